Background: an optimization exercise with open tools, aiming at small area and a short achievable clock period. Do not read the settings as production practice. Where RTL was checked, it was by simulation tests only, not by an equivalence proof against the original. Runs are listed by start time; runs that overlapped did not see each other's results, and the first one shown may already differ from the original design. Not every run is shown, and edits may drop behaviour that the tests do not exercise. The RTL of runs 3 to 8, 13, 16 to 22 and 28 was laid out without a check of its function. Power is estimated from default activity; no workload was simulated.

<file path="flow/constraint.sdc">
create_clock -name core_clock -period 5.5 [get_ports {clk}]
set_input_delay 1.1000 -clock core_clock [delete_from_list [all_inputs] [get_ports {clk}]]
set_output_delay 1.1000 -clock core_clock [all_outputs]
set_load 0.01 [all_outputs]
</file>
<file path="flow/run.sh">
#!/bin/bash
# synth_recipe.tcl (not shown) runs the flow's synth.tcl, then flattens the netlist and writes it again
# the make line also repeats each setting of config.mk as NAME=value (left out here)
make -C /OpenROAD-flow-scripts/flow DESIGN_CONFIG=/design/flow/config.mk WORK_HOME=/design/flow/orfs CLKGATE_MAP_FILE= SYNTH_SCRIPT=/design/flow/synth_recipe.tcl finish
</file>
<file path="flow/config.mk">
export PLATFORM = sky130hd
export DESIGN_NAME = byte_fifo
export DESIGN_NICKNAME = byte_fifo
export VERILOG_FILES = /design/flow/design.v
export SDC_FILE = /design/flow/constraint.sdc
export NUM_CORES = 4
export LEC_CHECK = 0
export CAP_MARGIN = 20
export CORE_MARGIN = 2
export CORE_UTILIZATION = 30
export SLEW_MARGIN = 20
</file>
<file path="flow/design.v">
module byte_fifo
  #(parameter DATA_OUT_BYTE_W = 16,
    parameter DATA_IN_BYTES_W = 16,
    parameter FIFO_BYTE_W = 32,    
    parameter NUM_BYTES_IN_W = 
    (DATA_IN_BYTES_W>511) ? 10 :
    (DATA_IN_BYTES_W>255) ? 9 :
    (DATA_IN_BYTES_W>127) ? 8 :
    (DATA_IN_BYTES_W>63)  ? 7 :
    (DATA_IN_BYTES_W>31)  ? 6 :
    (DATA_IN_BYTES_W>15)  ? 5 :
    (DATA_IN_BYTES_W>7)   ? 4 :
    (DATA_IN_BYTES_W>3)   ? 3 :
    (DATA_IN_BYTES_W>1)   ? 2 : 1,
    parameter NUM_BYTES_TAKEN_W =
    (DATA_OUT_BYTE_W>511) ? 10 :
    (DATA_OUT_BYTE_W>255) ? 9 :
    (DATA_OUT_BYTE_W>127) ? 8 :
    (DATA_OUT_BYTE_W>63)  ? 7 :
    (DATA_OUT_BYTE_W>31)  ? 6 :
    (DATA_OUT_BYTE_W>15)  ? 5 :
    (DATA_OUT_BYTE_W>7)   ? 4 :
    (DATA_OUT_BYTE_W>3)   ? 3 :
    (DATA_OUT_BYTE_W>1)   ? 2 : 1,
    parameter ADD_W = 
    (FIFO_BYTE_W>511) ? 10 :
    (FIFO_BYTE_W>255) ? 9 :
    (FIFO_BYTE_W>127) ? 8 :
    (FIFO_BYTE_W>63)  ? 7 :
    (FIFO_BYTE_W>31)  ? 6 :
    (FIFO_BYTE_W>15)  ? 5 :
    (FIFO_BYTE_W>7)   ? 4 :
    (FIFO_BYTE_W>3)   ? 3 :
    (FIFO_BYTE_W>1)   ? 2 : 1
    ) 
   (
    input                     clk,
    input                     rst_n,
    input                     sync_rst,
    input                            input_data_valid,
    input [NUM_BYTES_TAKEN_W-1:0]    num_bytes_taken_from_fifo,
    input [(DATA_IN_BYTES_W*8)-1:0]  input_data,
    input [NUM_BYTES_IN_W-1:0]       num_bytes_in,
    output                           data_valid,
    output reg [ADD_W-1:0]           num_bytes,
    output [(DATA_OUT_BYTE_W*8)-1:0] data
    );
   reg [(FIFO_BYTE_W*8)-1:0]      data_fifo;   
   wire [ADD_W-1:0]               din_shl;
   reg [ADD_W-1:0]                num_bytes_i;
   wire [(FIFO_BYTE_W*8)-1:0]     data_shl;
   wire [(DATA_IN_BYTES_W*8)-1:0] input_data_mask;
   reg [(FIFO_BYTE_W*8)-1:0]      data_fifo_in;
   wire [(FIFO_BYTE_W*8)-1:0]     data_fifo_shr;
   always @(*)
     if (sync_rst) 
       num_bytes_i = {ADD_W{1'b0}};
     else 
       num_bytes_i = (num_bytes_in & {NUM_BYTES_IN_W{input_data_valid}}) - (num_bytes_taken_from_fifo & {NUM_BYTES_TAKEN_W{data_valid}}) + num_bytes; 
   always @(posedge clk or negedge rst_n)
     if (~rst_n)
       num_bytes <= 'b0;
     else if (input_data_valid | data_valid | sync_rst)            
       num_bytes <= num_bytes_i ;
   assign din_shl         = (num_bytes - ({1'b0,num_bytes_taken_from_fifo} & {NUM_BYTES_TAKEN_W{data_valid}}));
   assign input_data_mask = input_data_valid ? {(DATA_IN_BYTES_W*8){1'b1}} >> ((DATA_IN_BYTES_W-num_bytes_in)*8) : {FIFO_BYTE_W*8{1'b0}};
   assign data_shl        = (input_data & input_data_mask) << (din_shl*8);
   always @(*)
    if (sync_rst) 
      data_fifo_in = {(FIFO_BYTE_W*8){1'b0}};
    else 
      data_fifo_in = (data_fifo_shr | data_shl);  
   always @(posedge clk or negedge rst_n)
     if (~rst_n)
       data_fifo <= 'b0;
     else if (input_data_valid | data_valid | sync_rst)            
       data_fifo <= data_fifo_in ;
   assign data = data_fifo[(DATA_OUT_BYTE_W*8)-1:0];
   assign data_valid = (num_bytes_taken_from_fifo=={NUM_BYTES_TAKEN_W{1'b0}}) ? 1'b0: (num_bytes>=num_bytes_taken_from_fifo & num_bytes!={ADD_W{1'b0}});
   assign data_fifo_shr =   ~data_valid ? data_fifo : data_fifo >> (num_bytes_taken_from_fifo*8);
endmodule
</file>
==> flow_summary.yaml, run 1 <==
die:
  core_area_um2: 114000
  die_width_um: 342
  rows: 124
  start_util_pct: 30.1
  chipHeight_um: 342
  die-area_um2: 117000
  ios: 277
routing:
  drt_first_pass_iters: 7
  ant_nets: 0
  drt_wl_total_mm: 238
  drtIter0Drc: 8169
  vias: 43309
  drc: 0
  viasPerCell: 6.93
  avgRoutedWirePerCell_um: 38.1
synth:
  seq_area_frac_synth_pct: 19.1
  ys_seq_elements: 262
  yosysUniqueCellTypes: 91
  syn_avg_cell_area_um2: 7.99
  synthFlopType: "dfrtp_1"
  synth_async_sr_flop_share_pct: 100
  synth_edf_count: 0
  postSynthCellCount: 4300
  synth_nets: 4467
  syn_area_um2: 34400
  yosys_warnings: 1
grt:
  grt_max_degree: 158
  track_usage_pct: 39.3
  grt_pass1_wl_mm: 329
  grt-ovfl-total: 0
  antenna_found_initial: 6
  grt_pass1_vias: 39759
timing:
  fin_crit_sh_pct: 96.0
  skew_ns: 0.0309
  slew_headroom_pct: 24.4
  rsz0062_at_grt: "false"
  fin_tns_setup_ns: 0
  tightest_slew_ns: 1.13
  finalHoldViolCount: 0
  final.min_clock_period_ns: 5.28
  slew_violations: 0
  setup_viol: 0
  holdWs_ns: 0.544
  max_freq_ghz: 0.189
power:
  p_leak_nw: 16.7
  power_density_nw_per_um2: 794
  peakVddDrop_mv: 0.654
  p_comb_share_pct: 82.0
  pwr-share-seq_pct: 10.4
  pwr-share-clk_pct: 7.7
  p_switching_mw: 20.4
  switching_share_pct: 59.1
  intPower_mw: 14.1
clock_tree:
  cts_tree: "yes"
  cts-root-buf: "clkbuf_16"
  cts_buffers: 36
  cts_sinks: 262
  cts-htree-levels: 2
  holdBufCountCts: 0
  post_cts_resized: 0
  cts_setup_buffers: 0
  clock_latency_ns: 0.60
  path_clk_slew_ns: 0.06
  clockBufferDepth: 3
setup_path:
  crit_arrival_ns: 5.71
  required_ns: 5.93
  path_class: "input pin to flop"
  cp-start-kind: "input pin"
  critPathLaunch: "num_bytes_taken_from_fifo[4]"
  cp_max_fo: 23
  r2r_start: "num_bytes[1]"
  cp-end-kind: "flop"
layout:
  syn_to_final_growth_pct: 26.3
  multiInputGateArea_um2: 25300
  regArea_um2: 6560
  final_area_um2: 43400
  layout.nets: 4866
  fillers: 11830
  drive_gt1_share_pct: 23.1
  utilization_pct: 38.1
place:
  place_area_um2: 42100
  hpwl_mm: 184
  portBuffers: 276
  routabilityCongestion: 1.09
status:
  status: "no timing/DRC/antenna violations"
min_path:
  hold_path_class: "input pin to asynchronous set/reset pin"
job:
  maxCapViolCount: 0
[metal layers]
layer	vias up	GRT usage, %	routed length [um]
met1	21289	54.4	95200
met3	620	16.7	38800
met2	4027	53.2	92300
met5	-	0	72
met4	10	15.5	12000
li1	17363	-	-
[logic make-up (layout without fill, tap and decap cells)]
logic type / Yosys count / count (layout) / share of synthesized area (%)
AO/OA/AOI/OAI: 1562 / 1562 / 31.6
AND/OR/NAND/NOR: 1301 / 1301 / 16.0
buffers and inverters: 609 / 1035 / 8.30
multiplexers: 528 / 528 / 23.7
flip-flops: 262 / 262 / 19.1
adder cells (fa/ha/maj): 25 / 25 / 1.04
XOR/XNOR: 13 / 13 / 0.331
other: 0 / 12 / 0
[sequential cells by signal, indices dropped and copies added (netlist names)]
name       cells
num_bytes      6
data_fifo    256
[synthesized netlist by cell type, types with 25 or more instances]
master,count,area [um^2]
a211oi_1,88,661
a21oi_1,306,1530
a221o_1,32,320
a221oi_1,58,508
a22o_1,89,780
a22oi_1,98,736
a31oi_1,38,238
and3_1,25,156
buf_1,79,297
buf_2,39,195
buf_4,130,976
clkbuf_1,313,1170
dfrtp_1,262,6560
inv_1,41,154
mux2_2,65,732
mux2i_1,241,2410
mux4_2,222,5000
nand2_1,634,2380
nand3_1,46,230
nor2_1,379,1420
nor3_1,102,510
o211ai_1,65,488
o21a_1,32,240
o21ai_0,280,1400
o221ai_1,62,543
o22ai_1,116,726
o2bb2ai_1,25,219
o32ai_1,42,368
[power groups by stage]
stage,Combinational (mW),Clock (mW),Sequential (mW)
finish,28.3,2.64,3.57
global route,28.5,2.69,3.58
CTS,26.5,2.63,3.48
detailed placement,26.5,0,3.52
global placement,26.5,0,3.51
floorplan,12.7,0,2.93
[through the flow]
stage	power [mW]	worst slack, ns	instances
detailed placement	30.0	-0.177	6171
global placement	30.0	-0.195	6171
CTS	32.7	0.432	6236
finish	34.5	0.219	6250
global route	34.7	0.0000240	6239
floorplan	15.6	0.00742	4300
[path summary, 6_finish.rpt]
path	endpoint	slack [ns]	cells past startpoint
min in group core_clock	data_fifo[3]	0.56	1
setup reg to reg	data_fifo[222]	0.27	17
hold / removal	data_fifo[109]	0.54	1
setup / recovery	data_fifo[222]	0.22	18
hold reg to reg	data_fifo[3]	0.56	1
max in group asynchronous	data_fifo[71]	3.65	2
[layout by cell type (no fill, tap or decap), types with 12 or more instances in the layout]
cell	instances
o221ai_1	62
a32oi_1	18
a21oi_1	303
nor3_1	98
mux2_2	65
a221o_1	32
a211oi_1	85
nand2b_1	15
a31oi_1	38
clkbuf_16	38
mux4_2	222
nand2_1	627
a211o_1	13
a2bb2oi_1	18
o2bb2ai_1	25
o32ai_1	42
o21ai_0	278
nand4_1	22
a22o_1	89
and3_1	25
a21o_1	22
dfrtp_1	262
nand3_1	46
buf_4	606
ha_1	17
o21a_1	32
a311oi_1	20
and2_1	17
o22ai_1	116
a221oi_1	58
a32o_1	22
nor2_1	373
a22oi_1	98
diode_2	12
o211ai_1	65
clkdlybuf4s50_1	269
o31ai_1	15
buf_12	43
mux2i_1	236
inv_1	37
[layout make-up]
cell class / count / area share (%)
Timing Repair Buffer: 925 / 18.9
Tap cell: 1512 / 4.36
Antenna cell: 12 / 0.0692
Multi-Input combinational cell: 3429 / 58.2
Clock buffer: 52 / 2.50
Sequential cell: 262 / 15.1
Clock inverter: 13 / 0.427
Inverter: 45 / 0.429
[critical path: stages]
cell	delay [ns]
buf_4	0.15
inv_2	0.07
ha_1	0.28
nor3_1	0.05
nor2_1	0.42
nand2_8	0.12
nor2_4	0.13
ha_2	0.19
inv_1	0.05
fa_4	0.49
xnor2_2	0.44
buf_4	0.41
buf_4	0.26
mux2i_1	0.27
buf_4	0.15
nor2_1	0.03
a2111oi_0	0.85
o22ai_1	0.22
==> run 2, diff against run 1 <==
==> flow/design.v (replaced) <==
module byte_fifo
  (
   input              clk,
   input              rst_n,
   input              sync_rst,
   input              input_data_valid,
   input  [4:0]       num_bytes_taken_from_fifo,
   input  [127:0]     input_data,
   input  [4:0]       num_bytes_in,
   output             data_valid,
   output reg [5:0]   num_bytes,
   output [127:0]     data
   );
   reg [4:0]   rp;    
   reg [4:0]   wp;    
   reg [127:0] mem_lo;   
   reg [127:0] mem_hi;   
   wire [4:0] t   = num_bytes_taken_from_fifo;
   wire [4:0] nin = input_data_valid ? num_bytes_in : 5'd0;
   assign data_valid = (t != 5'd0) && ({1'b0, t} <= num_bytes);
   wire [4:0] t_eff = data_valid ? t : 5'd0;
   always @(posedge clk or negedge rst_n)
     if (~rst_n) begin
        num_bytes <= 6'd0;
        rp        <= 5'd0;
        wp        <= 5'd0;
     end else if (sync_rst) begin
        num_bytes <= 6'd0;
        rp        <= 5'd0;
        wp        <= 5'd0;
     end else begin
        num_bytes <= num_bytes - {1'b0, t_eff} + {1'b0, nin};
        rp        <= rp + t_eff;
        wp        <= wp + nin;
     end
   wire [127:0] rot_d [0:4];
   wire [15:0]  rot_m [0:4];
   wire [15:0]  therm;
   genvar g, l;
   generate
      for (l = 0; l < 16; l = l + 1) begin : g_therm
         assign therm[l] = (nin > l);
      end
   endgenerate
   assign rot_d[0] = input_data;
   assign rot_m[0] = therm;
   generate
      for (g = 0; g < 4; g = g + 1) begin : g_wrot
         localparam integer S = 1 << g;
         assign rot_d[g+1] = wp[g] ? {rot_d[g][127-8*S:0], rot_d[g][127:128-8*S]} : rot_d[g];
         assign rot_m[g+1] = wp[g] ? {rot_m[g][15-S:0], rot_m[g][15:16-S]} : rot_m[g];
      end
   endgenerate
   generate
      for (l = 0; l < 16; l = l + 1) begin : g_lane
         wire hi = wp[4] ^ (l < wp[3:0]);
         always @(posedge clk) begin
            if (rot_m[4][l] & ~hi) mem_lo[8*l +: 8] <= rot_d[4][8*l +: 8];
            if (rot_m[4][l] &  hi) mem_hi[8*l +: 8] <= rot_d[4][8*l +: 8];
         end
      end
   endgenerate
   wire [127:0] sel;
   generate
      for (l = 0; l < 16; l = l + 1) begin : g_half
         wire hi = rp[4] ^ (l < rp[3:0]);
         assign sel[8*l +: 8] = hi ? mem_hi[8*l +: 8] : mem_lo[8*l +: 8];
      end
   endgenerate
   wire [127:0] rot_q [0:4];
   assign rot_q[0] = sel;
   generate
      for (g = 0; g < 4; g = g + 1) begin : g_rrot
         localparam integer S = 1 << g;
         assign rot_q[g+1] = rp[g] ? {rot_q[g][8*S-1:0], rot_q[g][127:8*S]} : rot_q[g];
      end
   endgenerate
   assign data = rot_q[4];
endmodule
==> flow_summary.yaml, run 2 <==
timing:
  skew_ns: 0.0168
  tightest_slew_ns: 1.10
  layout_setup_ws_ns: 0.0607
  fin_tns_setup_ns: 0
  final.min_clock_period_ns: 5.44
  max_freq_ghz: 0.184
  slew_violations: 0
  slew_headroom_pct: 26.4
  fin_crit_sh_pct: 98.9
  rsz0062_at_grt: "false"
  setup_viol: 0
  finalHoldViolCount: 0
power:
  peakVddDrop_mv: 0.484
  pwr-share-clk_pct: 9.2
  intPower_mw: 12.2
  finalPower_mw: 23.9
  pwr-share-seq_pct: 14.2
  p_comb_share_pct: 76.6
  switching_share_pct: 49.1
  p_leak_nw: 10.8
  p_switching_mw: 11.7
  power_density_nw_per_um2: 750
layout:
  reg_top3: "mem_hi (128), mem_lo (128), num_bytes (6)"
  layout_common_cells: "mux4_2 (307), clkdlybuf4s50_1 (276), edfxtp_1 (256)"
  drive_gt1_share_pct: 29.3
  layout.nets: 2629
  fillers: 8398
  syn_to_final_growth_pct: 21.9
  diodes: 0
  mostFrequentLayoutCell: "mux4_2"
synth:
  yosys_warnings: 1
  synth_edf_count: 256
  syn_avg_cell_area_um2: 11.7
  ys_seq_elements: 272
  seq_area_frac_synth_pct: 31.0
  yosys.area.top_type: "edfxtp_1"
  synthTopCellsByCount: "mux4_2 (307), edfxtp_1 (256), nand3_1 (193)"
  synthFlopType: "edfxtp_1"
  syn_area_um2: 26100
  synth_nets: 2408
  yosysUniqueCellTypes: 82
  netlist.area_leader.share_pct: 29.4
  yosys.cell_count.top_type: "mux4_2"
  netlist_top_cells_area: "edfxtp_1 (29%), mux4_2 (26%), mux2_2 (7.1%)"
  postSynthCellCount: 2240
  synth_async_sr_flop_share_pct: 5.88
die:
  core_area_um2: 86500
  die_width_um: 299
  chipHeight_um: 299
  ios: 277
  die-area_um2: 89400
  rows: 108
  start_util_pct: 30.2
routing:
  drc: 0
  drt_wl_total_mm: 121
  avgRoutedWirePerCell_um: 33.2
  vias: 23383
  ant_nets: 0
  drtIter0Drc: 3211
  drt_first_pass_iters: 8
  viasPerCell: 6.43
clock_tree:
  holdBufCountCts: 0
  path_clk_slew_ns: 0.06
  clockBufferDepth: 3
  cts_buffers: 29
  cts_tree: "yes"
  cts-root-buf: "clkbuf_16"
  clock_latency_ns: 0.59
  cts-htree-levels: 1
  cts_sinks: 272
setup_path:
  path_class: "flop to primary output"
  cp_max_fo: 30
  cp-start-kind: "flop"
  cp-end-kind: "primary output"
  required_ns: 4.40
  crit_arrival_ns: 4.34
job:
  maxCapViolCount: 0
grt:
  antenna_found_initial: 3
  grt_pass1_vias: 22249
  grt_max_degree: 86
  track_usage_pct: 26.4
  grt-ovfl-total: 0
  grt_pass1_wl_mm: 170
place:
  hpwl_mm: 96.0
  dp_slack_ns: 0.508
  portBuffers: 276
  routabilityCongestion: 1.02
status:
  status: "no timing/DRC/antenna violations"
min_path:
  hold_path_class: "flop to flop"
-- run 2: logic make-up (layout without fill, tap and decap cells) --
| family | count (synthesis) | in the layout | synth area share (%) |
|---|---|---|---|
| muxes | 623 | 623 | 39.7 |
| xor gates and xnor gates | 28 | 28 | 1.05 |
| AOI/OAI and AO/OA | 497 | 497 | 13.1 |
| adders and majority gates | 28 | 28 | 1.52 |
| DFF | 272 | 272 | 31.0 |
| buffers and inverters | 261 | 505 | 4.14 |
| and+or+nand+nor | 531 | 531 | 9.51 |
-- run 2: final timing paths --
check | from | to | slack, ns | cells after the start
max | rp[3] | data[118] | 0.06 | 7
min | num_bytes[0] | num_bytes[0] | 0.70 | 2
max reg2reg | num_bytes[1] | num_bytes[5] | 1.64 | 17
min reg2reg | num_bytes[0] | num_bytes[0] | 0.70 | 2
max in group asynchronous | rst_n | rp[3] | 3.92 | 1
min in group asynchronous | rst_n | wp[1] | 0.98 | 1
-- run 2: critical path, stage by stage (launching register included) --
cell	delay (ns)
dfrtp_4	0.67
or4_1	0.69
nand2_8	0.26
mux4_1	0.70
mux2_2	0.39
mux2_2	0.28
mux2_2	0.26
clkdlybuf4s50_1	0.48
-- run 2: routing by layer --
layer | global-route usage, % | up-vias | wire length (um)
li1 | - | 9657 | -
met1 | 36.0 | 11955 | 48100
met2 | 41.3 | 1577 | 54700
met3 | 5.07 | 194 | 12500
met4 | 10.3 | 0 | 5570
met5 | 0 | - | 0
-- run 2: stage by stage --
step | cells | cell area, um^2 | hold WS, ns | utilization [%]
finish | 3639 | 31800 | 0.702 | 36.8
global route | 3639 | 31800 | 0.755 | 36.8
CTS | 3632 | 31700 | 0.709 | 36.7
detailed placement | 3578 | 30600 | 0.699 | 35.4
global placement | 3578 | 30600 | 0.678 | 35.4
floorplan | 2240 | 26100 | 0.580 | -
-- run 2: power by group through the flow --
stage / clock [mW] / combinational, mW / sequential (mW)
finish: 2.21 / 18.3 / 3.39
global route: 2.30 / 18.9 / 3.42
CTS: 2.22 / 17.9 / 3.36
detailed placement: 0 / 17.8 / 3.40
global placement: 0 / 17.7 / 3.39
floorplan: 0 / 9.56 / 3.06
-- run 2: what timing repair did --
| item | CTS | global route |
|---|---|---|
| pin swaps | 0 | 1 |
| setup buffers | 0 | 5 |
| resized for setup | 1 | 7 |
| endpoints found under the setup margin | 1 | 19 |
-- run 2: layout make-up --
| type | count | area (um^2) | share of cell area [%] |
|---|---|---|---|
| Clock buffer | 31 | 733 | 2.30 |
| Clock inverter | 23 | 325 | 1.02 |
| Inverter | 31 | 120 | 0.377 |
| Multi-Input combinational cell | 1707 | 17100 | 53.6 |
| Sequential cell | 272 | 8120 | 25.5 |
| Tap cell | 1155 | 1450 | 4.54 |
| Timing Repair Buffer | 420 | 4030 | 12.7 |
==> run 3, diff against run 2 <==
--- a/flow/design.v
+++ b/flow/design.v
@@ -17,2 +17,3 @@
    reg [127:0] mem_hi;   
+   reg [15:0]  rd_hi;    
    wire [4:0] t   = num_bytes_taken_from_fifo;
@@ -20,3 +21,4 @@
    assign data_valid = (t != 5'd0) && ({1'b0, t} <= num_bytes);
-   wire [4:0] t_eff = data_valid ? t : 5'd0;
+   wire [4:0] t_eff  = data_valid ? t : 5'd0;
+   wire [4:0] rp_nxt = rp + t_eff;
    always @(posedge clk or negedge rst_n)
@@ -32,5 +34,17 @@
         num_bytes <= num_bytes - {1'b0, t_eff} + {1'b0, nin};
-        rp        <= rp + t_eff;
+        rp        <= rp_nxt;
         wp        <= wp + nin;
      end
+   genvar g, l;
+   generate
+      for (l = 0; l < 16; l = l + 1) begin : g_rdhi
+         always @(posedge clk or negedge rst_n)
+           if (~rst_n)
+             rd_hi[l] <= 1'b0;
+           else if (sync_rst)
+             rd_hi[l] <= 1'b0;
+           else
+             rd_hi[l] <= rp_nxt[4] ^ (l < rp_nxt[3:0]);
+      end
+   endgenerate
    wire [127:0] rot_d [0:4];
@@ -38,3 +52,2 @@
    wire [15:0]  therm;
-   genvar g, l;
    generate
@@ -65,4 +78,3 @@
       for (l = 0; l < 16; l = l + 1) begin : g_half
-         wire hi = rp[4] ^ (l < rp[3:0]);
-         assign sel[8*l +: 8] = hi ? mem_hi[8*l +: 8] : mem_lo[8*l +: 8];
+         assign sel[8*l +: 8] = rd_hi[l] ? mem_hi[8*l +: 8] : mem_lo[8*l +: 8];
       end
--- a/flow/config.mk
+++ b/flow/config.mk
@@ -7,2 +7,3 @@
 export LEC_CHECK = 0
+export ABC_CLOCK_PERIOD_IN_PS = 3000
 export CAP_MARGIN = 20
@@ -10,2 +11,3 @@
 export CORE_UTILIZATION = 30
+export SETUP_SLACK_MARGIN = 2.0
 export SLEW_MARGIN = 20
==> flow_summary.yaml, run 3 <==
synth:
  synth_nets: 1875
  synthTopCellsByCount: "mux4_2 (385), mux2_2 (273), edfxtp_1 (256)"
  syn_avg_cell_area_um2: 14.6
  synth_async_sr_flop_share_pct: 10.8
  synth_edf_count: 256
  yosys.cell_count.top_type: "mux4_2"
  synthFlopType: "edfxtp_1"
  netlist.area_leader.share_pct: 34.9
  yosys_warnings: 1
  yosys.area.top_type: "mux4_2"
  syn_area_um2: 24900
  postSynthCellCount: 1707
  yosysUniqueCellTypes: 58
  seq_area_frac_synth_pct: 34.0
  netlist_top_cells_area: "mux4_2 (35%), edfxtp_1 (31%), mux2_2 (12%)"
  ys_seq_elements: 287
setup_path:
  cp-start-kind: "flop"
  crit_chain: "buf_8 > buf_6 > buf_12 > buf_16 > mux2i_4 > mux2_4 > mux4_2 > inv_2 > buf_6"
  cp_common_cell: "buf_6"
  critPathTopFamily: "multiplexers"
  crit_buf_inv: 6
  cp-end-kind: "primary output"
  path_class: "flop to primary output"
  cp_max_fo: 6
  required_ns: 4.40
  crit_slowest_cell: "mux4_2"
  cpPeakStageDelay_ns: 0.52
  crit_arrival_ns: 2.79
grt:
  track_usage_pct: 18.3
  grt_pass1_wl_mm: 116
  antenna_found_initial: 2
  grt-ovfl-total: 0
  grt_max_degree: 148
  grt_pass1_vias: 16723
power:
  intPower_mw: 11.8
  finalPower_mw: 19.8
  p_leak_nw: 11.0
  pwr-share-clk_pct: 8.4
  p_comb_share_pct: 74.6
  pwr-share-seq_pct: 17.0
  power_density_nw_per_um2: 626
  peakVddDrop_mv: 0.333
  switching_share_pct: 40.5
  p_switching_mw: 8.02
job:
  maxCapViolCount: 0
layout:
  reg_top3: "mem_hi (128), mem_lo (128), rd_hi (16)"
  layout_common_cells: "mux4_2 (385), edfxtp_1 (256), mux2_4 (138), clkdlybuf4s50_1 (138), mux2_2 (135)"
  mostFrequentLayoutCell: "mux4_2"
  drive_gt1_share_pct: 60.4
  final_area_um2: 31600
  utilization_pct: 38.5
  syn_to_final_growth_pct: 27.3
  layout.nets: 2123
  fillers: 7559
timing:
  final.min_clock_period_ns: 3.89
  slew_violations: 0
  finalHoldViolCount: 0
  layout_setup_ws_ns: 1.61
  fin_tns_setup_ns: 0
  rsz0062_at_grt: "true"
  slew_headroom_pct: 29.2
  tightest_slew_ns: 1.06
  max_freq_ghz: 0.257
  setup_viol: 0
  skew_ns: 0.00756
  fin_crit_sh_pct: 70.7
die:
  die-area_um2: 85200
  die_width_um: 292
  start_util_pct: 30.3
  chipHeight_um: 292
  core_area_um2: 82100
  ios: 277
  rows: 105
clock_tree:
  cts-htree-levels: 1
  cts_tree: "yes"
  cts_buffers: 24
  cts-root-buf: "clkbuf_16"
  path_clk_slew_ns: 0.06
  clockBufferDepth: 3
  holdBufCountCts: 0
  clock_latency_ns: 0.55
  cts_sinks: 287
routing:
  drc: 0
  vias: 17608
  avgRoutedWirePerCell_um: 26.3
  ant_nets: 0
  drt_first_pass_iters: 8
  drtIter0Drc: 1884
  viasPerCell: 5.79
  drt_wl_total_mm: 80.1
place:
  routabilityCongestion: 0.932
  hpwl_mm: 63.4
  portBuffers: 276
  dp_slack_ns: 0.535
  place_area_um2: 28800
status:
  status: "no timing/DRC/antenna violations"
min_path:
  hold_path_class: "flop to flop"
run 3: cell count changes in the layout (fill, tap and decap cells not counted), sizes merged, moves of 34 or more:
cell / before / now
nand3: 193 / 7
clkdlybuf4s50: 276 / 138
inv: 34 / 157
nand2: 154 / 42
mux2: 165 / 273
o21ai: 119 / 13
buf: 144 / 236
mux4: 313 / 385
a21oi: 95 / 37
o221ai: 38 / 1
nor2: 91 / 57
run 3: final timing paths:
check                              from      endpoint  slack (ns)  depth (start not counted)
max in group asynchronous         rst_n         rp[1]        4.17                          2
hold / removal             num_bytes[0]  num_bytes[0]        0.72                          2
hold reg to reg            num_bytes[0]  num_bytes[0]        0.72                          2
setup reg to reg           num_bytes[3]     rd_hi[12]        2.14                         16
setup / recovery                  rp[1]      data[97]        1.61                          9
min in group asynchronous         rst_n  num_bytes[1]        0.98                          2
run 3: worst min-delay path: cells and delay by family (launching register included):
kind	cells	cell delay (ns)
DFF	1	0.42
and+or+nand+nor	1	0.11
adders and majority gates	1	0.15
run 3: power groups by stage:
| stage | clock network [mW] | registers (mW) | logic [mW] |
|---|---|---|---|
| 2_1_floorplan | 0 | 3.14 | 7.65 |
| 3_3_place_gp | 0 | 3.57 | 11.8 |
| 3_5_place_dp | 0 | 3.59 | 12.1 |
| 4_1_cts | 1.67 | 3.39 | 14.1 |
| 5_1_grt | 1.76 | 3.43 | 15.6 |
| 6_report | 1.66 | 3.38 | 14.8 |
run 3: layout make-up:
class | instances | area (um^2) | share of cell area [%]
Sequential cell | 287 | 8520 | 26.9
Clock buffer | 30 | 654 | 2.07
Clock inverter | 10 | 105 | 0.332
Inverter | 158 | 597 | 1.89
Timing Repair Buffer | 384 | 4300 | 13.6
Multi-Input combinational cell | 1100 | 16100 | 51.0
Antenna cell | 1 | 2.50 | 0.00791
Tap cell | 1070 | 1340 | 4.23
run 3: logic make-up after synthesis:
logic type	after synthesis	share of synthesized area, %
muxes	793	52.7
buffers and inverters	320	5.34
DFF	287	34.0
and+or+nand+nor	145	2.57
AOI/OAI and AO/OA	115	3.08
adders and majority gates	26	1.52
xor gates and xnor gates	21	0.770
run 3: metal layers:
metal / part of all wire, % / up-vias / track usage [%]
met3: 8.8 / 50 / 2.66
met1: 48 / 9228 / 29.8
met4: 0.98 / 4 / 2.09
met2: 42 / 925 / 26.0
met5: 0.034 / - / 0
li1: - / 7401 / -
run 3: repair_timing:
item                       in CTS  in global routing
setup endpoints to repair     223                258
pin swaps                      17                 16
buffers inserted               44                  3
gates cloned                   10                  2
gates resized for setup       953                150
run 3: through the flow:
stage	std cells	hold WS [ns]
after floorplan	1707	0.586
after global placement	2940	0.680
after detailed placement	2940	0.686
after CTS	3034	0.744
after global routing	3039	0.794
final	3040	0.725
==> run 4, diff against run 3 <==
--- a/flow/config.mk
+++ b/flow/config.mk
@@ -7,3 +7,2 @@
 export LEC_CHECK = 0
-export ABC_CLOCK_PERIOD_IN_PS = 3000
 export CAP_MARGIN = 20
==> flow_summary.yaml, run 4 <==
status:
  status: "no timing/DRC/antenna violations"
die:
  chipHeight_um: 292
  die-area_um2: 85200
  ios: 277
  rows: 105
  die_width_um: 292
  core_area_um2: 82100
  start_util_pct: 30.3
timing:
  slew_headroom_pct: 29.2
  fin_crit_sh_pct: 70.7
  fin_tns_setup_ns: 0
  setup_viol: 0
  tightest_slew_ns: 1.06
  rsz0062_at_grt: "true"
  finalHoldViolCount: 0
  skew_ns: 0.00756
  max_freq_ghz: 0.257
  final.min_clock_period_ns: 3.89
  slew_violations: 0
power:
  p_leak_nw: 11.0
  peakVddDrop_mv: 0.333
  power_density_nw_per_um2: 626
min_path:
  hold_end: "num_bytes[0]"
  hold_path_class: "flop to flop"
  min_from: "num_bytes[0]"
  whs_path_depth: 2
synth:
  synth_async_sr_flop_share_pct: 10.8
  yosys_warnings: 1
  netlist_top_cells_area: "mux4_2 (35%), edfxtp_1 (31%), mux2_2 (12%)"
  netlist.area_leader.share_pct: 34.9
  syn_avg_cell_area_um2: 14.6
  syn_area_um2: 24900
  yosys.area.top_type: "mux4_2"
  synth_nets: 1875
  synth_edf_count: 256
  yosys.cell_count.top_type: "mux4_2"
  yosysUniqueCellTypes: 58
  synthFlopType: "edfxtp_1"
  synthTopCellsByCount: "mux4_2 (385), mux2_2 (273), edfxtp_1 (256)"
  postSynthCellCount: 1707
  ys_seq_elements: 287
  seq_area_frac_synth_pct: 34.0
place:
  routabilityCongestion: 0.932
  portBuffers: 276
  place_area_um2: 28800
  hpwl_mm: 63.4
layout:
  final_area_um2: 31600
  mostFrequentLayoutCell: "mux4_2"
  fillers: 7559
  layout.nets: 2123
  reg_top3: "mem_hi (128), mem_lo (128), rd_hi (16)"
  drive_gt1_share_pct: 60.4
  syn_to_final_growth_pct: 27.3
  layout_common_cells: "mux4_2 (385), edfxtp_1 (256), mux2_4 (138), clkdlybuf4s50_1 (138), mux2_2 (135)"
setup_path:
  r2r_end: "rd_hi[12]"
  r2r_start: "num_bytes[3]"
  cp_num_cells: 9
  cp_common_cell: "buf_6"
  cp-start-kind: "flop"
  critPathTopFamily: "multiplexers"
  required_ns: 4.40
  reg2reg_depth: 16
  cpPeakStageDelay_ns: 0.52
  crit_arrival_ns: 2.79
  cp-end-kind: "primary output"
  crit_slowest_cell: "mux4_2"
  crit_buf_inv: 6
  ff2ff_setup_slack_ns: 2.14
  cp_max_fo: 6
  path_class: "flop to primary output"
  crit_chain: "buf_8 > buf_6 > buf_12 > buf_16 > mux2i_4 > mux2_4 > mux4_2 > inv_2 > buf_6"
routing:
  avgRoutedWirePerCell_um: 26.3
  drtIter0Drc: 1884
  drt_first_pass_iters: 8
  drt_wl_total_mm: 80.1
  ant_nets: 0
  viasPerCell: 5.79
  drc: 0
  vias: 17608
grt:
  track_usage_pct: 18.3
  antenna_found_initial: 2
  grt_pass1_wl_mm: 116
  grt_pass1_vias: 16723
  grt-ovfl-total: 0
  grt_max_degree: 148
clock_tree:
  cts_sinks: 287
  holdBufCountCts: 0
  clockBufferDepth: 3
  cts-htree-levels: 1
  cts_tree: "yes"
  cts_buffers: 24
  clock_latency_ns: 0.55
  cts-root-buf: "clkbuf_16"
  path_clk_slew_ns: 0.06
job:
  maxCapViolCount: 0
run 4: how the worst max path moves through the flow:
| stage | startpoint | end | slack (ns) |
|---|---|---|---|
| 2_1_floorplan | num_bytes_taken_from_fifo[3] | rd_hi[10] | 1.74 |
| 3_3_place_gp | num_bytes_taken_from_fifo[3] | rd_hi[2] | 0.65 |
| 3_5_place_dp | num_bytes_taken_from_fifo[3] | rd_hi[1] | 0.54 |
| 4_1_cts | rp[1] | data[29] | 1.51 |
| 5_1_grt | rp[1] | data[105] | 1.56 |
| 6_report | rp[1] | data[97] | 1.61 |
run 4: layer usage:
metal	vias to the layer above	share of wire (%)	track usage, %
met2	925	42	26.0
met4	4	0.98	2.09
met3	50	8.8	2.66
met5	-	0.034	0
met1	9228	48	29.8
li1	7401	-	-
run 4: what timing repair did:
item	in CTS	in global routing
buffers inserted	44	3
endpoints found under the setup margin	223	258
gates resized for setup	953	150
cloned	10	2
pin swaps	17	16
run 4: worst register-to-register path: stages, from the launching register on:
cell and delay, ns:
dfrtp_1 0.39, inv_1 0.15, ha_4 0.23, and3_4 0.19, a31oi_4 0.14, o21ai_2 0.08, buf_6 0.13, and2_4 0.14
ha_4 0.16, fa_2 0.33, a21o_1 0.19, a21oi_2 0.18, xnor2_2 0.14, xnor2_4 0.25, buf_12 0.14, buf_16 0.12
mux2_4 0.29
run 4: cells by family (layout without fill, tap and decap cells):
kind of cell	Yosys count	after routing	share of synthesized area, %
adder cells (fa/ha/maj)	26	26	1.52
multiplexers	793	793	52.7
XOR/XNOR	21	21	0.770
flip-flops	287	287	34.0
AND/OR/NAND/NOR	145	145	2.57
other	0	1	0
AO/OA/AOI/OAI	115	115	3.08
buffers and inverters	320	582	5.34
run 4: where the power goes:
part | switching, mW | total, mW | internal, mW | leakage [nW]
Clock | 0.761 | 1.66 | 0.896 | 0.362
Combinational | 6.92 | 14.8 | 7.86 | 7.91
Sequential | 0.342 | 3.38 | 3.03 | 2.75
run 4: per-stage QoR:
stage	cells	setup WS, ns	hold WS (ns)	total power [mW]	util, %
after floorplan	1707	1.74	0.586	10.8	-
after global placement	2940	0.653	0.680	15.4	35.1
after detailed placement	2940	0.535	0.686	15.7	35.1
after CTS	3034	1.51	0.744	19.1	38.0
after global routing	3039	1.56	0.794	20.8	38.5
final	3040	1.61	0.725	19.8	38.5
run 4: cell type report:
cell class	count	area [um^2]	area share, %
sequential	287	8520	26.9
tap	1070	1340	4.23
timing repair buffer	384	4300	13.6
inverter	158	597	1.89
multi-input combinational	1100	16100	51.0
antenna	1	2.50	0.00791
clock inverter	10	105	0.332
clock buffer	30	654	2.07
==> run 5, diff against run 4 <==
==> flow/design.v (replaced) <==
module byte_fifo
  (
   input              clk,
   input              rst_n,
   input              sync_rst,
   input              input_data_valid,
   input  [4:0]       num_bytes_taken_from_fifo,
   input  [127:0]     input_data,
   input  [4:0]       num_bytes_in,
   output             data_valid,
   output reg [5:0]   num_bytes,
   output [127:0]     data
   );
   reg [3:0]   rp;       
   reg [3:0]   wp;       
   reg [127:0] mem_a;    
   reg [127:0] mem_b;    
   wire [4:0] t   = num_bytes_taken_from_fifo;
   wire [4:0] nin = input_data_valid ? num_bytes_in : 5'd0;
   assign data_valid = (t != 5'd0) && ({1'b0, t} <= num_bytes);
   wire [4:0] t_eff = data_valid ? t : 5'd0;
   always @(posedge clk or negedge rst_n)
     if (~rst_n) begin
        num_bytes <= 6'd0;
        rp        <= 4'd0;
        wp        <= 4'd0;
     end else if (sync_rst) begin
        num_bytes <= 6'd0;
        rp        <= 4'd0;
        wp        <= 4'd0;
     end else begin
        num_bytes <= num_bytes - {1'b0, t_eff} + {1'b0, nin};
        rp        <= rp + t_eff[3:0];
        wp        <= wp + nin[3:0];
     end
   wire [127:0] rot_d [0:4];
   assign rot_d[0] = input_data;
   genvar g, l;
   generate
      for (g = 0; g < 4; g = g + 1) begin : g_wrot
         localparam integer S = 1 << g;
         assign rot_d[g+1] = wp[g] ? {rot_d[g][127-8*S:0], rot_d[g][127:128-8*S]} : rot_d[g];
      end
   endgenerate
   generate
      for (l = 0; l < 16; l = l + 1) begin : g_lane
         localparam [3:0] L = l;
         wire [3:0] p     = L - rp;
         wire       empty = (num_bytes <= {2'b00, p});
         wire       full  = (num_bytes > {2'b01, p});
         wire       rd    = data_valid & ({1'b0, p} < t);
         wire [7:0] din   = rot_d[4][8*l +: 8];
         always @(posedge clk) begin
            if (rd | empty) mem_a[8*l +: 8] <= full ? mem_b[8*l +: 8] : din;
            if (rd | ~full) mem_b[8*l +: 8] <= din;
         end
      end
   endgenerate
   wire [127:0] rot_q [0:4];
   assign rot_q[0] = mem_a;
   generate
      for (g = 0; g < 4; g = g + 1) begin : g_rrot
         localparam integer S = 1 << g;
         assign rot_q[g+1] = rp[g] ? {rot_q[g][8*S-1:0], rot_q[g][127:8*S]} : rot_q[g];
      end
   endgenerate
   assign data = rot_q[4];
endmodule
--- a/flow/config.mk
+++ b/flow/config.mk
@@ -10,3 +10,3 @@
 export CORE_UTILIZATION = 30
-export SETUP_SLACK_MARGIN = 2.0
+export SETUP_SLACK_MARGIN = 2
 export SLEW_MARGIN = 20
==> flow_summary.yaml, run 5 <==
setup_path:
  r2r_end: "num_bytes[5]"
  cp-end-kind: "primary output"
  cp_max_fo: 5
  required_ns: 4.40
  cp-start-kind: "flop"
  reg2reg_depth: 17
  ff2ff_setup_slack_ns: 1.79
  crit_arrival_ns: 2.89
  path_class: "flop to primary output"
  r2r_start: "num_bytes[4]"
place:
  portBuffers: 276
  dp_slack_ns: 0.464
  routabilityCongestion: 0.946
  place_inst: 3006
  hpwl_mm: 78.6
synth:
  netlist_top_cells_area: "edfxtp_1 (32%), mux4_2 (24%), mux2_2 (13%)"
  yosys_warnings: 1
  netlist.area_leader.share_pct: 31.5
  synth_nets: 2013
  synthFlopType: "edfxtp_1"
  synthTopCellsByCount: "mux2_2 (292), edfxtp_1 (256), mux4_2 (256)"
  syn_area_um2: 24400
  yosys.cell_count.top_type: "mux2_2"
  synth_async_sr_flop_share_pct: 5.19
  yosys.area.top_type: "edfxtp_1"
  postSynthCellCount: 1782
  syn_avg_cell_area_um2: 13.7
  seq_area_frac_synth_pct: 33.0
  yosysUniqueCellTypes: 56
  ys_seq_elements: 270
  synth_edf_count: 256
grt:
  antenna_found_initial: 8
  grt_pass1_vias: 19064
  track_usage_pct: 23.5
  grt_max_degree: 76
  grt-ovfl-total: 0
  grt_pass1_wl_mm: 143
clock_tree:
  holdBufCountCts: 0
  cts_sinks: 270
  cts_tree: "yes"
  clock_latency_ns: 0.56
  cts_buffers: 26
  cts-root-buf: "clkbuf_16"
  clockBufferDepth: 3
  path_clk_slew_ns: 0.07
  cts-htree-levels: 1
timing:
  rsz0062_at_grt: "true"
  fin_tns_setup_ns: 0
  layout_setup_ws_ns: 1.51
  slew_headroom_pct: 25.0
  final.min_clock_period_ns: 3.99
  max_freq_ghz: 0.250
  skew_ns: 0.0247
  slew_violations: 0
  finalHoldViolCount: 0
  holdWs_ns: 0.536
  setup_viol: 0
  fin_crit_sh_pct: 72.6
  tightest_slew_ns: 1.13
routing:
  ant_nets: 0
  avgRoutedWirePerCell_um: 32.4
  drtIter0Drc: 2665
  drt_wl_total_mm: 102
  drt_first_pass_iters: 6
  vias: 19980
  viasPerCell: 6.33
  drc: 0
die:
  chipHeight_um: 289
  core_area_um2: 80400
  rows: 104
  start_util_pct: 30.3
  die_width_um: 289
  ios: 277
  die-area_um2: 83500
layout:
  layout.nets: 2307
  layout_common_cells: "mux2_2 (292), mux4_2 (256), edfxtp_1 (256)"
  reg_top3: "mem_a (128), mem_b (128), num_bytes (6)"
  mostFrequentLayoutCell: "mux2_2"
  drive_gt1_share_pct: 47.6
  final_cells: 3156
  syn_to_final_growth_pct: 25.7
power:
  power_density_nw_per_um2: 772
  p_leak_nw: 10.5
  peakVddDrop_mv: 0.326
min_path:
  hold_end: "mem_a[21]"
  min_from: "mem_b[21]"
  whs_path_depth: 1
  hold_path_class: "flop to flop"
job:
  maxCapViolCount: 0
status:
  status: "no timing/DRC/antenna violations"
[run 5: cell count changes after synthesis, sizes merged, moves of 41 or more]
cell | before | now
o22ai | 9 | 99
ha | 19 | 82
mux2 | 273 | 314
mux4 | 385 | 256
o2bb2ai | 3 | 44
inv | 157 | 72
mux2i | 135 | 77
a221oi | 1 | 100
[run 5: final cells by class]
cell class | instances | area, um^2
Clock buffer | 33 | 677
Clock inverter | 14 | 96.3
Multi-Input combinational cell | 1275 | 15800
Timing Repair Buffer | 429 | 4370
Sequential cell | 270 | 8060
Antenna cell | 1 | 2.50
Inverter | 74 | 305
Fill cell | 7572 | 49800
Tap cell | 1060 | 1330
[run 5: worst max path at each step]
stage,endpoint,slack [ns],depth (start not counted),start
after global routing,data[51],1.49,7,rp[0]
final,data[51],1.51,7,rp[0]
after CTS,data[117],1.33,6,rp[0]
after detailed placement,num_bytes[5],0.46,15,num_bytes_taken_from_fifo[1]
after floorplan,num_bytes[5],1.45,14,num_bytes_taken_from_fifo[1]
after global placement,num_bytes[5],0.55,15,num_bytes_taken_from_fifo[1]
[run 5: cells by family after synthesis]
group,after synthesis,share of synthesized area [%]
xor+xnor,27,0.970
mux,647,41.9
simple gates,133,2.91
buf+inv,237,4.29
fa+ha+maj,89,4.78
compound gates,379,12.2
flops,270,33.0
[run 5: power by group]
part / switching (mW) / total [mW] / internal (mW)
registers: 1.23 / 5.26 / 4.03
clock network: 0.783 / 1.66 / 0.880
logic: 8.70 / 16.7 / 8.04
[run 5: repair_timing]
| item | 4_1_cts | 5_1_grt |
|---|---|---|
| resized for setup | 183 | 372 |
| cloned | 13 | 10 |
| setup endpoints to repair | 281 | 323 |
| buffers inserted | 38 | 40 |
| pin swaps | 9 | 16 |
[run 5: worst max-delay path, stage by stage (launching register included)]
cell	delay [ns]
dfrtp_4	0.52
clkbuf_16	0.20
buf_8	0.14
buf_16	0.13
mux4_2	0.52
buf_6	0.16
mux4_2	0.51
buf_6	0.15
[run 5: through the flow]
step	total power, mW	cell area [um^2]	util, %
after floorplan	13.9	24500	-
after global placement	20.5	28300	35.2
final	23.7	30600	38.1
after detailed placement	20.8	28300	35.2
after global routing	24.6	30600	38.1
after CTS	22.9	30000	37.3
[run 5: routing by layer]
layer  vias to the layer above  routed length (um)  GRT usage [%]
li1                       8119                   -              -
met1                     10205               38100           29.9
met2                      1407               48100           38.5
met3                       245                9780           4.20
met4                         4                6100           11.4
met5                         -                  27              0
==> run 6, diff against run 5 <==
--- a/flow/config.mk
+++ b/flow/config.mk
@@ -10,3 +10,3 @@
 export CORE_UTILIZATION = 30
-export SETUP_SLACK_MARGIN = 2
+export SETUP_SLACK_MARGIN = 3
 export SLEW_MARGIN = 20
==> flow_summary.yaml, run 6 <==
setup_path:
  crit_chain: "buf_12 > buf_8 > mux4_2 > mux4_2 > clkdlybuf4s15_2"
  required_ns: 4.40
  cp-start-kind: "flop"
  crit_slowest_cell: "mux4_2"
  cpPeakStageDelay_ns: 0.59
  crit_buf_inv: 3
  crit_arrival_ns: 2.82
  critPathTopFamily: "multiplexers"
  cp_common_cell: "mux4_2"
  cp_max_fo: 9
  cp-end-kind: "primary output"
  path_class: "flop to primary output"
synth:
  ys_seq_elements: 270
  synth_async_sr_flop_share_pct: 5.19
  synthTopCellsByCount: "mux2_2 (292), edfxtp_1 (256), mux4_2 (256)"
  netlist_top_cells_area: "edfxtp_1 (32%), mux4_2 (24%), mux2_2 (13%)"
  yosys.cell_count.top_type: "mux2_2"
  synth_nets: 2013
  syn_avg_cell_area_um2: 13.7
  yosys_warnings: 1
  yosys.area.top_type: "edfxtp_1"
  synth_edf_count: 256
  netlist.area_leader.share_pct: 31.5
  yosysUniqueCellTypes: 56
  syn_area_um2: 24400
  synthFlopType: "edfxtp_1"
  postSynthCellCount: 1782
  seq_area_frac_synth_pct: 33.0
power:
  peakVddDrop_mv: 0.416
  power_density_nw_per_um2: 821
  finalPower_mw: 28.6
  p_leak_nw: 12.4
clock_tree:
  cts-root-buf: "clkbuf_16"
  clock_latency_ns: 0.56
  cts_sinks: 270
  path_clk_slew_ns: 0.07
  clockBufferDepth: 3
  cts_tree: "yes"
  cts_buffers: 26
  cts-htree-levels: 1
layout:
  final_cells: 3273
  reg_top3: "mem_a (128), mem_b (128), num_bytes (6)"
  diodes: 0
  utilization_pct: 43.4
  layout_common_cells: "mux4_2 (256), edfxtp_1 (256), buf_6 (180)"
  syn_to_final_growth_pct: 43.0
  layout.nets: 2427
  drive_gt1_share_pct: 57.4
routing:
  avgRoutedWirePerCell_um: 32.0
  ant_nets: 0
  drtIter0Drc: 3138
  vias: 20484
  drc: 0
  drt_wl_total_mm: 105
  drt_first_pass_iters: 6
  viasPerCell: 6.26
job:
  maxCapViolCount: 0
grt:
  use_met2_pct: 39.2
  grt_pass1_wl_mm: 145
  track_usage_pct: 23.9
  grt_busiest_layer: "met2"
  use_met3_pct: 4.13
  grt_pass1_vias: 19691
  grtUsageMet1_pct: 32.0
  grt_max_degree: 88
  grt-ovfl-total: 0
  antenna_found_initial: 4
place:
  hpwl_mm: 76.5
  portBuffers: 276
  routabilityCongestion: 0.949
  place_inst: 2985
timing:
  rsz0062_at_grt: "true"
  setup_viol: 0
  tightest_slew_ns: 1.07
  fin_tns_setup_ns: 0
  skew_ns: 0.00938
  slew_headroom_pct: 28.5
  finalHoldViolCount: 0
  fin_crit_sh_pct: 71.2
  max_freq_ghz: 0.255
  final.min_clock_period_ns: 3.92
  slew_violations: 0
die:
  ios: 277
  core_area_um2: 80400
  rows: 104
  die_width_um: 289
  die-area_um2: 83500
  chipHeight_um: 289
  start_util_pct: 30.3
status:
  status: "no timing/DRC/antenna violations"
min_path:
  hold_path_class: "flop to flop"
==> run 6: cell counts after synthesis <==
No cell type changed its count.
==> run 6: area by class of cell <==
class | count | area, um^2
fill | 7054 | 45600
multi-input combinational | 1285 | 17700
sequential | 270 | 8080
timing repair buffer | 539 | 6610
tap | 1060 | 1330
clock buffer | 29 | 662
inverter | 74 | 329
clock inverter | 16 | 159
==> run 6: power by group <==
group	leakage (nW)	total (mW)	switching, mW	internal (mW)
Sequential	2.72	5.19	1.16	4.03
Combinational	9.26	21.7	10.2	11.5
Clock	0.391	1.76	0.795	0.966
==> run 6: repair_timing <==
action | 4_1_cts | 5_1_grt
cloned | 27 | 9
setup buffers | 160 | 47
gates resized for setup | 897 | 154
pin swaps | 81 | 70
setup endpoints to repair | 657 | 558
hold buffers | 0 | 0
==> run 6: metal layers <==
metal	vias to the layer above	wire, um	share of wire, %
li1	8376	-	-
met1	10361	40300	39
met2	1498	49100	47
met3	249	10600	10
met4	0	4630	4.4
met5	-	0	0
==> run 6: through the flow <==
| step | hold WS [ns] | setup WS [ns] | instance area [um^2] |
|---|---|---|---|
| after global routing | 0.552 | 1.56 | 34900 |
| final | 0.539 | 1.58 | 34900 |
| after detailed placement | 0.535 | 0.464 | 29300 |
| after global placement | 0.530 | 0.509 | 29300 |
| after CTS | 0.542 | 1.58 | 33800 |
| after floorplan | 0.523 | 1.45 | 25900 |
==> run 6: cells by family (layout without fill, tap and decap cells) <==
kind of cell / count (synthesis) / count (layout) / synth area share (%)
mux: 647 / 647 / 41.9
compound gates: 379 / 383 / 12.2
flops: 270 / 270 / 33.0
buf+inv: 237 / 658 / 4.29
simple gates: 133 / 139 / 2.91
fa+ha+maj: 89 / 89 / 4.78
xor+xnor: 27 / 27 / 0.970
==> run 6: worst paths after layout <==
| path | slack (ns) | end | startpoint | cells after the start |
|---|---|---|---|---|
| worst max-delay path | 1.58 | data[77] | rp[0] | 5 |
| worst min-delay path | 0.54 | mem_a[38] | mem_b[38] | 1 |
| worst max register to register | 1.84 | num_bytes[5] | num_bytes[4] | 16 |
| worst min register to register | 0.54 | mem_a[38] | mem_b[38] | 1 |
| max in group asynchronous | 4.01 | num_bytes[5] | rst_n | 1 |
| min in group asynchronous | 0.96 | wp[0] | rst_n | 1 |
==> run 7, diff against run 6 <==
--- a/flow/design.v
+++ b/flow/design.v
@@ -19,4 +19,7 @@
    wire [4:0] nin = input_data_valid ? num_bytes_in : 5'd0;
-   assign data_valid = (t != 5'd0) && ({1'b0, t} <= num_bytes);
-   wire [4:0] t_eff = data_valid ? t : 5'd0;
+   wire [6:0] left = {1'b0, num_bytes} - {2'b00, t};
+   assign data_valid = (t != 5'd0) && !left[6];
+   wire [5:0] cnt_keep = num_bytes + {1'b0, nin};
+   wire [5:0] cnt_take = num_bytes + {1'b0, nin} - {1'b0, t};
+   wire [4:0] rp_take  = {1'b0, rp} + t;    
    always @(posedge clk or negedge rst_n)
@@ -31,9 +34,21 @@
      end else begin
-        num_bytes <= num_bytes - {1'b0, t_eff} + {1'b0, nin};
-        rp        <= rp + t_eff[3:0];
-        wp        <= wp + nin[3:0];
+        num_bytes <= data_valid ? cnt_take : cnt_keep;
+        if (data_valid)
+          rp <= rp_take[3:0];
+        wp <= wp + nin[3:0];
      end
+   wire [15:0] ge_rp, lt_wp, lt_re;
+   genvar g, l;
+   generate
+      for (l = 0; l < 16; l = l + 1) begin : g_therm
+         assign ge_rp[l] = (rp <= l);
+         assign lt_wp[l] = (wp > l);
+         assign lt_re[l] = (rp_take[3:0] > l);
+      end
+   endgenerate
+   wire        wrap_w = (wp < rp);
+   wire [15:0] extra  = wrap_w ? (ge_rp | lt_wp) : (ge_rp & lt_wp);
+   wire [15:0] rd_int = rp_take[4] ? (ge_rp | lt_re) : (ge_rp & lt_re);
    wire [127:0] rot_d [0:4];
    assign rot_d[0] = input_data;
-   genvar g, l;
    generate
@@ -44,9 +59,8 @@
    endgenerate
+   wire ge16 = num_bytes[5] | num_bytes[4];
    generate
       for (l = 0; l < 16; l = l + 1) begin : g_lane
-         localparam [3:0] L = l;
-         wire [3:0] p     = L - rp;
-         wire       empty = (num_bytes <= {2'b00, p});
-         wire       full  = (num_bytes > {2'b01, p});
-         wire       rd    = data_valid & ({1'b0, p} < t);
+         wire       empty = ~ge16 & ~extra[l];
+         wire       full  = num_bytes[5] | (num_bytes[4] & extra[l]);
+         wire       rd    = data_valid & rd_int[l];
          wire [7:0] din   = rot_d[4][8*l +: 8];
--- a/flow/config.mk
+++ b/flow/config.mk
@@ -10,3 +10,3 @@
 export CORE_UTILIZATION = 30
-export SETUP_SLACK_MARGIN = 3
+export SETUP_SLACK_MARGIN = 2
 export SLEW_MARGIN = 20
==> flow_summary.yaml, run 7 <==
status:
  status: "no timing/DRC/antenna violations"
setup_path:
  cp-start-kind: "flop"
  cp_max_fo: 7
  cp-end-kind: "primary output"
  path_class: "flop to primary output"
  crit_buf_inv: 5
  critPathTopFamily: "multiplexers"
  crit_chain: "buf_12 > buf_12 > buf_16 > mux4_2 > buf_6 > mux4_2 > buf_6"
  critPathLaunch: "rp[0]"
  cpPeakStageDelay_ns: 0.57
  crit_arrival_ns: 2.82
  r2r_start: "rp[0]"
  crit_slowest_cell: "mux4_2"
  required_ns: 4.40
power:
  power_density_nw_per_um2: 727
  peakVddDrop_mv: 0.321
  p_leak_nw: 9.98
timing:
  final.min_clock_period_ns: 3.92
  slew_violations: 0
  skew_ns: 0.0127
  fin_tns_setup_ns: 0
  slew_headroom_pct: 37.7
  setup_viol: 0
  holdWs_ns: 0.541
  finalHoldViolCount: 0
  tightest_slew_ns: 0.935
  rsz0062_at_grt: "true"
  fin_crit_sh_pct: 71.3
  max_freq_ghz: 0.255
synth:
  synthMuxAreaShare_pct: 55.0
  synthFlopType: "edfxtp_1"
  synth_fa_ha_area_share_pct: 1.84
  yosys_warnings: 1
  yosysUniqueCellTypes: 53
  synth_compound_area_share_pct: 3.88
  synth_top_family_by_area: "multiplexers"
  seq_area_frac_synth_pct: 33.5
  syn_area_um2: 24000
  synth_edf_count: 256
  yosys.area.top_type: "mux4_2"
  synth_xor_area_share_pct: 0.512
  yosys.area_share.simple_pct: 2.13
  netlist.area_leader.share_pct: 46.3
  syn_avg_cell_area_um2: 17.6
  postSynthCellCount: 1358
  synth_nets: 1524
  yosys.cell_count.top_type: "mux4_2"
  synth_async_sr_flop_share_pct: 5.19
  synthTopCellsByCount: "mux4_2 (493), edfxtp_1 (256), mux2_2 (95)"
  ys_seq_elements: 270
  netlist_top_cells_area: "mux4_2 (46%), edfxtp_1 (32%), mux2_2 (4.5%)"
routing:
  viasPerCell: 6.27
  vias: 16927
  drt_first_pass_iters: 7
  wl_met1_mm: 36.8
  drt_wl_total_mm: 79.8
  ant_nets: 0
  drc: 0
  wl_met3_mm: 8.30
  drtIter0Drc: 2000
  highest_layer: "met4"
  avgRoutedWirePerCell_um: 29.5
  wl_met2_mm: 33.6
layout:
  reg_top3: "mem_a (128), mem_b (128), num_bytes (6)"
  drive_gt1_share_pct: 60.6
  diodes: 0
  syn_to_final_growth_pct: 24.9
  layout_common_cells: "mux4_2 (493), edfxtp_1 (256), clkdlybuf4s50_1 (138)"
  mostFrequentLayoutCell: "mux4_2"
  layout.nets: 1797
clock_tree:
  cts_sinks: 270
  cts-root-buf: "clkbuf_16"
  path_clk_slew_ns: 0.07
  cts_buffers: 26
  cts-htree-levels: 1
  cts_tree: "yes"
  clock_latency_ns: 0.56
  clockBufferDepth: 3
min_path:
  hold_path_class: "flop to flop"
  min_from: "mem_b[99]"
die:
  chipHeight_um: 287
  die-area_um2: 82100
  start_util_pct: 30.3
  core_area_um2: 79000
  die_width_um: 287
  rows: 103
  ios: 277
grt:
  grt_pass1_vias: 15429
  antenna_found_initial: 4
  grt_max_degree: 139
  track_usage_pct: 18.5
  grt_pass1_wl_mm: 112
  grt-ovfl-total: 0
job:
  maxCapViolCount: 0
place:
  hpwl_mm: 60.7
  portBuffers: 276
  routabilityCongestion: 0.881
## run 7: cell types whose count changed after synthesis, moves of 25 or more
cell	previous run	this run
mux4_2	256	493
a211oi_1	28	3
o22ai_1	99	3
o2bb2ai_1	44	1
a221oi_1	91	2
nor2_1	50	20
inv_1	71	9
ha_1	82	22
nand2_1	9	35
mux2i_1	68	2
mux2_2	292	95
## run 7: path summary, 6_finish.rpt
path,cells after the start,slack (ns),end
max,7,1.58,data[58]
min,1,0.54,mem_a[99]
max reg2reg,14,2.00,mem_a[110]
min reg2reg,1,0.54,mem_a[99]
max in group asynchronous,1,3.91,rp[3]
min in group asynchronous,1,1.01,num_bytes[3]
## run 7: area by class of cell
cell class	count	area [um^2]
repair buffers	391	3890
repair inverters	1	8.76
clock buffers	26	651
flip-flops and latches	270	8070
well taps	1050	1310
clock inverters	21	144
multi-input cells	928	15800
inverters	13	78.8
fillers	7190	49100
## run 7: report_power, final
part	switching, mW	total [mW]	internal (mW)
registers	1.11	5.22	4.11
logic	7.27	14.8	7.54
clock network	0.802	1.72	0.914
## run 7: cells by family after synthesis
group / Yosys count
muxes: 642
DFF: 270
buffers and inverters: 160
AOI/OAI and AO/OA: 131
and+or+nand+nor: 105
adders and majority gates: 36
xor gates and xnor gates: 14
## run 7: metrics by stage
step / total power [mW] / area (um^2) / setup slack, ns / utilization (%) / cells
5_1_grt: 22.8 / 29900 / 1.53 / 37.9 / 2700
3_5_place_dp: 19.3 / 27700 / 1.00 / 35.1 / 2567
6_report: 21.7 / 29900 / 1.58 / 37.9 / 2700
4_1_cts: 21.5 / 29200 / 1.38 / 37.0 / 2640
3_3_place_gp: 19.0 / 27700 / 1.05 / 35.1 / 2567
2_1_floorplan: 13.5 / 24000 / 1.86 / - / 1358
## run 7: per-layer routing
metal / track usage (%) / vias up
met2: 25.4 / 1100
met4: 2.45 / 0
met5: 0 / -
met3: 2.85 / 60
met1: 30.9 / 9087
li1: - / 6680
## run 7: what timing repair did
action / CTS / global route
gates resized for setup: 120 / 384
endpoints found under the setup margin: 507 / 355
setup buffers: 22 / 50
pin swaps: 9 / 23
gates cloned: 4 / 10
hold buffers: 0 / 0
==> run 8, diff against run 7 <==
--- a/flow/config.mk
+++ b/flow/config.mk
@@ -10,3 +10,3 @@
 export CORE_UTILIZATION = 30
-export SETUP_SLACK_MARGIN = 2
+export SETUP_SLACK_MARGIN = 1.5
 export SLEW_MARGIN = 20
==> flow_summary.yaml, run 8 <==
routing:
  drtIter0Drc: 2039
  drt_first_pass_iters: 6
  drt_wl_total_mm: 77.9
  ant_nets: 0
  drc: 0
  vias: 16500
  wl_met2_mm: 32.1
  highest_layer: "met4"
  wl_met3_mm: 8.84
  avgRoutedWirePerCell_um: 29.6
  viasPerCell: 6.26
  wl_met1_mm: 36.4
timing:
  setup_viol: 0
  slew_violations: 0
  tightest_slew_ns: 1.12
  fin_tns_setup_ns: 0
  fin_crit_sh_pct: 74.2
  final.min_clock_period_ns: 4.08
  max_freq_ghz: 0.245
  rsz0062_at_grt: "true"
  slew_headroom_pct: 25.5
  skew_ns: 0.0113
  finalHoldViolCount: 0
setup_path:
  cp_common_cell: "mux4_2"
  crit_slowest_cell: "mux4_2"
  cp_max_fo: 11
  critPathLaunch: "rp[0]"
  cp-end-kind: "primary output"
  path_class: "flop to primary output"
  cpPeakStageDelay_ns: 0.57
  r2r_start: "rp[1]"
  required_ns: 4.40
  crit_arrival_ns: 2.98
  cp-start-kind: "flop"
  crit_chain: "buf_12 > buf_8 > mux4_2 > mux4_2 > clkdlybuf4s50_1"
  crit_buf_inv: 3
  critPathTopFamily: "multiplexers"
place:
  portBuffers: 276
  routabilityCongestion: 0.882
  hpwl_mm: 60.7
grt:
  track_usage_pct: 18.3
  grt_max_degree: 129
  antenna_found_initial: 6
  grt-ovfl-total: 0
  grt_pass1_wl_mm: 111
  grt_pass1_vias: 15459
clock_tree:
  path_clk_slew_ns: 0.07
  cts-root-buf: "clkbuf_16"
  clockBufferDepth: 3
  cts_buffers: 24
  clock_latency_ns: 0.55
  cts_tree: "yes"
  cts_sinks: 270
  cts-htree-levels: 1
synth:
  synth_edf_count: 256
  yosys.cell_count.top_type: "mux4_2"
  syn_area_um2: 24000
  synthTopCellsByCount: "mux4_2 (493), edfxtp_1 (256), mux2_2 (95)"
  yosys_warnings: 1
  syn_avg_cell_area_um2: 17.6
  postSynthCellCount: 1358
  netlist.area_leader.share_pct: 46.3
  yosys.area.top_type: "mux4_2"
  synthFlopType: "edfxtp_1"
  synth_async_sr_flop_share_pct: 5.19
  netlist_top_cells_area: "mux4_2 (46%), edfxtp_1 (32%), mux2_2 (4.5%)"
  seq_area_frac_synth_pct: 33.5
  yosysUniqueCellTypes: 53
  synth_nets: 1524
  ys_seq_elements: 270
power:
  peakVddDrop_mv: 0.384
  pwr-share-clk_pct: 8.1
  p_switching_mw: 8.76
  switching_share_pct: 41.0
  intPower_mw: 12.6
  power_density_nw_per_um2: 734
  p_leak_nw: 9.57
  pwr-share-seq_pct: 24.3
  p_comb_share_pct: 67.6
job:
  maxCapViolCount: 0
die:
  start_util_pct: 30.3
  chipHeight_um: 287
  ios: 277
  die_width_um: 287
  die-area_um2: 82100
  rows: 103
  core_area_um2: 79000
layout:
  layout_common_cells: "mux4_2 (493), edfxtp_1 (256), clkdlybuf4s50_1 (224)"
  mostFrequentLayoutCell: "mux4_2"
  utilization_pct: 36.8
  reg_top3: "mem_a (128), mem_b (128), num_bytes (6)"
  syn_to_final_growth_pct: 21.4
  drive_gt1_share_pct: 48.1
  diodes: 0
  layout.nets: 1733
min_path:
  hold_path_class: "flop to flop"
  min_from: "mem_b[38]"
status:
  status: "no timing/DRC/antenna violations"
## run 8: cell counts after synthesis
Identical to the previous run, type by type.
## run 8: what timing repair did
action                                 in CTS  in global routing
endpoints found under the hold margin       0                  0
hold buffers                                0                  0
resized for setup                          26                 65
pin swaps                                   0                  0
setup buffers                              11                  5
cloned                                      2                  4
setup endpoints to repair                 151                219
## run 8: kinds of logic (layout without fill, tap and decap cells)
| kind of cell | Yosys count | count (layout) | share of synthesized area (%) |
|---|---|---|---|
| adder cells (fa/ha/maj) | 36 | 36 | 1.84 |
| flip-flops | 270 | 270 | 33.5 |
| AND/OR/NAND/NOR | 105 | 105 | 2.13 |
| AO/OA/AOI/OAI | 131 | 131 | 3.88 |
| buffers and inverters | 160 | 387 | 3.07 |
| XOR/XNOR | 14 | 14 | 0.512 |
| multiplexers | 642 | 642 | 55.0 |
## run 8: power by group through the flow
stage	registers (mW)	logic [mW]	clock network [mW]
6_report	5.18	14.4	1.74
5_1_grt	5.27	15.2	1.85
4_1_cts	5.14	14.3	1.77
3_5_place_dp	5.30	14.0	0
3_3_place_gp	5.22	13.8	0
2_1_floorplan	4.51	8.90	0
## run 8: path summary, 6_finish.rpt
| path | endpoint | slack [ns] | cells after the start |
|---|---|---|---|
| max | data[56] | 1.42 | 5 |
| min | mem_a[38] | 0.55 | 1 |
| max reg2reg | mem_b[25] | 1.73 | 9 |
| min reg2reg | mem_a[38] | 0.55 | 1 |
| max in group asynchronous | wp[1] | 3.94 | 1 |
| min in group asynchronous | num_bytes[5] | 1.00 | 1 |
## run 8: per-stage QoR
step                      instances  hold slack (ns)  setup slack [ns]  total power, mW  area (um^2)
final                          2635            0.547              1.42             21.4        29100
after global routing           2635            0.559              1.35             22.4        29100
after CTS                      2626            0.539              1.37             21.3        28700
after detailed placement       2569            0.532             0.871             19.3        27700
after global placement         2569            0.530             0.907             19.0        27700
after floorplan                1358            0.523              1.65             13.4        24000
## run 8: layer usage
layer  up-vias  GRT usage (%)
li1       6547              -
met2      1110           24.7
met4         0           2.25
met3        37           3.74
met5         -              0
met1      8806           30.5
## run 8: layout make-up
type / instances / area [um^2]
timing repair buffer: 330 / 3590
tap: 1050 / 1310
clock inverter: 17 / 188
clock buffer: 27 / 612
fill: 7220 / 49900
sequential: 270 / 8070
inverter: 13 / 65.1
multi-input combinational: 928 / 15200
==> run 9, diff against run 8 <==
--- a/flow/design.v
+++ b/flow/design.v
@@ -15,2 +15,6 @@
    reg [3:0]   wp;       
+   reg [3:0]   rp_lo;    
+   reg [3:0]   rp_hi;    
+   reg [3:0]   wp_lo;    
+   reg [3:0]   wp_hi;    
    reg [127:0] mem_a;    
@@ -24,2 +28,8 @@
    wire [4:0] rp_take  = {1'b0, rp} + t;    
+   wire [3:0] rp_nxt = sync_rst ? 4'd0 : data_valid ? rp_take[3:0] : rp;
+   wire [3:0] wp_nxt = sync_rst ? 4'd0 : wp + nin[3:0];
+   function [3:0] onehot2;
+      input [1:0] v;
+      onehot2 = 4'b0001 << v;
+   endfunction
    always @(posedge clk or negedge rst_n)
@@ -29,14 +39,17 @@
         wp        <= 4'd0;
-     end else if (sync_rst) begin
-        num_bytes <= 6'd0;
-        rp        <= 4'd0;
-        wp        <= 4'd0;
+        rp_lo     <= 4'b0001;
+        rp_hi     <= 4'b0001;
+        wp_lo     <= 4'b0001;
+        wp_hi     <= 4'b0001;
      end else begin
-        num_bytes <= data_valid ? cnt_take : cnt_keep;
-        if (data_valid)
-          rp <= rp_take[3:0];
-        wp <= wp + nin[3:0];
+        num_bytes <= sync_rst ? 6'd0 : data_valid ? cnt_take : cnt_keep;
+        rp        <= rp_nxt;
+        wp        <= wp_nxt;
+        rp_lo     <= onehot2(rp_nxt[1:0]);
+        rp_hi     <= onehot2(rp_nxt[3:2]);
+        wp_lo     <= onehot2(wp_nxt[1:0]);
+        wp_hi     <= onehot2(wp_nxt[3:2]);
      end
    wire [15:0] ge_rp, lt_wp, lt_re;
-   genvar g, l;
+   genvar g, l, i;
    generate
@@ -51,8 +64,13 @@
    wire [15:0] rd_int = rp_take[4] ? (ge_rp | lt_re) : (ge_rp & lt_re);
-   wire [127:0] rot_d [0:4];
-   assign rot_d[0] = input_data;
+   wire [127:0] wr1, wr2;
    generate
-      for (g = 0; g < 4; g = g + 1) begin : g_wrot
-         localparam integer S = 1 << g;
-         assign rot_d[g+1] = wp[g] ? {rot_d[g][127-8*S:0], rot_d[g][127:128-8*S]} : rot_d[g];
+      for (l = 0; l < 16; l = l + 1) begin : g_wrot
+         wire [7:0] s1 [0:3];
+         wire [7:0] s2 [0:3];
+         for (i = 0; i < 4; i = i + 1) begin : g_way
+            assign s1[i] = input_data[8*((l - i + 16) % 16) +: 8] & {8{wp_lo[i]}};
+            assign s2[i] = wr1[8*((l - 4*i + 16) % 16) +: 8] & {8{wp_hi[i]}};
+         end
+         assign wr1[8*l +: 8] = s1[0] | s1[1] | s1[2] | s1[3];
+         assign wr2[8*l +: 8] = s2[0] | s2[1] | s2[2] | s2[3];
       end
@@ -64,7 +82,9 @@
          wire       full  = num_bytes[5] | (num_bytes[4] & extra[l]);
-         wire       rd    = data_valid & rd_int[l];
-         wire [7:0] din   = rot_d[4][8*l +: 8];
+         wire       load  = data_valid & rd_int[l] | empty;
+         wire [7:0] din   = wr2[8*l +: 8];
          always @(posedge clk) begin
-            if (rd | empty) mem_a[8*l +: 8] <= full ? mem_b[8*l +: 8] : din;
-            if (rd | ~full) mem_b[8*l +: 8] <= din;
+            mem_a[8*l +: 8] <= (din & {8{load & ~full}})
+                             | (mem_b[8*l +: 8] & {8{load & full}})
+                             | (mem_a[8*l +: 8] & {8{~load}});
+            if (load | ~full) mem_b[8*l +: 8] <= din;
          end
@@ -72,11 +92,16 @@
    endgenerate
-   wire [127:0] rot_q [0:4];
-   assign rot_q[0] = mem_a;
+   wire [127:0] rd1, rd2;
    generate
-      for (g = 0; g < 4; g = g + 1) begin : g_rrot
-         localparam integer S = 1 << g;
-         assign rot_q[g+1] = rp[g] ? {rot_q[g][8*S-1:0], rot_q[g][127:8*S]} : rot_q[g];
+      for (l = 0; l < 16; l = l + 1) begin : g_rrot
+         wire [7:0] s1 [0:3];
+         wire [7:0] s2 [0:3];
+         for (i = 0; i < 4; i = i + 1) begin : g_way
+            assign s1[i] = mem_a[8*((l + i) % 16) +: 8] & {8{rp_lo[i]}};
+            assign s2[i] = rd1[8*((l + 4*i) % 16) +: 8] & {8{rp_hi[i]}};
+         end
+         assign rd1[8*l +: 8] = s1[0] | s1[1] | s1[2] | s1[3];
+         assign rd2[8*l +: 8] = s2[0] | s2[1] | s2[2] | s2[3];
       end
    endgenerate
-   assign data = rot_q[4];
+   assign data = rd2;
 endmodule
--- a/flow/config.mk
+++ b/flow/config.mk
@@ -10,3 +10,3 @@
 export CORE_UTILIZATION = 30
-export SETUP_SLACK_MARGIN = 1.5
+export SETUP_SLACK_MARGIN = 2
 export SLEW_MARGIN = 20
==> flow_summary.yaml, run 9 <==
synth:
  synth_nets: 3193
  yosys.area.top_type: "a22oi_1"
  seq_area_frac_synth_pct: 29.7
  synthFlopType: "edfxtp_1"
  synth_edf_count: 128
  syn_avg_cell_area_um2: 7.99
  synthTopCellsByCount: "a22oi_1 (950), nand2_1 (600), clkbuf_1 (212)"
  netlist.area_leader.share_pct: 29.5
  netlist_top_cells_area: "a22oi_1 (30%), edfxtp_1 (16%), dfxtp_1 (11%)"
  syn_area_um2: 24100
  yosysUniqueCellTypes: 84
  yosys_warnings: 1
  synth_async_sr_flop_share_pct: 10.5
  yosys.cell_count.top_type: "a22oi_1"
  ys_seq_elements: 286
  postSynthCellCount: 3023
timing:
  layout_setup_ws_ns: 1.92
  tightest_slew_ns: 1.17
  setup_viol: 0
  max_freq_ghz: 0.279
  holdWs_ns: 0.488
  slew_headroom_pct: 22.0
  slew_violations: 0
  fin_tns_setup_ns: 0
  final.min_clock_period_ns: 3.58
  fin_crit_sh_pct: 65.1
  finalHoldViolCount: 0
  skew_ns: 0.0183
  rsz0062_at_grt: "true"
routing:
  drtIter0Drc: 4175
  avgRoutedWirePerCell_um: 27.6
  drc: 0
  drt_first_pass_iters: 7
  ant_nets: 0
  vias: 28245
  viasPerCell: 6.55
  drt_wl_total_mm: 119
layout:
  final_cells: 4315
  fillers: 8146
  layout_common_cells: "a22oi_1 (768), nand2_1 (485), a22oi_2 (182)"
  syn_to_final_growth_pct: 29.9
  drive_gt1_share_pct: 22.9
  reg_top3: "mem_a (128), mem_b (128), num_bytes (6)"
  diodes: 0
  mostFrequentLayoutCell: "a22oi_1"
  final_area_um2: 31400
  layout.nets: 3403
place:
  routabilityCongestion: 0.989
  dp_slack_ns: 0.821
  hpwl_mm: 84.2
  place_inst: 4113
  portBuffers: 276
  place_area_um2: 27600
die:
  die_width_um: 288
  start_util_pct: 30.1
  rows: 104
  die-area_um2: 82800
  ios: 277
  chipHeight_um: 288
  core_area_um2: 80200
clock_tree:
  path_clk_slew_ns: 0.07
  cts-root-buf: "clkbuf_16"
  clock_latency_ns: 0.58
  cts_buffers: 28
  cts-htree-levels: 1
  cts_sinks: 286
  cts_tree: "yes"
  clockBufferDepth: 3
  holdBufCountCts: 0
job:
  maxCapViolCount: 0
setup_path:
  required_ns: 4.40
  reg2reg_depth: 7
  r2r_end: "mem_a[113]"
  ff2ff_setup_slack_ns: 2.15
  path_class: "flop to primary output"
  crit_chain: "buf_8 > buf_16 > a22oi_2 > nand2_2 > buf_6 > buf_4 > a22oi_2 > nand2_1 > buf_6"
  r2r_start: "wp_lo[2]"
  crit_slowest_cell: "dfrtp_4"
  cp-end-kind: "primary output"
  crit_arrival_ns: 2.48
  cp-start-kind: "flop"
  cp_max_fo: 20
  cpPeakStageDelay_ns: 0.54
status:
  status: "no timing/DRC/antenna violations"
min_path:
  min_from: "mem_b[57]"
  hold_path_class: "flop to flop"
  hold_end: "mem_a[57]"
  whs_path_depth: 2
grt:
  track_usage_pct: 26.9
  antenna_found_initial: 2
  grt_pass1_wl_mm: 169
  grt_max_degree: 82
  grt-ovfl-total: 0
  grt_pass1_vias: 24157
power:
  peakVddDrop_mv: 0.403
  p_leak_nw: 12.4
  power_density_nw_per_um2: 743
## run 9: stage by stage
stage	util, %	power, mW
after floorplan	-	13.0
after CTS	37.2	21.5
after global placement	34.5	18.7
final	39.1	23.3
after global routing	39.1	24.4
after detailed placement	34.5	18.8
## run 9: routing by layer
layer	GRT usage (%)	vias to the layer above	wire [um]
li1	-	12403	-
met1	39.2	13662	50500
met2	38.4	1923	49500
met3	5.30	253	13200
met4	10.5	4	5850
met5	0	-	27
## run 9: worst max-delay path, delay by kind of cell, from the launching register on
family / cells / cell delay, ns
buffers and inverters: 5 / 0.75
flip-flops: 1 / 0.54
AO/OA/AOI/OAI: 2 / 0.36
AND/OR/NAND/NOR: 2 / 0.23
## run 9: layout make-up
type	count	area (um^2)	share of cell area, %
inverter	127	492	1.57
multi-input combinational	2309	16800	53.7
tap	1060	1330	4.23
timing repair buffer	481	4560	14.5
clock buffer	33	751	2.39
clock inverter	19	156	0.499
sequential	286	7230	23.0
## run 9: what timing repair did
item | in CTS | in global routing
setup endpoints to repair | 387 | 358
hold endpoints to repair | 0 | 0
gates cloned | 4 | 11
gates resized for setup | 303 | 488
pin swaps | 82 | 129
setup buffers | 101 | 33
## run 9: cell families (layout without fill, tap and decap cells)
logic type,Yosys count,count (layout),synth area share [%]
mux,31,31,1.29
buf+inv,428,660,6.93
fa+ha+maj,46,46,2.35
simple gates,774,774,13.5
compound gates,1445,1445,45.8
flops,286,286,29.7
xor+xnor,13,13,0.503
## run 9: power by group
part / leakage, nW / total [mW] / switching (mW) / internal, mW
Sequential: 2.80 / 5.42 / 1.83 / 3.59
Clock: 0.456 / 1.96 / 0.882 / 1.07
Combinational: 9.15 / 15.9 / 9.77 / 6.14
## run 9: worst max path at each step
stage,start,endpoint
finish,rp_lo[2],data[19]
global route,rp_lo[2],data[108]
CTS,num_bytes_taken_from_fifo[2],data_valid
detailed placement,num_bytes_taken_from_fifo[1],data_valid
global placement,num_bytes_taken_from_fifo[1],data_valid
floorplan,num_bytes_taken_from_fifo[0],mem_b[56]
==> run 10, diff against run 9 <==
--- a/flow/config.mk
+++ b/flow/config.mk
@@ -10,3 +10,3 @@
 export CORE_UTILIZATION = 30
-export SETUP_SLACK_MARGIN = 2
+export SETUP_SLACK_MARGIN = 1.5
 export SLEW_MARGIN = 20
==> flow_summary.yaml, run 10 <==
synth:
  synth_edf_count: 128
  syn_avg_cell_area_um2: 7.99
  synth_async_sr_flop_share_pct: 10.5
  yosysUniqueCellTypes: 84
  synth_xor_area_share_pct: 0.503
  syn_area_um2: 24100
  synth_fa_ha_area_share_pct: 2.35
  seq_area_frac_synth_pct: 29.7
  synthTopCellsByCount: "a22oi_1 (950), nand2_1 (600), clkbuf_1 (212)"
  yosys_warnings: 1
  synth_nets: 3193
  yosys.cell_count.top_type: "a22oi_1"
  postSynthCellCount: 3023
  ys_seq_elements: 286
  synthFlopType: "edfxtp_1"
  synth_top_family_by_area: "compound AO/OA/AOI/OAI gates"
  netlist_top_cells_area: "a22oi_1 (30%), edfxtp_1 (16%), dfxtp_1 (11%)"
  synth_compound_area_share_pct: 45.8
  synthMuxAreaShare_pct: 1.29
  yosys.area_share.simple_pct: 13.5
  netlist.area_leader.share_pct: 29.5
  yosys.area.top_type: "a22oi_1"
setup_path:
  reg2reg_depth: 7
  path_class: "flop to primary output"
  cp-end-kind: "primary output"
  r2r_start: "rp[2]"
  crit_arrival_ns: 2.83
  cp-start-kind: "flop"
  cp_max_fo: 28
  crit_path_end: "data[35]"
  critPathLaunch: "rp_lo[1]"
  required_ns: 4.40
  r2r_end: "mem_b[46]"
  ff2ff_setup_slack_ns: 1.74
timing:
  layout_setup_ws_ns: 1.57
  skew_ns: 0.0363
  holdWs_ns: 0.493
  slew_violations: 0
  rsz0062_at_grt: "false"
  setup_viol: 0
  finalHoldViolCount: 0
  max_freq_ghz: 0.255
  tightest_slew_ns: 1.18
  fin_crit_sh_pct: 71.4
  fin_tns_setup_ns: 0
  final.min_clock_period_ns: 3.93
  slew_headroom_pct: 21.6
grt:
  antenna_found_initial: 1
  grt-ovfl-total: 0
  grt_max_degree: 120
  track_usage_pct: 25.5
  grt_pass1_wl_mm: 161
  grt_pass1_vias: 23034
layout:
  multiInputGateArea_um2: 15400
  reg_top3: "mem_a (128), mem_b (128), num_bytes (6)"
  fillers: 8335
  drive_gt1_share_pct: 6.21
  mostFrequentLayoutCell: "a22oi_1"
  diodes: 0
  layout.nets: 3274
  syn_to_final_growth_pct: 20.0
  layout_common_cells: "a22oi_1 (950), nand2_1 (593), clkdlybuf4s50_1 (270)"
  regArea_um2: 7220
  final_area_um2: 29000
clock_tree:
  cts-root-buf: "clkbuf_16"
  cts_buffers: 28
  clock_latency_ns: 0.59
  holdBufCountCts: 0
  cts-htree-levels: 1
  cts_tree: "yes"
  clockBufferDepth: 3
  cts_sinks: 286
  path_clk_slew_ns: 0.06
place:
  portBuffers: 276
  routabilityCongestion: 0.985
  place_area_um2: 27600
  dp_slack_ns: 0.498
  hpwl_mm: 83.8
routing:
  drtIter0Drc: 4242
  drt_wl_total_mm: 112
  avgRoutedWirePerCell_um: 26.7
  vias: 27087
  drc: 0
  ant_nets: 0
  viasPerCell: 6.47
  drt_first_pass_iters: 7
min_path:
  min_from: "mem_b[63]"
  hold_path_class: "flop to flop"
die:
  chipHeight_um: 288
  core_area_um2: 80200
  rows: 104
  ios: 277
  die-area_um2: 82800
  die_width_um: 288
  start_util_pct: 30.1
power:
  p_leak_nw: 11.4
  peakVddDrop_mv: 0.374
  finalPower_mw: 21.5
  power_density_nw_per_um2: 744
job:
  maxCapViolCount: 0
status:
  status: "no timing/DRC/antenna violations"
-- run 10: per-stage QoR --
step / util [%] / std cells
after floorplan: - / 3023
after global placement: 34.4 / 4118
after detailed placement: 34.4 / 4118
after CTS: 35.9 / 4180
after global routing: 36.1 / 4186
final: 36.1 / 4186
-- run 10: worst min path at each step --
| stage | slack, ns | depth (start not counted) | endpoint |
|---|---|---|---|
| finish | 0.49 | 2 | mem_a[63] |
| global route | 0.51 | 2 | mem_a[63] |
| CTS | 0.49 | 2 | mem_a[17] |
| detailed placement | 0.47 | 2 | mem_a[63] |
| global placement | 0.47 | 2 | mem_a[63] |
| floorplan | 0.45 | 2 | mem_a[70] |
-- run 10: timing repair --
action	CTS	global route
resized for setup	14	31
setup buffers	10	5
endpoints found under the setup margin	304	255
pin swaps	1	1
-- run 10: critical path, cell delays in order (launching register included) --
cell	delay [ns]
dfrtp_4	0.61
buf_4	0.28
a22oi_1	0.29
nand2_1	0.21
a22oi_1	0.23
nand2_1	0.12
clkdlybuf4s50_1	0.50
-- run 10: cell type report --
class	count	area share, %
multi-input combinational	2309	53.3
sequential	286	24.9
timing repair buffer	352	12.2
tap	1060	4.58
clock buffer	40	2.79
inverter	127	1.65
clock inverter	12	0.557
-- run 10: power breakdown --
group,total (mW),internal (mW),switching [mW]
clock,2.04,1.17,0.868
combinational,14.1,5.42,8.69
sequential,5.40,3.59,1.81
total,21.5,10.2,11.4
-- run 10: layer usage --
metal	part of all wire (%)	up-vias	track usage [%]
li1	-	12126	-
met1	44	13009	38.4
met2	41	1758	36.0
met3	11	192	4.29
met4	4.1	2	8.99
met5	0.029	-	0
-- run 10: logic make-up after synthesis --
family | count (synthesis)
fa+ha+maj | 46
mux | 31
flops | 286
buf+inv | 428
xor+xnor | 13
simple gates | 774
compound gates | 1445
==> run 11, diff against run 10 <==
--- a/flow/config.mk
+++ b/flow/config.mk
@@ -10,3 +10,3 @@
 export CORE_UTILIZATION = 30
-export SETUP_SLACK_MARGIN = 1.5
+export SETUP_SLACK_MARGIN = 2.5
 export SLEW_MARGIN = 20
==> flow_summary.yaml, run 11 <==
setup_path:
  crit_slowest_cell: "dfstp_4"
  critPathTopFamily: "buffers and inverters"
  crit_chain: "buf_12 > buf_12 > buf_16 > a22oi_2 > nand2_2 > buf_4 > buf_6 > a22oi_2 > nand2_1 > buf_2"
  cp-start-kind: "flop"
  required_ns: 4.40
  crit_buf_inv: 6
  cp_max_fo: 8
  cpPeakStageDelay_ns: 0.74
  cp-end-kind: "primary output"
  crit_arrival_ns: 2.61
  path_class: "flop to primary output"
routing:
  avgRoutedWirePerCell_um: 28.8
  wl_met2_mm: 53.3
  wl_met1_mm: 51.6
  drt_wl_total_mm: 129
  wl_met3_mm: 15.8
  vias: 30073
  viasPerCell: 6.73
  drtIter0Drc: 4566
  ant_nets: 0
  drt_first_pass_iters: 7
  highest_layer: "met5"
  drc: 0
die:
  die_width_um: 288
  ios: 277
  start_util_pct: 30.1
  die-area_um2: 82800
  core_area_um2: 80200
  rows: 104
  chipHeight_um: 288
timing:
  fin_crit_sh_pct: 67.5
  skew_ns: 0.0248
  tightest_slew_ns: 1.14
  slew_violations: 0
  slew_headroom_pct: 24.2
  rsz0062_at_grt: "true"
  max_freq_ghz: 0.269
  final.min_clock_period_ns: 3.71
  setup_viol: 0
  finalHoldViolCount: 0
  layout_setup_ws_ns: 1.79
  fin_tns_setup_ns: 0
layout:
  reg_top3: "mem_a (128), mem_b (128), num_bytes (6)"
  layout.nets: 3554
  mostFrequentLayoutCell: "a22oi_1"
  final_cells: 4467
  diodes: 0
  drive_gt1_share_pct: 34.9
  syn_to_final_growth_pct: 45.7
  layout_common_cells: "a22oi_1 (624), nand2_1 (454), a22oi_2 (326)"
synth:
  yosys.cell_count.top_type: "a22oi_1"
  synth_edf_count: 128
  synth_xor_area_share_pct: 0.503
  synth_compound_area_share_pct: 45.8
  syn_area_um2: 24100
  yosys.area_share.simple_pct: 13.5
  synth_top_family_by_area: "compound AO/OA/AOI/OAI gates"
  synth_nets: 3193
  yosysUniqueCellTypes: 84
  yosys_warnings: 1
  netlist_top_cells_area: "a22oi_1 (30%), edfxtp_1 (16%), dfxtp_1 (11%)"
  synth_fa_ha_area_share_pct: 2.35
  seq_area_frac_synth_pct: 29.7
  synthFlopType: "edfxtp_1"
  postSynthCellCount: 3023
  synth_async_sr_flop_share_pct: 10.5
  yosys.area.top_type: "a22oi_1"
  syn_avg_cell_area_um2: 7.99
  ys_seq_elements: 286
  synthTopCellsByCount: "a22oi_1 (950), nand2_1 (600), clkbuf_1 (212)"
  synthMuxAreaShare_pct: 1.29
  netlist.area_leader.share_pct: 29.5
clock_tree:
  cts_sinks: 286
  path_clk_slew_ns: 0.06
  clockBufferDepth: 3
  cts-root-buf: "clkbuf_16"
  cts-htree-levels: 1
  holdBufCountCts: 0
  clock_latency_ns: 0.59
  cts_tree: "yes"
  cts_buffers: 29
power:
  pwr-share-clk_pct: 7.3
  p_switching_mw: 14.3
  peakVddDrop_mv: 0.445
  intPower_mw: 13.0
  pwr-share-seq_pct: 20.3
  power_density_nw_per_um2: 775
  switching_share_pct: 52.4
  finalPower_mw: 27.3
  p_comb_share_pct: 72.4
  p_leak_nw: 13.7
grt:
  grt_max_degree: 120
  grt_pass1_vias: 25446
  track_usage_pct: 27.8
  grt-ovfl-total: 0
  antenna_found_initial: 5
  grt_pass1_wl_mm: 175
place:
  place_inst: 4113
  portBuffers: 276
  dp_slack_ns: 0.817
  routabilityCongestion: 0.952
  hpwl_mm: 84.4
job:
  maxCapViolCount: 0
status:
  status: "no timing/DRC/antenna violations"
min_path:
  hold_path_class: "flop to flop"
-- run 11: worst reg2reg max path, cell delays in order (launching register included) --
cell and delay [ns]:
dfrtp_1 0.33, buf_4 0.25, inv_1 0.15, ha_1 0.31, o21a_1 0.24, nor2_4 0.20, buf_8 0.24, o21ai_0 0.21
o221ai_1 0.25, buf_4 0.27, nor4b_1 0.38, a211o_1 0.17
-- run 11: area by class of cell --
class,count,area [um^2]
flip-flops and latches,286,7230
fillers,7694,45000
clock inverters,9,113
multi-input cells,2314,18500
clock buffers,45,816
repair buffers,626,6680
inverters,127,497
well taps,1060,1330
-- run 11: metal layers --
metal	vias to the layer above	track usage, %
li1	12717	-
met5	-	0.349
met2	2326	40.1
met1	14563	39.9
met4	10	11.6
met3	457	5.52
-- run 11: worst paths after layout --
check | startpoint | end | slack [ns] | depth (start not counted)
setup / recovery | rp_lo[0] | data[94] | 1.79 | 10
hold / removal | mem_b[70] | mem_a[70] | 0.49 | 2
setup reg to reg | rp[2] | mem_a[54] | 2.45 | 11
hold reg to reg | mem_b[70] | mem_a[70] | 0.49 | 2
max in group asynchronous | rst_n | rp_hi[2] | 4.18 | 2
min in group asynchronous | rst_n | wp_hi[1] | 0.95 | 2
-- run 11: per-stage QoR --
step / util (%) / instance area [um^2] / hold slack (ns)
after floorplan: - / 25000 / 0.455
after global placement: 35.2 / 28200 / 0.465
after detailed placement: 35.2 / 28200 / 0.472
after CTS: 40.0 / 32100 / 0.489
after global routing: 43.9 / 35200 / 0.524
final: 43.9 / 35200 / 0.486
-- run 11: cell families after synthesis --
kind of cell / Yosys count
AO/OA/AOI/OAI: 1445
AND/OR/NAND/NOR: 774
buffers and inverters: 428
flip-flops: 286
adder cells (fa/ha/maj): 46
multiplexers: 31
XOR/XNOR: 13
-- run 11: power by group through the flow --
stage	Combinational, mW	Sequential, mW	Clock [mW]
6_report	19.7	5.53	2.00
5_1_grt	20.7	5.53	2.08
4_1_cts	16.3	5.25	2.00
3_5_place_dp	14.0	5.49	0
3_3_place_gp	13.9	5.49	0
2_1_floorplan	9.60	4.15	0
-- run 11: timing repair --
action / in CTS / in global routing
endpoints found under the setup margin: 405 / 390
resized for setup: 781 / 544
setup buffers: 162 / 100
cloned: 20 / 18
pin swaps: 229 / 298
==> run 12, diff against run 11 <==
--- a/flow/config.mk
+++ b/flow/config.mk
@@ -10,3 +10,4 @@
 export CORE_UTILIZATION = 30
-export SETUP_SLACK_MARGIN = 2.5
+export CTS_BUF_LIST = sky130_fd_sc_hd__clkbuf_8
+export SETUP_SLACK_MARGIN = 2
 export SLEW_MARGIN = 20
==> flow_summary.yaml, run 12 <==
synth:
  netlist_top_cells_area: "a22oi_1 (30%), edfxtp_1 (16%), dfxtp_1 (11%)"
  yosys.area.top_type: "a22oi_1"
  yosys.cell_count.top_type: "a22oi_1"
  netlist.area_leader.share_pct: 29.5
  synth_edf_count: 128
  postSynthCellCount: 3023
  yosysUniqueCellTypes: 84
  syn_area_um2: 24100
  syn_avg_cell_area_um2: 7.99
  synth_nets: 3193
  synthTopCellsByCount: "a22oi_1 (950), nand2_1 (600), clkbuf_1 (212)"
  yosys_warnings: 1
  synth_async_sr_flop_share_pct: 10.5
  synthFlopType: "edfxtp_1"
  seq_area_frac_synth_pct: 29.7
  ys_seq_elements: 286
setup_path:
  cpPeakStageDelay_ns: 0.60
  cp_max_fo: 25
  crit_chain: "buf_16 > a22oi_1 > nand2_1 > buf_4 > a22oi_1 > nand2_1 > dlygate4sd2_1"
  crit_buf_inv: 3
  path_class: "flop to primary output"
  crit_slowest_cell: "dfrtp_4"
  ff2ff_setup_slack_ns: 2.09
  required_ns: 4.40
  cp-end-kind: "primary output"
  crit_arrival_ns: 2.52
  critPathTopFamily: "buffers and inverters"
  cp-start-kind: "flop"
clock_tree:
  path_clk_slew_ns: 0.07
  clock_latency_ns: 0.62
  cts_buffers: 45
  cts_sinks: 286
  cts_tree: "yes"
  cts-root-buf: "clkbuf_8"
  clockBufferDepth: 3
  cts-htree-levels: 2
timing:
  final.min_clock_period_ns: 3.62
  fin_crit_sh_pct: 65.9
  tightest_slew_ns: 1.14
  slew_headroom_pct: 24.0
  finalHoldViolCount: 0
  slew_violations: 0
  rsz0062_at_grt: "true"
  fin_tns_setup_ns: 0
  setup_viol: 0
  skew_ns: 0.0430
  max_freq_ghz: 0.276
  holdWs_ns: 0.479
power:
  p_leak_nw: 12.6
  power_density_nw_per_um2: 740
  switching_share_pct: 53.6
  p_comb_share_pct: 68.7
  intPower_mw: 10.7
  pwr-share-clk_pct: 7.8
  finalPower_mw: 23.0
  pwr-share-seq_pct: 23.5
  peakVddDrop_mv: 0.397
  p_switching_mw: 12.3
job:
  maxCapViolCount: 0
die:
  chipHeight_um: 288
  die_width_um: 288
  core_area_um2: 80200
  rows: 104
  ios: 277
  start_util_pct: 30.1
  die-area_um2: 82800
min_path:
  hold_path_class: "flop to flop"
layout:
  layout.nets: 3434
  drive_gt1_share_pct: 21.1
  final_cells: 4362
  reg_top3: "mem_a (128), mem_b (128), num_bytes (6)"
  layout_common_cells: "a22oi_1 (811), nand2_1 (504), buf_4 (155)"
  syn_to_final_growth_pct: 28.9
  utilization_pct: 38.8
  mostFrequentLayoutCell: "a22oi_1"
routing:
  avgRoutedWirePerCell_um: 27.2
  viasPerCell: 6.45
  drt_first_pass_iters: 9
  drc: 0
  vias: 28144
  ant_nets: 0
  drtIter0Drc: 4178
  drt_wl_total_mm: 119
place:
  place_inst: 4113
  hpwl_mm: 84.2
  portBuffers: 276
  routabilityCongestion: 0.989
grt:
  track_usage_pct: 27.1
  grt_max_degree: 82
  antenna_found_initial: 4
  grt_pass1_vias: 24455
  grt_pass1_wl_mm: 170
  grt-ovfl-total: 0
status:
  status: "no timing/DRC/antenna violations"
-- run 12: cell counts after synthesis --
No cell type changed its count.
-- run 12: cell families after synthesis --
| family | share of synthesized area, % |
|---|---|
| compound gates | 45.8 |
| xor+xnor | 0.503 |
| fa+ha+maj | 2.35 |
| buf+inv | 6.93 |
| flops | 29.7 |
| mux | 1.29 |
| simple gates | 13.5 |
-- run 12: path summary, 6_finish.rpt --
kind,from,end,depth (start not counted)
setup / recovery,rp_lo[1],data[13],7
hold / removal,mem_b[60],mem_a[60],2
setup reg to reg,wp_lo[0],mem_a[115],7
hold reg to reg,mem_b[60],mem_a[60],2
max in group asynchronous,rst_n,rp_lo[3],2
min in group asynchronous,rst_n,num_bytes[1],2
-- run 12: area by class of cell --
class                   instances  area (um^2)
multi-input cells            2309        16500
clock inverters                30          144
fillers                      8182        49000
repair buffers                495         4670
well taps                    1060         1330
clock buffers                  54          743
inverters                     127          492
flip-flops and latches        286         7230
diodes                          1         2.50
-- run 12: per-layer routing --
layer | vias up | share of wire [%] | global-route usage [%]
met3 | 261 | 11 | 5.98
li1 | 12477 | - | -
met5 | - | 0.023 | 0
met1 | 13548 | 42 | 39.0
met2 | 1854 | 42 | 39.1
met4 | 4 | 4.7 | 10.0
-- run 12: worst register-to-register path: stages (launching register included) --
cell,delay (ns)
dfstp_4,0.67
buf_4,0.47
a22oi_1,0.27
nand2_1,0.18
a22o_1,0.27
a221oi_1,0.88
a2111oi_0,0.29
a211o_1,0.28
-- run 12: repair_timing --
action                     CTS  global route
setup endpoints to repair  384           346
gates cloned                 5             7
buffers inserted           117            33
hold buffers                 0             0
pin swaps                  100           110
resized for setup          368           337
-- run 12: stage by stage --
stage          setup slack [ns]  cell area [um^2]
5_1_grt                    1.80             31100
3_5_place_dp              0.821             27600
6_report                   1.88             31100
2_1_floorplan              1.93             24200
3_3_place_gp              0.809             27600
4_1_cts                    1.74             29900
-- run 12: power groups by stage --
stage               Clock (mW)  Combinational (mW)  Sequential, mW
floorplan                    0                8.81            4.15
global placement             0                13.1            5.54
detailed placement           0                13.2            5.55
CTS                       1.80                14.4            5.20
global route              1.88                16.9            5.45
finish                    1.79                15.8            5.41
==> run 13, diff against run 12 <==
--- a/flow/design.v
+++ b/flow/design.v
@@ -30,5 +30,5 @@
    wire [3:0] wp_nxt = sync_rst ? 4'd0 : wp + nin[3:0];
-   function [3:0] onehot2;
+   function [3:0] onecold2;
       input [1:0] v;
-      onehot2 = 4'b0001 << v;
+      onecold2 = ~(4'b0001 << v);
    endfunction
@@ -39,6 +39,6 @@
         wp        <= 4'd0;
-        rp_lo     <= 4'b0001;
-        rp_hi     <= 4'b0001;
-        wp_lo     <= 4'b0001;
-        wp_hi     <= 4'b0001;
+        rp_lo     <= 4'b1110;
+        rp_hi     <= 4'b1110;
+        wp_lo     <= 4'b1110;
+        wp_hi     <= 4'b1110;
      end else begin
@@ -47,6 +47,6 @@
         wp        <= wp_nxt;
-        rp_lo     <= onehot2(rp_nxt[1:0]);
-        rp_hi     <= onehot2(rp_nxt[3:2]);
-        wp_lo     <= onehot2(wp_nxt[1:0]);
-        wp_hi     <= onehot2(wp_nxt[3:2]);
+        rp_lo     <= onecold2(rp_nxt[1:0]);
+        rp_hi     <= onecold2(rp_nxt[3:2]);
+        wp_lo     <= onecold2(wp_nxt[1:0]);
+        wp_hi     <= onecold2(wp_nxt[3:2]);
      end
@@ -70,7 +70,7 @@
          for (i = 0; i < 4; i = i + 1) begin : g_way
-            assign s1[i] = input_data[8*((l - i + 16) % 16) +: 8] & {8{wp_lo[i]}};
-            assign s2[i] = wr1[8*((l - 4*i + 16) % 16) +: 8] & {8{wp_hi[i]}};
+            assign s1[i] = input_data[8*((l - i + 16) % 16) +: 8] | {8{wp_lo[i]}};
+            assign s2[i] = wr1[8*((l - 4*i + 16) % 16) +: 8] | {8{wp_hi[i]}};
          end
-         assign wr1[8*l +: 8] = s1[0] | s1[1] | s1[2] | s1[3];
-         assign wr2[8*l +: 8] = s2[0] | s2[1] | s2[2] | s2[3];
+         assign wr1[8*l +: 8] = s1[0] & s1[1] & s1[2] & s1[3];
+         assign wr2[8*l +: 8] = s2[0] & s2[1] & s2[2] & s2[3];
       end
@@ -98,7 +98,7 @@
          for (i = 0; i < 4; i = i + 1) begin : g_way
-            assign s1[i] = mem_a[8*((l + i) % 16) +: 8] & {8{rp_lo[i]}};
-            assign s2[i] = rd1[8*((l + 4*i) % 16) +: 8] & {8{rp_hi[i]}};
+            assign s1[i] = mem_a[8*((l + i) % 16) +: 8] | {8{rp_lo[i]}};
+            assign s2[i] = rd1[8*((l + 4*i) % 16) +: 8] | {8{rp_hi[i]}};
          end
-         assign rd1[8*l +: 8] = s1[0] | s1[1] | s1[2] | s1[3];
-         assign rd2[8*l +: 8] = s2[0] | s2[1] | s2[2] | s2[3];
+         assign rd1[8*l +: 8] = s1[0] & s1[1] & s1[2] & s1[3];
+         assign rd2[8*l +: 8] = s2[0] & s2[1] & s2[2] & s2[3];
       end
--- a/flow/config.mk
+++ b/flow/config.mk
@@ -10,3 +10,2 @@
 export CORE_UTILIZATION = 30
-export CTS_BUF_LIST = sky130_fd_sc_hd__clkbuf_8
 export SETUP_SLACK_MARGIN = 2
==> flow_summary.yaml, run 13 <==
synth:
  postSynthCellCount: 2793
  netlist.area_leader.share_pct: 27.5
  netlist_top_cells_area: "o22ai_1 (28%), edfxtp_1 (18%), dfxtp_1 (12%)"
  synth_nets: 2963
  yosys.cell_count.top_type: "o22ai_1"
  synthFlopType: "edfxtp_1"
  ys_seq_elements: 286
  yosys_warnings: 1
  yosysUniqueCellTypes: 81
  synth_edf_count: 128
  syn_avg_cell_area_um2: 7.70
  syn_area_um2: 21500
  synthTopCellsByCount: "o22ai_1 (946), nor2_1 (526), clkbuf_1 (211)"
  yosys.area.top_type: "o22ai_1"
  synth_async_sr_flop_share_pct: 10.5
  seq_area_frac_synth_pct: 33.4
die:
  start_util_pct: 30.2
  chipHeight_um: 272
  die_width_um: 272
  die-area_um2: 73800
  core_area_um2: 71200
  rows: 98
  ios: 277
routing:
  drt_wl_total_mm: 121
  avgRoutedWirePerCell_um: 28.5
  drc: 0
  viasPerCell: 6.91
  ant_nets: 0
  vias: 29308
  drt_first_pass_iters: 12
  drtIter0Drc: 5761
layout:
  reg_top3: "mem_a (128), mem_b (128), num_bytes (6)"
  drive_gt1_share_pct: 32.3
  final_area_um2: 32600
  mostFrequentLayoutCell: "o22ai_1"
  layout.nets: 3439
  syn_to_final_growth_pct: 51.8
  layout_common_cells: "o22ai_1 (763), nor2_1 (358), buf_4 (212)"
clock_tree:
  cts_sinks: 286
  clock_latency_ns: 0.56
  cts_tree: "yes"
  cts-root-buf: "clkbuf_16"
  cts-htree-levels: 1
  clockBufferDepth: 3
  cts_buffers: 27
  path_clk_slew_ns: 0.07
timing:
  max_freq_ghz: 0.250
  setup_viol: 0
  fin_crit_sh_pct: 72.6
  tightest_slew_ns: 0.984
  slew_violations: 0
  slew_headroom_pct: 34.2
  finalHoldViolCount: 0
  rsz0062_at_grt: "true"
  final.min_clock_period_ns: 3.99
  skew_ns: 0.00921
  fin_tns_setup_ns: 0
setup_path:
  cpPeakStageDelay_ns: 0.65
  critPathTopFamily: "buffers and inverters"
  cp-start-kind: "flop"
  ff2ff_setup_slack_ns: 2.05
  crit_chain: "buf_12 > buf_12 > buf_4 > clkbuf_16 > o22ai_1 > nor2_2 > buf_4 > o22ai_1 > nor2_1 > buf_2"
  crit_arrival_ns: 2.89
  required_ns: 4.40
  cp-end-kind: "primary output"
  crit_slowest_cell: "dfstp_4"
  path_class: "flop to primary output"
  crit_buf_inv: 6
  cp_max_fo: 5
job:
  maxCapViolCount: 0
grt:
  grt_max_degree: 106
  track_usage_pct: 25.7
  grt_pass1_wl_mm: 148
  grt_pass1_vias: 22764
  antenna_found_initial: 2
  grt-ovfl-total: 0
place:
  routabilityCongestion: 0.922
  hpwl_mm: 70.9
  place_area_um2: 24800
  portBuffers: 276
status:
  status: "no timing/DRC/antenna violations"
min_path:
  hold_path_class: "flop to flop"
power:
  power_density_nw_per_um2: 842
  p_leak_nw: 12.1
  peakVddDrop_mv: 0.469
==> run 13: cell types whose count changed in the layout (fill, tap and decap cells not counted), sizes merged, moves of 38 or more <==
cell,before,now
nor2,46,529
o22ai,3,946
buf,256,530
a221o,10,56
o211ai,93,15
dlygate4sd2,39,1
clkbuf,98,60
o22a,1,42
nand2,601,109
a22oi,950,24
==> run 13: final cells by class <==
type                    count  area [um^2]
fillers                  6419        38600
multi-input cells        2140        15700
flip-flops and latches    286         7240
repair buffers            707         7240
well taps                 950         1190
clock buffers              32          724
inverters                 107          405
clock inverters            17          126
diodes                      3         7.51
==> run 13: routing by layer <==
layer  vias to the layer above  track usage [%]  part of all wire [%]
met5                         -                0                 0.011
li1                      12037                -                     -
met2                      2813             36.8                    39
met4                         2             5.51                   6.6
met1                     13632             39.4                    39
met3                       824             5.02                    15
==> run 13: what timing repair did <==
| item | 4_1_cts | 5_1_grt |
|---|---|---|
| gates resized for setup | 456 | 806 |
| endpoints found under the hold margin | 0 | 0 |
| hold buffers | 0 | 0 |
| cloned | 15 | 19 |
| pin swaps | 127 | 255 |
| setup buffers | 183 | 184 |
| endpoints found under the setup margin | 386 | 368 |
==> run 13: worst paths after layout <==
kind,from,to,cells after the start
min in group asynchronous,rst_n,num_bytes[0],2
setup reg to reg,rp[0],mem_a[124],12
setup / recovery,rp_lo[1],data[62],10
max in group asynchronous,rst_n,rp_lo[0],2
hold reg to reg,mem_b[23],mem_a[23],2
hold / removal,mem_b[23],mem_a[23],2
==> run 13: kinds of logic after synthesis <==
group                    Yosys count  synth area share, %
AO/OA/AOI/OAI                   1329                 42.1
XOR/XNOR                          14                0.704
flip-flops                       286                 33.4
buffers and inverters            367                 6.61
AND/OR/NAND/NOR                  747                 14.4
adder cells (fa/ha/maj)           49                 2.78
multiplexers                       1               0.0466
==> run 13: per-stage QoR <==
stage                     worst slack [ns]  hold WS, ns  std cells  utilization (%)  power, mW
final                                 1.51        0.448       4242             45.8       27.5
after floorplan                       2.00        0.425       2793                -       12.8
after global placement               0.971        0.431       3789             34.8       18.2
after CTS                             1.65        0.450       4036             39.5       21.9
after detailed placement             0.937        0.434       3789             34.8       18.4
after global routing                  1.54        0.455       4239             45.8       28.2
==> run 13: power by group <==
group	switching [mW]	internal [mW]	total, mW
combinational	11.0	8.80	19.8
sequential	2.25	3.61	5.86
clock	0.837	0.991	1.83
total	14.1	13.4	27.5
==> run 13: worst reg2reg max path: stages, from the launching register on <==
cell      delay (ns)
dfrtp_1         0.56
ha_2            0.27
inv_1           0.06
fa_2            0.49
nand2b_4        0.19
a21oi_4         0.25
buf_12          0.15
xnor2_4         0.12
buf_12          0.15
nand2_1         0.11
nor2_1          0.71
a22oi_1         0.17
o21ai_0         0.14
==> run 14, diff against run 13 <==
--- a/flow/design.v
+++ b/flow/design.v
@@ -30,5 +30,5 @@
    wire [3:0] wp_nxt = sync_rst ? 4'd0 : wp + nin[3:0];
-   function [3:0] onecold2;
+   function [3:0] onehot2;
       input [1:0] v;
-      onecold2 = ~(4'b0001 << v);
+      onehot2 = 4'b0001 << v;
    endfunction
@@ -39,6 +39,6 @@
         wp        <= 4'd0;
-        rp_lo     <= 4'b1110;
-        rp_hi     <= 4'b1110;
-        wp_lo     <= 4'b1110;
-        wp_hi     <= 4'b1110;
+        rp_lo     <= 4'b0001;
+        rp_hi     <= 4'b0001;
+        wp_lo     <= 4'b0001;
+        wp_hi     <= 4'b0001;
      end else begin
@@ -47,6 +47,6 @@
         wp        <= wp_nxt;
-        rp_lo     <= onecold2(rp_nxt[1:0]);
-        rp_hi     <= onecold2(rp_nxt[3:2]);
-        wp_lo     <= onecold2(wp_nxt[1:0]);
-        wp_hi     <= onecold2(wp_nxt[3:2]);
+        rp_lo     <= onehot2(rp_nxt[1:0]);
+        rp_hi     <= onehot2(rp_nxt[3:2]);
+        wp_lo     <= onehot2(wp_nxt[1:0]);
+        wp_hi     <= onehot2(wp_nxt[3:2]);
      end
@@ -70,7 +70,7 @@
          for (i = 0; i < 4; i = i + 1) begin : g_way
-            assign s1[i] = input_data[8*((l - i + 16) % 16) +: 8] | {8{wp_lo[i]}};
-            assign s2[i] = wr1[8*((l - 4*i + 16) % 16) +: 8] | {8{wp_hi[i]}};
+            assign s1[i] = input_data[8*((l - i + 16) % 16) +: 8] & {8{wp_lo[i]}};
+            assign s2[i] = wr1[8*((l - 4*i + 16) % 16) +: 8] & {8{wp_hi[i]}};
          end
-         assign wr1[8*l +: 8] = s1[0] & s1[1] & s1[2] & s1[3];
-         assign wr2[8*l +: 8] = s2[0] & s2[1] & s2[2] & s2[3];
+         assign wr1[8*l +: 8] = s1[0] | s1[1] | s1[2] | s1[3];
+         assign wr2[8*l +: 8] = s2[0] | s2[1] | s2[2] | s2[3];
       end
@@ -98,7 +98,7 @@
          for (i = 0; i < 4; i = i + 1) begin : g_way
-            assign s1[i] = mem_a[8*((l + i) % 16) +: 8] | {8{rp_lo[i]}};
-            assign s2[i] = rd1[8*((l + 4*i) % 16) +: 8] | {8{rp_hi[i]}};
+            assign s1[i] = mem_a[8*((l + i) % 16) +: 8] & {8{rp_lo[i]}};
+            assign s2[i] = rd1[8*((l + 4*i) % 16) +: 8] & {8{rp_hi[i]}};
          end
-         assign rd1[8*l +: 8] = s1[0] & s1[1] & s1[2] & s1[3];
-         assign rd2[8*l +: 8] = s2[0] & s2[1] & s2[2] & s2[3];
+         assign rd1[8*l +: 8] = s1[0] | s1[1] | s1[2] | s1[3];
+         assign rd2[8*l +: 8] = s2[0] | s2[1] | s2[2] | s2[3];
       end
==> flow/flow/run.sh (new file) <==
#!/bin/bash
# Standard layout, with plain buf_1 cells as the port buffers.
set -euo pipefail
bash standard.sh "BUFFER_PORTS_ARGS=-buffer_cell sky130_fd_sc_hd__buf_1" finish > standard.log 2>&1
==> flow/standard.sh (new file) <==
#!/bin/bash
# synth_recipe.tcl (not shown) runs the flow's synth.tcl, then flattens the netlist and writes it again
# the make line also repeats each setting of config.mk as NAME=value (left out here)
make -C /OpenROAD-flow-scripts/flow DESIGN_CONFIG=/design/flow/config.mk WORK_HOME=/design/flow/orfs CLKGATE_MAP_FILE= SYNTH_SCRIPT=/design/flow/synth_recipe.tcl "${@:-finish}"
removed: flow/run.sh
==> flow_summary.yaml, run 14 <==
die:
  die-area_um2: 82800
  rows: 104
  start_util_pct: 30.1
  chipHeight_um: 288
  ios: 277
  die_width_um: 288
  core_area_um2: 80200
timing:
  finalHoldViolCount: 0
  skew_ns: 0.0365
  final.min_clock_period_ns: 3.49
  slew_headroom_pct: 8.78
  max_freq_ghz: 0.286
  tightest_slew_ns: 1.37
  fin_crit_sh_pct: 63.5
  slew_violations: 0
  fin_tns_setup_ns: 0
  setup_viol: 0
  rsz0062_at_grt: "true"
synth:
  yosys.area_share.simple_pct: 13.5
  syn_area_um2: 24100
  synth_top_family_by_area: "compound AO/OA/AOI/OAI gates"
  yosys.area.top_type: "a22oi_1"
  synth_edf_count: 128
  synthTopCellsByCount: "a22oi_1 (950), nand2_1 (600), clkbuf_1 (212)"
  postSynthCellCount: 3023
  yosys.cell_count.top_type: "a22oi_1"
  yosys_warnings: 1
  synthMuxAreaShare_pct: 1.29
  synth_async_sr_flop_share_pct: 10.5
  syn_avg_cell_area_um2: 7.99
  netlist.area_leader.share_pct: 29.5
  ys_seq_elements: 286
  synth_xor_area_share_pct: 0.503
  synth_nets: 3193
  synthFlopType: "edfxtp_1"
  synth_compound_area_share_pct: 45.8
  netlist_top_cells_area: "a22oi_1 (30%), edfxtp_1 (16%), dfxtp_1 (11%)"
  yosysUniqueCellTypes: 84
  synth_fa_ha_area_share_pct: 2.35
  seq_area_frac_synth_pct: 29.7
layout:
  reg_top3: "mem_a (128), mem_b (128), num_bytes (6)"
  drive_gt1_share_pct: 7.84
  layout.nets: 3283
  final_cells: 4198
  syn_to_final_growth_pct: 14.2
  layout_common_cells: "a22oi_1 (947), nand2_1 (581), buf_1 (269)"
  mostFrequentLayoutCell: "a22oi_1"
setup_path:
  cp-start-kind: "flop"
  cp_max_fo: 4
  crit_arrival_ns: 2.39
  cp-end-kind: "primary output"
  required_ns: 4.40
  path_class: "flop to primary output"
clock_tree:
  cts-htree-levels: 1
  cts_tree: "yes"
  cts_buffers: 29
  clockBufferDepth: 3
  cts_sinks: 286
  path_clk_slew_ns: 0.07
  clock_latency_ns: 0.60
  cts-root-buf: "clkbuf_16"
power:
  p_leak_nw: 10.7
  power_density_nw_per_um2: 751
  peakVddDrop_mv: 0.492
routing:
  vias: 27503
  drc: 0
  ant_nets: 0
  drt_first_pass_iters: 12
  drtIter0Drc: 4657
  avgRoutedWirePerCell_um: 27.3
  viasPerCell: 6.55
  drt_wl_total_mm: 115
place:
  place_inst: 4111
  hpwl_mm: 83.0
  portBuffers: 276
  routabilityCongestion: 1.05
status:
  status: "no timing/DRC/antenna violations"
job:
  maxCapViolCount: 0
min_path:
  hold_path_class: "flop to flop"
grt:
  grt_max_degree: 120
  antenna_found_initial: 3
  grt_pass1_vias: 23432
  grt_pass1_wl_mm: 164
  track_usage_pct: 26.1
  grt-ovfl-total: 0
## run 14: cell count changes after synthesis, sizes merged, moves of 41 or more
cell / before / now
o22ai: 946 / 3
a22oi: 24 / 950
nand2: 109 / 601
nor2: 529 / 46
o211ai: 15 / 93
a221o: 56 / 10
o22a: 42 / 1
## run 14: metrics by stage
stage | setup slack, ns | area (um^2) | util [%] | hold slack, ns | power [mW]
6_report | 2.01 | 27600 | 34.4 | 0.481 | 20.7
5_1_grt | 1.97 | 27600 | 34.4 | 0.497 | 21.8
2_1_floorplan | 1.93 | 24200 | - | 0.455 | 13.0
3_5_place_dp | 1.26 | 25900 | 32.3 | 0.471 | 17.5
4_1_cts | 2.00 | 27200 | 34.0 | 0.479 | 19.9
3_3_place_gp | 1.34 | 25900 | 32.3 | 0.466 | 17.4
## run 14: cells by family after synthesis
| group | after synthesis |
|---|---|
| multiplexers | 31 |
| AO/OA/AOI/OAI | 1445 |
| buffers and inverters | 428 |
| flip-flops | 286 |
| XOR/XNOR | 13 |
| AND/OR/NAND/NOR | 774 |
| adder cells (fa/ha/maj) | 46 |
## run 14: final cells by class
type / count / area, um^2
clock buffers: 41 / 822
multi-input cells: 2309 / 15600
well taps: 1060 / 1330
clock inverters: 13 / 144
flip-flops and latches: 286 / 7230
repair buffers: 360 / 1980
diodes: 2 / 5.00
fillers: 8471 / 52600
inverters: 127 / 482
## run 14: report_power, final
group          switching, mW  total, mW  leakage (nW)  internal (mW)
registers               1.75       5.34          2.80           3.59
logic                   8.95       13.3          7.44           4.36
clock network          0.901       2.05         0.475           1.15
total                   11.6       20.7          10.7           9.10
## run 14: repair_timing
item	in CTS	in global routing
buffers inserted	19	10
hold buffers	0	0
pin swaps	1	0
cloned	0	1
resized for setup	21	50
endpoints found under the setup margin	265	279
## run 14: final timing paths
| path | startpoint | to | slack [ns] | cells past startpoint |
|---|---|---|---|---|
| setup / recovery | rp_lo[0] | data[12] | 2.01 | 7 |
| min in group asynchronous | rst_n | wp_lo[2] | 0.61 | 1 |
| hold reg to reg | mem_b[123] | mem_a[123] | 0.48 | 2 |
| setup reg to reg | wp_lo[2] | mem_a[114] | 2.16 | 7 |
| max in group asynchronous | rst_n | rp_hi[1] | 4.26 | 1 |
| hold / removal | mem_b[123] | mem_a[123] | 0.48 | 2 |
## run 14: layer usage
layer / wire length, um / up-vias / global-route usage, %
met5: 27 / - / 0
met4: 5030 / 4 / 9.37
met3: 14700 / 206 / 5.88
met2: 46600 / 1991 / 36.5
met1: 48500 / 13162 / 38.7
li1: - / 12140 / -
## run 14: critical path: stages, from the launching register on
cell and delay (ns):
dfstp_4 0.65, buf_4 0.20, buf_4 0.18, a22oi_1 0.09, nand2_1 0.21, a22oi_1 0.12, nand2_1 0.16, buf_1 0.20
==> run 15, diff against run 14 <==
--- a/flow/config.mk
+++ b/flow/config.mk
@@ -10,3 +10,3 @@
 export CORE_UTILIZATION = 30
-export SETUP_SLACK_MARGIN = 2
+export SETUP_SLACK_MARGIN = 2.25
 export SLEW_MARGIN = 20
==> flow_summary.yaml, run 15 <==
timing:
  skew_ns: 0.0171
  tightest_slew_ns: 1.22
  fin_crit_sh_pct: 63.7
  finalHoldViolCount: 0
  final.min_clock_period_ns: 3.50
  rsz0062_at_grt: "true"
  fin_tns_setup_ns: 0
  max_freq_ghz: 0.285
  slew_headroom_pct: 18.4
  setup_viol: 0
  slew_violations: 0
layout:
  layout.nets: 3355
  multiInputGateArea_um2: 18200
  mostFrequentLayoutCell: "a22oi_1"
  drive_gt1_share_pct: 30.6
  syn_to_final_growth_pct: 32.3
  regArea_um2: 7230
  final_area_um2: 32000
  layout_common_cells: "a22oi_1 (561), nand2_1 (457), a22oi_2 (389)"
  reg_top3: "mem_a (128), mem_b (128), num_bytes (6)"
  fillers: 7986
grt:
  track_usage_pct: 27.6
  antenna_found_initial: 3
  grt_pass1_vias: 24980
  grt-ovfl-total: 0
  grt_pass1_wl_mm: 173
  grt_max_degree: 83
min_path:
  min_from: "mem_b[57]"
  hold_path_class: "flop to flop"
synth:
  synthMuxAreaShare_pct: 1.29
  seq_area_frac_synth_pct: 29.7
  synth_top_family_by_area: "compound AO/OA/AOI/OAI gates"
  synth_xor_area_share_pct: 0.503
  netlist_top_cells_area: "a22oi_1 (30%), edfxtp_1 (16%), dfxtp_1 (11%)"
  ys_seq_elements: 286
  yosys.area.top_type: "a22oi_1"
  synth_compound_area_share_pct: 45.8
  yosys_warnings: 1
  netlist.area_leader.share_pct: 29.5
  synth_edf_count: 128
  synth_nets: 3193
  syn_avg_cell_area_um2: 7.99
  yosys.area_share.simple_pct: 13.5
  yosys.cell_count.top_type: "a22oi_1"
  synth_async_sr_flop_share_pct: 10.5
  synthFlopType: "edfxtp_1"
  syn_area_um2: 24100
  synth_fa_ha_area_share_pct: 2.35
  yosysUniqueCellTypes: 84
  postSynthCellCount: 3023
  synthTopCellsByCount: "a22oi_1 (950), nand2_1 (600), clkbuf_1 (212)"
power:
  p_comb_share_pct: 68.1
  pwr-share-clk_pct: 8.9
  p_leak_nw: 12.0
  intPower_mw: 11.2
  pwr-share-seq_pct: 23.0
  peakVddDrop_mv: 0.360
  power_density_nw_per_um2: 769
  p_switching_mw: 13.3
  switching_share_pct: 54.4
  finalPower_mw: 24.6
die:
  core_area_um2: 80200
  rows: 104
  start_util_pct: 30.1
  ios: 277
  die-area_um2: 82800
  chipHeight_um: 288
  die_width_um: 288
clock_tree:
  cts_buffers: 29
  holdBufCountCts: 0
  cts-root-buf: "clkbuf_16"
  cts_tree: "yes"
  clockBufferDepth: 3
  cts-htree-levels: 1
  clock_latency_ns: 0.58
  cts_sinks: 286
  path_clk_slew_ns: 0.07
routing:
  drtIter0Drc: 4708
  vias: 28516
  viasPerCell: 6.68
  avgRoutedWirePerCell_um: 28.7
  drc: 0
  drt_wl_total_mm: 122
  drt_first_pass_iters: 9
  ant_nets: 0
setup_path:
  required_ns: 4.40
  crit_arrival_ns: 2.40
  cp_max_fo: 6
  critPathLaunch: "rp_lo[2]"
  path_class: "flop to primary output"
  cp-start-kind: "flop"
  cp-end-kind: "primary output"
  r2r_start: "wp_lo[2]"
status:
  status: "no timing/DRC/antenna violations"
place:
  place_area_um2: 26100
  routabilityCongestion: 0.982
  hpwl_mm: 83.6
  portBuffers: 276
job:
  maxCapViolCount: 0
-- run 15: stage by stage --
step,setup WS [ns],cells,utilization [%],hold slack [ns]
after floorplan,2.05,3023,-,0.455
after global placement,1.34,4108,32.6,0.468
after global routing,1.93,4268,39.9,0.515
after CTS,2.06,4241,38.0,0.487
after detailed placement,1.31,4109,32.6,0.470
final,2.00,4269,39.9,0.487
-- run 15: final timing paths --
check | endpoint | slack [ns] | cells past startpoint
min in group asynchronous | wp_lo[3] | 0.62 | 1
worst min-delay path | mem_a[57] | 0.49 | 2
worst max register to register | mem_b[123] | 2.32 | 6
max in group asynchronous | rp_hi[3] | 4.26 | 1
worst min register to register | mem_a[57] | 0.49 | 2
worst max-delay path | data[10] | 2.00 | 7
-- run 15: area by class of cell --
class | count | area share, %
clock buffers | 35 | 2.44
inverters | 127 | 1.55
well taps | 1060 | 4.15
clock inverters | 19 | 0.862
diodes | 1 | 0.00783
multi-input cells | 2312 | 57.0
flip-flops and latches | 286 | 22.6
repair buffers | 429 | 11.4
-- run 15: per-layer routing --
layer / track usage, % / part of all wire, % / vias to the layer above
met5: 0 / 0.018 / -
met4: 12.2 / 6.2 / 2
met3: 6.11 / 13 / 397
met2: 39.5 / 41 / 2170
met1: 39.4 / 40 / 13642
li1: - / - / 12305
-- run 15: power by group through the flow --
stage	combinational [mW]	sequential, mW	clock [mW]
4_1_cts	15.0	5.40	2.20
3_3_place_gp	12.0	5.61	0
6_report	16.7	5.64	2.19
3_5_place_dp	12.1	5.63	0
5_1_grt	17.6	5.66	2.28
2_1_floorplan	9.19	4.15	0
-- run 15: timing repair --
action	4_1_cts	5_1_grt
cloned	26	5
setup buffers	52	21
pin swaps	337	183
resized for setup	555	266
setup endpoints to repair	357	275
-- run 15: cells by family (layout without fill, tap and decap cells) --
kind of cell,count (synthesis),count (layout)
AOI/OAI and AO/OA,1445,1445
and+or+nand+nor,774,776
buffers and inverters,428,610
xor gates and xnor gates,13,13
DFF,286,286
muxes,31,31
adders and majority gates,46,47
other,0,1
-- run 15: worst max-delay path: stages (launching register included) --
cell and delay [ns]:
dfrtp_4 0.52, buf_12 0.17, buf_6 0.15, a22oi_1 0.29, nand2_2 0.16, a22oi_1 0.20
nand2_1 0.16, buf_2 0.18
==> run 16, diff against run 15 <==
--- a/flow/design.v
+++ b/flow/design.v
@@ -52,3 +52,3 @@
      end
-   wire [15:0] ge_rp, lt_wp, lt_re;
+   wire [15:0] ge_rp, lt_wp, lt_t;
    genvar g, l, i;
@@ -58,3 +58,3 @@
          assign lt_wp[l] = (wp > l);
-         assign lt_re[l] = (rp_take[3:0] > l);
+         assign lt_t[l]  = (t > l);
       end
@@ -63,3 +63,14 @@
    wire [15:0] extra  = wrap_w ? (ge_rp | lt_wp) : (ge_rp & lt_wp);
-   wire [15:0] rd_int = rp_take[4] ? (ge_rp | lt_re) : (ge_rp & lt_re);
+   wire [15:0] rd_q, rd_int;
+   generate
+      for (l = 0; l < 16; l = l + 1) begin : g_rdrot
+         wire [3:0] s1, s2;
+         for (i = 0; i < 4; i = i + 1) begin : g_way
+            assign s1[i] = lt_t[(l - i + 16) % 16] & rp_lo[i];
+            assign s2[i] = rd_q[(l - 4*i + 16) % 16] & rp_hi[i];
+         end
+         assign rd_q[l]   = |s1;
+         assign rd_int[l] = |s2;
+      end
+   endgenerate
    wire [127:0] wr1, wr2;
--- a/flow/config.mk
+++ b/flow/config.mk
@@ -10,3 +10,3 @@
 export CORE_UTILIZATION = 30
-export SETUP_SLACK_MARGIN = 2.25
+export SETUP_SLACK_MARGIN = 2
 export SLEW_MARGIN = 20
==> flow_summary.yaml, run 16 <==
min_path:
  hold_path_class: "flop to flop"
  min_from: "mem_b[127]"
  whs_path_depth: 1
grt:
  grt_pass1_wl_mm: 158
  grt-ovfl-total: 0
  grt_pass1_vias: 22719
  grt_max_degree: 96
  track_usage_pct: 25.0
  antenna_found_initial: 9
setup_path:
  crit_arrival_ns: 2.38
  cp-end-kind: "primary output"
  reg2reg_depth: 9
  cp-start-kind: "input pin"
  r2r_start: "rp[2]"
  required_ns: 4.40
  critPathLaunch: "num_bytes_taken_from_fifo[0]"
  path_class: "input pin to primary output"
  cp_max_fo: 19
timing:
  layout_setup_ws_ns: 2.02
  fin_crit_sh_pct: 63.3
  skew_ns: 0.0132
  slew_violations: 0
  finalHoldViolCount: 0
  final.min_clock_period_ns: 3.48
  rsz0062_at_grt: "true"
  max_freq_ghz: 0.287
  setup_viol: 0
  fin_tns_setup_ns: 0
  tightest_slew_ns: 1.02
  slew_headroom_pct: 31.7
clock_tree:
  clock_latency_ns: 0.58
  clockBufferDepth: 3
  cts_buffers: 27
  cts_tree: "yes"
  cts_sinks: 286
  path_clk_slew_ns: 0.07
  cts-root-buf: "clkbuf_16"
  holdBufCountCts: 0
  cts-htree-levels: 1
power:
  finalPower_mw: 18.8
  peakVddDrop_mv: 0.322
  p_leak_nw: 10.4
  power_density_nw_per_um2: 682
die:
  die_width_um: 289
  die-area_um2: 83300
  core_area_um2: 80400
  rows: 104
  ios: 277
  chipHeight_um: 289
  start_util_pct: 30.2
routing:
  drt_first_pass_iters: 8
  drt_wl_total_mm: 112
  viasPerCell: 6.62
  ant_nets: 0
  vias: 27620
  drtIter0Drc: 5023
  drc: 0
  avgRoutedWirePerCell_um: 26.8
synth:
  yosys_warnings: 1
  seq_area_frac_synth_pct: 29.5
  netlist_top_cells_area: "a22oi_1 (32%), edfxtp_1 (16%), dfxtp_1 (11%)"
  synthFlopType: "edfxtp_1"
  syn_avg_cell_area_um2: 8.05
  yosysUniqueCellTypes: 100
  yosys.area.top_type: "a22oi_1"
  synth_edf_count: 128
  ys_seq_elements: 286
  postSynthCellCount: 3018
  synthTopCellsByCount: "a22oi_1 (1037), nand2_1 (614), clkbuf_1 (214)"
  yosys.cell_count.top_type: "a22oi_1"
  synth_nets: 3187
  netlist.area_leader.share_pct: 32.0
  syn_area_um2: 24300
  synth_async_sr_flop_share_pct: 10.5
status:
  status: "no timing/DRC/antenna violations"
place:
  hpwl_mm: 81.7
  routabilityCongestion: 0.958
  dp_slack_ns: 1.34
  portBuffers: 276
layout:
  reg_top3: "mem_a (128), mem_b (128), num_bytes (6)"
  utilization_pct: 34.2
  mostFrequentLayoutCell: "a22oi_1"
  layout.nets: 3261
  syn_to_final_growth_pct: 13.2
  layout_common_cells: "a22oi_1 (1036), nand2_1 (594), buf_1 (270)"
  drive_gt1_share_pct: 8.54
job:
  maxCapViolCount: 0
[run 16: per-stage QoR]
stage          instance area, um^2  cells  hold slack, ns
3_3_place_gp                 25600   4082           0.447
5_1_grt                      27500   4174           0.481
2_1_floorplan                24400   3018           0.441
6_report                     27500   4174           0.464
3_5_place_dp                 25600   4082           0.454
4_1_cts                      27100   4157           0.467
[run 16: logic make-up after synthesis]
family / synth area share, %
adder cells (fa/ha/maj): 1.68
buffers and inverters: 6.46
XOR/XNOR: 0.504
flip-flops: 29.5
AND/OR/NAND/NOR: 15.5
multiplexers: 1.37
AO/OA/AOI/OAI: 45.0
[run 16: timing repair]
| item | CTS | global route |
|---|---|---|
| pin swaps | 3 | 8 |
| gates resized for setup | 41 | 47 |
| buffers inserted | 22 | 15 |
| endpoints found under the hold margin | 0 | 0 |
| endpoints found under the setup margin | 176 | 255 |
| cloned | 3 | 1 |
[run 16: cell type report]
| class | count | area (um^2) |
|---|---|---|
| timing repair inverter | 1 | 8.76 |
| clock buffer | 37 | 764 |
| tap | 1060 | 1330 |
| sequential | 286 | 7220 |
| clock inverter | 13 | 214 |
| antenna | 1 | 2.50 |
| timing repair buffer | 354 | 2020 |
| inverter | 39 | 170 |
| multi-input combinational | 2383 | 15800 |
| fill | 8430 | 52900 |
[run 16: metal layers]
layer  part of all wire (%)  vias up  global-route usage [%]
met2                     40     2163                    34.3
met5                  0.063        -                       0
met3                     14      144                    4.74
met4                    2.3       10                    5.10
met1                     43    13191                    39.5
li1                       -    12112                       -
[run 16: worst max-delay path, cell delays in order]
cell	delay (ns)
buf_1	0.06
buf_4	0.29
nand2b_1	0.11
a211oi_1	0.28
o21a_2	0.19
or2_4	0.19
inv_16	0.04
buf_6	0.11
[run 16: where the power goes]
part / switching, mW / leakage (nW) / internal (mW)
combinational: 7.66 / 7.16 / 3.90
sequential: 1.65 / 2.80 / 3.50
clock: 0.850 / 0.476 / 1.22
[run 16: path summary, 6_finish.rpt]
| kind | to | slack, ns |
|---|---|---|
| setup / recovery | data_valid | 2.02 |
| hold / removal | mem_a[127] | 0.46 |
| max in group asynchronous | wp_lo[2] | 4.31 |
| hold reg to reg | mem_a[127] | 0.46 |
| min in group asynchronous | num_bytes[5] | 0.59 |
| setup reg to reg | mem_a[88] | 2.03 |
==> run 17, diff against run 16 <==
--- a/flow/design.v
+++ b/flow/design.v
@@ -39,4 +39,4 @@
         wp        <= 4'd0;
-        rp_lo     <= 4'b0001;
-        rp_hi     <= 4'b0001;
+        rp_lo     <= 4'b0000;    
+        rp_hi     <= 4'b0000;
         wp_lo     <= 4'b0001;
==> flow_summary.yaml, run 17 <==
synth:
  ys_seq_elements: 286
  syn_avg_cell_area_um2: 8.05
  yosys.cell_count.top_type: "a22oi_1"
  synth_edf_count: 128
  synth_async_sr_flop_share_pct: 10.5
  synthTopCellsByCount: "a22oi_1 (1037), nand2_1 (614), clkbuf_1 (214)"
  synthFlopType: "edfxtp_1"
  yosysUniqueCellTypes: 100
  seq_area_frac_synth_pct: 29.5
  yosys_warnings: 1
  yosys.area.top_type: "a22oi_1"
  syn_area_um2: 24300
  synth_nets: 3187
  netlist_top_cells_area: "a22oi_1 (32%), edfxtp_1 (16%), dfxtp_1 (11%)"
  postSynthCellCount: 3018
  netlist.area_leader.share_pct: 32.0
die:
  chipHeight_um: 289
  die-area_um2: 83300
  die_width_um: 289
  core_area_um2: 80400
  ios: 277
  start_util_pct: 30.2
  rows: 104
timing:
  tightest_slew_ns: 1.07
  fin_crit_sh_pct: 65.3
  setup_viol: 0
  max_freq_ghz: 0.278
  skew_ns: 0.0264
  rsz0062_at_grt: "true"
  fin_tns_setup_ns: 0
  slew_headroom_pct: 28.4
  finalHoldViolCount: 0
  slew_violations: 0
  final.min_clock_period_ns: 3.59
layout:
  layout.nets: 3276
  layout_common_cells: "a22oi_1 (1030), nand2_1 (588), buf_1 (271)"
  diodes: 0
  syn_to_final_growth_pct: 13.3
  fillers: 8472
  regArea_um2: 7220
  drive_gt1_share_pct: 9.17
  multiInputGateArea_um2: 15800
  mostFrequentLayoutCell: "a22oi_1"
  reg_top3: "mem_a (128), mem_b (128), num_bytes (6)"
clock_tree:
  cts_sinks: 286
  path_clk_slew_ns: 0.06
  cts_tree: "yes"
  cts-root-buf: "clkbuf_16"
  clock_latency_ns: 0.59
  cts_buffers: 28
  clockBufferDepth: 3
  cts-htree-levels: 1
power:
  peakVddDrop_mv: 0.309
  pwr-share-seq_pct: 27.5
  p_comb_share_pct: 62.1
  p_leak_nw: 10.4
  pwr-share-clk_pct: 10.4
  power_density_nw_per_um2: 677
  finalPower_mw: 18.6
  switching_share_pct: 54.4
  p_switching_mw: 10.1
  intPower_mw: 8.50
routing:
  drc: 0
  vias: 27144
  ant_nets: 0
  avgRoutedWirePerCell_um: 26.0
  drt_wl_total_mm: 109
  drt_first_pass_iters: 9
  viasPerCell: 6.48
  drtIter0Drc: 4369
grt:
  grt-ovfl-total: 0
  grt_pass1_vias: 22428
  grt_pass1_wl_mm: 154
  antenna_found_initial: 7
  track_usage_pct: 24.3
  grt_max_degree: 105
job:
  maxCapViolCount: 0
setup_path:
  cp-end-kind: "primary output"
  cp_max_fo: 4
  path_class: "input pin to primary output"
  crit_arrival_ns: 2.49
  cp-start-kind: "input pin"
  required_ns: 4.40
place:
  routabilityCongestion: 0.952
  hpwl_mm: 79.5
  portBuffers: 276
min_path:
  hold_path_class: "flop to flop"
status:
  status: "no timing/DRC/antenna violations"
==> run 17: per-stage QoR <==
stage          worst slack [ns]  hold WS [ns]  instances  util, %  cell area, um^2
4_1_cts                    1.71         0.456       4148     33.4            26900
3_3_place_gp               1.18         0.449       4079     31.8            25600
2_1_floorplan              1.69         0.441       3018        -            24400
6_report                   1.91         0.463       4189     34.2            27500
5_1_grt                    1.82         0.477       4189     34.2            27500
3_5_place_dp               1.10         0.454       4079     31.8            25600
==> run 17: cell type report <==
type / instances / area share (%)
multi-input cells: 2383 / 57.4
flip-flops and latches: 286 / 26.2
repair buffers: 368 / 7.60
well taps: 1060 / 4.82
clock buffers: 39 / 2.77
inverters: 39 / 0.655
clock inverters: 13 / 0.518
repair inverters: 1 / 0.0409
==> run 17: cells by family after synthesis <==
kind of cell    Yosys count  share of synthesized area (%)
compound gates         1434                           45.0
flops                   286                           29.5
mux                      31                           1.37
buf+inv                 349                           6.47
fa+ha+maj                31                           1.68
xor+xnor                 14                          0.504
simple gates            873                           15.5
==> run 17: worst max-delay path: stages <==
cell and delay, ns:
buf_1 0.10, buf_8 0.11, inv_1 0.08, ha_1 0.29
o211ai_1 0.08, o21a_2 0.25, or2_4 0.30, clkinv_16 0.06
clkbuf_2 0.12
==> run 17: final timing paths <==
check | start | to | slack [ns] | cells past startpoint
setup / recovery | num_bytes_taken_from_fifo[3] | data_valid | 1.91 | 9
hold / removal | mem_b[20] | mem_a[20] | 0.46 | 1
setup reg to reg | rp[1] | mem_a[87] | 2.14 | 8
hold reg to reg | mem_b[20] | mem_a[20] | 0.46 | 1
max in group asynchronous | rst_n | wp_hi[2] | 4.31 | 1
min in group asynchronous | rst_n | num_bytes[1] | 0.59 | 1
==> run 17: metal layers <==
layer,vias up,global-route usage (%),part of all wire [%]
met5,-,0,0.011
met3,90,5.29,14
met2,1878,32.9,40
met1,13045,38.8,44
li1,12129,-,-
met4,2,3.78,1.7
==> run 17: what timing repair did <==
| action | CTS | global route |
|---|---|---|
| hold buffers | 0 | 0 |
| cloned | 0 | 3 |
| buffers inserted | 17 | 38 |
| resized for setup | 31 | 57 |
| endpoints found under the setup margin | 215 | 218 |
| pin swaps | 1 | 6 |
==> run 17: power groups by stage <==
stage               Clock [mW]  Sequential (mW)  Combinational, mW
floorplan                    0             4.05               7.82
global placement             0             5.28               10.1
detailed placement           0             5.29               10.3
CTS                       1.94             5.04               10.8
global route              2.01             5.16               12.5
finish                    1.93             5.12               11.6
==> run 18, diff against run 17 <==
--- a/flow/design.v
+++ b/flow/design.v
@@ -27,3 +27,3 @@
    wire [5:0] cnt_take = num_bytes + {1'b0, nin} - {1'b0, t};
-   wire [4:0] rp_take  = {1'b0, rp} + t;    
+   wire [4:0] rp_take  = {1'b0, rp} + t;
    wire [3:0] rp_nxt = sync_rst ? 4'd0 : data_valid ? rp_take[3:0] : rp;
@@ -52,3 +52,3 @@
      end
-   wire [15:0] ge_rp, lt_wp, lt_t;
+   wire [15:0] lt_t, lt_nin;
    genvar g, l, i;
@@ -56,9 +56,6 @@
       for (l = 0; l < 16; l = l + 1) begin : g_therm
-         assign ge_rp[l] = (rp <= l);
-         assign lt_wp[l] = (wp > l);
-         assign lt_t[l]  = (t > l);
+         assign lt_t[l]   = (t > l);
+         assign lt_nin[l] = (nin > l);
       end
    endgenerate
-   wire        wrap_w = (wp < rp);
-   wire [15:0] extra  = wrap_w ? (ge_rp | lt_wp) : (ge_rp & lt_wp);
    wire [15:0] rd_q, rd_int;
@@ -75,2 +72,27 @@
    endgenerate
+   wire [15:0] wr_q, wr_int;
+   generate
+      for (l = 0; l < 16; l = l + 1) begin : g_wrlane
+         wire [3:0] s1, s2;
+         for (i = 0; i < 4; i = i + 1) begin : g_way
+            assign s1[i] = lt_nin[(l - i + 16) % 16] & wp_lo[i];
+            assign s2[i] = wr_q[(l - 4*i + 16) % 16] & wp_hi[i];
+         end
+         assign wr_q[l]   = |s1;
+         assign wr_int[l] = |s2;
+      end
+   endgenerate
+   reg [15:0] lane_ne, lane_fu;
+   wire [15:0] rd = {16{data_valid}} & rd_int;
+   always @(posedge clk or negedge rst_n)
+     if (~rst_n) begin
+        lane_ne <= 16'd0;
+        lane_fu <= 16'd0;
+     end else if (sync_rst) begin
+        lane_ne <= 16'd0;
+        lane_fu <= 16'd0;
+     end else begin
+        lane_ne <= lane_fu | (lane_ne & ~rd) | wr_int;
+        lane_fu <= (lane_fu & (~rd | wr_int)) | (lane_ne & ~lane_fu & ~rd & wr_int);
+     end
    wire [127:0] wr1, wr2;
@@ -88,8 +110,6 @@
    endgenerate
-   wire ge16 = num_bytes[5] | num_bytes[4];
    generate
       for (l = 0; l < 16; l = l + 1) begin : g_lane
-         wire       empty = ~ge16 & ~extra[l];
-         wire       full  = num_bytes[5] | (num_bytes[4] & extra[l]);
-         wire       load  = data_valid & rd_int[l] | empty;
+         wire       full  = lane_fu[l];
+         wire       load  = rd[l] | ~lane_ne[l];
          wire [7:0] din   = wr2[8*l +: 8];
==> flow_summary.yaml, run 18 <==
clock_tree:
  path_clk_slew_ns: 0.06
  clock_latency_ns: 0.61
  clockBufferDepth: 3
  holdBufCountCts: 0
  cts-root-buf: "clkbuf_16"
  cts_buffers: 30
  cts-htree-levels: 1
  cts_tree: "yes"
  cts_sinks: 318
synth:
  synthTopCellsByCount: "a22oi_1 (1034), nand2_1 (593), clkbuf_1 (242)"
  syn_avg_cell_area_um2: 8.46
  synth_edf_count: 128
  netlist.area_leader.share_pct: 30.5
  yosys.cell_count.top_type: "a22oi_1"
  postSynthCellCount: 3010
  seq_area_frac_synth_pct: 31.3
  yosys_warnings: 1
  yosysUniqueCellTypes: 77
  ys_seq_elements: 318
  synth_nets: 3171
  syn_area_um2: 25500
  synth_async_sr_flop_share_pct: 19.5
  yosys.area.top_type: "a22oi_1"
  netlist_top_cells_area: "a22oi_1 (30%), edfxtp_1 (15%), mux2_2 (11%)"
  synthFlopType: "edfxtp_1"
setup_path:
  crit_buf_inv: 2
  crit_chain: "buf_16 > a22oi_1 > nand2_2 > a22oi_1 > nand2_1 > buf_1"
  path_class: "flop to primary output"
  cp-start-kind: "flop"
  crit_arrival_ns: 2.37
  cpPeakStageDelay_ns: 0.58
  critPathLaunch: "rp_lo[2]"
  ff2ff_setup_slack_ns: 2.27
  r2r_end: "mem_a[49]"
  cp_num_cells: 6
  crit_slowest_cell: "dfrtp_4"
  cp_common_cell: "a22oi_1"
  critPathTopFamily: "flip-flops"
  cp-end-kind: "primary output"
  r2r_start: "rp_lo[0]"
  cp_max_fo: 38
  crit_path_end: "data[122]"
  required_ns: 4.40
  reg2reg_depth: 8
place:
  place_area_um2: 27200
  routabilityCongestion: 0.935
  dp_slack_ns: 1.03
  hpwl_mm: 81.3
  place_inst: 4150
  portBuffers: 276
grt:
  grt_max_degree: 150
  grt_pass1_vias: 23284
  grt_pass1_wl_mm: 160
  antenna_found_initial: 6
  track_usage_pct: 24.1
  grt-ovfl-total: 0
die:
  die-area_um2: 87200
  chipHeight_um: 295
  ios: 277
  die_width_um: 295
  start_util_pct: 30.4
  core_area_um2: 83800
  rows: 106
timing:
  fin_crit_sh_pct: 63.1
  rsz0062_at_grt: "true"
  final.min_clock_period_ns: 3.47
  fin_tns_setup_ns: 0
  max_freq_ghz: 0.288
  setup_viol: 0
  tightest_slew_ns: 0.971
  layout_setup_ws_ns: 2.03
  slew_headroom_pct: 35.3
  finalHoldViolCount: 0
  slew_violations: 0
  skew_ns: 0.0275
routing:
  viasPerCell: 6.42
  drt_first_pass_iters: 12
  avgRoutedWirePerCell_um: 26.6
  ant_nets: 0
  vias: 27198
  drc: 0
  drtIter0Drc: 4862
  drt_wl_total_mm: 113
layout:
  drive_gt1_share_pct: 17.1
  final_area_um2: 29200
  layout.nets: 3240
  syn_to_final_growth_pct: 14.6
  final_cells: 4239
  reg_top3: "mem_a (128), mem_b (128)"
  mostFrequentLayoutCell: "a22oi_1"
  layout_common_cells: "a22oi_1 (994), nand2_1 (537), buf_1 (265)"
power:
  power_density_nw_per_um2: 626
  peakVddDrop_mv: 0.354
  p_leak_nw: 11.1
job:
  maxCapViolCount: 0
min_path:
  hold_path_class: "flop to flop"
status:
  status: "no timing/DRC/antenna violations"
[run 18: changes by cell type after synthesis, sizes merged, moves of 15 or more]
cell    previous run  this run
mux2              15       257
a221o             81         7
buf               96        62
nor2              72        39
dfrtp             28        60
clkbuf           214       242
nand3             57        34
a21oi             71        52
o21ai             73        55
nor3b             16         0
nand2            615       600
[run 18: worst reg2reg max path: stages, from the launching register on]
cell       delay [ns]
dfrtp_4          0.59
clkbuf_16        0.28
o32ai_1          0.33
o221ai_1         0.26
o21ai_0          0.24
o2111ai_1        0.16
o21ai_0          0.49
nand2_1          0.39
mux2_2           0.37
[run 18: worst min path at each step]
stage	startpoint	to	slack, ns	depth (start not counted)
after CTS	lane_ne[12]	lane_fu[12]	0.52	2
final	lane_ne[12]	lane_fu[12]	0.53	2
after global routing	lane_ne[12]	lane_fu[12]	0.57	2
after global placement	lane_ne[8]	lane_fu[8]	0.50	2
after detailed placement	lane_ne[8]	lane_fu[8]	0.50	2
after floorplan	lane_ne[12]	lane_fu[12]	0.48	2
[run 18: power by group]
group,internal [mW],switching (mW)
registers,3.54,1.63
logic,3.89,7.00
clock network,1.24,0.950
total,8.67,9.58
[run 18: cells by family (layout without fill, tap and decap cells)]
family                   Yosys count  in the layout  share of synthesized area [%]
adder cells (fa/ha/maj)           23             23                           1.15
buffers and inverters            336            429                           5.10
XOR/XNOR                          17             17                          0.585
flip-flops                       318            318                           31.3
AO/OA/AOI/OAI                   1313           1313                           38.2
multiplexers                     259            259                           11.7
AND/OR/NAND/NOR                  744            744                           12.0
other                              0              2                              0
[run 18: stage by stage]
| step | power [mW] | util [%] | hold WS [ns] |
|---|---|---|---|
| floorplan | 11.0 | - | 0.477 |
| global placement | 15.0 | 32.4 | 0.498 |
| detailed placement | 15.1 | 32.4 | 0.497 |
| CTS | 17.5 | 34.0 | 0.516 |
| global route | 19.1 | 34.8 | 0.574 |
| finish | 18.3 | 34.8 | 0.527 |
[run 18: final cells by class]
| cell class | count | area (um^2) |
|---|---|---|
| Multi-Input combinational cell | 2356 | 16600 |
| Clock inverter | 19 | 215 |
| Timing Repair Buffer | 341 | 1960 |
| Antenna cell | 2 | 5.00 |
| Tap cell | 1134 | 1420 |
| Sequential cell | 318 | 8020 |
| Fill cell | 8792 | 54600 |
| Inverter | 32 | 124 |
| Clock buffer | 37 | 817 |
[run 18: timing repair]
action | 4_1_cts | 5_1_grt
cloned | 2 | 7
gates resized for setup | 32 | 127
pin swaps | 2 | 7
buffers inserted | 12 | 10
hold endpoints to repair | 0 | 0
setup endpoints to repair | 244 | 167
[run 18: layer usage]
layer / share of wire, % / track usage (%)
met5: 0.024 / 0
met4: 2.4 / 4.64
met3: 11 / 2.53
met2: 43 / 35.3
met1: 44 / 37.8
==> run 19, diff against run 18 <==
--- a/flow/design.v
+++ b/flow/design.v
@@ -27,3 +27,3 @@
    wire [5:0] cnt_take = num_bytes + {1'b0, nin} - {1'b0, t};
-   wire [4:0] rp_take  = {1'b0, rp} + t;
+   wire [4:0] rp_take  = {1'b0, rp} + t;    
    wire [3:0] rp_nxt = sync_rst ? 4'd0 : data_valid ? rp_take[3:0] : rp;
@@ -52,3 +52,3 @@
      end
-   wire [15:0] lt_t, lt_nin;
+   wire [15:0] ge_rp, lt_wp, lt_t;
    genvar g, l, i;
@@ -56,6 +56,9 @@
       for (l = 0; l < 16; l = l + 1) begin : g_therm
-         assign lt_t[l]   = (t > l);
-         assign lt_nin[l] = (nin > l);
+         assign ge_rp[l] = (rp <= l);
+         assign lt_wp[l] = (wp > l);
+         assign lt_t[l]  = (t > l);
       end
    endgenerate
+   wire        wrap_w = (wp < rp);
+   wire [15:0] extra  = wrap_w ? (ge_rp | lt_wp) : (ge_rp & lt_wp);
    wire [15:0] rd_q, rd_int;
@@ -72,27 +75,2 @@
    endgenerate
-   wire [15:0] wr_q, wr_int;
-   generate
-      for (l = 0; l < 16; l = l + 1) begin : g_wrlane
-         wire [3:0] s1, s2;
-         for (i = 0; i < 4; i = i + 1) begin : g_way
-            assign s1[i] = lt_nin[(l - i + 16) % 16] & wp_lo[i];
-            assign s2[i] = wr_q[(l - 4*i + 16) % 16] & wp_hi[i];
-         end
-         assign wr_q[l]   = |s1;
-         assign wr_int[l] = |s2;
-      end
-   endgenerate
-   reg [15:0] lane_ne, lane_fu;
-   wire [15:0] rd = {16{data_valid}} & rd_int;
-   always @(posedge clk or negedge rst_n)
-     if (~rst_n) begin
-        lane_ne <= 16'd0;
-        lane_fu <= 16'd0;
-     end else if (sync_rst) begin
-        lane_ne <= 16'd0;
-        lane_fu <= 16'd0;
-     end else begin
-        lane_ne <= lane_fu | (lane_ne & ~rd) | wr_int;
-        lane_fu <= (lane_fu & (~rd | wr_int)) | (lane_ne & ~lane_fu & ~rd & wr_int);
-     end
    wire [127:0] wr1, wr2;
@@ -110,6 +88,8 @@
    endgenerate
+   wire ge16 = num_bytes[5] | num_bytes[4];
    generate
       for (l = 0; l < 16; l = l + 1) begin : g_lane
-         wire       full  = lane_fu[l];
-         wire       load  = rd[l] | ~lane_ne[l];
+         wire       empty = ~ge16 & ~extra[l];
+         wire       full  = num_bytes[5] | (num_bytes[4] & extra[l]);
+         wire       load  = data_valid & rd_int[l] | empty;
          wire [7:0] din   = wr2[8*l +: 8];
--- a/flow/config.mk
+++ b/flow/config.mk
@@ -9,3 +9,3 @@
 export CORE_MARGIN = 2
-export CORE_UTILIZATION = 30
+export CORE_UTILIZATION = 50
 export SETUP_SLACK_MARGIN = 2
==> flow_summary.yaml, run 19 <==
status:
  status: "no timing/DRC/antenna violations"
die:
  die_width_um: 224
  start_util_pct: 50.8
  chipHeight_um: 224
  die-area_um2: 50400
  ios: 277
  rows: 80
  core_area_um2: 47800
setup_path:
  cpPeakStageDelay_ns: 0.30
  required_ns: 4.40
  cp-end-kind: "primary output"
  cp-start-kind: "input pin"
  crit_buf_inv: 5
  critPathTopFamily: "buffers and inverters"
  crit_arrival_ns: 2.55
  crit_chain: "buf_2 > buf_12 > clkinvlp_4 > ha_4 > a211oi_1 > o21a_2 > or2_4 > inv_16 > buf_2"
  crit_slowest_cell: "or2_4"
  path_class: "input pin to primary output"
  cp_common_cell: "buf_2"
  cp_max_fo: 11
synth:
  synth_top_family_by_area: "compound AO/OA/AOI/OAI gates"
  synth_compound_area_share_pct: 45.0
  netlist.area_leader.share_pct: 32.0
  yosys.cell_count.top_type: "a22oi_1"
  yosysUniqueCellTypes: 100
  syn_area_um2: 24300
  yosys.area.top_type: "a22oi_1"
  postSynthCellCount: 3018
  synth_fa_ha_area_share_pct: 1.68
  yosys_warnings: 1
  seq_area_frac_synth_pct: 29.5
  netlist_top_cells_area: "a22oi_1 (32%), edfxtp_1 (16%), dfxtp_1 (11%)"
  yosys.area_share.simple_pct: 15.5
  synthFlopType: "edfxtp_1"
  synth_xor_area_share_pct: 0.504
  syn_avg_cell_area_um2: 8.05
  synth_edf_count: 128
  synth_nets: 3187
  synth_async_sr_flop_share_pct: 10.5
  synthMuxAreaShare_pct: 1.37
  synthTopCellsByCount: "a22oi_1 (1037), nand2_1 (614), clkbuf_1 (214)"
  ys_seq_elements: 286
clock_tree:
  path_clk_slew_ns: 0.06
  cts-htree-levels: 1
  clock_latency_ns: 0.58
  cts-root-buf: "clkbuf_16"
  cts_buffers: 31
  clockBufferDepth: 3
  holdBufCountCts: 0
  cts_sinks: 286
  cts_tree: "yes"
routing:
  drc: 0
  drt_wl_total_mm: 109
  viasPerCell: 7.39
  ant_nets: 0
  drt_first_pass_iters: 8
  drtIter0Drc: 5082
  avgRoutedWirePerCell_um: 29.3
  vias: 27622
layout:
  layout_common_cells: "a22oi_1 (1033), nand2_1 (597), buf_1 (270)"
  drive_gt1_share_pct: 8.56
  fillers: 4403
  mostFrequentLayoutCell: "a22oi_1"
  syn_to_final_growth_pct: 10.9
  reg_top3: "mem_a (128), mem_b (128), num_bytes (6)"
  layout.nets: 3264
  utilization_pct: 56.4
timing:
  slew_headroom_pct: 33.3
  holdWs_ns: 0.461
  setup_viol: 0
  rsz0062_at_grt: "true"
  fin_tns_setup_ns: 0
  skew_ns: 0.0143
  slew_violations: 0
  finalHoldViolCount: 0
  max_freq_ghz: 0.274
  final.min_clock_period_ns: 3.65
  layout_setup_ws_ns: 1.85
  tightest_slew_ns: 1.00
  fin_crit_sh_pct: 66.3
place:
  dp_slack_ns: 1.01
  portBuffers: 276
  routabilityCongestion: 0.990
  hpwl_mm: 80.5
grt:
  grt-ovfl-total: 0
  grt_max_degree: 129
  track_usage_pct: 41.4
  grt_pass1_wl_mm: 159
  grt_pass1_vias: 23898
  antenna_found_initial: 2
power:
  peakVddDrop_mv: 0.346
  power_density_nw_per_um2: 701
  p_leak_nw: 10.5
job:
  maxCapViolCount: 0
min_path:
  hold_path_class: "flop to flop"
[run 19: changes by cell type in the layout (fill, tap and decap cells not counted), sizes merged, moves of 14 or more]
cell	delta
buf	+18
nand2	+15
a21oi	+19
nor2	+33
mux2i	+14
nand3	+23
mux2	-242
o21ai	+18
nor3b	+16
clkinv	-14
dfrtp	-32
a221o	+74
[run 19: logic make-up (layout without fill, tap and decap cells)]
kind of cell	after synthesis	in the layout
compound gates	1434	1434
simple gates	873	873
buf+inv	349	451
flops	286	286
fa+ha+maj	31	31
mux	31	31
xor+xnor	14	14
other cells	0	2
[run 19: cell type report]
type                       instances  area, um^2  area share, %
multi-input combinational       2383       15700           58.4
sequential                       286        7220           26.8
timing repair buffer             353        2030           7.52
clock buffer                      48         880           3.26
tap                              615         769           2.85
inverter                          39         174          0.645
clock inverter                    10         134          0.496
timing repair inverter             1        8.76         0.0325
antenna                            2        5.00         0.0186
[run 19: metrics by stage]
step	total power, mW	cell area [um^2]	cells
global placement	15.3	25000	3632
finish	18.9	27000	3737
floorplan	11.9	24400	3018
CTS	18.1	26500	3710
detailed placement	15.6	25000	3632
global route	19.8	27000	3736
[run 19: per-layer routing]
metal	track usage (%)	up-vias	wire, um
met5	0	-	0
met4	24.1	0	7630
met3	7.72	264	12500
met2	59.6	1960	45700
met1	57.9	13273	43700
li1	-	12125	-
[run 19: worst paths after layout]
kind                                         startpoint          to  slack (ns)  cells past startpoint
setup / recovery           num_bytes_taken_from_fifo[1]  data_valid        1.85                      9
hold / removal                                 mem_b[9]    mem_a[9]        0.46                      1
setup reg to reg                                  rp[2]   mem_a[63]        2.07                      9
hold reg to reg                                mem_b[9]    mem_a[9]        0.46                      1
max in group asynchronous                         rst_n    rp_hi[0]        4.31                      1
min in group asynchronous                         rst_n    wp_lo[2]        0.60                      1
[run 19: power by group]
part | internal (mW) | total (mW) | leakage, nW | switching (mW)
Clock | 1.24 | 2.09 | 0.491 | 0.855
Combinational | 3.95 | 11.7 | 7.16 | 7.79
Sequential | 3.50 | 5.08 | 2.80 | 1.57
[run 19: worst reg2reg max path, stage by stage (launching register included)]
cell     delay (ns)
dfrtp_1        0.71
inv_1          0.19
ha_1           0.38
nor3_1         0.10
a21oi_4        0.28
nand2_4        0.20
maj3_1         0.43
or2_1          0.37
nor2b_2        0.28
a221o_1        0.36
[run 19: what timing repair did]
item                       in CTS  in global routing
setup endpoints to repair     238                263
pin swaps                       3                  5
setup buffers                  18                 24
gates resized for setup        36                 45
gates cloned                    2                  0
==> run 20, diff against run 19 <==
--- a/flow/config.mk
+++ b/flow/config.mk
@@ -9,4 +9,4 @@
 export CORE_MARGIN = 2
-export CORE_UTILIZATION = 50
-export SETUP_SLACK_MARGIN = 2
+export CORE_UTILIZATION = 30
+export SETUP_SLACK_MARGIN = 1.5
 export SLEW_MARGIN = 20
==> flow_summary.yaml, run 20 <==
place:
  hpwl_mm: 79.8
  routabilityCongestion: 0.929
  dp_slack_ns: 0.960
  portBuffers: 276
die:
  start_util_pct: 30.2
  ios: 277
  chipHeight_um: 289
  rows: 104
  core_area_um2: 80400
  die_width_um: 289
  die-area_um2: 83300
layout:
  drive_gt1_share_pct: 6.33
  syn_to_final_growth_pct: 10.2
  reg_top3: "mem_a (128), mem_b (128), num_bytes (6)"
  fillers: 8536
  layout_common_cells: "a22oi_1 (1037), nand2_1 (614), buf_1 (272)"
  layout.nets: 3227
  regArea_um2: 7220
  mostFrequentLayoutCell: "a22oi_1"
  multiInputGateArea_um2: 15600
timing:
  final.min_clock_period_ns: 3.98
  fin_crit_sh_pct: 72.4
  skew_ns: 0.0185
  slew_headroom_pct: 22.8
  finalHoldViolCount: 0
  rsz0062_at_grt: "true"
  layout_setup_ws_ns: 1.52
  max_freq_ghz: 0.251
  setup_viol: 0
  slew_violations: 0
  tightest_slew_ns: 1.15
  fin_tns_setup_ns: 0
synth:
  syn_avg_cell_area_um2: 8.05
  synthFlopType: "edfxtp_1"
  yosys.area.top_type: "a22oi_1"
  synthTopCellsByCount: "a22oi_1 (1037), nand2_1 (614), clkbuf_1 (214)"
  postSynthCellCount: 3018
  synth_nets: 3187
  seq_area_frac_synth_pct: 29.5
  netlist_top_cells_area: "a22oi_1 (32%), edfxtp_1 (16%), dfxtp_1 (11%)"
  netlist.area_leader.share_pct: 32.0
  yosys.cell_count.top_type: "a22oi_1"
  ys_seq_elements: 286
  syn_area_um2: 24300
  yosys_warnings: 1
  synth_async_sr_flop_share_pct: 10.5
  yosysUniqueCellTypes: 100
  synth_edf_count: 128
setup_path:
  cp_max_fo: 22
  required_ns: 4.40
  critPathTopFamily: "buffers and inverters"
  r2r_start: "rp[2]"
  r2r_end: "mem_a[11]"
  reg2reg_depth: 9
  path_class: "input pin to primary output"
  crit_buf_inv: 6
  ff2ff_setup_slack_ns: 1.77
  cp-start-kind: "input pin"
  crit_chain: "buf_1 > buf_12 > inv_1 > ha_1 > o211ai_1 > o21a_2 > or2_1 > buf_8 > inv_12 > buf_1"
  crit_slowest_cell: "ha_1"
  cpPeakStageDelay_ns: 0.30
  cp-end-kind: "primary output"
  crit_arrival_ns: 2.88
  cp_common_cell: "buf_1"
clock_tree:
  path_clk_slew_ns: 0.07
  clockBufferDepth: 3
  cts-root-buf: "clkbuf_16"
  holdBufCountCts: 0
  clock_latency_ns: 0.59
  cts_buffers: 28
  cts_tree: "yes"
  cts_sinks: 286
  cts-htree-levels: 1
grt:
  grt_pass1_vias: 22212
  grt-ovfl-total: 0
  antenna_found_initial: 2
  track_usage_pct: 23.6
  grt_pass1_wl_mm: 151
  grt_max_degree: 135
routing:
  drt_first_pass_iters: 10
  ant_nets: 0
  drc: 0
  vias: 26982
  drt_wl_total_mm: 105
  avgRoutedWirePerCell_um: 25.4
  viasPerCell: 6.51
  drtIter0Drc: 5168
min_path:
  hold_path_class: "flop to flop"
  min_from: "mem_b[24]"
  whs_path_depth: 1
  hold_end: "mem_a[24]"
power:
  p_leak_nw: 10.1
  power_density_nw_per_um2: 674
  peakVddDrop_mv: 0.362
status:
  status: "no timing/DRC/antenna violations"
job:
  maxCapViolCount: 0
==> run 20: cell counts after synthesis <==
No cell type changed its count.
==> run 20: cells by family (layout without fill, tap and decap cells) <==
family / Yosys count / after routing / synth area share [%]
other cells: 0 / 2 / 0
xor+xnor: 14 / 14 / 0.504
compound gates: 1434 / 1434 / 45.0
simple gates: 873 / 873 / 15.5
fa+ha+maj: 31 / 31 / 1.68
buf+inv: 349 / 411 / 6.47
flops: 286 / 286 / 29.5
mux: 31 / 31 / 1.37
==> run 20: worst max path at each step <==
stage / start / end / slack (ns) / cells past startpoint
after floorplan: num_bytes_taken_from_fifo[1] / data_valid / 1.53 / 11
after global placement: num_bytes_taken_from_fifo[1] / mem_a[18] / 0.92 / 13
after detailed placement: num_bytes_taken_from_fifo[1] / mem_a[22] / 0.96 / 13
after CTS: num_bytes_taken_from_fifo[1] / data_valid / 1.35 / 10
after global routing: num_bytes_taken_from_fifo[3] / data_valid / 1.44 / 10
final: num_bytes_taken_from_fifo[3] / data_valid / 1.52 / 10
==> run 20: metrics by stage <==
| stage | power [mW] | instances | util [%] | hold WS (ns) | instance area [um^2] |
|---|---|---|---|---|---|
| 6_report | 18.0 | 4142 | 33.3 | 0.458 | 26800 |
| 5_1_grt | 19.1 | 4141 | 33.3 | 0.481 | 26800 |
| 4_1_cts | 17.6 | 4131 | 33.1 | 0.454 | 26600 |
| 3_5_place_dp | 15.6 | 4077 | 31.8 | 0.454 | 25600 |
| 3_3_place_gp | 15.4 | 4075 | 31.8 | 0.447 | 25600 |
| 2_1_floorplan | 11.8 | 3018 | - | 0.441 | 24300 |
==> run 20: metal layers <==
layer	vias to the layer above	share of wire, %	global-route usage (%)
li1	12038	-	-
met1	12888	45	38.9
met2	1951	40	31.6
met3	105	14	3.86
met4	0	1.5	3.41
met5	-	0	0
==> run 20: report_power, final <==
part           switching (mW)  internal [mW]  leakage (nW)
combinational            7.23           3.62          6.89
clock                   0.870           1.09         0.451
sequential               1.72           3.50          2.80
==> run 20: timing repair <==
item	4_1_cts	5_1_grt
cloned	0	1
hold endpoints to repair	0	0
pin swaps	0	1
setup endpoints to repair	97	59
resized for setup	8	16
setup buffers	2	8
==> run 20: area by class of cell <==
cell class              count  area share (%)
inverters                  39           0.607
clock inverters            17           0.640
repair buffers            320            5.68
diodes                      2          0.0187
well taps                1060            4.95
flip-flops and latches    286            27.0
multi-input cells        2383            58.3
clock buffers              35            2.87
==> run 21, diff against run 20 <==
--- a/flow/config.mk
+++ b/flow/config.mk
@@ -10,3 +10,3 @@
 export CORE_UTILIZATION = 30
-export SETUP_SLACK_MARGIN = 1.5
+export SETUP_SLACK_MARGIN = 1.75
 export SLEW_MARGIN = 20
==> flow_summary.yaml, run 21 <==
status:
  status: "no timing/DRC/antenna violations"
timing:
  rsz0062_at_grt: "true"
  final.min_clock_period_ns: 3.87
  setup_viol: 0
  max_freq_ghz: 0.258
  slew_headroom_pct: 28.3
  slew_violations: 0
  fin_crit_sh_pct: 70.4
  holdWs_ns: 0.470
  tightest_slew_ns: 1.08
  skew_ns: 0.0115
  fin_tns_setup_ns: 0
  finalHoldViolCount: 0
min_path:
  hold_end: "mem_a[125]"
  min_from: "mem_b[125]"
  hold_path_class: "flop to flop"
  whs_path_depth: 1
setup_path:
  cpPeakStageDelay_ns: 0.40
  critPathTopFamily: "simple AND/OR/NAND/NOR gates"
  ff2ff_setup_slack_ns: 1.93
  crit_arrival_ns: 2.77
  r2r_start: "rp[3]"
  crit_chain: "clkbuf_2 > buf_4 > nor3_4 > and2_4 > or2_4 > bufinv_16 > buf_2"
  cp-end-kind: "primary output"
  cp_max_fo: 28
  crit_slowest_cell: "nor3_4"
  r2r_end: "mem_a[58]"
  crit_buf_inv: 4
  reg2reg_depth: 9
  cp-start-kind: "input pin"
  required_ns: 4.40
  path_class: "input pin to primary output"
place:
  hpwl_mm: 80.7
  routabilityCongestion: 0.944
  place_area_um2: 25600
  portBuffers: 276
  place_inst: 4082
layout:
  fillers: 8513
  diodes: 0
  final_cells: 4152
  utilization_pct: 33.6
  layout_common_cells: "a22oi_1 (1037), nand2_1 (614), buf_1 (271)"
  layout.nets: 3239
  reg_top3: "mem_a (128), mem_b (128), num_bytes (6)"
  drive_gt1_share_pct: 6.76
  mostFrequentLayoutCell: "a22oi_1"
  final_area_um2: 27000
  syn_to_final_growth_pct: 11.1
die:
  core_area_um2: 80400
  start_util_pct: 30.2
  chipHeight_um: 289
  rows: 104
  die-area_um2: 83300
  die_width_um: 289
  ios: 277
synth:
  yosysUniqueCellTypes: 100
  postSynthCellCount: 3018
  yosys.area.top_type: "a22oi_1"
  synth_edf_count: 128
  netlist_top_cells_area: "a22oi_1 (32%), edfxtp_1 (16%), dfxtp_1 (11%)"
  synth_xor_area_share_pct: 0.504
  synth_top_family_by_area: "compound AO/OA/AOI/OAI gates"
  synth_fa_ha_area_share_pct: 1.68
  synthMuxAreaShare_pct: 1.37
  yosys.area_share.simple_pct: 15.5
  ys_seq_elements: 286
  netlist.area_leader.share_pct: 32.0
  synthTopCellsByCount: "a22oi_1 (1037), nand2_1 (614), clkbuf_1 (214)"
  synth_compound_area_share_pct: 45.0
  seq_area_frac_synth_pct: 29.5
  synthFlopType: "edfxtp_1"
  syn_avg_cell_area_um2: 8.05
  syn_area_um2: 24300
  yosys_warnings: 1
  synth_async_sr_flop_share_pct: 10.5
  synth_nets: 3187
  yosys.cell_count.top_type: "a22oi_1"
clock_tree:
  path_clk_slew_ns: 0.06
  clock_latency_ns: 0.58
  cts_tree: "yes"
  cts_sinks: 286
  cts-htree-levels: 1
  cts_buffers: 28
  clockBufferDepth: 3
  cts-root-buf: "clkbuf_16"
routing:
  drt_wl_total_mm: 108
  viasPerCell: 6.55
  vias: 27214
  drc: 0
  drt_first_pass_iters: 7
  avgRoutedWirePerCell_um: 26.0
  ant_nets: 0
  drtIter0Drc: 5210
power:
  power_density_nw_per_um2: 675
  p_leak_nw: 10.3
  peakVddDrop_mv: 0.328
grt:
  grt_pass1_wl_mm: 156
  grt_max_degree: 108
  track_usage_pct: 24.5
  grt_pass1_vias: 22497
  grt-ovfl-total: 0
  antenna_found_initial: 5
job:
  maxCapViolCount: 0
## run 21: cell count changes in the layout (fill, tap and decap cells not counted), moves of 2 or more
cell / before / now
buf_12: 8 / 10
clkbuf_2: 4 / 2
clkinv_1: 2 / 5
buf_4: 29 / 36
clkbuf_8: 3 / 5
buf_16: 1 / 4
diode_2: 2 / 0
## run 21: layout make-up
| class | count | area [um^2] | area share, % |
|---|---|---|---|
| repair buffers | 331 | 1730 | 6.40 |
| inverters | 39 | 180 | 0.667 |
| well taps | 1060 | 1330 | 4.91 |
| repair inverters | 1 | 8.76 | 0.0324 |
| multi-input cells | 2383 | 15600 | 57.9 |
| clock buffers | 36 | 781 | 2.89 |
| clock inverters | 16 | 135 | 0.500 |
| flip-flops and latches | 286 | 7220 | 26.7 |
## run 21: per-layer routing
| layer | up-vias | wire (um) | global-route usage, % |
|---|---|---|---|
| met5 | - | 27 | 0 |
| met4 | 4 | 2060 | 4.63 |
| met3 | 122 | 14500 | 3.99 |
| met2 | 2006 | 43400 | 33.4 |
| met1 | 13030 | 48000 | 39.5 |
| li1 | 12052 | - | - |
## run 21: logic make-up (layout without fill, tap and decap cells)
logic type | Yosys count | after routing
AO/OA/AOI/OAI | 1434 | 1434
AND/OR/NAND/NOR | 873 | 873
buffers and inverters | 349 | 423
flip-flops | 286 | 286
adder cells (fa/ha/maj) | 31 | 31
multiplexers | 31 | 31
XOR/XNOR | 14 | 14
## run 21: how the worst max path moves through the flow
stage / start / endpoint / slack [ns] / depth (start not counted)
after floorplan: num_bytes_taken_from_fifo[1] / data_valid / 1.69 / 11
after global placement: num_bytes_taken_from_fifo[2] / data_valid / 1.10 / 8
after global routing: num_bytes_taken_from_fifo[4] / data_valid / 1.58 / 7
final: num_bytes_taken_from_fifo[4] / data_valid / 1.63 / 7
after detailed placement: num_bytes_taken_from_fifo[2] / data_valid / 1.12 / 8
after CTS: num_bytes_taken_from_fifo[1] / data_valid / 1.62 / 9
## run 21: report_power, final
part,internal (mW),total (mW),switching (mW)
Sequential,3.50,5.20,1.70
Combinational,3.74,11.1,7.37
Clock,1.06,1.90,0.849
## run 21: per-stage QoR
step / power [mW] / setup slack, ns
floorplan: 11.9 / 1.69
global placement: 15.5 / 1.10
detailed placement: 15.6 / 1.12
CTS: 17.7 / 1.62
global route: 19.2 / 1.58
finish: 18.2 / 1.63
## run 21: repair_timing
item,4_1_cts,5_1_grt
cloned,2,0
resized for setup,24,13
pin swaps,0,1
buffers inserted,11,5
hold buffers,0,0
endpoints found under the setup margin,97,123
==> run 22, diff against run 21 <==
--- a/flow/config.mk
+++ b/flow/config.mk
@@ -7,2 +7,3 @@
 export LEC_CHECK = 0
+export ABC_AREA = 1
 export CAP_MARGIN = 20
@@ -10,3 +11,3 @@
 export CORE_UTILIZATION = 30
-export SETUP_SLACK_MARGIN = 1.75
+export SETUP_SLACK_MARGIN = 2
 export SLEW_MARGIN = 20
==> flow_summary.yaml, run 22 <==
synth:
  synth_edf_count: 128
  ys_seq_elements: 286
  yosys_warnings: 1
  synth_async_sr_flop_share_pct: 10.5
  yosys.area_share.simple_pct: 30.6
  synth_nets: 4105
  synth_xor_area_share_pct: 0.309
  synthTopCellsByCount: "nand2_1 (786), inv_1 (487), nand3_1 (371)"
  yosys.cell_count.top_type: "nand2_1"
  synth_fa_ha_area_share_pct: 1.44
  synthMuxAreaShare_pct: 0
  netlist.area_leader.share_pct: 15.1
  syn_avg_cell_area_um2: 6.47
  yosys.area.top_type: "edfxtp_1"
  synth_compound_area_share_pct: 27.9
  netlist_top_cells_area: "edfxtp_1 (15%), nand2_1 (12%), dfxtp_1 (10%)"
  synthFlopType: "edfxtp_1"
  syn_area_um2: 25500
  yosysUniqueCellTypes: 52
  seq_area_frac_synth_pct: 28.1
  synth_top_family_by_area: "simple AND/OR/NAND/NOR gates"
  postSynthCellCount: 3936
timing:
  rsz0062_at_grt: "true"
  final.min_clock_period_ns: 3.61
  layout_setup_ws_ns: 1.89
  fin_crit_sh_pct: 65.5
  slew_headroom_pct: 19.4
  fin_tns_setup_ns: 0
  slew_violations: 0
  finalHoldViolCount: 0
  max_freq_ghz: 0.277
  tightest_slew_ns: 1.20
  setup_viol: 0
  skew_ns: 0.0197
routing:
  drt_wl_total_mm: 117
  vias: 30951
  drt_first_pass_iters: 8
  viasPerCell: 5.90
  ant_nets: 0
  avgRoutedWirePerCell_um: 22.4
  drtIter0Drc: 4933
  drc: 0
setup_path:
  ff2ff_setup_slack_ns: 2.07
  reg2reg_depth: 8
  crit_arrival_ns: 2.51
  cp_max_fo: 10
  path_class: "flop to primary output"
  cp-end-kind: "primary output"
  r2r_start: "wp_lo[3]"
  r2r_end: "mem_a[51]"
  cp-start-kind: "flop"
  required_ns: 4.40
die:
  start_util_pct: 30.4
  core_area_um2: 83800
  rows: 106
  die_width_um: 295
  ios: 277
  die-area_um2: 87300
  chipHeight_um: 295
clock_tree:
  holdBufCountCts: 0
  clock_latency_ns: 0.58
  path_clk_slew_ns: 0.07
  cts_buffers: 27
  cts_sinks: 286
  clockBufferDepth: 3
  cts-htree-levels: 1
  cts_tree: "yes"
  cts-root-buf: "clkbuf_16"
layout:
  regArea_um2: 7180
  layout.nets: 4257
  fillers: 9118
  diodes: 0
  multiInputGateArea_um2: 16000
  reg_top3: "mem_a (128), mem_b (128), num_bytes (6)"
  mostFrequentLayoutCell: "nand2_1"
  layout_common_cells: "nand2_1 (785), inv_1 (462), nand3_1 (370)"
  syn_to_final_growth_pct: 17.0
  drive_gt1_share_pct: 13.3
grt:
  antenna_found_initial: 2
  track_usage_pct: 25.5
  grt-ovfl-total: 0
  grt_pass1_wl_mm: 171
  grt_pass1_vias: 25961
  grt_max_degree: 98
status:
  status: "no timing/DRC/antenna violations"
min_path:
  min_from: "mem_b[125]"
  hold_end: "mem_a[125]"
  whs_path_depth: 2
  hold_path_class: "flop to flop"
place:
  hpwl_mm: 89.4
  routabilityCongestion: 0.970
  dp_slack_ns: 1.34
  portBuffers: 276
power:
  power_density_nw_per_um2: 691
  peakVddDrop_mv: 0.371
  p_leak_nw: 12.8
job:
  maxCapViolCount: 0
## run 22: cell count changes in the layout (fill, tap and decap cells not counted), moves of 61 or more
cell	change
a21oi_1	+154
nand3_1	+313
inv_1	+428
a22oi_1	-964
nor2_1	+198
buf_2	+65
nor2_2	+61
nand4_1	+147
buf_1	-95
o21ai_0	+141
o22ai_1	+312
nand2_1	+171
a221o_1	-81
## run 22: worst max-delay path by stage
stage / from / end / slack [ns] / depth (start not counted)
after floorplan: num_bytes_taken_from_fifo[1] / data_valid / 2.10 / 10
after detailed placement: num_bytes_taken_from_fifo[4] / mem_b[45] / 1.34 / 12
after CTS: rp_lo[0] / data[102] / 1.90 / 9
after global placement: num_bytes_taken_from_fifo[4] / mem_b[73] / 1.41 / 12
after global routing: rp_lo[0] / data[76] / 1.84 / 11
final: rp_lo[0] / data[72] / 1.89 / 8
## run 22: cell families (layout without fill, tap and decap cells)
logic type	Yosys count	after routing
AOI/OAI and AO/OA	1138	1138
buffers and inverters	762	934
and+or+nand+nor	1714	1714
adders and majority gates	27	27
xor gates and xnor gates	9	9
DFF	286	286
## run 22: worst max-delay path, stage by stage, from the launching register on
cell,delay [ns]
dfrtp_4,0.63
clkinv_16,0.14
buf_8,0.16
o22ai_1,0.21
nor2_2,0.08
o22ai_1,0.15
a21oi_1,0.05
o21ai_0,0.28
buf_1,0.23
## run 22: per-stage QoR
stage          cells  area [um^2]  power [mW]  util, %  hold WS [ns]
2_1_floorplan   3936        25500        12.5        -         0.442
3_3_place_gp    5134        27300        16.8     32.6         0.484
3_5_place_dp    5134        27300        16.9     32.6         0.493
4_1_cts         5220        29100        19.6     34.7         0.499
5_1_grt         5242        29800        21.9     35.6         0.523
6_report        5242        29800        20.6     35.6         0.488
## run 22: timing repair
item / 4_1_cts / 5_1_grt
gates cloned: 13 / 3
endpoints found under the hold margin: 0 / 0
gates resized for setup: 179 / 259
endpoints found under the setup margin: 211 / 164
buffers inserted: 24 / 19
pin swaps: 15 / 23
## run 22: report_power, final
group / switching, mW / leakage [nW] / internal (mW) / total, mW
clock: 0.852 / 0.439 / 1.05 / 1.90
sequential: 1.11 / 2.78 / 3.50 / 4.61
combinational: 9.72 / 9.55 / 4.37 / 14.1
## run 22: area by class of cell
class	instances	share of cell area [%]
clock buffers	39	2.65
clock inverters	10	0.319
inverters	506	6.77
multi-input cells	2888	53.6
flip-flops and latches	286	24.1
well taps	1134	4.76
repair buffers	368	7.29
repair inverters	11	0.499
## run 22: per-layer routing
metal / up-vias / share of wire (%) / GRT usage (%)
li1: 14180 / - / -
met1: 14498 / 44 / 38.6
met2: 2103 / 41 / 37.6
met3: 166 / 12 / 3.71
met4: 4 / 3.0 / 6.35
met5: - / 0.022 / 0
==> run 23, diff against run 22 <==
--- a/flow/design.v
+++ b/flow/design.v
@@ -23,4 +23,5 @@
    wire [4:0] nin = input_data_valid ? num_bytes_in : 5'd0;
-   wire [6:0] left = {1'b0, num_bytes} - {2'b00, t};
-   assign data_valid = (t != 5'd0) && !left[6];
+   wire [6:0] left   = {1'b0, num_bytes} - {2'b00, t};
+   wire       t_le_n = !left[6];
+   assign data_valid = (t != 5'd0) && t_le_n;
    wire [5:0] cnt_keep = num_bytes + {1'b0, nin};
@@ -28,3 +29,3 @@
    wire [4:0] rp_take  = {1'b0, rp} + t;    
-   wire [3:0] rp_nxt = sync_rst ? 4'd0 : data_valid ? rp_take[3:0] : rp;
+   wire [3:0] rp_nxt = sync_rst ? 4'd0 : t_le_n ? rp_take[3:0] : rp;
    wire [3:0] wp_nxt = sync_rst ? 4'd0 : wp + nin[3:0];
@@ -44,3 +45,3 @@
      end else begin
-        num_bytes <= sync_rst ? 6'd0 : data_valid ? cnt_take : cnt_keep;
+        num_bytes <= sync_rst ? 6'd0 : t_le_n ? cnt_take : cnt_keep;
         rp        <= rp_nxt;
@@ -93,3 +94,3 @@
          wire       full  = num_bytes[5] | (num_bytes[4] & extra[l]);
-         wire       load  = data_valid & rd_int[l] | empty;
+         wire       load  = t_le_n & rd_int[l] | empty;
          wire [7:0] din   = wr2[8*l +: 8];
--- a/flow/config.mk
+++ b/flow/config.mk
@@ -7,3 +7,2 @@
 export LEC_CHECK = 0
-export ABC_AREA = 1
 export CAP_MARGIN = 20
==> flow_summary.yaml, run 23 <==
status:
  status: "no timing/DRC/antenna violations"
timing:
  finalHoldViolCount: 0
  fin_tns_setup_ns: 0
  skew_ns: 0.0181
  tightest_slew_ns: 1.07
  setup_viol: 0
  final.min_clock_period_ns: 3.51
  slew_headroom_pct: 28.0
  rsz0062_at_grt: "true"
  max_freq_ghz: 0.285
  slew_violations: 0
  layout_setup_ws_ns: 1.99
  fin_crit_sh_pct: 63.9
synth:
  synth_edf_count: 128
  synth_async_sr_flop_share_pct: 10.5
  synth_nets: 3143
  synthTopCellsByCount: "a22oi_1 (1038), nand2_1 (567), clkbuf_1 (202)"
  netlist.area_leader.share_pct: 32.9
  ys_seq_elements: 286
  yosys.cell_count.top_type: "a22oi_1"
  seq_area_frac_synth_pct: 30.2
  syn_avg_cell_area_um2: 7.96
  yosys.area.top_type: "a22oi_1"
  syn_area_um2: 23700
  synthFlopType: "edfxtp_1"
  netlist_top_cells_area: "a22oi_1 (33%), edfxtp_1 (16%), dfxtp_1 (11%)"
  postSynthCellCount: 2974
  yosys_warnings: 1
  yosysUniqueCellTypes: 75
clock_tree:
  cts_sinks: 286
  cts_buffers: 28
  cts_tree: "yes"
  cts-htree-levels: 1
  clock_latency_ns: 0.58
  cts-root-buf: "clkbuf_16"
  clockBufferDepth: 3
  path_clk_slew_ns: 0.06
grt:
  antenna_found_initial: 4
  grt_pass1_wl_mm: 158
  grt_max_degree: 101
  grt_pass1_vias: 22800
  grt-ovfl-total: 0
  track_usage_pct: 25.4
setup_path:
  required_ns: 4.40
  reg2reg_depth: 8
  crit_arrival_ns: 2.41
  cp-start-kind: "flop"
  cp-end-kind: "primary output"
  path_class: "flop to primary output"
  cp_max_fo: 11
place:
  hpwl_mm: 79.8
  portBuffers: 276
  place_area_um2: 25300
  dp_slack_ns: 1.04
  routabilityCongestion: 0.978
layout:
  layout_common_cells: "a22oi_1 (1024), nand2_1 (543), buf_1 (271)"
  mostFrequentLayoutCell: "a22oi_1"
  layout.nets: 3222
  final_area_um2: 27100
  reg_top3: "mem_a (128), mem_b (128), num_bytes (6)"
  utilization_pct: 34.5
  drive_gt1_share_pct: 7.84
  syn_to_final_growth_pct: 14.4
  fillers: 8280
die:
  start_util_pct: 30.1
  core_area_um2: 78600
  ios: 277
  rows: 103
  die-area_um2: 81200
  chipHeight_um: 285
  die_width_um: 285
power:
  p_switching_mw: 10.6
  power_density_nw_per_um2: 712
  p_leak_nw: 10.7
  peakVddDrop_mv: 0.308
  pwr-share-seq_pct: 26.9
  p_comb_share_pct: 63.3
  intPower_mw: 8.63
  switching_share_pct: 55.2
  pwr-share-clk_pct: 9.7
routing:
  drt_first_pass_iters: 8
  avgRoutedWirePerCell_um: 26.8
  drc: 0
  viasPerCell: 6.53
  drt_wl_total_mm: 111
  vias: 26937
  ant_nets: 0
  drtIter0Drc: 4694
min_path:
  whs_path_depth: 1
  hold_path_class: "flop to flop"
job:
  maxCapViolCount: 0
## run 23: changes by cell type in the layout (fill, tap and decap cells not counted), sizes merged, moves of 38 or more
| cell | change |
|---|---|
| nand4 | -156 |
| o221ai | -63 |
| a22oi | +962 |
| inv | -470 |
| nand3 | -328 |
| a221o | +59 |
| nand2 | -267 |
| nor2 | -245 |
| o2111ai | -38 |
| a21o | +38 |
| a21oi | -191 |
| o21ai | -205 |
| o22ai | -354 |
## run 23: final cells by class
type | count | area, um^2 | area share (%)
multi-input cells | 2355 | 15600 | 57.5
flip-flops and latches | 286 | 7220 | 26.7
repair buffers | 348 | 1950 | 7.22
well taps | 1050 | 1310 | 4.85
clock buffers | 39 | 762 | 2.81
inverters | 34 | 134 | 0.494
clock inverters | 12 | 118 | 0.434
diodes | 1 | 2.50 | 0.00924
## run 23: cells by family after synthesis
| logic type | synth area share (%) |
|---|---|
| flops | 30.2 |
| simple gates | 15.0 |
| xor+xnor | 0.518 |
| buf+inv | 5.31 |
| mux | 1.26 |
| fa+ha+maj | 1.93 |
| compound gates | 45.8 |
## run 23: final timing paths
path                       startpoint         end  slack [ns]
max                          rp_lo[3]    data[96]        1.99
min                        mem_b[111]  mem_a[111]        0.47
max reg2reg                     rp[3]   mem_a[15]        2.07
min reg2reg                mem_b[111]  mem_a[111]        0.47
max in group asynchronous       rst_n    rp_lo[1]        4.34
min in group asynchronous       rst_n    wp_lo[3]        0.58
## run 23: timing repair
item / in CTS / in global routing
hold buffers: 0 / 0
cloned: 1 / 2
gates resized for setup: 40 / 68
buffers inserted: 18 / 19
pin swaps: 5 / 9
endpoints found under the setup margin: 335 / 185
endpoints found under the hold margin: 0 / 0
## run 23: worst max-delay path: stages (launching register included)
cell,delay [ns]
dfrtp_4,0.59
buf_4,0.18
buf_8,0.15
a22oi_1,0.22
nand2_2,0.13
a22oi_1,0.20
nand2_1,0.18
buf_1,0.17
## run 23: power by group through the flow
stage	clock network (mW)	logic, mW	registers, mW
final	1.87	12.2	5.19
after floorplan	0	8.05	4.08
after CTS	1.89	11.5	5.14
after detailed placement	0	10.9	5.36
after global routing	1.98	13.1	5.24
after global placement	0	10.8	5.36
## run 23: per-layer routing
metal	GRT usage (%)	vias up	part of all wire [%]
met5	0	-	0.028
met4	10.3	4	4.7
met3	6.76	238	13
met2	35.8	1830	41
met1	36.5	12917	41
li1	-	11948	-
## run 23: through the flow
step           power, mW  hold WS [ns]  std cells
2_1_floorplan       12.1         0.432       2974
3_3_place_gp        16.1         0.443       4033
3_5_place_dp        16.2         0.455       4033
4_1_cts             18.5         0.460       4103
5_1_grt             20.4         0.479       4124
6_report            19.3         0.467       4125
==> run 24, diff against run 23 <==
--- a/flow/config.mk
+++ b/flow/config.mk
@@ -10,2 +10,3 @@
 export CORE_UTILIZATION = 30
+export CTS_BUF_LIST = sky130_fd_sc_hd__clkbuf_4 sky130_fd_sc_hd__clkbuf_8
 export SETUP_SLACK_MARGIN = 2
==> flow_summary.yaml, run 24 <==
setup_path:
  crit_arrival_ns: 2.37
  required_ns: 4.40
  cp_common_cell: "nor2_4"
  cpPeakStageDelay_ns: 0.62
  cp_max_fo: 9
  path_class: "input pin to primary output"
  cp-start-kind: "input pin"
  crit_buf_inv: 3
  crit_slowest_cell: "or4_4"
  critPathTopFamily: "simple AND/OR/NAND/NOR gates"
  crit_chain: "buf_4 > buf_12 > or4_4 > nor2_4 > nor2_4 > buf_2"
  cp-end-kind: "primary output"
timing:
  setup_viol: 0
  rsz0062_at_grt: "true"
  max_freq_ghz: 0.288
  skew_ns: 0.0361
  slew_headroom_pct: 33.8
  layout_setup_ws_ns: 2.03
  final.min_clock_period_ns: 3.47
  fin_tns_setup_ns: 0
  finalHoldViolCount: 0
  tightest_slew_ns: 0.993
  slew_violations: 0
  holdWs_ns: 0.468
  fin_crit_sh_pct: 63.0
synth:
  synthTopCellsByCount: "a22oi_1 (1038), nand2_1 (567), clkbuf_1 (202)"
  netlist_top_cells_area: "a22oi_1 (33%), edfxtp_1 (16%), dfxtp_1 (11%)"
  yosys.area.top_type: "a22oi_1"
  postSynthCellCount: 2974
  ys_seq_elements: 286
  synth_fa_ha_area_share_pct: 1.93
  yosysUniqueCellTypes: 75
  seq_area_frac_synth_pct: 30.2
  synth_top_family_by_area: "compound AO/OA/AOI/OAI gates"
  synthMuxAreaShare_pct: 1.26
  yosys_warnings: 1
  syn_avg_cell_area_um2: 7.96
  synth_compound_area_share_pct: 45.8
  synth_async_sr_flop_share_pct: 10.5
  syn_area_um2: 23700
  netlist.area_leader.share_pct: 32.9
  yosys.cell_count.top_type: "a22oi_1"
  yosys.area_share.simple_pct: 15.0
  synthFlopType: "edfxtp_1"
  synth_edf_count: 128
  synth_nets: 3143
  synth_xor_area_share_pct: 0.518
place:
  hpwl_mm: 79.8
  portBuffers: 276
  dp_slack_ns: 1.04
  routabilityCongestion: 0.978
  place_area_um2: 25300
layout:
  syn_to_final_growth_pct: 15.9
  layout_common_cells: "a22oi_1 (1021), nand2_1 (532), buf_1 (271)"
  utilization_pct: 34.9
  reg_top3: "mem_a (128), mem_b (128), num_bytes (6)"
  mostFrequentLayoutCell: "a22oi_1"
  final_area_um2: 27500
  fillers: 8265
  drive_gt1_share_pct: 9.82
  layout.nets: 3248
clock_tree:
  cts_buffers: 45
  path_clk_slew_ns: 0.07
  cts-htree-levels: 2
  cts_sinks: 286
  clockBufferDepth: 3
  clock_latency_ns: 0.62
  cts-root-buf: "clkbuf_8"
  cts_tree: "yes"
power:
  peakVddDrop_mv: 0.280
  p_leak_nw: 10.8
  power_density_nw_per_um2: 716
die:
  die_width_um: 285
  rows: 103
  start_util_pct: 30.1
  die-area_um2: 81200
  core_area_um2: 78600
  chipHeight_um: 285
  ios: 277
routing:
  vias: 27323
  ant_nets: 0
  drc: 0
  viasPerCell: 6.56
  drtIter0Drc: 4874
  drt_wl_total_mm: 111
  avgRoutedWirePerCell_um: 26.7
  drt_first_pass_iters: 8
grt:
  grt_max_degree: 101
  grt_pass1_vias: 22943
  antenna_found_initial: 4
  grt_pass1_wl_mm: 159
  grt-ovfl-total: 0
  track_usage_pct: 25.5
status:
  status: "no timing/DRC/antenna violations"
job:
  maxCapViolCount: 0
min_path:
  hold_path_class: "flop to flop"
-- run 24: what timing repair did --
item / 4_1_cts / 5_1_grt
pin swaps: 6 / 14
hold endpoints to repair: 0 / 0
endpoints found under the setup margin: 316 / 208
cloned: 1 / 4
setup buffers: 21 / 23
gates resized for setup: 46 / 87
hold buffers: 0 / 0
-- run 24: worst paths after layout --
check / start / to / slack [ns] / cells past startpoint
setup / recovery: num_bytes_taken_from_fifo[4] / data_valid / 2.03 / 6
hold / removal: mem_b[48] / mem_a[48] / 0.47 / 1
setup reg to reg: rp_lo[2] / mem_b[48] / 2.09 / 8
hold reg to reg: mem_b[48] / mem_a[48] / 0.47 / 1
max in group asynchronous: rst_n / rp_hi[1] / 4.34 / 1
min in group asynchronous: rst_n / num_bytes[1] / 0.58 / 1
-- run 24: final cells by class --
class	instances	area, um^2	area share [%]
multi-input cells	2356	15700	57.1
flip-flops and latches	286	7220	26.3
repair buffers	356	2060	7.51
well taps	1050	1310	4.79
clock buffers	61	777	2.83
clock inverters	23	267	0.971
inverters	34	134	0.488
diodes	2	5.00	0.0182
-- run 24: metal layers --
layer / part of all wire, % / track usage, % / up-vias
met5: 0.0090 / 0 / -
met4: 4.6 / 10.0 / 2
met3: 13 / 5.78 / 251
met2: 41 / 36.3 / 1947
met1: 41 / 37.1 / 13099
li1: - / - / 12024
-- run 24: cell families (layout without fill, tap and decap cells) --
kind of cell / Yosys count / in the layout
and+or+nand+nor: 838 / 838
other: 0 / 2
AOI/OAI and AO/OA: 1438 / 1439
DFF: 286 / 286
buffers and inverters: 333 / 474
xor gates and xnor gates: 14 / 14
muxes: 29 / 29
adders and majority gates: 36 / 36
-- run 24: power by group --
group | total (mW) | internal [mW] | switching (mW)
Clock | 2.09 | 1.17 | 0.917
Sequential | 5.21 | 3.53 | 1.68
Combinational | 12.4 | 4.16 | 8.20
Total | 19.7 | 8.86 | 10.8
-- run 24: through the flow --
step	total power, mW	instances
after global routing	20.7	4167
after detailed placement	16.2	4033
final	19.7	4168
after floorplan	12.1	2974
after CTS	18.8	4139
after global placement	16.1	4033
==> run 25, diff against run 24 <==
--- a/flow/config.mk
+++ b/flow/config.mk
@@ -10,4 +10,3 @@
 export CORE_UTILIZATION = 30
-export CTS_BUF_LIST = sky130_fd_sc_hd__clkbuf_4 sky130_fd_sc_hd__clkbuf_8
-export SETUP_SLACK_MARGIN = 2
+export SETUP_SLACK_MARGIN = 2.1
 export SLEW_MARGIN = 20
==> flow_summary.yaml, run 25 <==
setup_path:
  crit_arrival_ns: 2.35
  required_ns: 4.40
  crit_chain: "buf_6 > buf_6 > a22oi_1 > nand2_1 > a22oi_1 > nand2_1 > buf_1"
  reg2reg_depth: 9
  crit_buf_inv: 3
  critPathTopFamily: "flip-flops"
  crit_slowest_cell: "dfrtp_4"
  cp-end-kind: "primary output"
  r2r_start: "rp[3]"
  r2r_end: "mem_a[48]"
  path_class: "flop to primary output"
  cp-start-kind: "flop"
  cp_max_fo: 14
  ff2ff_setup_slack_ns: 2.19
  cpPeakStageDelay_ns: 0.50
routing:
  drt_first_pass_iters: 9
  viasPerCell: 6.59
  avgRoutedWirePerCell_um: 27.6
  drtIter0Drc: 5176
  vias: 27422
  drt_wl_total_mm: 115
  ant_nets: 0
  drc: 0
place:
  dp_slack_ns: 0.967
  hpwl_mm: 80.1
  portBuffers: 276
  routabilityCongestion: 0.980
layout:
  reg_top3: "mem_a (128), mem_b (128), num_bytes (6)"
  drive_gt1_share_pct: 16.0
  layout.nets: 3255
  layout_common_cells: "a22oi_1 (902), nand2_1 (452), buf_1 (266)"
  syn_to_final_growth_pct: 20.6
  mostFrequentLayoutCell: "a22oi_1"
clock_tree:
  cts_tree: "yes"
  clockBufferDepth: 3
  holdBufCountCts: 0
  clock_latency_ns: 0.58
  cts-htree-levels: 1
  path_clk_slew_ns: 0.06
  cts-root-buf: "clkbuf_16"
  cts_sinks: 286
  cts_buffers: 28
timing:
  fin_crit_sh_pct: 62.7
  rsz0062_at_grt: "true"
  fin_tns_setup_ns: 0
  final.min_clock_period_ns: 3.45
  slew_headroom_pct: 33.3
  max_freq_ghz: 0.290
  skew_ns: 0.0178
  finalHoldViolCount: 0
  setup_viol: 0
  tightest_slew_ns: 1.00
  slew_violations: 0
  layout_setup_ws_ns: 2.05
die:
  die-area_um2: 81200
  ios: 277
  core_area_um2: 78600
  rows: 103
  start_util_pct: 30.1
  chipHeight_um: 285
  die_width_um: 285
grt:
  track_usage_pct: 25.5
  grt-ovfl-total: 0
  antenna_found_initial: 4
  grt_pass1_wl_mm: 159
  grt_max_degree: 101
  grt_pass1_vias: 22809
min_path:
  whs_path_depth: 2
  hold_end: "mem_a[62]"
  hold_path_class: "flop to flop"
  min_from: "mem_b[62]"
synth:
  yosys.cell_count.top_type: "a22oi_1"
  netlist.area_leader.share_pct: 32.9
  ys_seq_elements: 286
  synth_edf_count: 128
  yosys.area_share.simple_pct: 15.0
  synth_fa_ha_area_share_pct: 1.93
  synth_compound_area_share_pct: 45.8
  postSynthCellCount: 2974
  synth_nets: 3143
  yosysUniqueCellTypes: 75
  yosys_warnings: 1
  synth_top_family_by_area: "compound AO/OA/AOI/OAI gates"
  yosys.area.top_type: "a22oi_1"
  netlist_top_cells_area: "a22oi_1 (33%), edfxtp_1 (16%), dfxtp_1 (11%)"
  seq_area_frac_synth_pct: 30.2
  synthTopCellsByCount: "a22oi_1 (1038), nand2_1 (567), clkbuf_1 (202)"
  synthFlopType: "edfxtp_1"
  synth_async_sr_flop_share_pct: 10.5
  synthMuxAreaShare_pct: 1.26
  syn_area_um2: 23700
  syn_avg_cell_area_um2: 7.96
  synth_xor_area_share_pct: 0.518
power:
  peakVddDrop_mv: 0.366
  p_leak_nw: 11.0
  power_density_nw_per_um2: 723
job:
  maxCapViolCount: 0
status:
  status: "no timing/DRC/antenna violations"
==> run 25: worst register-to-register path, delay by kind of cell, from the launching register on <==
family	cells	cell delay, ns
buf+inv	1	0.18
compound gates	3	0.75
fa+ha+maj	2	0.66
simple gates	3	1.13
flops	1	0.53
==> run 25: layout make-up <==
class / count / area (um^2)
inverters: 34 / 138
well taps: 1050 / 1310
multi-input cells: 2357 / 16500
fillers: 8089 / 50100
clock buffers: 36 / 731
diodes: 1 / 2.50
repair buffers: 379 / 2480
flip-flops and latches: 286 / 7220
clock inverters: 16 / 189
==> run 25: layer usage <==
| metal | share of wire (%) | vias up | track usage (%) |
|---|---|---|---|
| met3 | 13 | 264 | 4.90 |
| met5 | 0 | - | 0 |
| met4 | 5.0 | 0 | 9.31 |
| li1 | - | 12023 | - |
| met2 | 41 | 2022 | 36.6 |
| met1 | 40 | 13113 | 37.5 |
==> run 25: cell families after synthesis <==
logic type               after synthesis
AO/OA/AOI/OAI                       1438
XOR/XNOR                              14
adder cells (fa/ha/maj)               36
buffers and inverters                333
flip-flops                           286
multiplexers                          29
AND/OR/NAND/NOR                      838
==> run 25: where the power goes <==
| group | internal [mW] | leakage (nW) | switching (mW) |
|---|---|---|---|
| clock network | 1.09 | 0.439 | 0.861 |
| logic | 4.70 | 7.74 | 8.75 |
| registers | 3.53 | 2.80 | 1.73 |
==> run 25: worst max path at each step <==
stage,from,endpoint,cells past startpoint
floorplan,num_bytes_taken_from_fifo[4],data_valid,11
global placement,num_bytes_taken_from_fifo[2],mem_a[115],10
detailed placement,num_bytes_taken_from_fifo[3],mem_a[117],9
CTS,rp_lo[2],data[106],6
global route,rp_lo[2],data[82],7
finish,rp_lo[2],data[33],7
==> run 25: per-stage QoR <==
step                      total power, mW  hold slack [ns]  area (um^2)  std cells  util [%]
after global routing                 21.6            0.482        28600       4159      36.3
after global placement               16.2            0.442        25300       4035      32.2
after detailed placement             16.3            0.449        25300       4035      32.2
after floorplan                      12.1            0.432        23800       2974         -
after CTS                            18.7            0.466        26800       4119      34.1
final                                20.7            0.464        28600       4159      36.3
==> run 25: what timing repair did <==
action,CTS,global route
setup endpoints to repair,341,319
cloned,4,18
buffers inserted,28,20
gates resized for setup,59,290
pin swaps,4,55
==> run 26, diff against run 25 <==
--- a/flow/config.mk
+++ b/flow/config.mk
@@ -10,3 +10,3 @@
 export CORE_UTILIZATION = 30
-export SETUP_SLACK_MARGIN = 2.1
+export SETUP_SLACK_MARGIN = 2.2
 export SLEW_MARGIN = 20
==> flow_summary.yaml, run 26 <==
clock_tree:
  path_clk_slew_ns: 0.07
  cts-htree-levels: 1
  cts_tree: "yes"
  cts-root-buf: "clkbuf_16"
  holdBufCountCts: 0
  clockBufferDepth: 3
  cts_sinks: 286
  clock_latency_ns: 0.60
  cts_buffers: 28
routing:
  viasPerCell: 6.62
  drtIter0Drc: 4564
  drt_wl_total_mm: 116
  drt_first_pass_iters: 7
  drc: 0
  ant_nets: 0
  avgRoutedWirePerCell_um: 27.8
  vias: 27658
place:
  hpwl_mm: 79.8
  place_inst: 4034
  portBuffers: 276
  routabilityCongestion: 0.960
layout:
  final_cells: 4177
  reg_top3: "mem_a (128), mem_b (128), num_bytes (6)"
  drive_gt1_share_pct: 23.1
  utilization_pct: 38.4
  mostFrequentLayoutCell: "a22oi_1"
  fillers: 7977
  syn_to_final_growth_pct: 27.4
  layout.nets: 3268
  layout_common_cells: "a22oi_1 (761), nand2_1 (428), a22oi_2 (277)"
grt:
  antenna_found_initial: 6
  track_usage_pct: 26.2
  grt_pass1_wl_mm: 163
  grt-ovfl-total: 0
  grt_pass1_vias: 23378
  grt_max_degree: 117
setup_path:
  path_class: "flop to primary output"
  required_ns: 4.40
  cpPeakStageDelay_ns: 0.51
  crit_arrival_ns: 2.32
  cp_common_cell: "a22oi_1"
  crit_chain: "buf_12 > buf_16 > a22oi_1 > nand2_2 > a22oi_1 > nand2_1 > buf_1"
  cp_max_fo: 13
  cp-end-kind: "primary output"
  crit_slowest_cell: "dfrtp_4"
  cp-start-kind: "flop"
synth:
  syn_avg_cell_area_um2: 7.96
  synthTopCellsByCount: "a22oi_1 (1038), nand2_1 (567), clkbuf_1 (202)"
  netlist_top_cells_area: "a22oi_1 (33%), edfxtp_1 (16%), dfxtp_1 (11%)"
  yosys.area.top_type: "a22oi_1"
  synth_edf_count: 128
  yosys.cell_count.top_type: "a22oi_1"
  postSynthCellCount: 2974
  netlist.area_leader.share_pct: 32.9
  synth_async_sr_flop_share_pct: 10.5
  yosys_warnings: 1
  synthFlopType: "edfxtp_1"
  seq_area_frac_synth_pct: 30.2
  ys_seq_elements: 286
  yosysUniqueCellTypes: 75
  synth_nets: 3143
  syn_area_um2: 23700
timing:
  max_freq_ghz: 0.292
  fin_tns_setup_ns: 0
  holdWs_ns: 0.463
  rsz0062_at_grt: "true"
  setup_viol: 0
  finalHoldViolCount: 0
  final.min_clock_period_ns: 3.42
  skew_ns: 0.0275
  slew_violations: 0
  tightest_slew_ns: 1.09
  fin_crit_sh_pct: 62.2
  slew_headroom_pct: 26.8
die:
  ios: 277
  start_util_pct: 30.1
  die-area_um2: 81200
  chipHeight_um: 285
  core_area_um2: 78600
  die_width_um: 285
  rows: 103
status:
  status: "no timing/DRC/antenna violations"
power:
  finalPower_mw: 22.0
  peakVddDrop_mv: 0.325
  p_leak_nw: 11.5
  power_density_nw_per_um2: 729
min_path:
  hold_path_class: "flop to flop"
job:
  maxCapViolCount: 0
==> run 26: final timing paths <==
kind	end	depth (start not counted)	startpoint	slack, ns
hold reg to reg	mem_a[62]	2	mem_b[62]	0.46
setup / recovery	data[65]	7	rp_lo[2]	2.08
max in group asynchronous	rp_lo[3]	1	rst_n	4.34
min in group asynchronous	wp_lo[3]	1	rst_n	0.57
setup reg to reg	mem_a[51]	10	rp_lo[2]	2.27
hold / removal	mem_a[62]	2	mem_b[62]	0.46
==> run 26: cell families after synthesis <==
group                    after synthesis  synth area share, %
multiplexers                          29                 1.26
buffers and inverters                333                 5.31
XOR/XNOR                              14                0.518
flip-flops                           286                 30.2
AO/OA/AOI/OAI                       1438                 45.8
adder cells (fa/ha/maj)               36                 1.93
AND/OR/NAND/NOR                      838                 15.0
==> run 26: area by class of cell <==
cell class | instances | area [um^2] | share of cell area, %
inverters | 34 | 140 | 0.465
well taps | 1050 | 1310 | 4.36
clock inverters | 13 | 200 | 0.664
repair buffers | 393 | 3090 | 10.2
diodes | 6 | 15.0 | 0.0498
flip-flops and latches | 286 | 7220 | 23.9
multi-input cells | 2356 | 17300 | 57.5
clock buffers | 39 | 835 | 2.77
==> run 26: where the power goes <==
part / leakage (nW) / internal (mW) / switching, mW / total (mW)
logic: 8.18 / 5.36 / 9.14 / 14.5
registers: 2.80 / 3.53 / 1.82 / 5.35
clock network: 0.498 / 1.25 / 0.896 / 2.15
==> run 26: metal layers <==
metal  track usage (%)  wire (um)  up-vias
met1              37.5      47400    13332
met4              9.49       5250        2
li1                  -          -    12081
met5                 0         13        -
met3              5.70      14000      280
met2              38.7      49500     1963
==> run 26: critical path, delay by kind of cell (launching register included) <==
family	cells	cell delay (ns)
buffers and inverters	3	0.50
AOI/OAI and AO/OA	2	0.43
DFF	1	0.51
and+or+nand+nor	2	0.27
==> run 26: repair_timing <==
action,in CTS,in global routing
pin swaps,92,117
buffers inserted,39,16
resized for setup,232,371
endpoints found under the setup margin,370,284
cloned,18,12
endpoints found under the hold margin,0,0
==> run 26: stage by stage <==
step                area, um^2  worst slack (ns)
floorplan                23900              1.77
global placement         25300             0.971
detailed placement       25300             0.908
CTS                      28200              2.08
global route             30200              2.03
finish                   30200              2.08
==> run 27, diff against run 26 <==
--- a/flow/design.v
+++ b/flow/design.v
@@ -35,2 +35,6 @@
    endfunction
+   always @(posedge clk) begin
+      rp_lo <= onehot2(rp_nxt[1:0]);
+      rp_hi <= onehot2(rp_nxt[3:2]);
+   end
    always @(posedge clk or negedge rst_n)
@@ -40,4 +44,2 @@
         wp        <= 4'd0;
-        rp_lo     <= 4'b0000;    
-        rp_hi     <= 4'b0000;
         wp_lo     <= 4'b0001;
@@ -48,4 +50,2 @@
         wp        <= wp_nxt;
-        rp_lo     <= onehot2(rp_nxt[1:0]);
-        rp_hi     <= onehot2(rp_nxt[3:2]);
         wp_lo     <= onehot2(wp_nxt[1:0]);
--- a/flow/config.mk
+++ b/flow/config.mk
@@ -10,3 +10,3 @@
 export CORE_UTILIZATION = 30
-export SETUP_SLACK_MARGIN = 2.2
+export SETUP_SLACK_MARGIN = 2
 export SLEW_MARGIN = 20
==> flow_summary.yaml, run 27 <==
status:
  status: "no timing/DRC/antenna violations"
synth:
  postSynthCellCount: 2981
  synth_nets: 3150
  seq_area_frac_synth_pct: 29.9
  syn_area_um2: 23800
  yosysUniqueCellTypes: 82
  yosys_warnings: 1
  synthTopCellsByCount: "a22oi_1 (1054), nand2_1 (587), clkbuf_1 (241)"
  yosys.area.top_type: "a22oi_1"
  yosys.cell_count.top_type: "a22oi_1"
  syn_avg_cell_area_um2: 7.99
  synthFlopType: "dfxtp_1"
  ys_seq_elements: 286
  netlist_top_cells_area: "a22oi_1 (33%), edfxtp_1 (16%), dfxtp_1 (11%)"
  synth_async_sr_flop_share_pct: 7.69
  synth_edf_count: 128
  netlist.area_leader.share_pct: 33.2
setup_path:
  cpPeakStageDelay_ns: 0.55
  reg2reg_depth: 9
  cp_max_fo: 15
  cp-start-kind: "input pin"
  critPathLaunch: "num_bytes_taken_from_fifo[1]"
  r2r_end: "mem_a[17]"
  crit_arrival_ns: 3.94
  crit_chain: "buf_4 > buf_12 > buf_6 > buf_4 > a41oi_2 > o22ai_1 > a221o_1 > or4_4 > a21oi_4 > buf_12 > nor3b_1 > a221o_1"
  ff2ff_setup_slack_ns: 2.11
  path_class: "input pin to flop"
  crit_slowest_cell: "or4_4"
  required_ns: 5.96
  r2r_start: "rp[3]"
  cp-end-kind: "flop"
layout:
  regArea_um2: 7180
  drive_gt1_share_pct: 6.72
  syn_to_final_growth_pct: 13.9
  utilization_pct: 34.4
  layout.nets: 3227
  fillers: 8245
  reg_top3: "mem_a (128), mem_b (128), num_bytes (6)"
  multiInputGateArea_um2: 15600
  layout_common_cells: "a22oi_1 (1053), nand2_1 (587), buf_1 (270)"
  mostFrequentLayoutCell: "a22oi_1"
die:
  start_util_pct: 30.2
  rows: 103
  die-area_um2: 81600
  die_width_um: 286
  core_area_um2: 78700
  chipHeight_um: 286
  ios: 277
grt:
  grt-ovfl-total: 0
  antenna_found_initial: 9
  grt_pass1_vias: 23065
  grt_pass1_wl_mm: 158
  grt_max_degree: 149
  track_usage_pct: 25.2
job:
  maxCapViolCount: 0
min_path:
  whs_path_depth: 1
  hold_path_class: "flop to flop"
  hold_end: "mem_a[93]"
  min_from: "mem_b[93]"
clock_tree:
  cts-root-buf: "clkbuf_16"
  cts_sinks: 286
  cts-htree-levels: 1
  path_clk_slew_ns: 0.07
  cts_tree: "yes"
  holdBufCountCts: 0
  clockBufferDepth: 3
  clock_latency_ns: 0.59
  cts_buffers: 28
routing:
  vias: 27243
  drt_first_pass_iters: 10
  viasPerCell: 6.59
  avgRoutedWirePerCell_um: 26.8
  drc: 0
  ant_nets: 0
  drt_wl_total_mm: 111
  drtIter0Drc: 5208
timing:
  fin_crit_sh_pct: 63.3
  final.min_clock_period_ns: 3.48
  tightest_slew_ns: 1.01
  max_freq_ghz: 0.287
  slew_violations: 0
  finalHoldViolCount: 0
  setup_viol: 0
  rsz0062_at_grt: "true"
  skew_ns: 0.0203
  fin_tns_setup_ns: 0
  slew_headroom_pct: 32.6
power:
  p_leak_nw: 10.5
  power_density_nw_per_um2: 701
  peakVddDrop_mv: 0.240
place:
  routabilityCongestion: 0.961
  hpwl_mm: 81.0
  portBuffers: 276
[run 27: cell types whose count changed after synthesis, sizes merged, moves of 12 or more]
cell | before | now
a21oi | 42 | 63
a221o | 59 | 85
a22oi | 1038 | 1054
buf | 97 | 62
clkbuf | 202 | 241
inv | 34 | 22
nand2 | 567 | 587
nand3 | 50 | 7
o211a | 17 | 4
o211ai | 30 | 6
[run 27: area by class of cell]
type                    count  area share (%)
flip-flops and latches    286            26.5
repair buffers            350            7.32
well taps                1050            4.85
inverters                  25           0.365
clock inverters            22           0.821
multi-input cells        2367            57.5
clock buffers              30            2.61
diodes                      2          0.0185
[run 27: timing repair]
item / in CTS / in global routing
cloned: 1 / 1
setup endpoints to repair: 305 / 263
buffers inserted: 19 / 12
resized for setup: 49 / 30
pin swaps: 6 / 4
[run 27: layer usage]
| layer | GRT usage [%] | up-vias | share of wire [%] |
|---|---|---|---|
| li1 | - | 12021 | - |
| met1 | 37.7 | 13051 | 42 |
| met2 | 36.5 | 1964 | 42 |
| met3 | 4.79 | 203 | 13 |
| met4 | 6.75 | 4 | 3.1 |
| met5 | 0 | - | 0.024 |
[run 27: per-stage QoR]
step | instance area [um^2] | instances | worst slack [ns] | hold slack, ns | power [mW]
2_1_floorplan | 23900 | 2981 | 1.93 | 0.441 | 11.9
3_3_place_gp | 25400 | 4045 | 1.06 | 0.450 | 15.9
3_5_place_dp | 25400 | 4045 | 0.998 | 0.454 | 16.0
4_1_cts | 26800 | 4117 | 1.96 | 0.465 | 18.3
5_1_grt | 27100 | 4131 | 1.93 | 0.476 | 20.0
6_report | 27100 | 4132 | 2.02 | 0.465 | 19.0
[run 27: worst max-delay path by stage]
stage	to	slack (ns)
after floorplan	data_valid	1.93
after global placement	mem_a[96]	1.06
after detailed placement	mem_a[100]	1.0
after CTS	mem_a[87]	1.96
after global routing	mem_a[20]	1.93
final	mem_a[37]	2.02
[run 27: cell families (layout without fill, tap and decap cells)]
group                      after synthesis  count (layout)  share of synthesized area [%]
AOI/OAI and AO/OA                     1472            1472                           46.8
other                                    0               2                              0
and+or+nand+nor                        824             824                           14.5
buffers and inverters                  328             427                           5.45
DFF                                    286             286                           29.9
adders and majority gates               32              32                           1.76
muxes                                   25              25                           1.05
xor gates and xnor gates                14              14                          0.515
[run 27: worst max-delay path: cells and delay by family]
kind	cells	cell delay [ns]
buffers and inverters	5	0.69
AO/OA/AOI/OAI	5	1.53
AND/OR/NAND/NOR	2	0.61
[run 27: where the power goes]
group          switching, mW  total (mW)  internal (mW)
logic                   7.78        11.8           4.07
registers               1.70        5.22           3.52
clock network          0.857        1.94           1.08
==> run 28, diff against run 27 <==
--- a/flow/design.v
+++ b/flow/design.v
@@ -17,2 +17,4 @@
    reg [3:0]   rp_hi;    
+   reg [3:0]   rp_lo2;   
+   reg [3:0]   rp_hi2;   
    reg [3:0]   wp_lo;    
@@ -39,2 +41,10 @@
    end
+   always @(posedge clk or negedge rst_n)
+     if (~rst_n) begin
+        rp_lo2 <= 4'b0000;
+        rp_hi2 <= 4'b0000;
+     end else begin
+        rp_lo2 <= onehot2(rp_nxt[1:0]);
+        rp_hi2 <= onehot2(rp_nxt[3:2]);
+     end
    always @(posedge clk or negedge rst_n)
@@ -110,4 +120,4 @@
          for (i = 0; i < 4; i = i + 1) begin : g_way
-            assign s1[i] = mem_a[8*((l + i) % 16) +: 8] & {8{rp_lo[i]}};
-            assign s2[i] = rd1[8*((l + 4*i) % 16) +: 8] & {8{rp_hi[i]}};
+            assign s1[i] = mem_a[8*((l + i) % 16) +: 8] & {8{l < 8 ? rp_lo[i] : rp_lo2[i]}};
+            assign s2[i] = rd1[8*((l + 4*i) % 16) +: 8] & {8{l < 8 ? rp_hi[i] : rp_hi2[i]}};
          end
--- a/flow/config.mk
+++ b/flow/config.mk
@@ -10,2 +10,3 @@
 export CORE_UTILIZATION = 30
+export PLACE_DENSITY = 0.8
 export SETUP_SLACK_MARGIN = 2
==> flow_summary.yaml, run 28 <==
die:
  start_util_pct: 30.4
  chipHeight_um: 288
  die-area_um2: 82700
  ios: 277
  core_area_um2: 79300
  die_width_um: 288
  rows: 103
synth:
  ys_seq_elements: 294
  yosysUniqueCellTypes: 89
  synth_async_sr_flop_share_pct: 10.2
  syn_area_um2: 24100
  yosys.cell_count.top_type: "a22oi_1"
  synth_edf_count: 128
  postSynthCellCount: 3003
  synth_nets: 3172
  yosys.area.top_type: "a22oi_1"
  seq_area_frac_synth_pct: 30.3
  syn_avg_cell_area_um2: 8.03
  yosys_warnings: 1
  synthTopCellsByCount: "a22oi_1 (1037), nand2_1 (577), clkbuf_1 (213)"
  netlist_top_cells_area: "a22oi_1 (32%), edfxtp_1 (16%), dfxtp_1 (11%)"
  netlist.area_leader.share_pct: 32.3
  synthFlopType: "dfxtp_1"
clock_tree:
  clock_latency_ns: 0.58
  cts-root-buf: "clkbuf_16"
  clockBufferDepth: 3
  cts_sinks: 294
  holdBufCountCts: 0
  cts-htree-levels: 1
  cts_buffers: 28
  path_clk_slew_ns: 0.07
  cts_tree: "yes"
setup_path:
  cp_max_fo: 64
  crit_arrival_ns: 2.39
  reg2reg_depth: 8
  cp-start-kind: "flop"
  path_class: "flop to primary output"
  cp-end-kind: "primary output"
  r2r_end: "mem_a[59]"
  r2r_start: "rp[3]"
  required_ns: 4.40
  ff2ff_setup_slack_ns: 2.09
job:
  maxCapViolCount: 0
layout:
  syn_to_final_growth_pct: 12.4
  mostFrequentLayoutCell: "a22oi_1"
  final_cells: 4134
  fillers: 8217
  reg_top3: "mem_a (128), mem_b (128), num_bytes (6)"
  drive_gt1_share_pct: 6.36
  layout_common_cells: "a22oi_1 (1035), nand2_1 (574), buf_1 (269)"
  layout.nets: 3231
  diodes: 0
routing:
  drt_first_pass_iters: 9
  drt_wl_total_mm: 107
  drc: 0
  avgRoutedWirePerCell_um: 25.9
  vias: 27794
  ant_nets: 0
  drtIter0Drc: 6091
  viasPerCell: 6.72
timing:
  skew_ns: 0.0179
  slew_violations: 0
  final.min_clock_period_ns: 3.49
  setup_viol: 0
  slew_headroom_pct: 29.1
  tightest_slew_ns: 1.06
  fin_crit_sh_pct: 63.4
  finalHoldViolCount: 0
  fin_tns_setup_ns: 0
  layout_setup_ws_ns: 2.01
  max_freq_ghz: 0.287
  rsz0062_at_grt: "true"
grt:
  track_usage_pct: 23.9
  grt-ovfl-total: 0
  grt_pass1_vias: 23203
  antenna_found_initial: 3
  grt_pass1_wl_mm: 153
  grt_max_degree: 129
status:
  status: "no timing/DRC/antenna violations"
place:
  portBuffers: 276
  routabilityCongestion: 1.01
  hpwl_mm: 80.0
  dp_slack_ns: 1.05
  place_inst: 4062
min_path:
  min_from: "mem_b[110]"
  whs_path_depth: 1
  hold_path_class: "flop to flop"
  hold_end: "mem_a[110]"
power:
  peakVddDrop_mv: 0.315
  finalPower_mw: 19.5
  power_density_nw_per_um2: 720
  p_leak_nw: 10.5
[run 28: layout make-up]
cell class / count / area [um^2] / share of cell area (%)
multi-input combinational: 2357 / 15600 / 57.5
clock buffer: 43 / 830 / 3.06
clock inverter: 9 / 105 / 0.387
timing repair buffer: 326 / 1660 / 6.11
sequential: 294 / 7400 / 27.3
tap: 1050 / 1310 / 4.84
inverter: 55 / 214 / 0.789
[run 28: stage by stage]
step	utilization, %	hold slack [ns]	area [um^2]
5_1_grt	34.2	0.487	27100
3_5_place_dp	32.3	0.456	25600
6_report	34.2	0.473	27100
2_1_floorplan	-	0.446	24200
4_1_cts	33.8	0.472	26800
3_3_place_gp	32.3	0.451	25600
[run 28: kinds of logic (layout without fill, tap and decap cells)]
kind of cell	count (synthesis)	in the layout	share of synthesized area, %
AO/OA/AOI/OAI	1451	1451	45.7
buffers and inverters	353	433	5.72
adder cells (fa/ha/maj)	32	32	1.73
flip-flops	294	294	30.3
XOR/XNOR	14	14	0.508
AND/OR/NAND/NOR	830	831	14.8
multiplexers	29	29	1.20
[run 28: layer usage]
layer	vias to the layer above	track usage (%)	part of all wire (%)
met5	-	0	0.14
met1	12926	35.3	38
met3	323	7.61	18
li1	11997	-	-
met4	8	5.98	3.4
met2	2540	33.1	40
[run 28: report_power, final]
group	internal (mW)	switching [mW]
combinational	4.03	8.05
clock	1.10	0.847
sequential	3.62	1.88
total	8.75	10.8
[run 28: repair_timing]
action | in CTS | in global routing
gates resized for setup | 54 | 36
buffers inserted | 5 | 11
endpoints found under the setup margin | 359 | 207
pin swaps | 3 | 4
gates cloned | 1 | 2
[run 28: worst max-delay path, stage by stage (launching register included)]
cell and delay [ns]:
dfxtp_4 0.51, buf_12 0.31, a22oi_1 0.18, nand2_1 0.26, a22oi_1 0.14, nand2_1 0.19, buf_1 0.19
[run 28: worst max path at each step]
stage | endpoint | slack [ns] | startpoint
floorplan | data_valid | 2.00 | num_bytes_taken_from_fifo[2]
global placement | mem_b[125] | 1.14 | num_bytes_taken_from_fifo[1]
detailed placement | mem_b[125] | 1.05 | num_bytes_taken_from_fifo[1]
CTS | data_valid | 1.97 | num_bytes_taken_from_fifo[4]
global route | mem_a[84] | 1.95 | rp[2]
finish | data[16] | 2.01 | rp_lo[2]
==> run 29, diff against run 28 <==
--- a/flow/design.v
+++ b/flow/design.v
@@ -17,4 +17,2 @@
    reg [3:0]   rp_hi;    
-   reg [3:0]   rp_lo2;   
-   reg [3:0]   rp_hi2;   
    reg [3:0]   wp_lo;    
@@ -41,10 +39,2 @@
    end
-   always @(posedge clk or negedge rst_n)
-     if (~rst_n) begin
-        rp_lo2 <= 4'b0000;
-        rp_hi2 <= 4'b0000;
-     end else begin
-        rp_lo2 <= onehot2(rp_nxt[1:0]);
-        rp_hi2 <= onehot2(rp_nxt[3:2]);
-     end
    always @(posedge clk or negedge rst_n)
@@ -120,4 +110,4 @@
          for (i = 0; i < 4; i = i + 1) begin : g_way
-            assign s1[i] = mem_a[8*((l + i) % 16) +: 8] & {8{l < 8 ? rp_lo[i] : rp_lo2[i]}};
-            assign s2[i] = rd1[8*((l + 4*i) % 16) +: 8] & {8{l < 8 ? rp_hi[i] : rp_hi2[i]}};
+            assign s1[i] = mem_a[8*((l + i) % 16) +: 8] & {8{rp_lo[i]}};
+            assign s2[i] = rd1[8*((l + 4*i) % 16) +: 8] & {8{rp_hi[i]}};
          end
==> flow_summary.yaml, run 29 <==
status:
  status: "no timing/DRC/antenna violations"
clock_tree:
  clock_latency_ns: 0.57
  cts-root-buf: "clkbuf_16"
  cts_sinks: 286
  cts_tree: "yes"
  holdBufCountCts: 0
  cts-htree-levels: 1
  cts_buffers: 27
  path_clk_slew_ns: 0.07
  clockBufferDepth: 3
power:
  switching_share_pct: 54.9
  p_comb_share_pct: 61.9
  intPower_mw: 8.55
  peakVddDrop_mv: 0.350
  p_switching_mw: 10.4
  pwr-share-seq_pct: 27.6
  power_density_nw_per_um2: 708
  pwr-share-clk_pct: 10.5
  p_leak_nw: 10.4
  finalPower_mw: 19.0
setup_path:
  cp-end-kind: "primary output"
  crit_arrival_ns: 2.35
  cpPeakStageDelay_ns: 0.55
  crit_chain: "buf_12 > a22oi_1 > nand2_1 > a22oi_1 > nand2_1 > buf_1"
  path_class: "flop to primary output"
  crit_slowest_cell: "dfxtp_4"
  crit_buf_inv: 2
  cp_max_fo: 68
  cp-start-kind: "flop"
  critPathTopFamily: "flip-flops"
  required_ns: 4.40
routing:
  drtIter0Drc: 6161
  drt_first_pass_iters: 12
  avgRoutedWirePerCell_um: 26.1
  drt_wl_total_mm: 107
  vias: 27616
  ant_nets: 0
  drc: 0
  viasPerCell: 6.72
die:
  die_width_um: 286
  die-area_um2: 81600
  start_util_pct: 30.2
  chipHeight_um: 286
  ios: 277
  core_area_um2: 78700
  rows: 103
synth:
  netlist.area_leader.share_pct: 33.2
  synthTopCellsByCount: "a22oi_1 (1054), nand2_1 (587), clkbuf_1 (241)"
  syn_area_um2: 23800
  synthFlopType: "dfxtp_1"
  postSynthCellCount: 2981
  yosysUniqueCellTypes: 82
  synth_nets: 3150
  ys_seq_elements: 286
  syn_avg_cell_area_um2: 7.99
  netlist_top_cells_area: "a22oi_1 (33%), edfxtp_1 (16%), dfxtp_1 (11%)"
  seq_area_frac_synth_pct: 29.9
  synth_edf_count: 128
  yosys_warnings: 1
  synth_async_sr_flop_share_pct: 7.69
  yosys.area.top_type: "a22oi_1"
  yosys.cell_count.top_type: "a22oi_1"
layout:
  multiInputGateArea_um2: 15500
  fillers: 7983
  syn_to_final_growth_pct: 12.4
  reg_top3: "mem_a (128), mem_b (128), num_bytes (6)"
  regArea_um2: 7180
  mostFrequentLayoutCell: "a22oi_1"
  layout.nets: 3203
  drive_gt1_share_pct: 5.63
  final_area_um2: 26800
  layout_common_cells: "a22oi_1 (1054), nand2_1 (587), buf_1 (272)"
timing:
  slew_violations: 0
  max_freq_ghz: 0.290
  skew_ns: 0.0166
  rsz0062_at_grt: "true"
  finalHoldViolCount: 0
  fin_tns_setup_ns: 0
  tightest_slew_ns: 1.15
  setup_viol: 0
  final.min_clock_period_ns: 3.45
  slew_headroom_pct: 23.0
  fin_crit_sh_pct: 62.8
place:
  portBuffers: 276
  routabilityCongestion: 1.00
  place_area_um2: 25300
  hpwl_mm: 79.4
job:
  maxCapViolCount: 0
grt:
  grt-ovfl-total: 0
  grt_max_degree: 129
  grt_pass1_wl_mm: 155
  antenna_found_initial: 9
  track_usage_pct: 24.4
  grt_pass1_vias: 23390
min_path:
  hold_path_class: "flop to flop"
run 29: cell types whose count changed after synthesis, moves of 9 or more:
cell,change
inv_1,-33
nand2b_1,-10
and3b_1,-9
nor3_1,+13
nor2_1,-10
nand2_1,+10
and3_1,+16
clkbuf_1,+28
buf_1,-16
buf_2,-12
a22oi_1,+17
run 29: tightest hold or removal path: cells and delay by family, from the launching register on:
kind,cells,cell delay (ns)
AOI/OAI and AO/OA,2,0.12
DFF,1,0.32
run 29: power by group through the flow:
stage	clock, mW	sequential, mW	combinational [mW]
2_1_floorplan	0	4.08	7.85
3_3_place_gp	0	5.22	10.5
3_5_place_dp	0	5.27	10.7
4_1_cts	1.98	5.08	11.2
5_1_grt	2.07	5.24	12.6
6_report	1.99	5.23	11.7
run 29: logic make-up (layout without fill, tap and decap cells):
kind of cell    count (synthesis)  after routing  synth area share (%)
mux                            25             25                  1.05
flops                         286            286                  29.9
xor+xnor                       14             14                 0.515
simple gates                  824            824                  14.5
other cells                     0              5                     0
fa+ha+maj                      32             32                  1.76
buf+inv                       328            401                  5.45
compound gates               1472           1472                  46.8
run 29: metrics by stage:
| stage | util, % | setup slack, ns | std cells | hold slack [ns] |
|---|---|---|---|---|
| finish | 34.0 | 2.05 | 4109 | 0.466 |
| global route | 34.0 | 2.00 | 4104 | 0.478 |
| CTS | 33.7 | 1.89 | 4097 | 0.465 |
| detailed placement | 32.1 | 0.980 | 4037 | 0.456 |
| global placement | 32.1 | 1.05 | 4037 | 0.445 |
| floorplan | - | 1.93 | 2981 | 0.441 |
run 29: layout make-up:
class	instances	area share, %
Timing Repair Buffer	327	6.30
Clock buffer	33	2.68
Multi-Input combinational cell	2367	58.0
Tap cell	1050	4.91
Antenna cell	5	0.0467
Inverter	25	0.369
Clock inverter	16	0.832
Sequential cell	286	26.8
run 29: worst paths after layout:
check                            from    endpoint  slack [ns]  depth (start not counted)
setup / recovery             rp_lo[2]    data[19]        2.05                          6
hold / removal             mem_b[115]  mem_a[115]        0.47                          2
setup reg to reg                rp[3]   mem_a[53]        2.09                          9
hold reg to reg            mem_b[115]  mem_a[115]        0.47                          2
max in group asynchronous       rst_n    wp_lo[0]        4.71                          2
min in group asynchronous       rst_n       wp[2]        0.50                          2
run 29: layer usage:
layer | vias up | GRT usage [%] | share of wire, %
met4 | 4 | 9.71 | 5.4
met5 | - | 0 | 0.021
met3 | 358 | 7.09 | 16
li1 | 11960 | - | -
met1 | 12947 | 34.0 | 38
met2 | 2347 | 35.3 | 41
run 29: timing repair:
action | 4_1_cts | 5_1_grt
setup endpoints to repair | 329 | 207
buffers inserted | 11 | 7
endpoints found under the hold margin | 0 | 0
gates cloned | 0 | 0
gates resized for setup | 30 | 32
pin swaps | 1 | 4
==> run 30, diff against run 29 <==
--- a/flow/config.mk
+++ b/flow/config.mk
@@ -10,3 +10,3 @@
 export CORE_UTILIZATION = 30
-export PLACE_DENSITY = 0.8
+export PLACE_DENSITY = 0.7
 export SETUP_SLACK_MARGIN = 2
==> flow_summary.yaml, run 30 <==
layout:
  layout_common_cells: "a22oi_1 (1054), nand2_1 (587), buf_1 (272)"
  drive_gt1_share_pct: 6.18
  syn_to_final_growth_pct: 12.7
  mostFrequentLayoutCell: "a22oi_1"
  layout.nets: 3206
  reg_top3: "mem_a (128), mem_b (128), num_bytes (6)"
place:
  portBuffers: 276
  hpwl_mm: 79.5
  dp_slack_ns: 0.844
  routabilityCongestion: 0.979
timing:
  setup_viol: 0
  fin_crit_sh_pct: 65.9
  fin_tns_setup_ns: 0
  final.min_clock_period_ns: 3.63
  max_freq_ghz: 0.276
  layout_setup_ws_ns: 1.87
  rsz0062_at_grt: "true"
  finalHoldViolCount: 0
  skew_ns: 0.0169
  slew_violations: 0
  tightest_slew_ns: 1.14
  slew_headroom_pct: 24.2
synth:
  synth_edf_count: 128
  syn_avg_cell_area_um2: 7.99
  postSynthCellCount: 2981
  ys_seq_elements: 286
  netlist_top_cells_area: "a22oi_1 (33%), edfxtp_1 (16%), dfxtp_1 (11%)"
  yosys.cell_count.top_type: "a22oi_1"
  syn_area_um2: 23800
  synthFlopType: "dfxtp_1"
  yosysUniqueCellTypes: 82
  synthTopCellsByCount: "a22oi_1 (1054), nand2_1 (587), clkbuf_1 (241)"
  netlist.area_leader.share_pct: 33.2
  synth_async_sr_flop_share_pct: 7.69
  yosys_warnings: 1
  seq_area_frac_synth_pct: 29.9
  yosys.area.top_type: "a22oi_1"
  synth_nets: 3150
clock_tree:
  cts_tree: "yes"
  cts-root-buf: "clkbuf_16"
  holdBufCountCts: 0
  cts_sinks: 286
  path_clk_slew_ns: 0.06
  cts-htree-levels: 1
  clockBufferDepth: 3
  clock_latency_ns: 0.58
  cts_buffers: 27
setup_path:
  crit_arrival_ns: 2.53
  r2r_end: "mem_a[19]"
  crit_path_end: "data_valid"
  cp-end-kind: "primary output"
  ff2ff_setup_slack_ns: 2.18
  cp_max_fo: 11
  cp-start-kind: "input pin"
  critPathLaunch: "num_bytes_taken_from_fifo[1]"
  r2r_start: "rp[3]"
  reg2reg_depth: 8
  path_class: "input pin to primary output"
  required_ns: 4.40
status:
  status: "no timing/DRC/antenna violations"
die:
  chipHeight_um: 286
  die_width_um: 286
  core_area_um2: 78700
  ios: 277
  rows: 103
  start_util_pct: 30.2
  die-area_um2: 81600
routing:
  drt_wl_total_mm: 108
  viasPerCell: 6.69
  drt_first_pass_iters: 8
  ant_nets: 0
  avgRoutedWirePerCell_um: 26.3
  drc: 0
  drtIter0Drc: 6003
  vias: 27488
power:
  power_density_nw_per_um2: 704
  p_leak_nw: 10.4
  peakVddDrop_mv: 0.272
grt:
  antenna_found_initial: 5
  grt_max_degree: 140
  track_usage_pct: 24.7
  grt_pass1_vias: 22954
  grt_pass1_wl_mm: 156
  grt-ovfl-total: 0
job:
  maxCapViolCount: 0
min_path:
  whs_path_depth: 1
  hold_path_class: "flop to flop"
## run 30: cell counts after synthesis
Identical to the previous run, type by type.
## run 30: kinds of logic (layout without fill, tap and decap cells)
kind of cell,count (synthesis),after routing,share of synthesized area [%]
AO/OA/AOI/OAI,1472,1472,46.8
other,0,3,0
adder cells (fa/ha/maj),32,32,1.76
buffers and inverters,328,405,5.45
multiplexers,25,25,1.05
AND/OR/NAND/NOR,824,824,14.5
XOR/XNOR,14,14,0.515
flip-flops,286,286,29.9
## run 30: worst min-delay path by stage
stage	startpoint	endpoint	slack [ns]
floorplan	mem_b[110]	mem_a[110]	0.44
global placement	mem_b[31]	mem_a[31]	0.45
detailed placement	mem_b[17]	mem_a[17]	0.46
CTS	mem_b[25]	mem_a[25]	0.47
global route	mem_b[32]	mem_a[32]	0.48
finish	mem_b[25]	mem_a[25]	0.47
## run 30: where the power goes
group | internal, mW | switching (mW)
sequential | 3.52 | 1.68
combinational | 4.00 | 7.85
clock | 0.972 | 0.851
total | 8.49 | 10.4
## run 30: per-layer routing
metal	GRT usage, %	wire length [um]
met3	5.41	15300
met2	35.5	44900
met4	7.47	4250
met5	0	56
met1	36.4	43700
## run 30: cell type report
cell class / instances / area, um^2
diodes: 3 / 7.51
clock buffers: 37 / 753
clock inverters: 13 / 92.6
fillers: 8163 / 51900
inverters: 25 / 98.8
multi-input cells: 2367 / 15600
flip-flops and latches: 286 / 7180
well taps: 1050 / 1310
repair buffers: 330 / 1730
## run 30: stage by stage
stage	hold slack (ns)	power [mW]	util, %	area (um^2)	instances
floorplan	0.441	11.9	-	23900	2981
global placement	0.450	15.8	32.2	25300	4037
detailed placement	0.456	16.0	32.2	25300	4037
CTS	0.469	18.1	33.7	26600	4102
global route	0.479	19.9	34.1	26800	4108
finish	0.470	18.9	34.1	26800	4111
## run 30: what timing repair did
action | 4_1_cts | 5_1_grt
buffers inserted | 14 | 3
gates cloned | 1 | 3
pin swaps | 5 | 1
endpoints found under the setup margin | 325 | 288
gates resized for setup | 40 | 32
## run 30: critical path, cell delays in order
cell    delay [ns]
buf_2         0.20
buf_4         0.21
or4_4         0.55
nor2_4        0.26
nor2_4        0.07
buf_1         0.13

afterwards: timing with drivers on the ports:
In the flow no input, the clock included, has a driving cell. The finished layouts below were timed again as built, in two steps. Step 1 sets driving cells, clkbuf_16 on the clock port and buf_2 on the other inputs (assumed; they add their load-dependent delay and slew). Step 2 moves the port delays by t, midway between the first and last clock arrival at a register: inputs arrive t later, outputs are due t later. That takes back most of the time a late clock gives input paths. a / b / c = no drivers / after step 1 / after step 2; a / b = the first two.
| run | t (ns) | slack for setup (ns) | hold slack, ns | worst register clock-pin slew, ns | worst slew at a driven data input, ns |
|---|---|---|---|---|---|
| run 1 | 0.657 | 0.219 / 0.172 / -0.485 | 0.544 / 0.522 / 0.557 | 0.06 / 0.06 | 0.11 |
| run 2 | 0.642 | 0.061 / 0.001 / 0.502 | 0.702 / 0.702 / 0.702 | 0.07 / 0.07 | 0.06 |
| run 3 | 0.599 | 1.611 / 1.555 / 1.420 | 0.725 / 0.725 / 0.725 | 0.07 / 0.07 | 0.08 |
| run 4 | 0.599 | 1.611 / 1.555 / 1.420 | 0.725 / 0.725 / 0.725 | 0.07 / 0.07 | 0.08 |
| run 5 | 0.613 | 1.508 / 1.448 / 1.142 | 0.536 / 0.536 / 0.536 | 0.07 / 0.07 | 0.12 |
| run 6 | 0.615 | 1.584 / 1.525 / 1.159 | 0.539 / 0.539 / 0.539 | 0.07 / 0.07 | 0.08 |
| run 7 | 0.613 | 1.577 / 1.516 / 1.467 | 0.541 / 0.541 / 0.541 | 0.07 / 0.07 | 0.06 |
| run 8 | 0.597 | 1.420 / 1.364 / 1.081 | 0.547 / 0.547 / 0.547 | 0.07 / 0.07 | 0.06 |
| run 9 | 0.626 | 1.920 / 1.859 / 1.537 | 0.488 / 0.488 / 0.488 | 0.07 / 0.07 | 0.07 |
| run 10 | 0.638 | 1.574 / 1.511 / 1.312 | 0.493 / 0.493 / 0.493 | 0.07 / 0.07 | 0.06 |
| run 11 | 0.636 | 1.786 / 1.725 / 1.798 | 0.486 / 0.486 / 0.486 | 0.07 / 0.07 | 0.09 |
| run 12 | 0.651 | 1.876 / 1.820 / 1.545 | 0.479 / 0.479 / 0.479 | 0.07 / 0.07 | 0.07 |
| run 13 | 0.615 | 1.508 / 1.449 / 1.418 | 0.448 / 0.448 / 0.448 | 0.07 / 0.07 | 0.07 |
| run 14 | 0.639 | 2.007 / 1.950 / 1.479 | 0.481 / 0.481 / 0.481 | 0.07 / 0.07 | 0.08 |
| run 15 | 0.630 | 1.995 / 1.937 / 1.677 | 0.487 / 0.487 / 0.487 | 0.07 / 0.07 | 0.08 |
| run 16 | 0.631 | 2.020 / 1.985 / 1.506 | 0.464 / 0.464 / 0.464 | 0.07 / 0.07 | 0.09 |
| run 17 | 0.641 | 1.909 / 1.876 / 1.510 | 0.463 / 0.463 / 0.463 | 0.07 / 0.07 | 0.09 |
| run 18 | 0.649 | 2.029 / 1.972 / 1.467 | 0.527 / 0.527 / 0.527 | 0.07 / 0.07 | 0.09 |
| run 19 | 0.632 | 1.854 / 1.831 / 1.529 | 0.461 / 0.461 / 0.461 | 0.07 / 0.07 | 0.10 |
| run 20 | 0.637 | 1.516 / 1.495 / 1.357 | 0.458 / 0.458 / 0.458 | 0.07 / 0.07 | 0.09 |
| run 21 | 0.631 | 1.626 / 1.588 / 1.350 | 0.470 / 0.470 / 0.470 | 0.07 / 0.07 | 0.10 |
| run 22 | 0.629 | 1.895 / 1.834 / 1.853 | 0.488 / 0.488 / 0.488 | 0.07 / 0.07 | 0.08 |
| run 23 | 0.636 | 1.988 / 1.927 / 1.435 | 0.467 / 0.467 / 0.467 | 0.07 / 0.07 | 0.09 |
| run 24 | 0.653 | 2.033 / 2.002 / 1.442 | 0.468 / 0.468 / 0.468 | 0.07 / 0.07 | 0.09 |
| run 25 | 0.632 | 2.049 / 1.984 / 1.533 | 0.464 / 0.464 / 0.464 | 0.07 / 0.07 | 0.08 |
| run 26 | 0.647 | 2.079 / 2.021 / 1.597 | 0.463 / 0.463 / 0.463 | 0.07 / 0.07 | 0.10 |
| run 27 | 0.635 | 2.018 / 1.959 / 1.423 | 0.465 / 0.465 / 0.465 | 0.07 / 0.07 | 0.07 |
| run 28 | 0.631 | 2.012 / 1.952 / 1.446 | 0.473 / 0.473 / 0.473 | 0.07 / 0.07 | 0.08 |
| run 29 | 0.621 | 2.047 / 1.991 / 1.511 | 0.466 / 0.466 / 0.466 | 0.07 / 0.07 | 0.09 |
| run 30 | 0.629 | 1.874 / 1.819 / 1.291 | 0.470 / 0.456 / 0.470 | 0.07 / 0.07 | 0.08 |
Met with ideal ports but missed after step 2: setup timing in run 1. For run 1, which loses most, drivers alone change the setup slack by -0.047 ns; drivers and shift together by -0.704 ns.
